Background: an optimization exercise with open tools, aiming at small area. Do not read the settings as production practice. RTL that was checked went through simulation tests only; none was proved equivalent to the original. Order is by start time. A run may have started before the one above it ended, and the first run may already hold edits. The series may have gaps, and a smaller design here may also do less where the tests do not look. No functional check of the RTL was part of runs 5, 9 to 11 and 14. The clock port is modelled as an ideal driver; clocking choices that lean on that would not hold on a real chip. Power and IR drop assume default switching activity.

## design.v

```verilog
`timescale 1ns/1ps
module ddr2_ctrl #
  (
   parameter BANK_WIDTH    = 2,
   parameter COL_WIDTH     = 10,
   parameter CS_BITS       = 0,
   parameter CS_NUM        = 1,
   parameter ROW_WIDTH     = 14,
   parameter ADDITIVE_LAT  = 0,
   parameter BURST_LEN     = 4,
   parameter CAS_LAT       = 5,
   parameter ECC_ENABLE    = 0,
   parameter REG_ENABLE    = 1,
   parameter TREFI_NS      = 7800,
   parameter TRAS          = 40000,
   parameter TRCD          = 15000,
   parameter TRRD          = 10000,
   parameter TRFC          = 105000,
   parameter TRP           = 15000,
   parameter TRTP          = 7500,
   parameter TWR           = 15000,
   parameter TWTR          = 10000,
   parameter CLK_PERIOD    = 3000,
   parameter MULTI_BANK_EN = 1,
   parameter TWO_T_TIME_EN = 0,
   parameter DDR_TYPE      = 1
   )
  (
   input                   clk,
   input                   rst,
   input [2:0]             af_cmd,
   input [30:0]            af_addr,
   input                   af_empty,
   input                   phy_init_done,
   output                  ctrl_ref_flag,
   output                  ctrl_af_rden,
   output reg              ctrl_wren,
   output reg              ctrl_rden,
   output [ROW_WIDTH-1:0]  ctrl_addr,
   output [BANK_WIDTH-1:0] ctrl_ba,
   output                  ctrl_ras_n,
   output                  ctrl_cas_n,
   output                  ctrl_we_n,
   output [CS_NUM-1:0]     ctrl_cs_n
   );
  localparam ROW_RANGE_START     = COL_WIDTH;
  localparam ROW_RANGE_END       = ROW_WIDTH + ROW_RANGE_START - 1;
  localparam BANK_RANGE_START    = ROW_RANGE_END + 1;
  localparam BANK_RANGE_END      = BANK_WIDTH + BANK_RANGE_START - 1;
  localparam CS_RANGE_START      = BANK_RANGE_START + BANK_WIDTH;
  localparam CS_RANGE_END        = CS_BITS + CS_RANGE_START - 1;
  localparam CMP_WIDTH            = CS_BITS + BANK_WIDTH + ROW_WIDTH;
  localparam CMP_ROW_RANGE_START  = 0;
  localparam CMP_ROW_RANGE_END    = ROW_WIDTH + CMP_ROW_RANGE_START - 1;
  localparam CMP_BANK_RANGE_START = CMP_ROW_RANGE_END + 1;
  localparam CMP_BANK_RANGE_END   = BANK_WIDTH + CMP_BANK_RANGE_START - 1;
  localparam CMP_CS_RANGE_START   = CMP_BANK_RANGE_END + 1;
  localparam CMP_CS_RANGE_END     = CS_BITS + CMP_CS_RANGE_START-1;
  localparam BURST_LEN_DIV2      = BURST_LEN / 2;
  localparam OPEN_BANK_NUM       = 4;
  localparam CS_BITS_FIX         = (CS_BITS == 0) ? 1 : CS_BITS;
  localparam integer TRAS_CYC = (TRAS + CLK_PERIOD)/CLK_PERIOD;
  localparam integer TRRD_CYC = (TRRD + CLK_PERIOD)/CLK_PERIOD;
  localparam integer TRCD_CYC = (((TRCD + CLK_PERIOD)/CLK_PERIOD) >
                                 ADDITIVE_LAT )?
             ((TRCD+CLK_PERIOD)/ CLK_PERIOD) - ADDITIVE_LAT : 0;
  localparam integer TRFC_CYC = (TRFC + CLK_PERIOD)/CLK_PERIOD;
  localparam integer TRP_CYC =  ((TRP + CLK_PERIOD)/CLK_PERIOD) +1;
  localparam integer TRTP_TMP_MIN = (((TRTP + CLK_PERIOD)/CLK_PERIOD) >= 2)?
                                     ((TRTP + CLK_PERIOD)/CLK_PERIOD) : 2;
  localparam integer TRTP_CYC = TRTP_TMP_MIN + ADDITIVE_LAT
                                + BURST_LEN_DIV2 - 2;
  localparam integer WR_LAT = (DDR_TYPE > 0) ? CAS_LAT + ADDITIVE_LAT - 1 : 1;
  localparam integer TWR_CYC = ((TWR + CLK_PERIOD)/CLK_PERIOD) +
             WR_LAT + BURST_LEN_DIV2 ;
  localparam integer TWTR_TMP_MIN = (TWTR + CLK_PERIOD)/CLK_PERIOD;
  localparam integer TWTR_CYC = (DDR_TYPE > 0) ? (TWTR_TMP_MIN + (CAS_LAT -1)
                                 + BURST_LEN_DIV2 ): 2;
  localparam TRTW_CYC = (DDR_TYPE > 0) ? BURST_LEN_DIV2 + 4 :
             (CAS_LAT == 25) ? 2 + BURST_LEN_DIV2 : CAS_LAT + BURST_LEN_DIV2;
  localparam integer CAS_LAT_RD = (CAS_LAT == 25) ? 2 : CAS_LAT;
  localparam TRAS_COUNT = (TRAS_CYC > 0) ? TRAS_CYC : 0;
  localparam TRCD_COUNT = (TRCD_CYC > 0) ? TRCD_CYC : 0;
  localparam TRRD_COUNT = (TRRD_CYC > 0) ? TRRD_CYC : 0;
  localparam TRFC_COUNT = (TRFC_CYC > 0) ? TRFC_CYC : 0;
  localparam TRP_COUNT  = (TRP_CYC > 0)  ? TRP_CYC  : 0;
  localparam TRTP_COUNT = (TRTP_CYC > 0) ? TRTP_CYC : 0;
  localparam TWR_COUNT  = (TWR_CYC > 0)  ? TWR_CYC  : 0;
  localparam TWTR_COUNT = (TWTR_CYC > 0) ? TWTR_CYC : 0;
  localparam TRTW_COUNT = (TRTW_CYC > 0) ? TRTW_CYC : 0;
  localparam TREFI_COUNT = ((TREFI_NS * 1000)/CLK_PERIOD) - 1;
  localparam   CTRL_IDLE                =     5'h00;
  localparam   CTRL_PRECHARGE           =     5'h01;
  localparam   CTRL_PRECHARGE_WAIT      =     5'h02;
  localparam   CTRL_AUTO_REFRESH        =     5'h03;
  localparam   CTRL_AUTO_REFRESH_WAIT   =     5'h04;
  localparam   CTRL_ACTIVE              =     5'h05;
  localparam   CTRL_ACTIVE_WAIT         =     5'h06;
  localparam   CTRL_BURST_READ          =     5'h07;
  localparam   CTRL_READ_WAIT           =     5'h08;
  localparam   CTRL_BURST_WRITE         =     5'h09;
  localparam   CTRL_WRITE_WAIT          =     5'h0A;
  localparam   CTRL_PRECHARGE_WAIT1     =     5'h0B;
  reg [CMP_WIDTH-1:0]                      act_addr_r;
  wire [30:0]                              af_addr_r;
  reg [30:0]                               af_addr_r1;
  reg [30:0]                               af_addr_r2;
  reg [30:0]                               af_addr_r3;
  wire [2:0]                               af_cmd_r;
  reg [2:0]                                af_cmd_r1;
  reg [2:0]                                af_cmd_r2;
  reg                                      af_valid_r;
  reg                                      af_valid_r1;
  reg                                      af_valid_r2;
  reg [CS_BITS_FIX :0]                     auto_cnt_r;
  reg                                      auto_ref_r;
  reg [(OPEN_BANK_NUM*CMP_WIDTH)-1:0]      bank_cmp_addr_r;
  reg [OPEN_BANK_NUM-1:0]                  bank_hit;
  reg [OPEN_BANK_NUM-1:0]                  bank_hit_r;
  reg [OPEN_BANK_NUM-1:0]                  bank_hit_r1;
  reg [OPEN_BANK_NUM-1:0]                  bank_valid_r;
  reg                                      bank_conflict_r;
  reg                                      conflict_resolved_r;
  reg                                      ctrl_af_rden_r;
  reg                                      conflict_detect_r;
  wire                                     conflict_detect;
  reg                                      cs_change_r;
  reg                                      cs_change_sticky_r;
  reg [ROW_WIDTH-1:0]                      ddr_addr_r;
  wire [ROW_WIDTH-1:0]                     ddr_addr_col;
  wire [ROW_WIDTH-1:0]                     ddr_addr_row;
  reg [BANK_WIDTH-1:0]                     ddr_ba_r;
  reg                                      ddr_cas_n_r;
  reg [CS_NUM-1:0]                         ddr_cs_n_r;
  reg                                      ddr_ras_n_r;
  reg                                      ddr_we_n_r;
  reg [4:0]                                next_state;
  reg                                      no_precharge_wait_r;
  reg                                      no_precharge_r;
  reg                                      no_precharge_r1;
  reg                                      phy_init_done_r;
  reg [4:0]                                precharge_ok_cnt_r;
  reg                                      precharge_ok_r;
  reg [4:0]                                ras_cnt_r;
  reg [3:0]                                rcd_cnt_r;
  reg                                      rcd_cnt_ok_r;
  reg [2:0]                                rdburst_cnt_r;
  reg                                      rdburst_ok_r;
  reg                                      rdburst_rden_ok_r;
  reg                                      rd_af_flag_r;
  wire                                     rd_flag;
  reg                                      rd_flag_r;
  reg [4:0]                                rd_to_wr_cnt_r;
  reg                                      rd_to_wr_ok_r;
  reg                                      ref_flag_r;
  reg [11:0]                               refi_cnt_r;
  reg                                      refi_cnt_ok_r;
  reg                                      rst_r
                                            ;
  reg                                      rst_r1
                                            ;
  reg [7:0]                                rfc_cnt_r;
  reg                                      rfc_ok_r;
  reg [3:0]                                row_miss;
  reg [3:0]                                row_conflict_r;
  reg [3:0]                                rp_cnt_r;
  reg                                      rp_cnt_ok_r;
  reg [CMP_WIDTH-1:0]                      sb_open_add_r;
  reg [4:0]                                state_r;
  reg [4:0]                                state_r1;
  wire                                     sm_rden;
  reg                                      sm_rden_r;
  reg [2:0]                                trrd_cnt_r;
  reg                                      trrd_cnt_ok_r;
  reg [2:0]                                two_t_enable_r;
  reg [CS_NUM-1:0]                         two_t_enable_r1;
  reg [2:0]                                wrburst_cnt_r;
  reg                                      wrburst_ok_r;
  reg                                      wrburst_wren_ok_r;
  wire                                     wr_flag;
  reg                                      wr_flag_r;
  reg [4:0]                                wr_to_rd_cnt_r;
  reg                                      wr_to_rd_ok_r;
  assign sm_rden = ((state_r == CTRL_BURST_WRITE) ||
                    (state_r == CTRL_BURST_READ)) ;
  assign ctrl_af_rden = sm_rden || rd_af_flag_r;
  always @(posedge clk) begin
    rst_r  <= rst;
    rst_r1 <= rst_r;
  end
  assign wr_flag = (af_valid_r2) ? ((af_cmd_r2 == 3'b000) ? 1'b1 : 1'b0): 1'b0;
  assign rd_flag = (af_valid_r2) ? ((af_cmd_r2 == 3'b001) ? 1'b1 : 1'b0): 1'b0;
  always @(posedge clk) begin
    rd_flag_r <= rd_flag;
    wr_flag_r <= wr_flag;
  end
  always @(posedge clk) begin
    if (rst_r1)
      rd_af_flag_r <= 1'd0;
    else if((ctrl_af_rden_r) ||
            (rd_af_flag_r && (af_valid_r || af_valid_r1)))
         rd_af_flag_r <= 1'd0;
    else if (~af_valid_r1 || ~af_valid_r)
         rd_af_flag_r <= 1'd1;
  end
  always @(posedge clk) begin
    if (rst_r1)begin
      af_valid_r <= 1'd0;
    end else begin
      if (ctrl_af_rden_r || sm_rden_r || ~af_valid_r1
          || ~af_valid_r2)begin
        af_valid_r <= ctrl_af_rden_r;
      end
    end
  end
  assign af_addr_r = af_addr;
  assign af_cmd_r = af_cmd;
  always@(posedge clk) begin
    if (rst_r1)begin
      af_valid_r1 <= 1'd0;
      af_addr_r1 <= {31{1'b0}};
      af_cmd_r1 <= {3{1'b0}};
    end else if (~af_valid_r1 || sm_rden_r ||
                  ~af_valid_r2) begin
      af_valid_r1 <= af_valid_r;
      af_addr_r1 <= af_addr_r;
      af_cmd_r1 <= af_cmd_r;
    end
  end
  always@(posedge clk) begin
    if (rst_r1)begin
      af_valid_r2 <= 1'd0;
      af_addr_r2 <= {31{1'b0}};
      af_cmd_r2 <= {3{1'b0}};
      bank_hit_r <= {OPEN_BANK_NUM{1'b0}};
      bank_conflict_r <= 1'b0;
      row_conflict_r <= 4'b0;
    end else if(sm_rden || ~af_valid_r2)begin
      af_valid_r2 <= af_valid_r1;
      af_addr_r2 <= af_addr_r1;
      af_cmd_r2 <= af_cmd_r1;
      if(MULTI_BANK_EN)begin
        bank_hit_r <= bank_hit;
        row_conflict_r <= row_miss;
        bank_conflict_r <= (~(|bank_hit));
      end else begin
        bank_hit_r <= {OPEN_BANK_NUM{1'b0}};
        bank_conflict_r <= 1'd0;
        row_conflict_r[0] <= (af_addr_r1[CS_RANGE_END:ROW_RANGE_START]
                              != sb_open_add_r[CMP_WIDTH-1:0]);
      end
    end
  end  
  generate
    if(CS_NUM > 1) begin: gen_cs_change
       always @(posedge clk) begin
          if(sm_rden || ~af_valid_r2)begin
            cs_change_r <= af_addr_r1[CS_RANGE_END:CS_RANGE_START] !=
                       af_addr_r2[CS_RANGE_END:CS_RANGE_START] ;
            cs_change_sticky_r <=
             af_addr_r1[CS_RANGE_END:CS_RANGE_START] !=
             af_addr_r2[CS_RANGE_END:CS_RANGE_START] ;
          end else
            cs_change_r <= 1'd0;
       end
    end  
    else begin: gen_cs_0
       always @(posedge clk) begin
          cs_change_r <= 1'd0;
          cs_change_sticky_r <= 1'd0;
       end
    end
 endgenerate
  assign conflict_detect = (MULTI_BANK_EN) ?
                           ((|(row_conflict_r[3:0] & bank_hit_r[3:0]))
                            | bank_conflict_r) & af_valid_r2 :
                           row_conflict_r[0] & af_valid_r2;
  always @(posedge clk) begin
    conflict_detect_r <= conflict_detect;
    sm_rden_r <= sm_rden;
    af_addr_r3 <= af_addr_r2;
    ctrl_af_rden_r <= ctrl_af_rden & ~af_empty;
  end
  always @(posedge clk) begin
   conflict_resolved_r <= (act_addr_r ==
                           af_addr_r2[CS_RANGE_END:ROW_RANGE_START]);
    if((state_r == CTRL_ACTIVE))
      act_addr_r <= af_addr_r2[CS_RANGE_END:ROW_RANGE_START];
  end
  genvar bank_i;
  generate  
    if(MULTI_BANK_EN) begin: gen_multi_bank_open
      for (bank_i = 0; bank_i < OPEN_BANK_NUM;
           bank_i = bank_i + 1) begin: gen_bank_hit1
        always @(*) begin
          bank_hit[bank_i]
            = ((bank_cmp_addr_r[(CMP_WIDTH*(bank_i+1))-1:
                                (CMP_WIDTH*bank_i)+ROW_WIDTH] ==
                af_addr_r1[CS_RANGE_END:BANK_RANGE_START]) &&
               bank_valid_r[bank_i]);
          row_miss[bank_i]
            = (bank_cmp_addr_r[(CMP_WIDTH*bank_i)+ROW_WIDTH-1:
                               (CMP_WIDTH*bank_i)] !=
               af_addr_r1[ROW_RANGE_END:ROW_RANGE_START]);
        end
      end
      always @(posedge clk) begin
        no_precharge_wait_r  <= bank_valid_r[3] & bank_conflict_r;
        bank_hit_r1 <= bank_hit_r;
      end
      always@(*)
        no_precharge_r = ~bank_valid_r[3] & bank_conflict_r;
      always@(posedge clk)
        no_precharge_r1 <= no_precharge_r;
      always @(posedge clk) begin
        if ((state_r1 == CTRL_AUTO_REFRESH)) begin
          bank_valid_r    <= {(OPEN_BANK_NUM-1){1'b0}};
          bank_cmp_addr_r <= {(OPEN_BANK_NUM*CMP_WIDTH-1){1'b0}};
        end else begin
          if (state_r1 == CTRL_ACTIVE) begin
            bank_cmp_addr_r[CMP_WIDTH-1:0]
              <= af_addr_r3[CS_RANGE_END:ROW_RANGE_START];
            bank_valid_r[0] <= 1'b1;
            case ({bank_hit_r1[2:0]})
              3'b001: begin
                bank_cmp_addr_r[CMP_WIDTH-1:0]
                  <= af_addr_r3[CS_RANGE_END:ROW_RANGE_START];
                bank_valid_r[0] <= 1'b1;
              end
              3'b010: begin  
                bank_cmp_addr_r[(2*CMP_WIDTH)-1:CMP_WIDTH]
                  <= bank_cmp_addr_r[CMP_WIDTH-1:0];
                bank_valid_r[1] <= bank_valid_r[0];
              end
              3'b100:begin  
                bank_cmp_addr_r[(2*CMP_WIDTH)-1:CMP_WIDTH]
                  <= bank_cmp_addr_r[CMP_WIDTH-1:0];
                bank_cmp_addr_r[(3*CMP_WIDTH)-1:2*CMP_WIDTH]
                  <= bank_cmp_addr_r[(2*CMP_WIDTH)-1:CMP_WIDTH];
                bank_valid_r[1] <= bank_valid_r[0];
                bank_valid_r[2] <= bank_valid_r[1];
              end
              default: begin  
                bank_cmp_addr_r[(2*CMP_WIDTH)-1:CMP_WIDTH]
                  <= bank_cmp_addr_r[CMP_WIDTH-1:0];
                bank_cmp_addr_r[(3*CMP_WIDTH)-1:2*CMP_WIDTH]
                  <= bank_cmp_addr_r[(2*CMP_WIDTH)-1:CMP_WIDTH];
                bank_cmp_addr_r[(4*CMP_WIDTH)-1:3*CMP_WIDTH]
                  <= bank_cmp_addr_r[(3*CMP_WIDTH)-1:2*CMP_WIDTH];
                bank_valid_r[1] <= bank_valid_r[0];
                bank_valid_r[2] <= bank_valid_r[1];
                bank_valid_r[3] <= bank_valid_r[2];
              end
            endcase
          end
        end
      end
    end else begin: gen_single_bank_open  
      always @(posedge clk) begin
        no_precharge_r       <= 1'd0;
        no_precharge_r1      <= 1'd0;
        no_precharge_wait_r  <= 1'd0;
        if (rst_r1)
          sb_open_add_r <= {CMP_WIDTH{1'b0}};
        else if (state_r == CTRL_ACTIVE)
          sb_open_add_r <= af_addr_r2[CS_RANGE_END:ROW_RANGE_START];
      end
    end
  endgenerate
  always @(posedge clk) begin
    if (state_r == CTRL_BURST_WRITE) begin
      wrburst_cnt_r <= BURST_LEN_DIV2;
    end else if (wrburst_cnt_r >= 3'd1)
      wrburst_cnt_r <= wrburst_cnt_r - 1;
  end  
  always @(posedge clk) begin
    if (rst_r1) begin
      ctrl_wren   <= 1'b0;
    end else if (state_r == CTRL_BURST_WRITE) begin
      ctrl_wren   <= 1'b1;
    end else if (wrburst_wren_ok_r)
      ctrl_wren   <= 1'b0;
  end
  always @(posedge clk) begin
    if ((state_r == CTRL_BURST_WRITE)
        && (BURST_LEN_DIV2 > 2))
      wrburst_ok_r <= 1'd0;
    else if ((wrburst_cnt_r <= 3'd3) ||
             (BURST_LEN_DIV2 <= 2))
      wrburst_ok_r <= 1'b1;
  end
  always @(posedge clk) begin
     if(wrburst_cnt_r == 3'd2)
       wrburst_wren_ok_r <=1'b1;
     else
       wrburst_wren_ok_r <= 1'b0;
  end
  always @(posedge clk) begin
   if (state_r == CTRL_BURST_READ) begin
      rdburst_cnt_r <= BURST_LEN_DIV2;
    end else if (rdburst_cnt_r >= 3'd1)
      rdburst_cnt_r <= rdburst_cnt_r - 1;
  end  
   always @(posedge clk) begin
    if (rst_r1) begin
      ctrl_rden   <= 1'b0;
    end else if (state_r == CTRL_BURST_READ) begin
      ctrl_rden   <= 1'b1;
    end else if (rdburst_rden_ok_r)
      ctrl_rden   <= 1'b0;
   end
  always @(posedge clk) begin
    if ((state_r == CTRL_BURST_READ)
        && (BURST_LEN_DIV2 > 2))
      rdburst_ok_r <= 1'd0;
    else if ((rdburst_cnt_r <=( 3'd3 - cs_change_sticky_r)) ||
             (BURST_LEN_DIV2 <= 2))
      rdburst_ok_r <= 1'b1;
  end
  always @(posedge clk) begin
     if (rdburst_cnt_r == 3'd2)
       rdburst_rden_ok_r <= 1'b1;
     else
       rdburst_rden_ok_r <= 1'b0;
  end
  always @(posedge clk) begin
    if (state_r == CTRL_PRECHARGE)
      rp_cnt_r <= TRP_COUNT;
    else if (rp_cnt_r != 4'd0)
      rp_cnt_r <= rp_cnt_r - 1;
  end
  always @(posedge clk) begin
    if (state_r == CTRL_PRECHARGE)
      rp_cnt_ok_r <= 1'd0;
    else if (rp_cnt_r <= 4'd3)
      rp_cnt_ok_r <= 1'd1;
  end
  always @(posedge clk) begin
    if (state_r == CTRL_AUTO_REFRESH)
      rfc_cnt_r <= TRFC_COUNT;
    else if (rfc_cnt_r != 8'd0)
      rfc_cnt_r <= rfc_cnt_r - 1;
  end
  always @(posedge clk) begin
    if (state_r == CTRL_AUTO_REFRESH)
      rfc_ok_r <= 1'b0;
    else if(rfc_cnt_r <= 8'd3)
      rfc_ok_r <= 1'b1;
  end
  always @(posedge clk) begin
    if (state_r == CTRL_ACTIVE)
      rcd_cnt_r <= TRCD_COUNT;
    else if (rcd_cnt_r != 4'd0)
      rcd_cnt_r <= rcd_cnt_r - 1;
  end
  always @(posedge clk) begin
    if ((state_r == CTRL_ACTIVE)
        && (TRCD_COUNT > 2))
      rcd_cnt_ok_r <= 1'd0;
    else if (rcd_cnt_r <= 4'd3)
      rcd_cnt_ok_r <= 1;
  end
  always @(posedge clk) begin
    if (state_r == CTRL_ACTIVE)
      trrd_cnt_r <= TRRD_COUNT;
    else if (trrd_cnt_r != 3'd0)
      trrd_cnt_r <= trrd_cnt_r - 1;
  end
  always @(posedge clk) begin
    if (state_r == CTRL_ACTIVE)
      trrd_cnt_ok_r <= 1'd0;
    else if (trrd_cnt_r <= 3'd3)
      trrd_cnt_ok_r <= 1;
  end
  always @(posedge clk) begin
    if (state_r == CTRL_ACTIVE)
      ras_cnt_r <= TRAS_COUNT;
    else if (ras_cnt_r != 5'd0)
      ras_cnt_r <= ras_cnt_r - 1;
  end
  always @(posedge clk) begin
    if (state_r == CTRL_BURST_READ) begin
      if (precharge_ok_cnt_r < TRTP_COUNT)
        precharge_ok_cnt_r <= TRTP_COUNT;
    end else if (state_r == CTRL_BURST_WRITE)
      precharge_ok_cnt_r <= TWR_COUNT;
    else if (state_r == CTRL_ACTIVE)
      precharge_ok_cnt_r <= TRAS_COUNT;
    else if (precharge_ok_cnt_r != 5'd0)
      precharge_ok_cnt_r <= precharge_ok_cnt_r - 1;
  end
  always @(posedge clk) begin
    if ((state_r == CTRL_BURST_READ) ||
        (state_r == CTRL_BURST_WRITE)||
        (state_r == CTRL_ACTIVE))
      precharge_ok_r <= 1'd0;
    else if(precharge_ok_cnt_r <= 5'd3)
      precharge_ok_r <=1'd1;
  end
  always @(posedge clk) begin
    if (rst_r1)
      wr_to_rd_cnt_r <= 5'd0;
    else if (state_r == CTRL_BURST_WRITE)
      wr_to_rd_cnt_r <= (TWTR_COUNT);
    else if (wr_to_rd_cnt_r != 5'd0)
      wr_to_rd_cnt_r <= wr_to_rd_cnt_r - 1;
  end
  always @(posedge clk) begin
    if (state_r == CTRL_BURST_WRITE)
      wr_to_rd_ok_r <= 1'd0;
    else if (wr_to_rd_cnt_r <= 5'd3)
      wr_to_rd_ok_r <= 1'd1;
  end
  always @(posedge clk) begin
    if (rst_r1)
      rd_to_wr_cnt_r <= 5'd0;
    else if (state_r == CTRL_BURST_READ)
      rd_to_wr_cnt_r <= (TRTW_COUNT);
    else if (rd_to_wr_cnt_r != 5'd0)
      rd_to_wr_cnt_r <= rd_to_wr_cnt_r - 1;
  end
  always @(posedge clk) begin
    if (state_r == CTRL_BURST_READ)
      rd_to_wr_ok_r <= 1'b0;
    else if (rd_to_wr_cnt_r <= 5'd3)
      rd_to_wr_ok_r <= 1'b1;
  end
  always @(posedge clk) begin
     if(refi_cnt_r == (TREFI_COUNT -1))
       refi_cnt_ok_r <= 1'b1;
     else
       refi_cnt_ok_r <= 1'b0;
  end
  always @(posedge clk) begin
    if ((rst_r1) || (refi_cnt_ok_r))  begin
      refi_cnt_r <= 12'd0;
    end else begin
      refi_cnt_r <= refi_cnt_r + 1;
    end
  end  
  always @(posedge clk) begin
    if (refi_cnt_ok_r) begin
      ref_flag_r <= 1'b1;
    end else begin
      ref_flag_r <= 1'b0;
    end
  end  
  assign ctrl_ref_flag = ref_flag_r;
  always @(posedge clk)begin
    if (rst_r1)
      auto_ref_r <= 1'b0;
    else if (ref_flag_r)
      auto_ref_r <= 1'b1;
    else if (state_r == CTRL_AUTO_REFRESH)
      auto_ref_r <= 1'b0;
  end
  always @(posedge clk)begin
    if (rst_r1 || (state_r1 == CTRL_PRECHARGE))
      auto_cnt_r <= 'd0;
    else if (state_r1 == CTRL_AUTO_REFRESH)
      auto_cnt_r <= auto_cnt_r + 1;
  end
  always @(posedge clk)
    phy_init_done_r <= phy_init_done;
  always @(posedge clk)begin
    if (rst_r1) begin
      state_r    <= CTRL_IDLE;
      state_r1 <= CTRL_IDLE;
    end else begin
      state_r    <= next_state;
      state_r1 <= state_r;
    end
  end
  always @(*) begin
    next_state = state_r;
    (* full_case, parallel_case *) case (state_r)
      CTRL_IDLE: begin
        if (phy_init_done_r)
          next_state = CTRL_AUTO_REFRESH;
      end
      CTRL_PRECHARGE: begin
        if (auto_ref_r)
          next_state = CTRL_PRECHARGE_WAIT1;
        else if (no_precharge_wait_r && !TWO_T_TIME_EN)
          next_state = CTRL_ACTIVE;
        else
          next_state = CTRL_PRECHARGE_WAIT;
      end
      CTRL_PRECHARGE_WAIT:begin
        if (rp_cnt_ok_r)begin
          if (auto_ref_r)
            next_state = CTRL_PRECHARGE;
          else
            next_state = CTRL_ACTIVE;
        end
      end
      CTRL_PRECHARGE_WAIT1:
        if (rp_cnt_ok_r)
          next_state = CTRL_AUTO_REFRESH;
      CTRL_AUTO_REFRESH:
        next_state = CTRL_AUTO_REFRESH_WAIT;
      CTRL_AUTO_REFRESH_WAIT:
        if (auto_cnt_r < (CS_NUM))begin
           if (rfc_ok_r )
              next_state = CTRL_AUTO_REFRESH;
           end else if (rfc_ok_r)begin
              if(auto_ref_r)
                next_state = CTRL_PRECHARGE;
              else if  ( wr_flag || rd_flag)
                next_state = CTRL_ACTIVE;
            end
      CTRL_ACTIVE:
        next_state = CTRL_ACTIVE_WAIT;
      CTRL_ACTIVE_WAIT: begin
        if (rcd_cnt_ok_r) begin
          if ((conflict_detect_r && ~conflict_resolved_r) ||
              auto_ref_r) begin
            if (no_precharge_r1 && ~auto_ref_r && trrd_cnt_ok_r)
              next_state = CTRL_ACTIVE;
            else  if(precharge_ok_r)
              next_state = CTRL_PRECHARGE;
          end else if ((wr_flag_r) && (rd_to_wr_ok_r))
            next_state = CTRL_BURST_WRITE;
          else if ((rd_flag_r)&& (wr_to_rd_ok_r))
            next_state = CTRL_BURST_READ;
        end
      end
      CTRL_BURST_WRITE: begin
        if (BURST_LEN_DIV2 == 1) begin
          if (wr_flag)
            next_state = CTRL_BURST_WRITE;
          else
            next_state = CTRL_WRITE_WAIT;
        end else
          next_state = CTRL_WRITE_WAIT;
      end
      CTRL_WRITE_WAIT: begin
        if ((conflict_detect) || auto_ref_r) begin
          if (no_precharge_r && ~auto_ref_r && wrburst_ok_r)
            next_state = CTRL_ACTIVE;
          else if (precharge_ok_r)
            next_state = CTRL_PRECHARGE;
        end else if (wrburst_ok_r && wr_flag)
          next_state = CTRL_BURST_WRITE;
        else if ((rd_flag) && (wr_to_rd_ok_r))
          next_state = CTRL_BURST_READ;
      end
      CTRL_BURST_READ: begin
        if (BURST_LEN_DIV2 == 1) begin
          if (rd_flag)
            next_state = CTRL_BURST_READ;
          else
            next_state = CTRL_READ_WAIT;
        end else
          next_state = CTRL_READ_WAIT;
      end
      CTRL_READ_WAIT: begin
        if ((conflict_detect) || auto_ref_r)begin
          if (no_precharge_r && ~auto_ref_r && rdburst_ok_r)
            next_state = CTRL_ACTIVE;
          else if (precharge_ok_r)
            next_state = CTRL_PRECHARGE;
        end else if (rdburst_ok_r  && rd_flag && ~cs_change_r)
          next_state = CTRL_BURST_READ;
        else if (wr_flag && (rd_to_wr_ok_r))
          next_state = CTRL_BURST_WRITE;
      end
    endcase
  end
  always @(posedge clk) begin
     if ((state_r == CTRL_AUTO_REFRESH) ||
         (state_r == CTRL_ACTIVE) ||
         (state_r == CTRL_PRECHARGE)) begin
       ddr_ras_n_r <= 1'b0;
       two_t_enable_r[0] <= 1'b0;
     end else begin
       if (TWO_T_TIME_EN)
         ddr_ras_n_r <= two_t_enable_r[0] ;
       else
         ddr_ras_n_r <= 1'd1;
       two_t_enable_r[0] <= 1'b1;
     end
  end
  always @(posedge clk)begin
    if ((state_r == CTRL_BURST_WRITE) ||
        (state_r == CTRL_BURST_READ) ||
        (state_r == CTRL_AUTO_REFRESH)) begin
      ddr_cas_n_r <= 1'b0;
      two_t_enable_r[1] <= 1'b0;
    end else begin
      if (TWO_T_TIME_EN)
        ddr_cas_n_r <= two_t_enable_r[1];
      else
        ddr_cas_n_r <= 1'b1;
      two_t_enable_r[1] <= 1'b1;
    end
  end
  always @(posedge clk) begin
    if ((state_r == CTRL_BURST_WRITE) ||
        (state_r == CTRL_PRECHARGE)) begin
      ddr_we_n_r <= 1'b0;
      two_t_enable_r[2] <= 1'b0;
    end else begin
      if(TWO_T_TIME_EN)
        ddr_we_n_r <= two_t_enable_r[2];
      else
        ddr_we_n_r <= 1'b1;
      two_t_enable_r[2] <= 1'b1;
    end
  end
  generate
    if (TWO_T_TIME_EN) begin: gen_addr_col_two_t
      if (COL_WIDTH == ROW_WIDTH-1) begin: gen_ddr_addr_col_0
        assign ddr_addr_col = {af_addr_r3[COL_WIDTH-1:10], 1'b0,
                               af_addr_r3[9:0]};
      end else begin
        if (COL_WIDTH > 10) begin: gen_ddr_addr_col_1
          assign ddr_addr_col = {{(ROW_WIDTH-COL_WIDTH-1){1'b0}},
                                 af_addr_r3[COL_WIDTH-1:10], 1'b0,
                                 af_addr_r3[9:0]};
        end else begin: gen_ddr_addr_col_2
          assign ddr_addr_col = {{(ROW_WIDTH-COL_WIDTH-1){1'b0}}, 1'b0,
                               af_addr_r3[COL_WIDTH-1:0]};
        end
      end
    end else begin: gen_addr_col_one_t
      if (COL_WIDTH == ROW_WIDTH-1) begin: gen_ddr_addr_col_0_1
        assign ddr_addr_col = {af_addr_r2[COL_WIDTH-1:10], 1'b0,
                               af_addr_r2[9:0]};
      end else begin
        if (COL_WIDTH > 10) begin: gen_ddr_addr_col_1_1
          assign ddr_addr_col = {{(ROW_WIDTH-COL_WIDTH-1){1'b0}},
                                 af_addr_r2[COL_WIDTH-1:10], 1'b0,
                                 af_addr_r2[9:0]};
        end else begin: gen_ddr_addr_col_2_1
          assign ddr_addr_col = {{(ROW_WIDTH-COL_WIDTH-1){1'b0}}, 1'b0,
                                 af_addr_r2[COL_WIDTH-1:0]};
        end
      end
    end
  endgenerate
  generate
    if (TWO_T_TIME_EN)
      assign ddr_addr_row = af_addr_r3[ROW_RANGE_END:ROW_RANGE_START];
    else
      assign ddr_addr_row = af_addr_r2[ROW_RANGE_END:ROW_RANGE_START];
  endgenerate
  always @(posedge clk)begin
    if ((state_r == CTRL_ACTIVE) ||
        ((state_r1 == CTRL_ACTIVE) && TWO_T_TIME_EN))
      ddr_addr_r <= ddr_addr_row;
    else if ((state_r == CTRL_BURST_WRITE) ||
             (state_r == CTRL_BURST_READ)  ||
             (((state_r1 == CTRL_BURST_WRITE) ||
               (state_r1 == CTRL_BURST_READ)) &&
              TWO_T_TIME_EN))
      ddr_addr_r <= ddr_addr_col;
    else if (((state_r == CTRL_PRECHARGE)  ||
              ((state_r1 == CTRL_PRECHARGE) && TWO_T_TIME_EN))
             && auto_ref_r) begin
      ddr_addr_r <= {ROW_WIDTH{1'b0}};
      ddr_addr_r[10] <= 1'b1;
    end else if ((state_r == CTRL_PRECHARGE) ||
                 ((state_r1 == CTRL_PRECHARGE) && TWO_T_TIME_EN))
      ddr_addr_r <= {ROW_WIDTH{1'b0}};
    else
      ddr_addr_r <= {ROW_WIDTH{1'b0}};
  end
  always @(posedge clk)begin
    if (((state_r == CTRL_PRECHARGE)  ||
         ((state_r1 == CTRL_PRECHARGE) && TWO_T_TIME_EN)) &&
        bank_conflict_r && MULTI_BANK_EN)
      ddr_ba_r <= bank_cmp_addr_r[(3*CMP_WIDTH)+CMP_BANK_RANGE_END:
                                  (3*CMP_WIDTH)+CMP_BANK_RANGE_START];
    else begin
      if (TWO_T_TIME_EN)
        ddr_ba_r <= af_addr_r3[BANK_RANGE_END:BANK_RANGE_START];
      else
        ddr_ba_r <= af_addr_r2[BANK_RANGE_END:BANK_RANGE_START];
    end
  end
  generate
    if (CS_BITS == 0) begin: gen_ddr_cs_0
      always @(posedge clk)
        if (rst_r1)
          ddr_cs_n_r[0] <= 1'b1;
        else
          ddr_cs_n_r[0] <= 1'b0;
      end else begin: gen_ddr_cs_1
      if(TWO_T_TIME_EN) begin: gen_2t_cs
         always @(posedge clk)
           if (rst_r1)
             ddr_cs_n_r <= {CS_NUM{1'b1}};
           else if ((state_r1 == CTRL_AUTO_REFRESH)) begin
             ddr_cs_n_r <= {CS_NUM{1'b1}};
             ddr_cs_n_r[auto_cnt_r] <= 1'b0;
           end else if (auto_ref_r && (state_r1 == CTRL_PRECHARGE)) begin
             ddr_cs_n_r <= {CS_NUM{1'b0}};
           end else if ((state_r1 == CTRL_PRECHARGE) && ( bank_conflict_r
                    && MULTI_BANK_EN))begin
                  ddr_cs_n_r <= {CS_NUM{1'b1}};
                  ddr_cs_n_r[bank_cmp_addr_r[(3*CMP_WIDTH)+CMP_CS_RANGE_END:
                  (3*CMP_WIDTH)+CMP_CS_RANGE_START]] <= 1'b0;
           end else begin
             ddr_cs_n_r <= {CS_NUM{1'b1}};
             ddr_cs_n_r[af_addr_r3[CS_RANGE_END:CS_RANGE_START]] <= 1'b0;
           end  
        end else begin: gen_1t_cs  
         always @(posedge clk)
           if (rst_r1)
             ddr_cs_n_r <= {CS_NUM{1'b1}};
           else if ((state_r == CTRL_AUTO_REFRESH) ) begin
             ddr_cs_n_r <= {CS_NUM{1'b1}};
             ddr_cs_n_r[auto_cnt_r] <= 1'b0;
           end else if (auto_ref_r && (state_r == CTRL_PRECHARGE) ) begin
             ddr_cs_n_r <= {CS_NUM{1'b0}};
           end else if ((state_r == CTRL_PRECHARGE)  &&
                 (bank_conflict_r && MULTI_BANK_EN))begin
                  ddr_cs_n_r <= {CS_NUM{1'b1}};
                  ddr_cs_n_r[bank_cmp_addr_r[(3*CMP_WIDTH)+CMP_CS_RANGE_END:
                  (3*CMP_WIDTH)+CMP_CS_RANGE_START]] <= 1'b0;
           end else begin
             ddr_cs_n_r <= {CS_NUM{1'b1}};
             ddr_cs_n_r[af_addr_r2[CS_RANGE_END:CS_RANGE_START]] <= 1'b0;
           end  
        end  
    end
  endgenerate
  always @(posedge clk)begin
     if(&two_t_enable_r)
        two_t_enable_r1 <= {CS_NUM{1'b1}};
     else
        two_t_enable_r1 <= {CS_NUM{1'b0}};
  end
  assign ctrl_addr  = ddr_addr_r;
  assign ctrl_ba    = ddr_ba_r;
  assign ctrl_ras_n = ddr_ras_n_r;
  assign ctrl_cas_n = ddr_cas_n_r;
  assign ctrl_we_n  = ddr_we_n_r;
  assign ctrl_cs_n  = (TWO_T_TIME_EN) ?
                      (ddr_cs_n_r | two_t_enable_r1) :
                      ddr_cs_n_r;
endmodule
`timescale 1ns/1ps
module ddr2_ctrl_top (
  input         clk,
  input         rst,
  input  [2:0]  af_cmd,
  input  [30:0] af_addr,
  input         af_empty,
  input         phy_init_done,
  output        ctrl_ref_flag,
  output        ctrl_af_rden,
  output        ctrl_wren,
  output        ctrl_rden,
  output [12:0] ctrl_addr,
  output [1:0]  ctrl_ba,
  output        ctrl_ras_n,
  output        ctrl_cas_n,
  output        ctrl_we_n,
  output [0:0]  ctrl_cs_n
);
  ddr2_ctrl #(
    .BANK_WIDTH    (2),
    .COL_WIDTH     (10),
    .CS_BITS       (0),
    .CS_NUM        (1),
    .ROW_WIDTH     (13),
    .ADDITIVE_LAT  (0),
    .BURST_LEN     (4),
    .CAS_LAT       (5),
    .ECC_ENABLE    (0),
    .REG_ENABLE    (1),
    .TREFI_NS      (7800),
    .TRAS          (45000),
    .TRCD          (15000),
    .TRRD          (10000),
    .TRFC          (127333),
    .TRP           (15000),
    .TRTP          (7500),
    .TWR           (15000),
    .TWTR          (10000),
    .CLK_PERIOD    (3759),
    .MULTI_BANK_EN (1),
    .TWO_T_TIME_EN (0),
    .DDR_TYPE      (1)
  ) u_ctrl (
    .clk           (clk),
    .rst           (rst),
    .af_cmd        (af_cmd),
    .af_addr       (af_addr),
    .af_empty      (af_empty),
    .phy_init_done (phy_init_done),
    .ctrl_ref_flag (ctrl_ref_flag),
    .ctrl_af_rden  (ctrl_af_rden),
    .ctrl_wren     (ctrl_wren),
    .ctrl_rden     (ctrl_rden),
    .ctrl_addr     (ctrl_addr),
    .ctrl_ba       (ctrl_ba),
    .ctrl_ras_n    (ctrl_ras_n),
    .ctrl_cas_n    (ctrl_cas_n),
    .ctrl_we_n     (ctrl_we_n),
    .ctrl_cs_n     (ctrl_cs_n)
  );
endmodule
```

## run.sh

```bash
#!/bin/bash
# synth_recipe.tcl (not shown) runs the flow's synth.tcl, then flattens the netlist and writes it again
# the make line also repeats each setting of config.mk as NAME=value (left out here)
make -C /OpenROAD-flow-scripts/flow DESIGN_CONFIG=/design/flow/config.mk WORK_HOME=/design/flow/orfs CLKGATE_MAP_FILE= SYNTH_SCRIPT=/design/flow/synth_recipe.tcl finish
```

## config.mk

```make
export PLATFORM = sky130hd
export DESIGN_NAME = ddr2_ctrl_top
export DESIGN_NICKNAME = ddr2_ctrl_top
export VERILOG_FILES = /design/flow/design.v
export SDC_FILE = /design/flow/constraint.sdc
export NUM_CORES = 4
export LEC_CHECK = 0
export CAP_MARGIN = 20
export CORE_MARGIN = 2
export CORE_UTILIZATION = 40
export PLACE_DENSITY = 0.6
export SLEW_MARGIN = 20
```

## constraint.sdc

```tcl
create_clock -name core_clock -period 5.0 [get_ports {clk}]
set_input_delay 1.0000 -clock core_clock [delete_from_list [all_inputs] [get_ports {clk}]]
set_output_delay 1.0000 -clock core_clock [all_outputs]
set_load 0.01 [all_outputs]
```

==> results of run 1 <==
-- report_power, final --
group	switching, uW	leakage [uW]	internal [uW]
sequential	246	0.00227	2470
combinational	451	0.00240	447
clock	877	0.000460	1190
-- cell usage in the layout (no fill, tap or decap), types with 9 or more instances in the layout --
master,netlist,layout
nor3_1,27,27
xor2_1,28,28
nand2_1,199,199
nand2b_1,15,15
inv_1,35,35
mux2i_1,49,49
a21oi_1,114,114
clkdlybuf4s50_1,0,54
nand3_1,16,16
nor2_1,109,108
xnor2_1,75,75
nor2b_1,17,16
nand4_1,19,19
dfxtp_1,254,253
or3_1,9,9
nor4_1,13,13
ha_1,26,26
edfxtp_1,20,20
clkbuf_16,0,29
o21ai_0,15,15
-- worst max-delay path by stage --
stage / cells after the start / from / end / slack (ns)
5_1_grt: 4 / u_ctrl.state_r[1] / ctrl_af_rden / 1.20
4_1_cts: 4 / u_ctrl.state_r[1] / ctrl_af_rden / 1.32
3_5_place_dp: 4 / u_ctrl.state_r[1] / ctrl_af_rden / 1.93
2_1_floorplan: 4 / u_ctrl.state_r[3] / ctrl_af_rden / 2.88
3_3_place_gp: 4 / u_ctrl.state_r[1] / ctrl_af_rden / 1.92
6_report: 4 / u_ctrl.state_r[1] / ctrl_af_rden / 1.31
-- state kept, by name, indices dropped and copies added (netlist names), 5 cells and up --
name                       flops
u_ctrl.bank_cmp_addr_r        60
u_ctrl.af_addr_r3             15
u_ctrl.rfc_cnt_r               8
u_ctrl.rd_to_wr_cnt_r          5
u_ctrl.refi_cnt_r             12
u_ctrl.wr_to_rd_cnt_r          5
u_ctrl.state_r                 5
u_ctrl.af_addr_r2             25
u_ctrl.act_addr_r             15
u_ctrl.ddr_addr_r             13
u_ctrl.precharge_ok_cnt_r      5
u_ctrl.af_addr_r1             25
u_ctrl.state_r1                5
-- kinds of logic (layout without fill, tap and decap cells) --
kind of cell	after synthesis	in the layout	share of synthesized area, %
compound gates	184	184	9.690
xor+xnor	103	103	8.096
fa+ha+maj	27	27	3.009
buf+inv	106	151	4.087
flops	274	274	51.02
mux	54	54	4.907
other cells	1	1	0.03365
simple gates	463	463	19.16
-- layout make-up --
| class | instances | area, sq um |
|---|---|---|
| tap | 378 | 473.0 |
| fill | 2716 | 14790 |
| multi-input combinational | 832 | 5019 |
| timing repair buffer | 61 | 593.1 |
| clock buffer | 39 | 803.3 |
| clock inverter | 15 | 122.6 |
| sequential | 274 | 5689 |
| inverter | 36 | 135.1 |
-- cells in the mapped netlist (all sizes together), types with 6 or more instances --
library cell / n / area, sq um
dfxtp: 254 / 5085
nand2: 199 / 747.0
a21oi: 115 / 579.3
nor2: 111 / 426.7
xnor2: 75 / 656.9
mux2i: 49 / 490.5
clkbuf: 39 / 146.4
inv: 36 / 135.1
buf: 31 / 173.9
nor3: 28 / 145.1
xor2: 28 / 245.2
ha: 26 / 325.3
edfxtp: 20 / 600.6
nand4: 19 / 118.9
nor2b: 18 / 115.1
o21ai: 17 / 85.08
nand3: 16 / 80.08
nand2b: 15 / 93.84
nor4: 13 / 81.33
and2: 10 / 62.56
or3: 9 / 56.30
a31oi: 7 / 43.79
nor3b: 7 / 73.82
a211oi: 6 / 50.05
and3: 6 / 38.79
-- critical path, delay by kind of cell, from the launching register on --
kind | cells | cell delay [ns]
DFF | 1 | 0.87
and+or+nand+nor | 2 | 0.46
buffers and inverters | 1 | 0.48
AOI/OAI and AO/OA | 1 | 0.32
-- metal layers --
| metal | GRT usage [%] | vias up | share of wire [%] |
|---|---|---|---|
| met2 | 26.93 | 108 | 45 |
| li1 | - | 4115 | - |
| met3 | 2.359 | 28 | 3.5 |
| met1 | 22.59 | 3704 | 50 |
| met5 | 0 | - | 0 |
| met4 | 4.237 | 0 | 1.7 |
-- metrics by stage --
stage / instance area (sq um) / util, % / setup WS, ns / instances / power (uW)
global route: 12830 / 46.45 / 1.195 / 1635 / 6005
global placement: 11910 / 43.09 / 1.919 / 1581 / 3624
finish: 12830 / 46.45 / 1.312 / 1635 / 5677
CTS: 12830 / 46.44 / 1.316 / 1635 / 5743
detailed placement: 11910 / 43.09 / 1.934 / 1581 / 3662
floorplan: 11140 / - / 2.877 / 1212 / 3439
==> summary.md, run 1 <==
| Metric | Value |
|---|---|
| DRC errors left | 0 |
| R2r startpoint | u_ctrl.state_r[1] |
| Synth Flop Type | dfxtp_1 |
| Vias | 7,955 |
| CTS Buffer Depth | 3 |
| Die Width | about 170 microns |
| Die area | about 29,000 sq um |
| Pwr/cell area | around 440 nW/um^2 |
| Post-synth cell types | 73 |
| Final Hold Fails | 0 |
| RSZ-0062 raised after global routing | no |
| Post-route ant nets | 0 |
| Final Skew | around 0.011 ns |
| Vias in the first global route | between 7,000 and 8,000 |
| CTS-repair resized insts | 0 |
| CTS Buf Count | 29 |
| Nature of the critical path startpoint | register |
| Routability cong. | 0.8855 |
| CTS tree | yes |
| Setup TNS | 0 ns |
| GR Overflow Total | 0 |
| Die Span Y | between 150 and 200 microns |
| Critical path fanouts, max | 26 |
| CTS Root Cell | clkbuf_16 |
| Fmax | about 0.27 GHz |
| CP arrival | about 2.7 ns |
| Seq/Total Area, Yosys | between 50% and 60% |
| Max Slew Vio Count | 0 |
| Maxcap violations | 0 |
| Initial DRC Count | 410 |
| # H-tree levels | 1 |
| # rows | 61 |
| Setup bufs post-CTS | 0 |
| DR pass1 iterations | 4 |
| Async S/R FF share, synth | 0% |
| Hold Path Class | register to register |
| Syn Area/Cell | around 9.2 sq um |
| Critical path endpoint category | output pin |
| Min Tclk post-route | ~3.7 ns |
| Vias per inst | about 4.9 |
| Critical R2R Capture | u_ctrl.precharge_ok_cnt_r[1] |
| HPWL Detailed | 15.94 mm |
| Wirelength per Cell | 14.39 microns |
| Layout cells sized above 1 | a little over 6% |
| Post-synth EDFFs | 20 |
| I/O pin count | between 60 and 70 |
| VDD IR-drop max | ~0.23 mV |
| Core Box Area | 27,630 sq um |
| Yosys reg bits | 274 |
| Mapped cell area | between 10,000 and 15,000 sq um |
| Initial Utilization | 40.33% |
| Slowest stage cell on the critical path | dfxtp_1 |
| Status | no timing/DRC/antenna violations |
| Final period utilization | between 70% and 80% |
| Critical path type | register to output pin |
| Delay of the slowest cell on the worst path | 0.87 ns |
| Initial antenna violation count | 0 |
| Later-pin clock latency in the skew report | between 0.5 and 0.6 ns |
| R2R cell count | 4 |
| Post-Syn Instances | roughly 1,200 |
| Net total in the final layout | between 1,000 and 1,500 |
| # setup viols final | 0 |
| GR Util All Layers | 16.36% |
| Reg clk slew, reported paths | approximately 0.07 ns |
| P&R area growth vs syn | 15.18% |
| WHS | about 0.32 ns |
| Crit-path cells | nor3b_2, o21a_2, or2_2, clkdlybuf4s50_1 |
| Total Routed Length | approximately 24 mm |
| Worst hold endpoint | u_ctrl.rst_r1 |
| Hold path startpoint | u_ctrl.rst_r |
| R2R setup slack | ~2.3 ns |
| Port-buffer cells | 54 |
| Max-slew headroom | between 40% and 50% |
| Cts hold-fix bufs | 0 |
| WHS Path Cells | 0 |
| Clk sinks | 274 |
| First-pass GRT wire length | ~39 mm |
| Req. time, crit path | ~4.0 ns |
| Leakage | between 0.005 and 0.006 uW |
| Synth warn | 1 |
| Inserted Diodes | 0 |
| Largest net degree at the start of global routing | 66 |
| Worst-Margin Slew | approximately 0.84 ns |
==> inputs of run 2 (changes only) <==
==> design.v (replaced) <==
`timescale 1ns/1ps
module ddr2_ctrl
  (
   input         clk,
   input         rst,
   input  [2:0]  af_cmd,
   input  [30:0] af_addr,
   input         af_empty,
   input         phy_init_done,
   output        ctrl_ref_flag,
   output        ctrl_af_rden,
   output        ctrl_wren,
   output        ctrl_rden,
   output [12:0] ctrl_addr,
   output [1:0]  ctrl_ba,
   output        ctrl_ras_n,
   output        ctrl_cas_n,
   output        ctrl_we_n,
   output [0:0]  ctrl_cs_n
   );
  localparam [3:0] S_IDLE = 4'b0000;
  localparam [3:0] S_ARW  = 4'b0001;    
  localparam [3:0] S_PW   = 4'b0010;    
  localparam [3:0] S_PW1  = 4'b0011;    
  localparam [3:0] S_AW   = 4'b0100;    
  localparam [3:0] S_WW   = 4'b0110;    
  localparam [3:0] S_RW   = 4'b0111;    
  localparam [3:0] S_AR   = 4'b1001;    
  localparam [3:0] S_PRE  = 4'b1010;    
  localparam [3:0] S_ACT  = 4'b1011;    
  localparam [3:0] S_BW   = 4'b1100;    
  localparam [3:0] S_BR   = 4'b1101;    
  reg [3:0] state_r;
  reg [3:0] next_state;
  wire is_cmd  = state_r[3];
  wire is_bst  = state_r[3] & state_r[2];                   
  wire is_bw   = is_bst & ~state_r[0];
  wire is_br   = is_bst &  state_r[0];
  wire is_ar   = state_r[3] & ~state_r[2] & ~state_r[1];
  wire is_pre  = state_r[3] & ~state_r[2] & state_r[1] & ~state_r[0];
  wire is_act  = state_r[3] & ~state_r[2] & state_r[1] &  state_r[0];
  wire is_arw  = (state_r == S_ARW);
  reg rst_r, rst_r1, cs_n_r;
  always @(posedge clk) begin
    rst_r  <= rst;
    rst_r1 <= rst_r;
    cs_n_r <= rst_r1;
  end
  reg phy_init_done_r;
  always @(posedge clk)
    phy_init_done_r <= phy_init_done;
  reg  [11:0] ref_cnt;
  wire        ref_top  = ref_cnt[11] & ref_cnt[4] & ref_cnt[3];      
  wire        ref_flag = ref_top & ref_cnt[1] & ref_cnt[0];          
  wire        ref_near = ref_top & (ref_cnt[1] ^ ref_cnt[0]);        
  always @(posedge clk) begin
    if (rst_r1 & ~ref_near)
      ref_cnt <= 12'd0;
    else if (~rst_r1 & ref_flag)
      ref_cnt <= 12'd1;
    else
      ref_cnt <= ref_cnt + 12'd1;
  end
  reg auto_ref_r;
  always @(posedge clk) begin
    if (rst_r1)
      auto_ref_r <= 1'b0;
    else if (ref_flag)
      auto_ref_r <= 1'b1;
    else if (is_ar)
      auto_ref_r <= 1'b0;
  end
  reg [5:0] wait_cnt;
  always @(posedge clk) begin
    if (is_ar)
      wait_cnt <= 6'd32;
    else if (is_act)
      wait_cnt <= 6'd2;
    else if (is_pre)
      wait_cnt <= 6'd3;
    else if (wait_cnt != 6'd0)
      wait_cnt <= wait_cnt - 6'd1;
  end
  wire wait_ok  = (wait_cnt == 6'd0);
  wire first_arw = is_arw & wait_cnt[5];    
  reg [2:0] ta_cnt;
  reg       last_wr;
  always @(posedge clk) begin
    if (rst_r1)
      ta_cnt <= 3'd0;
    else if (is_bw)
      ta_cnt <= 3'd7;
    else if (is_br)
      ta_cnt <= 3'd4;
    else if (ta_cnt != 3'd0)
      ta_cnt <= ta_cnt - 3'd1;
  end
  always @(posedge clk) begin
    if (is_bw)
      last_wr <= 1'b1;
    else if (is_br)
      last_wr <= 1'b0;
  end
  wire ta_zero    = (ta_cnt == 3'd0);
  wire wr_to_rd_ok = ~last_wr | ta_zero;
  wire rd_to_wr_ok =  last_wr | ta_zero;
  wire r1_bw      =  last_wr & (ta_cnt == 3'd7);    
  wire r1_br      = ~last_wr & ta_cnt[2];           
  wire sm_rden_r  = r1_bw | r1_br;
  assign ctrl_wren =  last_wr & ta_cnt[2] & ta_cnt[1];
  assign ctrl_rden = ~last_wr & (ta_cnt[2] | (ta_cnt[1] & ta_cnt[0]));
  reg [3:0] pre_cnt;
  always @(posedge clk) begin
    if (is_act)
      pre_cnt <= 4'd10;
    else if (is_bw)
      pre_cnt <= 4'd8;
    else if (is_br)
      pre_cnt <= pre_cnt;
    else if (pre_cnt != 4'd0)
      pre_cnt <= pre_cnt - 4'd1;
  end
  wire precharge_ok = (pre_cnt == 4'd0) & ~r1_br;
  wire sm_rden = is_bst;
  reg  rd_af_flag_r, ctrl_af_rden_r;
  reg  af_valid_r, af_valid_r1, af_valid_r2;
  reg  [1:0]  bank1, bank2;
  reg  [12:0] row1, row2;
  reg  [9:0]  col1, col2;
  reg         rd1, rd2;        
  reg         bank_conflict_r;
  assign ctrl_af_rden = sm_rden | rd_af_flag_r;
  always @(posedge clk) begin
    if (rst_r1)
      rd_af_flag_r <= 1'b0;
    else if (ctrl_af_rden_r | (rd_af_flag_r & (af_valid_r | af_valid_r1)))
      rd_af_flag_r <= 1'b0;
    else if (~af_valid_r1 | ~af_valid_r)
      rd_af_flag_r <= 1'b1;
  end
  always @(posedge clk)
    ctrl_af_rden_r <= ctrl_af_rden & ~af_empty;
  always @(posedge clk) begin
    if (rst_r1)
      af_valid_r <= 1'b0;
    else if (ctrl_af_rden_r | sm_rden_r | ~af_valid_r1 | ~af_valid_r2)
      af_valid_r <= ctrl_af_rden_r;
  end
  wire en1 = ~af_valid_r1 | sm_rden_r | ~af_valid_r2;
  always @(posedge clk) begin
    if (rst_r1) begin
      af_valid_r1 <= 1'b0;
      bank1       <= 2'b00;
    end else if (en1) begin
      af_valid_r1 <= af_valid_r;
      bank1       <= af_addr[24:23];
    end
    if (en1) begin
      row1 <= af_addr[22:10];
      col1 <= af_addr[9:0];
      rd1  <= af_cmd[0];
    end
  end
  wire en2 = sm_rden | ~af_valid_r2;
  always @(posedge clk) begin
    if (rst_r1)
      af_valid_r2 <= 1'b0;
    else if (en2)
      af_valid_r2 <= af_valid_r1;
  end
  reg  [3:0]  bank_open;
  reg  [1:0]  mru0, mru1, mru2;
  reg  [12:0] open_row [0:3];
  wire        all_open = &bank_open;
  wire [1:0]  lru_bank = all_open ? (mru0 ^ mru1 ^ mru2) : 2'b00;
  always @(posedge clk) begin
    if (en2) begin
      bank2 <= bank1;
      row2  <= row1;
      col2  <= col1;
      rd2   <= rd1;
      bank_conflict_r <= ~bank_open[bank1];
    end
  end
  wire act_upd = is_act & ~rst_r1;
  wire hit0 = (mru0 == bank2);
  wire hit1 = (mru1 == bank2);
  always @(posedge clk) begin
    if (first_arw)
      bank_open <= 4'b0000;
    else if (act_upd)
      bank_open[bank2] <= 1'b1;
    if (act_upd) begin
      mru0 <= bank2;
      if (~hit0)
        mru1 <= mru0;
      if (~hit0 & ~hit1)
        mru2 <= mru1;
      open_row[bank2] <= row2;
    end
  end
  wire wr_flag = af_valid_r2 & ~rd2;
  wire rd_flag = af_valid_r2 &  rd2;
  wire row_miss = (open_row[bank2] != row2);
  wire conflict_detect = af_valid_r2 & (bank_conflict_r | row_miss);
  wire no_precharge = bank_conflict_r & ~all_open;
  always @(posedge clk) begin
    if (rst_r1)
      state_r <= S_IDLE;
    else
      state_r <= next_state;
  end
  always @(*) begin
    next_state = state_r;
    case (state_r)
      S_IDLE:
        if (phy_init_done_r)
          next_state = S_AR;
      S_PRE:
        next_state = auto_ref_r ? S_PW1 : S_PW;
      S_PW:
        if (wait_ok)
          next_state = auto_ref_r ? S_PRE : S_ACT;
      S_PW1:
        if (wait_ok)
          next_state = S_AR;
      S_AR:
        next_state = S_ARW;
      S_ARW:
        if (wait_ok) begin
          if (auto_ref_r)
            next_state = S_PRE;
          else if (af_valid_r2)
            next_state = S_ACT;
        end
      S_ACT:
        next_state = S_AW;
      S_AW:
        if (wait_ok) begin
          if (auto_ref_r) begin
            if (precharge_ok)
              next_state = S_PRE;
          end else if (~rd2 & rd_to_wr_ok)
            next_state = S_BW;
          else if (rd2 & wr_to_rd_ok)
            next_state = S_BR;
        end
      S_BW:
        next_state = S_WW;
      S_WW:
        if (conflict_detect | auto_ref_r) begin
          if (no_precharge & ~auto_ref_r)
            next_state = S_ACT;
          else if (precharge_ok)
            next_state = S_PRE;
        end else if (wr_flag)
          next_state = S_BW;
        else if (rd_flag & wr_to_rd_ok)
          next_state = S_BR;
      S_BR:
        next_state = S_RW;
      S_RW:
        if (conflict_detect | auto_ref_r) begin
          if (no_precharge & ~auto_ref_r)
            next_state = S_ACT;
          else if (precharge_ok)
            next_state = S_PRE;
        end else if (rd_flag)
          next_state = S_BR;
        else if (wr_flag & rd_to_wr_ok)
          next_state = S_BW;
      default:
        next_state = state_r;
    endcase
  end
  reg        ras_n_r, cas_n_r, we_n_r;
  reg [12:0] addr_r;
  reg [1:0]  ba_r;
  always @(posedge clk) begin
    ras_n_r <= ~is_cmd | state_r[2];
    cas_n_r <= ~is_cmd | state_r[1];
    we_n_r  <= ~is_cmd | state_r[0];
  end
  always @(posedge clk) begin
    if (is_act)
      addr_r <= row2;
    else if (is_bst)
      addr_r <= {3'b000, col2};
    else
      addr_r <= {2'b00, is_pre & auto_ref_r, 10'd0};
    if (is_pre & bank_conflict_r)
      ba_r <= lru_bank;
    else
      ba_r <= bank2;
  end
  assign ctrl_ref_flag = ref_flag;
  assign ctrl_addr  = addr_r;
  assign ctrl_ba    = ba_r;
  assign ctrl_ras_n = ras_n_r;
  assign ctrl_cas_n = cas_n_r;
  assign ctrl_we_n  = we_n_r;
  assign ctrl_cs_n  = cs_n_r;
endmodule
`timescale 1ns/1ps
module ddr2_ctrl_top (
  input         clk,
  input         rst,
  input  [2:0]  af_cmd,
  input  [30:0] af_addr,
  input         af_empty,
  input         phy_init_done,
  output        ctrl_ref_flag,
  output        ctrl_af_rden,
  output        ctrl_wren,
  output        ctrl_rden,
  output [12:0] ctrl_addr,
  output [1:0]  ctrl_ba,
  output        ctrl_ras_n,
  output        ctrl_cas_n,
  output        ctrl_we_n,
  output [0:0]  ctrl_cs_n
);
  ddr2_ctrl u_ctrl (
    .clk           (clk),
    .rst           (rst),
    .af_cmd        (af_cmd),
    .af_addr       (af_addr),
    .af_empty      (af_empty),
    .phy_init_done (phy_init_done),
    .ctrl_ref_flag (ctrl_ref_flag),
    .ctrl_af_rden  (ctrl_af_rden),
    .ctrl_wren     (ctrl_wren),
    .ctrl_rden     (ctrl_rden),
    .ctrl_addr     (ctrl_addr),
    .ctrl_ba       (ctrl_ba),
    .ctrl_ras_n    (ctrl_ras_n),
    .ctrl_cas_n    (ctrl_cas_n),
    .ctrl_we_n     (ctrl_we_n),
    .ctrl_cs_n     (ctrl_cs_n)
  );
endmodule
==> summary.md, run 2 <==
| Metric | Value |
|---|---|
| Post-route cell area | 8144 sq um (was 12,830 sq um) |
| P&R area growth vs syn | 20.11% (was 15.18%) |
| Syn Area/Cell | 13.92 sq um (was 9.194 sq um) |
| Post-Syn Instances | 487 (was 1,212) |
| Total Routed Length | 12.39 mm (was 23.53 mm) |
| Fmax | 0.3128 GHz (was 0.2712 GHz) |
| Share of the synthesized area in the top cell type | 48.27% (was 45.63%) |
| Post-route ant nets | 0 (unchanged) |
| Slowest stage cell on the critical path | dfxtp_1 (unchanged) |
| Most common cell after layout, fill and taps aside | edfxtp_1 (was dfxtp_1) |
| Reg area | 4594 sq um (was 5689 sq um) |
| Req. time, crit path | 4.00 ns (about the same) |
| Mux share of post-synthesis cell area | 6.293% (was 4.907%) |
| Yosys reg bits | 175 (was 274) |
| Biggest register | u_ctrl.open_row (was u_ctrl.bank_cmp_addr_r) |
| # setup viols final | 0 (unchanged) |
| Layout cells sized above 1 | 9.660% (was 6.046%) |
| HPWL Detailed | 8.256 mm (was 15.94 mm) |
| Main combinational cell family by area after synthesis | simple AND/OR/NAND/NOR gates (unchanged) |
| GR Util All Layers | 14.75% (was 16.36%) |
| Max-slew headroom | 36.96% (was 43.96%) |
| Vias in the first global route | 3,939 (was 7,673) |
| Setup TNS | 0 ns (unchanged) |
| Area of the multi-input gates | 2059 sq um (was 5019 sq um) |
| Critical path fanouts, max | 15 (was 26) |
| Inst Count DP | 747 (was 1,581) |
| GR Overflow Total | 0 (unchanged) |
| Post-synth EDFFs | 109 (was 20) |
| Max Slew Vio Count | 0 (unchanged) |
| Wirelength per Cell | 15.91 microns (was 14.39 microns) |
| CTS tree | yes (unchanged) |
| Routability cong. | 0.8437 (was 0.8855) |
| Final Hold Fails | 0 (unchanged) |
| Fillcell total | 1,430 (was 2,716) |
| Nature of the critical path startpoint | register (unchanged) |
| Inserted Diodes | 0 (unchanged) |
| CP arrival | 2.20 ns (was 2.69 ns) |
| Min Tclk post-route | 3.197 ns (was 3.688 ns) |
| Initial Utilization | 40.89% (was 40.33%) |
| DRC errors left | 0 (unchanged) |
| Synth Flop Type | edfxtp_1 (was dfxtp_1) |
| Top cells by area, synth | edfxtp_1 48%, dfxtp_1 19%, mux4_1 3.9%, xnor2_1 3.4%, nor2_1 2.5% (was dfxtp_1 46%, nand2_1 6.7%, xnor2_1 5.9%, edfxtp_1 5.4%, a21oi_1 5.1%) |
| Initial DRC Count | 229 (was 410) |
| Post-synth cell types | 56 (was 73) |
| Synth warn | 1 (unchanged) |
| VDD IR-drop max | 0.2620 mV (was 0.2324 mV) |
| RSZ-0062 raised after global routing | no (unchanged) |
| Worst-Margin Slew | 0.9445 ns (was 0.8395 ns) |
| I/O pin count | 61 (unchanged) |
| Final Skew | 0.008851 ns (was 0.01054 ns) |
| Crit-path cells | nand2_1, nand2b_1, clkdlybuf4s50_1 (was nor3b_2, o21a_2, or2_2, clkdlybuf4s50_1) |
| First-pass GRT wire length | 20.41 mm (was 38.91 mm) |
| Leakage | 0.002881 uW (was 0.005127 uW) |
| CTS Buf Count | 17 (was 29) |
| Commonest cells post-synth | 109 x edfxtp_1, 66 x dfxtp_1, 45 x nor2_1 (was 254 x dfxtp_1, 199 x nand2_1, 114 x a21oi_1) |
| Cell with the most instances after synthesis | edfxtp_1 (was dfxtp_1) |
| DR pass1 iterations | 4 (unchanged) |
| Mapped cell area | 6780 sq um (was 11,140 sq um) |
| Pwr/cell area | 459.0 nW/um^2 (was 442.3 nW/um^2) |
| Post-Synth Adder-Cell Area | 1.255% (was 3.009%) |
| Async S/R FF share, synth | 0% (unchanged) |
| Post-Synth XOR/XNOR Area | 4.909% (was 8.096%) |
| Clk sinks | 175 (was 274) |
| Later-pin clock latency in the skew report | 0.43 ns (was 0.55 ns) |
| Hold Path Class | register to register (unchanged) |
| Delay of the slowest cell on the worst path | 0.64 ns (was 0.87 ns) |
| Critical path endpoint category | output pin (unchanged) |
| Place WS | 1.822 ns (was 1.934 ns) |
| Die Span Y | 134.2 microns (was 170.9 microns) |
| Seq/Total Area, Yosys | 67.76% (was 51.02%) |
| Vias | 3,929 (was 7,955) |
| Compound-gate portion of the synthesized area | 8.249% (was 9.690%) |
| Vias per inst | 5.044 (was 4.865) |
| CTS Root Cell | clkbuf_16 (unchanged) |
| # rows | 47 (was 61) |
| Largest net degree at the start of global routing | 30 (was 66) |
| Initial antenna violation count | 0 (unchanged) |
| Die area | 18,010 sq um (was 29,210 sq um) |
| Max reg flops | 52 (was 60) |
| Net total in the final layout | 590 (was 1,298) |
| Maxcap violations | 0 (unchanged) |
| Die Width | 134.2 microns (was 170.9 microns) |
| Placed cell areas | 7548 sq um (was 11,910 sq um) |
| Final setup margin | 1.803 ns (was 1.312 ns) |
| Port-buffer cells | 52 (was 54) |
| Reg clk slew, reported paths | 0.07 ns (about the same) |
| Area leader, netlist | edfxtp_1 (was dfxtp_1) |
| Status | no timing/DRC/antenna violations (unchanged) |
| CTS Buffer Depth | 2 (was 3) |
| Commonest non-fill, non-tap cells in the layout | 109 x edfxtp_1, 66 x dfxtp_1, 52 x clkdlybuf4s50_1, 44 x nor2_1, 26 x xnor2_1 (was 253 x dfxtp_1, 199 x nand2_1, 114 x a21oi_1, 108 x nor2_1, 75 x xnor2_1) |
| Final period utilization | 63.95% (was 73.75%) |
| Synth Area in Simple Gates | 9.541% (was 19.16%) |
| Setup bufs post-CTS | 0 (unchanged) |
| Critical path type | register to output pin (unchanged) |
| Cts hold-fix bufs | 0 (unchanged) |
| CTS-repair resized insts | 0 (unchanged) |
| Final std cells w/o fill | 779 (was 1,635) |
| Core Box Area | 16,580 sq um (was 27,630 sq um) |
| # H-tree levels | 4 (was 1) |
## run 2: cell types whose count changed in the layout (fill, tap and decap cells not counted), sizes merged, moves of 20 or more
| cell | before | now |
|---|---|---|
| dfxtp | 254 | 66 |
| nand2 | 199 | 23 |
| a21oi | 115 | 21 |
| edfxtp | 20 | 109 |
| nor2 | 111 | 45 |
| xnor2 | 75 | 26 |
| mux2i | 49 | 4 |
| nor3 | 28 | 4 |
| clkbuf | 39 | 17 |
| ha | 26 | 6 |
## run 2: final timing paths
check | startpoint | to | slack [ns] | depth (start not counted)
worst max-delay path | u_ctrl.state_r[2] | ctrl_af_rden | 1.80 | 3
worst min-delay path | u_ctrl.rst_r | u_ctrl.rst_r1 | 0.34 | 0
worst max register to register | register | u_ctrl.state_r[0] | 1.87 | 7
worst min register to register | u_ctrl.rst_r | u_ctrl.rst_r1 | 0.34 | 0
## run 2: metal layers
layer	track usage, %	routed length [microns]	vias up	share of wire [%]
li1	-	-	1927	-
met5	0	0	-	0
met1	20.68	5880	1905	47
met4	6.199	227	0	1.8
met3	3.175	480	16	3.9
met2	22.36	5804	81	47
## run 2: where the power goes
group	switching, uW	leakage (uW)	internal [uW]
Combinational	307	0.000987	313
Clock	616	0.000292	673
Sequential	163	0.00160	1670
Total	1090	0.00288	2650
## run 2: logic make-up after synthesis
group | count (synthesis)
compound gates | 83
flops | 175
xor+xnor | 38
simple gates | 129
buf+inv | 34
fa+ha+maj | 7
mux | 21
## run 2: layout make-up
class / count / area share [%]
Tap cell: 220 / 3.380
Timing Repair Buffer: 57 / 6.852
Clock inverter: 15 / 2.059
Inverter: 17 / 0.7835
Sequential cell: 175 / 56.41
Multi-Input combinational cell: 278 / 25.29
Clock buffer: 17 / 5.224
## run 2: worst max-delay path, delay by kind of cell, from the launching register on
| family | cells | cell delay (ns) |
|---|---|---|
| simple gates | 2 | 0.56 |
| flops | 1 | 0.64 |
| buf+inv | 1 | 0.56 |
## run 2: per-stage QoR
step                hold slack (ns)  utilization, %  total power, uW
floorplan                    0.3096               -             2277
global placement             0.3218           45.52             2447
detailed placement           0.3261           45.52             2474
CTS                          0.3428           49.09             3759
global route                 0.3525           49.11             3921
finish                       0.3443           49.11             3738
==> inputs of run 3 (changes only) <==
==> flow/run.sh (new file) <==
#!/bin/bash
# Standard ORFS layout with two changes: ports are buffered with buf_1, and
# CTS inserts no dummy loads. Each tool's output goes to a log file here.
set -euo pipefail
export BUFFER_PORTS_ARGS="-buffer_cell sky130_fd_sc_hd__buf_1"
export CTS_ARGS="-sink_clustering_enable -repair_clock_nets -dont_use_dummy_load"
bash standard.sh > standard.log 2>&1
==> standard.sh (new file) <==
#!/bin/bash
# synth_recipe.tcl (not shown) runs the flow's synth.tcl, then flattens the netlist and writes it again
# the make line also repeats each setting of config.mk as NAME=value (left out here)
make -C /OpenROAD-flow-scripts/flow DESIGN_CONFIG=/design/flow/config.mk WORK_HOME=/design/flow/orfs CLKGATE_MAP_FILE= SYNTH_SCRIPT=/design/flow/synth_recipe.tcl "${@:-finish}"
removed: run.sh
==> summary.md, run 3 <==
| Metric | Value |
|---|---|
| Post-route cell area | 7651 sq um (was 8144 sq um) |
| R2R setup slack | 1.81 ns (was 1.87 ns) |
| Inserted Diodes | 0 (unchanged) |
| Switch Pwr | 924.8 uW (was 1086 uW) |
| Fillcell total | 1,502 (was 1,430) |
| Max Slew Vio Count | 0 (unchanged) |
| Max reg flops | 52 (unchanged) |
| Largest net degree at the start of global routing | 30 (unchanged) |
| Wirelength per Cell | 15.82 microns (was 15.91 microns) |
| Final period utilization | 63.70% (was 63.95%) |
| RSZ-0062 raised after global routing | no (unchanged) |
| Post-synth cell types | 56 (unchanged) |
| Status | no timing/DRC/antenna violations (unchanged) |
| Clock power share | 30.0% (was 34.5%) |
| Commonest cells post-synth | 109 x edfxtp_1, 66 x dfxtp_1, 45 x nor2_1 (unchanged) |
| CTS tree | yes (unchanged) |
| Seq/Total Area, Yosys | 67.76% (unchanged) |
| Synth warn | 1 (unchanged) |
| Hold path startpoint | u_ctrl.rst_r (unchanged) |
| Req. time, crit path | 5.32 ns (was 4.00 ns) |
| CTS Root Cell | clkbuf_16 (unchanged) |
| Combinational share of power | 16.9% (was 16.6%) |
| Pwr/cell area | 451.3 nW/um^2 (was 459.0 nW/um^2) |
| Register share of total power | 53.1% (was 48.9%) |
| CP arrival | 3.51 ns (was 2.20 ns) |
| Worst path bufs/invs | 0 (was 1) |
| Internal | 2528 uW (was 2652 uW) |
| Post-route ant nets | 0 (unchanged) |
| I/O pin count | 61 (unchanged) |
| Total Routed Length | 12.09 mm (was 12.39 mm) |
| CTS-repair resized insts | 0 (unchanged) |
| Share of the synthesized area in the top cell type | 48.27% (unchanged) |
| Slowest stage cell on the critical path | dfxtp_1 (unchanged) |
| Die area | 18,010 sq um (unchanged) |
| Die Width | 134.2 microns (unchanged) |
| Vias | 3,910 (was 3,929) |
| Post-Syn Instances | 487 (unchanged) |
| Routability cong. | 0.8830 (was 0.8437) |
| Critical path fanouts, max | 13 (was 15) |
| Synth Flop Type | edfxtp_1 (unchanged) |
| P&R area growth vs syn | 12.84% (was 20.11%) |
| Commonest non-fill, non-tap cells in the layout | 109 x edfxtp_1, 66 x dfxtp_1, 52 x buf_1, 44 x nor2_1, 26 x xnor2_1 (was 109 x edfxtp_1, 66 x dfxtp_1, 52 x clkdlybuf4s50_1, 44 x nor2_1, 26 x xnor2_1) |
| Worst hold endpoint | u_ctrl.rst_r1 (unchanged) |
| Reg clk slew, reported paths | 0.06 ns (was 0.07 ns) |
| Worst-Margin Slew | 0.9086 ns (was 0.9445 ns) |
| DRC errors left | 0 (unchanged) |
| Initial antenna violation count | 0 (unchanged) |
| Setup bufs post-CTS | 0 (unchanged) |
| Design Power | 3453 uW (was 3738 uW) |
| Crit path max-delay family | simple AND/OR/NAND/NOR gates (was flip-flops) |
| Initial Utilization | 40.89% (unchanged) |
| Setup TNS | 0 ns (unchanged) |
| Fmax | 0.3140 GHz (was 0.3128 GHz) |
| Vias in the first global route | 3,892 (was 3,939) |
| Net Sw Frac | 26.79% (was 29.05%) |
| DR pass1 iterations | 5 (was 4) |
| Hold Path Class | register to register (unchanged) |
| Port-buffer cells | 52 (unchanged) |
| Area leader, netlist | edfxtp_1 (unchanged) |
| Layout cells sized above 1 | 7.353% (was 9.660%) |
| HPWL Detailed | 8.134 mm (was 8.256 mm) |
| Async S/R FF share, synth | 0% (unchanged) |
| Critical path endpoint category | register (was output pin) |
| Critical R2R Capture | u_ctrl.state_r[0] (unchanged) |
| Core Box Area | 16,580 sq um (unchanged) |
| Die Span Y | 134.2 microns (unchanged) |
| Post-synth EDFFs | 109 (unchanged) |
| # H-tree levels | 4 (unchanged) |
| Net total in the final layout | 590 (unchanged) |
| CTS Buffer Depth | 2 (unchanged) |
| # setup viols final | 0 (unchanged) |
| Placed cell areas | 7223 sq um (was 7548 sq um) |
| Initial DRC Count | 218 (was 229) |
| GR Overflow Total | 0 (unchanged) |
| R2R cell count | 7 (unchanged) |
| First-pass GRT wire length | 19.90 mm (was 20.41 mm) |
| Min Tclk post-route | 3.185 ns (was 3.197 ns) |
| Clk sinks | 175 (unchanged) |
| Vias per inst | 5.118 (was 5.044) |
| Most common cell after layout, fill and taps aside | edfxtp_1 (unchanged) |
| WHS Path Cells | 0 (unchanged) |
| Cts hold-fix bufs | 0 (unchanged) |
| Place WS | 1.823 ns (was 1.822 ns) |
| Yosys reg bits | 175 (unchanged) |
| Crit-path cells | mux4_2, xor2_1, or3_4, nor4_4, o211ai_2, and2_4, a311oi_2 (was nand2_1, nand2b_1, clkdlybuf4s50_1) |
| Biggest register | u_ctrl.open_row (unchanged) |
| GR Util All Layers | 14.24% (was 14.75%) |
| Final Hold Fails | 0 (unchanged) |
| VDD IR-drop max | 0.2343 mV (was 0.2620 mV) |
| Cell with the most instances after synthesis | edfxtp_1 (unchanged) |
| Syn Area/Cell | 13.92 sq um (unchanged) |
| # rows | 47 (unchanged) |
| Final Skew | 0.02162 ns (was 0.008851 ns) |
| Final setup margin | 1.815 ns (was 1.803 ns) |
| Nature of the critical path startpoint | register (unchanged) |
| Later-pin clock latency in the skew report | 0.42 ns (was 0.43 ns) |
| Critical path type | register to register (was register to output pin) |
| Top cells by area, synth | edfxtp_1 48%, dfxtp_1 19%, mux4_1 3.9%, xnor2_1 3.4%, nor2_1 2.5% (unchanged) |
| CTS Buf Count | 17 (unchanged) |
| WHS | 0.3306 ns (was 0.3443 ns) |
| Max-slew headroom | 39.36% (was 36.96%) |
| Delay of the slowest cell on the worst path | 0.82 ns (was 0.64 ns) |
| Maxcap violations | 0 (unchanged) |
| Leakage | 0.002664 uW (was 0.002881 uW) |
| Mapped cell area | 6780 sq um (unchanged) |
-- run 3: cell counts after synthesis --
No cell type changed its count.
-- run 3: cell type report --
type | instances | area, sq um | share of cell area [%]
flip-flops and latches | 175 | 4594 | 60.05
repair buffers | 57 | 232.7 | 3.042
inverters | 17 | 63.81 | 0.8340
clock buffers | 17 | 425.4 | 5.560
well taps | 220 | 275.3 | 3.598
multi-input cells | 278 | 2059 | 26.92
-- run 3: per-stage QoR --
stage          util [%]  cells
2_1_floorplan         -    487
3_3_place_gp      43.56    747
3_5_place_dp      43.56    747
4_1_cts           46.12    764
5_1_grt           46.14    764
6_report          46.14    764
-- run 3: per-layer routing --
layer	wire [microns]	global-route usage [%]	share of wire, %
met3	501	3.137	4.1
met4	175	6.023	1.4
met5	0	0	0
met2	5741	22.19	48
met1	5668	19.36	47
-- run 3: how the worst max path moves through the flow --
| stage | depth (start not counted) | from | endpoint |
|---|---|---|---|
| finish | 7 | register | u_ctrl.state_r[0] |
| CTS | 7 | register | u_ctrl.state_r[0] |
| floorplan | 4 | u_ctrl.state_r[3] | u_ctrl.open_row[0][0] |
| global placement | 7 | register | u_ctrl.state_r[0] |
| detailed placement | 7 | register | u_ctrl.state_r[0] |
| global route | 5 | u_ctrl.state_r[3] | u_ctrl.open_row[3][1] |
-- run 3: kinds of logic after synthesis --
family                     synth area share [%]
adders and majority gates                 1.255
buffers and inverters                     1.993
AOI/OAI and AO/OA                         8.249
muxes                                     6.293
and+or+nand+nor                           9.540
xor gates and xnor gates                  4.909
DFF                                       67.76
-- run 3: power by group through the flow --
| stage | logic, uW | registers, uW | clock network (uW) |
|---|---|---|---|
| finish | 582 | 1830 | 1040 |
| global route | 662 | 1850 | 1120 |
| CTS | 583 | 1830 | 1060 |
| detailed placement | 579 | 1860 | 0 |
| global placement | 552 | 1850 | 0 |
| floorplan | 497 | 1780 | 0 |
==> inputs of run 4 (changes only) <==
==> run.sh (new file) <==
#!/bin/bash
# synth_recipe.tcl (not shown) runs the flow's synth.tcl, then flattens the netlist and writes it again
# the make line also repeats each setting of config.mk as NAME=value (left out here)
make -C /OpenROAD-flow-scripts/flow DESIGN_CONFIG=/design/flow/config.mk WORK_HOME=/design/flow/orfs CLKGATE_MAP_FILE= SYNTH_SCRIPT=/design/flow/synth_recipe.tcl finish
--- a/config.mk
+++ b/config.mk
@@ -8,5 +8,8 @@
 export CAP_MARGIN = 20
 export CORE_MARGIN = 2
 export CORE_UTILIZATION = 40
+export CTS_BUF_LIST = sky130_fd_sc_hd__clkbuf_8
+export CTS_CLUSTER_DIAMETER = 100
+export CTS_CLUSTER_SIZE = 30
 export PLACE_DENSITY = 0.6
 export SLEW_MARGIN = 20
removed: flow/run.sh
removed: standard.sh
==> summary.md, run 4 <==
| Metric | Value |
|---|---|
| Status | no timing/DRC/antenna violations (unchanged) |
| Final Hold Fails | 0 (unchanged) |
| Mapped cell area | 6780 sq um (unchanged) |
| Core Box Area | 16,580 sq um (unchanged) |
| # rows | 47 (unchanged) |
| Die area | 18,010 sq um (unchanged) |
| Syn Area/Cell | 13.92 sq um (unchanged) |
| Maxcap violations | 0 (unchanged) |
| Cts hold-fix bufs | 0 (unchanged) |
| Setup bufs post-CTS | 0 (unchanged) |
| Wirelength per Cell | 15.89 microns (was 15.82 microns) |
| Synth Flop Type | edfxtp_1 (unchanged) |
| Cell with the most instances after synthesis | edfxtp_1 (unchanged) |
| CP arrival | 2.23 ns (was 3.51 ns) |
| Max-slew headroom | 38.43% (was 39.36%) |
| Max reg flops | 52 (unchanged) |
| Post-synth cell types | 56 (unchanged) |
| Worst hold endpoint | u_ctrl.rst_r1 (unchanged) |
| Hold path startpoint | u_ctrl.rst_r (unchanged) |
| HPWL Detailed | 8.256 mm (was 8.134 mm) |
| Final Skew | 0.009419 ns (was 0.02162 ns) |
| Slowest stage cell on the critical path | dfxtp_1 (unchanged) |
| Share of the synthesized area in the top cell type | 48.27% (unchanged) |
| Die Span Y | 134.2 microns (unchanged) |
| Biggest register | u_ctrl.open_row (unchanged) |
| Post-route cell area | 7953 sq um (was 7651 sq um) |
| I/O pin count | 61 (unchanged) |
| # setup viols final | 0 (unchanged) |
| Async S/R FF share, synth | 0% (unchanged) |
| Crit-path cells | nand2_1, nand2b_1, clkdlybuf4s50_1 (was mux4_2, xor2_1, or3_4, nor4_4, o211ai_2, and2_4, a311oi_2) |
| Synth warn | 1 (unchanged) |
| Post-Syn Instances | 487 (unchanged) |
| CTS-repair resized insts | 0 (unchanged) |
| VDD IR-drop max | 0.1862 mV (was 0.2343 mV) |
| Post-synth EDFFs | 109 (unchanged) |
| CTS Buffer Depth | 2 (unchanged) |
| Initial Utilization | 40.89% (unchanged) |
| Max Slew Vio Count | 0 (unchanged) |
| Fillcell total | 1,458 (was 1,502) |
| Largest net degree at the start of global routing | 30 (unchanged) |
| Port-buffer cells | 52 (unchanged) |
| Min Tclk post-route | 3.225 ns (was 3.185 ns) |
| Vias in the first global route | 3,907 (was 3,892) |
| Total Routed Length | 12.38 mm (was 12.09 mm) |
| Yosys reg bits | 175 (unchanged) |
| Net total in the final layout | 590 (unchanged) |
| Die Width | 134.2 microns (unchanged) |
| Critical R2R Capture | u_ctrl.state_r[0] (unchanged) |
| Initial DRC Count | 239 (was 218) |
| Clk sinks | 175 (unchanged) |
| Commonest non-fill, non-tap cells in the layout | 109 x edfxtp_1, 66 x dfxtp_1, 52 x clkdlybuf4s50_1, 44 x nor2_1, 26 x xnor2_1 (was 109 x edfxtp_1, 66 x dfxtp_1, 52 x buf_1, 44 x nor2_1, 26 x xnor2_1) |
| WHS Path Cells | 0 (unchanged) |
| Req. time, crit path | 4.00 ns (was 5.32 ns) |
| Nature of the critical path startpoint | register (unchanged) |
| Critical path type | register to output pin (was register to register) |
| Setup TNS | 0 ns (unchanged) |
| Delay of the slowest cell on the worst path | 0.65 ns (was 0.82 ns) |
| CTS Root Cell | clkbuf_8 (was clkbuf_16) |
| Inserted Diodes | 0 (unchanged) |
| DR pass1 iterations | 4 (was 5) |
| Vias per inst | 5.023 (was 5.118) |
| R2R cell count | 7 (unchanged) |
| Layout cells sized above 1 | 9.660% (was 7.353%) |
| R2R setup slack | 1.88 ns (was 1.81 ns) |
| CTS Buf Count | 17 (unchanged) |
| # H-tree levels | 4 (unchanged) |
| Reg clk slew, reported paths | 0.09 ns (was 0.06 ns) |
| Critical path endpoint category | output pin (was register) |
| GR Util All Layers | 14.68% (was 14.24%) |
| RSZ-0062 raised after global routing | no (unchanged) |
| CTS tree | yes (unchanged) |
| Most common cell after layout, fill and taps aside | edfxtp_1 (unchanged) |
| Hold Path Class | register to register (unchanged) |
| Post-route ant nets | 0 (unchanged) |
| Leakage | 0.002793 uW (was 0.002664 uW) |
| Worst-Margin Slew | 0.9225 ns (was 0.9086 ns) |
| DRC errors left | 0 (unchanged) |
| Later-pin clock latency in the skew report | 0.46 ns (was 0.42 ns) |
| Initial antenna violation count | 0 (unchanged) |
| Vias | 3,913 (was 3,910) |
| Crit path max-delay family | flip-flops (was simple AND/OR/NAND/NOR gates) |
| P&R area growth vs syn | 17.29% (was 12.84%) |
| Area leader, netlist | edfxtp_1 (unchanged) |
| Critical path fanouts, max | 15 (was 13) |
| GR Overflow Total | 0 (unchanged) |
| Placed cell areas | 7548 sq um (was 7223 sq um) |
| Seq/Total Area, Yosys | 67.76% (unchanged) |
| First-pass GRT wire length | 20.36 mm (was 19.90 mm) |
| Top cells by area, synth | edfxtp_1 48%, dfxtp_1 19%, mux4_1 3.9%, xnor2_1 3.4%, nor2_1 2.5% (unchanged) |
| Fmax | 0.3101 GHz (was 0.3140 GHz) |
| Final period utilization | 64.50% (was 63.70%) |
| Commonest cells post-synth | 109 x edfxtp_1, 66 x dfxtp_1, 45 x nor2_1 (unchanged) |
| Routability cong. | 0.8437 (was 0.8830) |
| Pwr/cell area | 427.5 nW/um^2 (was 451.3 nW/um^2) |
| Worst path bufs/invs | 1 (was 0) |
[run 4: cell types whose count changed in the layout (fill, tap and decap cells not counted), sizes merged]
cell | previous run | this run
buf | 57 | 5
clkdlybuf4s50 | 0 | 52
clkinv | 0 | 7
inv | 17 | 25
[run 4: layer usage]
layer / vias to the layer above / track usage [%] / wire [microns]
li1: 1917 / - / -
met5: - / 0 / 0
met4: 0 / 5.380 / 199
met3: 19 / 3.553 / 452
met2: 85 / 22.19 / 5785
met1: 1892 / 20.71 / 5942
[run 4: kinds of logic after synthesis]
| kind of cell | Yosys count | share of synthesized area [%] |
|---|---|---|
| AOI/OAI and AO/OA | 83 | 8.249 |
| xor gates and xnor gates | 38 | 4.909 |
| adders and majority gates | 7 | 1.255 |
| buffers and inverters | 34 | 1.993 |
| DFF | 175 | 67.76 |
| muxes | 21 | 6.293 |
| and+or+nand+nor | 129 | 9.540 |
[run 4: worst max path at each step]
stage / start / endpoint / slack [ns] / cells after the start
2_1_floorplan: u_ctrl.state_r[3] / u_ctrl.open_row[0][0] / 2.28 / 4
3_3_place_gp: register / u_ctrl.state_r[0] / 1.84 / 7
3_5_place_dp: register / u_ctrl.state_r[0] / 1.82 / 7
4_1_cts: u_ctrl.state_r[3] / ctrl_af_rden / 1.78 / 3
5_1_grt: register / u_ctrl.state_r[0] / 1.63 / 7
6_report: u_ctrl.state_r[2] / ctrl_af_rden / 1.77 / 3
[run 4: through the flow]
stage | power (uW) | hold WS [ns] | std cells | util (%) | setup slack, ns
after floorplan | 2277 | 0.3096 | 487 | - | 2.283
after global placement | 2447 | 0.3218 | 747 | 45.52 | 1.840
after detailed placement | 2474 | 0.3261 | 747 | 45.52 | 1.822
after CTS | 3423 | 0.3495 | 779 | 47.94 | 1.783
after global routing | 3586 | 0.3572 | 779 | 47.96 | 1.630
final | 3400 | 0.3453 | 779 | 47.96 | 1.775
[run 4: cell type report]
class                   count  area, sq um  area share (%)
flip-flops and latches    175         4594           57.77
multi-input cells         278         2059           25.90
repair buffers             57        558.0           7.017
well taps                 220        275.3           3.461
clock buffers              17        234.0           2.942
clock inverters            15        167.7           2.108
inverters                  17        63.81          0.8024
[run 4: power breakdown]
group          leakage, uW  total [uW]  internal, uW  switching (uW)
clock             0.000205         952           380             572
combinational     0.000987         620           313             307
sequential         0.00160        1830          1670             163
total              0.00279        3400          2360            1040
==> inputs of run 5 (changes only) <==
--- a/design.v
+++ b/design.v
@@ -75,13 +75,18 @@
     if (is_ar)
       wait_cnt <= 6'd32;
     else if (is_act)
-      wait_cnt <= 6'd2;
+      wait_cnt <= 6'd10;
     else if (is_pre)
       wait_cnt <= 6'd3;
+    else if (is_bw)
+      wait_cnt <= 6'd8;
+    else if (is_br)
+      wait_cnt <= wait_cnt;
     else if (wait_cnt != 6'd0)
       wait_cnt <= wait_cnt - 6'd1;
   end
-  wire wait_ok  = (wait_cnt == 6'd0);
+  wire wait_ok   = (wait_cnt == 6'd0);
+  wire rcd_ok    = ~wait_cnt[3] | (wait_cnt[2:0] == 3'd0);   
   wire first_arw = is_arw & wait_cnt[5];    
   reg [2:0] ta_cnt;
   reg       last_wr;
@@ -109,18 +114,7 @@
   wire sm_rden_r  = r1_bw | r1_br;
   assign ctrl_wren =  last_wr & ta_cnt[2] & ta_cnt[1];
   assign ctrl_rden = ~last_wr & (ta_cnt[2] | (ta_cnt[1] & ta_cnt[0]));
-  reg [3:0] pre_cnt;
-  always @(posedge clk) begin
-    if (is_act)
-      pre_cnt <= 4'd10;
-    else if (is_bw)
-      pre_cnt <= 4'd8;
-    else if (is_br)
-      pre_cnt <= pre_cnt;
-    else if (pre_cnt != 4'd0)
-      pre_cnt <= pre_cnt - 4'd1;
-  end
-  wire precharge_ok = (pre_cnt == 4'd0) & ~r1_br;
+  wire precharge_ok = wait_ok & ~r1_br;
   wire sm_rden = is_bst;
   reg  rd_af_flag_r, ctrl_af_rden_r;
   reg  af_valid_r, af_valid_r1, af_valid_r2;
@@ -236,7 +230,7 @@
       S_ACT:
         next_state = S_AW;
       S_AW:
-        if (wait_ok) begin
+        if (rcd_ok) begin
           if (auto_ref_r) begin
             if (precharge_ok)
               next_state = S_PRE;
==> flow/run.sh (new file) <==
#!/bin/bash
# Standard ORFS layout with two changes: ports are buffered with buf_1, and
# CTS inserts no dummy loads and uses small clock buffers. Each tool's output
# goes to a log file here.
set -euo pipefail
export BUFFER_PORTS_ARGS="-buffer_cell sky130_fd_sc_hd__buf_1"
export CTS_ARGS="-sink_clustering_enable -repair_clock_nets -dont_use_dummy_load -buf_list sky130_fd_sc_hd__clkbuf_8 -sink_clustering_size 30 -sink_clustering_max_diameter 100"
bash standard.sh > standard.log 2>&1
==> standard.sh (new file) <==
#!/bin/bash
# synth_recipe.tcl (not shown) runs the flow's synth.tcl, then flattens the netlist and writes it again
# the make line also repeats each setting of config.mk as NAME=value (left out here)
make -C /OpenROAD-flow-scripts/flow DESIGN_CONFIG=/design/flow/config.mk WORK_HOME=/design/flow/orfs CLKGATE_MAP_FILE= SYNTH_SCRIPT=/design/flow/synth_recipe.tcl "${@:-finish}"
--- a/config.mk
+++ b/config.mk
@@ -8,8 +8,5 @@
 export CAP_MARGIN = 20
 export CORE_MARGIN = 2
 export CORE_UTILIZATION = 40
-export CTS_BUF_LIST = sky130_fd_sc_hd__clkbuf_8
-export CTS_CLUSTER_DIAMETER = 100
-export CTS_CLUSTER_SIZE = 30
 export PLACE_DENSITY = 0.6
 export SLEW_MARGIN = 20
removed: run.sh
==> summary.md, run 5 <==
| Metric | Value |
|---|---|
| I/O pin count | 61 (unchanged) |
| Synth Flop Type | edfxtp_1 (unchanged) |
| Yosys reg bits | 171 (was 175) |
| Final Hold Fails | 0 (unchanged) |
| Internal | 2181 uW (was 2358 uW) |
| Hold Path Class | register to register (unchanged) |
| Critical path type | register to register (was register to output pin) |
| Reg clk slew, reported paths | 0.09 ns (about the same) |
| Met3 usage | 4.483% (was 3.553%) |
| CTS-repair resized insts | 0 (unchanged) |
| Synth Area in Simple Gates | 8.785% (was 9.541%) |
| Main combinational cell family by area after synthesis | simple AND/OR/NAND/NOR gates (unchanged) |
| Setup TNS | 0 ns (unchanged) |
| Most common cell after layout, fill and taps aside | edfxtp_1 (unchanged) |
| CTS Buffer Depth | 2 (unchanged) |
| Syn Area/Cell | 13.49 sq um (was 13.92 sq um) |
| DR pass1 iterations | 4 (unchanged) |
| Compound-gate portion of the synthesized area | 8.557% (was 8.249%) |
| WHS | 0.3415 ns (was 0.3453 ns) |
| Final period utilization | 65.48% (was 64.50%) |
| GR Overflow Total | 0 (unchanged) |
| CTS Root Cell | clkbuf_8 (unchanged) |
| Status | no timing/DRC/antenna violations (unchanged) |
| Final setup margin | 1.726 ns (was 1.775 ns) |
| Port-buffer cells | 52 (unchanged) |
| Area of the multi-input gates | 1939 sq um (was 2059 sq um) |
| Fillcell total | 1,492 (was 1,458) |
| P&R area growth vs syn | 9.769% (was 17.29%) |
| Area leader, netlist | edfxtp_1 (unchanged) |
| Pwr/cell area | 422.7 nW/um^2 (was 427.5 nW/um^2) |
| # H-tree levels | 4 (unchanged) |
| Post-Syn Instances | 490 (was 487) |
| Cts hold-fix bufs | 0 (unchanged) |
| GR Util All Layers | 14.67% (was 14.68%) |
| Routability cong. | 0.8362 (was 0.8437) |
| Die Width | 132.5 microns (was 134.2 microns) |
| Initial DRC Count | 277 (was 239) |
| Design Power | 3067 uW (was 3400 uW) |
| HPWL Detailed | 7.899 mm (was 8.256 mm) |
| Wirelength per Cell | 15.92 microns (was 15.89 microns) |
| First-pass GRT wire length | 20.11 mm (was 20.36 mm) |
| Later-pin clock latency in the skew report | 0.44 ns (was 0.46 ns) |
| Inst Count DP | 741 (was 747) |
| Min Tclk post-route | 3.274 ns (was 3.225 ns) |
| Commonest non-fill, non-tap cells in the layout | 109 x edfxtp_1, 62 x dfxtp_1, 52 x buf_1, 49 x nor2_1, 39 x nand2_1 (was 109 x edfxtp_1, 66 x dfxtp_1, 52 x clkdlybuf4s50_1, 44 x nor2_1, 26 x xnor2_1) |
| Nature of the critical path startpoint | register (unchanged) |
| Combinational share of power | 18.8% (was 18.2%) |
| Register share of total power | 58.4% (was 53.8%) |
| Vias per inst | 5.074 (was 5.023) |
| Critical path fanouts, max | 14 (was 15) |
| Setup bufs post-CTS | 0 (unchanged) |
| Post-synth cell types | 50 (was 56) |
| CTS Buf Count | 17 (unchanged) |
| GR Util met2 | 24.15% (was 22.19%) |
| Mapped cell area | 6609 sq um (was 6780 sq um) |
| DRC errors left | 0 (unchanged) |
| Post-route ant nets | 0 (unchanged) |
| Top cells by area, synth | edfxtp_1 50%, dfxtp_1 19%, mux4_2 4.1%, nor2_1 2.8%, xnor2_1 2.4% (was edfxtp_1 48%, dfxtp_1 19%, mux4_1 3.9%, xnor2_1 3.4%, nor2_1 2.5%) |
| RSZ-0062 raised after global routing | no (unchanged) |
| Layout cells sized above 1 | 8.303% (was 9.660%) |
| Leakage | 0.002475 uW (was 0.002793 uW) |
| Async S/R FF share, synth | 0% (unchanged) |
| Biggest register | u_ctrl.open_row (unchanged) |
| # rows | 46 (was 47) |
| Vias | 3,846 (was 3,913) |
| Die area | 17,570 sq um (was 18,010 sq um) |
| Inserted Diodes | 0 (unchanged) |
| Net total in the final layout | 588 (was 590) |
| Max-slew headroom | 37.09% (was 38.43%) |
| Clock power share | 22.9% (was 28.0%) |
| Post-Synth XOR/XNOR Area | 4.638% (was 4.909%) |
| Commonest cells post-synth | 109 x edfxtp_1, 62 x dfxtp_1, 50 x nor2_1 (was 109 x edfxtp_1, 66 x dfxtp_1, 45 x nor2_1) |
| VDD IR-drop max | 0.1843 mV (was 0.1862 mV) |
| Total Routed Length | 12.07 mm (was 12.38 mm) |
| Max reg flops | 52 (unchanged) |
| Place WS | 1.651 ns (was 1.822 ns) |
| Initial Utilization | 41.30% (was 40.89%) |
| Clk sinks | 171 (was 175) |
| Worst-Margin Slew | 0.9426 ns (was 0.9225 ns) |
| Cell with the most instances after synthesis | edfxtp_1 (unchanged) |
| GRT met1 Usage | 18.15% (was 20.71%) |
| Synth warn | 1 (unchanged) |
| CP arrival | 3.61 ns (was 2.23 ns) |
| Fmax | 0.3054 GHz (was 0.3101 GHz) |
| Core Box Area | 16,000 sq um (was 16,580 sq um) |
| Vias in the first global route | 3,962 (was 3,907) |
| Req. time, crit path | 5.33 ns (was 4.00 ns) |
| Initial antenna violation count | 0 (unchanged) |
| Post-synth EDFFs | 109 (unchanged) |
| Maxcap violations | 0 (unchanged) |
| Seq/Total Area, Yosys | 68.31% (was 67.76%) |
| Share of the synthesized area in the top cell type | 49.53% (was 48.27%) |
| Mux share of post-synthesis cell area | 5.964% (was 6.293%) |
| CTS tree | yes (unchanged) |
| Post-Synth Adder-Cell Area | 1.287% (was 1.255%) |
| Gr busiest metal | met2 (unchanged) |
| Largest net degree at the start of global routing | 30 (unchanged) |
| Net Sw Frac | 28.87% (was 30.65%) |
| Final Skew | 0.02865 ns (was 0.009419 ns) |
| Final std cells w/o fill | 758 (was 779) |
| Switch Pwr | 885.5 uW (was 1042 uW) |
| # setup viols final | 0 (unchanged) |
| Reg area | 4514 sq um (was 4594 sq um) |
| Max Slew Vio Count | 0 (unchanged) |
| Die Span Y | 132.5 microns (was 134.2 microns) |
| Critical path endpoint category | register (was output pin) |
==> run 5: cell count changes after synthesis, moves of 7 or more <==
cell      before  now
nand2_1       23   39
mux4_1        10    0
clkbuf_1      10   18
mux4_2         4   12
o21ai_0       19   11
xnor2_1       26   18
nand3_1       14    7
==> run 5: layer usage <==
metal  up-vias  share of wire [%]
met1      1846                 44
li1       1883                  -
met2       107                 50
met5         -                  0
met3        10                5.3
met4         0                1.2
==> run 5: path summary, 6_finish.rpt <==
check                                  start                end  slack (ns)  depth (start not counted)
worst max-delay path                register  u_ctrl.state_r[3]        1.73                          7
worst min-delay path            u_ctrl.rst_r      u_ctrl.rst_r1        0.34                          0
worst max register to register      register  u_ctrl.state_r[3]        1.73                          7
worst min register to register  u_ctrl.rst_r      u_ctrl.rst_r1        0.34                          0
==> run 5: cells by family after synthesis <==
group	count (synthesis)
DFF	171
xor gates and xnor gates	35
adders and majority gates	7
buffers and inverters	39
and+or+nand+nor	130
AOI/OAI and AO/OA	84
muxes	24
==> run 5: worst max-delay path, cell delays in order (launching register included) <==
cell       delay, ns
dfxtp_1         0.88
mux4_2          0.60
xor2_1          0.16
nor4_1          0.39
nand4_1         0.32
o21a_1          0.24
a41o_1          0.24
a2111oi_2       0.34
==> run 5: metrics by stage <==
step	instance area, sq um	util, %
finish	7254	45.34
global route	7254	45.34
CTS	7254	45.34
detailed placement	7020	43.88
global placement	7018	43.86
floorplan	6609	-
==> run 5: power by group through the flow <==
stage                     clock (uW)  combinational (uW)  sequential [uW]
after detailed placement           0                 573             1820
after floorplan                    0                 499             1730
after global placement             0                 556             1810
final                            701                 576             1790
after global routing             789                 650             1810
after CTS                        733                 576             1790
==> run 5: final cells by class <==
| cell class | instances | share of cell area, % |
|---|---|---|
| clock buffer | 17 | 3.225 |
| multi-input combinational | 280 | 26.73 |
| sequential | 171 | 62.23 |
| inverter | 17 | 0.8796 |
| timing repair buffer | 57 | 3.208 |
| tap | 216 | 3.725 |
==> inputs of run 6 (changes only) <==
--- a/design.v
+++ b/design.v
@@ -50,16 +50,17 @@
   always @(posedge clk)
     phy_init_done_r <= phy_init_done;
   reg  [11:0] ref_cnt;
-  wire        ref_top  = ref_cnt[11] & ref_cnt[4] & ref_cnt[3];      
-  wire        ref_flag = ref_top & ref_cnt[1] & ref_cnt[0];          
-  wire        ref_near = ref_top & (ref_cnt[1] ^ ref_cnt[0]);        
+  wire [11:0] ref_nxt  = {ref_cnt[10:0],
+                          ~(ref_cnt[11] ^ ref_cnt[5] ^ ref_cnt[3] ^ ref_cnt[0])};
+  wire        ref_flag = (ref_cnt == 12'd1968);
+  wire        ref_near = (ref_cnt == 12'd2540) | (ref_cnt == 12'd984);
   always @(posedge clk) begin
     if (rst_r1 & ~ref_near)
       ref_cnt <= 12'd0;
     else if (~rst_r1 & ref_flag)
       ref_cnt <= 12'd1;
     else
-      ref_cnt <= ref_cnt + 12'd1;
+      ref_cnt <= ref_nxt;
   end
   reg auto_ref_r;
   always @(posedge clk) begin
@@ -120,7 +121,7 @@
   reg  af_valid_r, af_valid_r1, af_valid_r2;
   reg  [1:0]  bank1, bank2;
   reg  [12:0] row1, row2;
-  reg  [9:0]  col1, col2;
+  reg  [9:0]  col1;
   reg         rd1, rd2;        
   reg         bank_conflict_r;
   assign ctrl_af_rden = sm_rden | rd_af_flag_r;
@@ -171,11 +172,14 @@
     if (en2) begin
       bank2 <= bank1;
       row2  <= row1;
-      col2  <= col1;
       rd2   <= rd1;
       bank_conflict_r <= ~bank_open[bank1];
     end
   end
+  reg [9:0] col_r;
+  always @(posedge clk)
+    if (~af_valid_r2 | sm_rden_r)
+      col_r <= col1;
   wire act_upd = is_act & ~rst_r1;
   wire hit0 = (mru0 == bank2);
   wire hit1 = (mru1 == bank2);
@@ -268,27 +272,25 @@
     endcase
   end
   reg        ras_n_r, cas_n_r, we_n_r;
-  reg [12:0] addr_r;
-  reg [1:0]  ba_r;
   always @(posedge clk) begin
     ras_n_r <= ~is_cmd | state_r[2];
     cas_n_r <= ~is_cmd | state_r[1];
     we_n_r  <= ~is_cmd | state_r[0];
   end
+  reg        a10_r;
+  reg [1:0]  ba_r;
   always @(posedge clk) begin
-    if (is_act)
-      addr_r <= row2;
-    else if (is_bst)
-      addr_r <= {3'b000, col2};
-    else
-      addr_r <= {2'b00, is_pre & auto_ref_r, 10'd0};
+    a10_r <= is_pre & auto_ref_r;
     if (is_pre & bank_conflict_r)
       ba_r <= lru_bank;
     else
       ba_r <= bank2;
   end
+  wire cmd_act = ~ras_n_r & cas_n_r & we_n_r;
+  assign ctrl_addr[12:11] = row2[12:11] & {2{cmd_act}};
+  assign ctrl_addr[10]    = (row2[10] & cmd_act) | a10_r;
+  assign ctrl_addr[9:0]   = (row2[9:0] & {10{cmd_act}}) | (col_r & {10{ras_n_r}});
   assign ctrl_ref_flag = ref_flag;
-  assign ctrl_addr  = addr_r;
   assign ctrl_ba    = ba_r;
   assign ctrl_ras_n = ras_n_r;
   assign ctrl_cas_n = cas_n_r;
==> flow/run.sh (replaced) <==
#!/bin/bash
# Standard ORFS layout with two changes: ports are buffered with buf_1, and
# CTS inserts no dummy loads and uses small clock buffers. Each tool's output
# goes to a log file here.
set -euo pipefail
export BUFFER_PORTS_ARGS="-buffer_cell sky130_fd_sc_hd__buf_1"
export CTS_ARGS="-sink_clustering_enable -repair_clock_nets -dont_use_dummy_load -buf_list sky130_fd_sc_hd__clkbuf_4 sky130_fd_sc_hd__clkbuf_8"
bash standard.sh > standard.log 2>&1
==> config.mk (replaced) <==
export PLATFORM = sky130hd
export DESIGN_NAME = ddr2_ctrl_top
export DESIGN_NICKNAME = ddr2_ctrl_top
export VERILOG_FILES = /design/flow/design.v
export SDC_FILE = /design/flow/constraint.sdc
export NUM_CORES = 4
export LEC_CHECK = 0
export CAP_MARGIN = 0
export CORE_MARGIN = 2
export CORE_UTILIZATION = 70
export PLACE_DENSITY = 0.8
export SLEW_MARGIN = 0
==> summary.md, run 6 <==
| Metric | Value |
|---|---|
| Routability cong. | 0.8917 (was 0.8362) |
| Synth warn | 1 (unchanged) |
| Post-synth EDFFs | 109 (unchanged) |
| Place WS | 2.078 ns (was 1.651 ns) |
| Area leader, netlist | edfxtp_1 (unchanged) |
| Post-synth cell types | 60 (was 50) |
| HPWL Detailed | 7.546 mm (was 7.899 mm) |
| Die Width | 99.14 microns (was 132.5 microns) |
| Synth Flop Type | edfxtp_1 (unchanged) |
| Syn Area/Cell | 14.14 sq um (was 13.49 sq um) |
| Async S/R FF share, synth | 0% (unchanged) |
| I/O pin count | 61 (unchanged) |
| First Err | [ERROR STA-0564] clock_tree_synthesis positional arguments not supported. |
| # rows | 34 (was 46) |
| Stopping stage | clock tree synthesis |
| Port-buffer cells | 52 (unchanged) |
| Inst Count DP | 592 (was 741) |
| Seq/Total Area, Yosys | 67.46% (was 68.31%) |
| Top cells by area, synth | edfxtp_1 52%, dfxtp_1 16%, mux4_1 2.9%, mux4_2 2.5%, xor2_1 2.5% (was edfxtp_1 50%, dfxtp_1 19%, mux4_2 4.1%, nor2_1 2.8%, xnor2_1 2.4%) |
| Status | did not finish (was no timing/DRC/antenna violations) |
| Die Span Y | 99.14 microns (was 132.5 microns) |
| Yosys reg bits | 159 (was 171) |
| Initial Utilization | 72.30% (was 41.30%) |
| Cell with the most instances after synthesis | edfxtp_1 (unchanged) |
| Commonest cells post-synth | 109 x edfxtp_1, 50 x dfxtp_1, 29 x nor2_1 (was 109 x edfxtp_1, 62 x dfxtp_1, 50 x nor2_1) |
| Mapped cell area | 6336 sq um (was 6609 sq um) |
| Share of the synthesized area in the top cell type | 51.66% (was 49.53%) |
| Post-Syn Instances | 448 (was 490) |
-- run 6: cell count changes after synthesis, sizes merged, moves of 9 or more --
cell,change
a21oi,-10
o21ai,+9
and2,+13
nand2,-13
nor2,-21
xnor2,-10
dfxtp,-12
-- run 6: worst max path at each step --
stage	start	endpoint	slack, ns
floorplan	u_ctrl.state_r[2]	u_ctrl.open_row[2][0]	2.30
global placement	register	u_ctrl.state_r[2]	2.13
detailed placement	register	u_ctrl.state_r[0]	2.08
-- run 6: per-stage QoR --
| stage | util (%) | area, sq um | hold slack, ns |
|---|---|---|---|
| 2_1_floorplan | - | 6336 | 0.3096 |
| 3_3_place_gp | 75.63 | 6628 | 0.3127 |
| 3_5_place_dp | 75.63 | 6628 | 0.3240 |
-- run 6: logic make-up after synthesis --
group | after synthesis | synth area share (%)
buffers and inverters | 36 | 2.251
adder cells (fa/ha/maj) | 6 | 1.145
multiplexers | 21 | 6.536
AND/OR/NAND/NOR | 115 | 9.716
flip-flops | 159 | 67.46
AO/OA/AOI/OAI | 85 | 9.301
XOR/XNOR | 26 | 3.594
-- run 6: power by group through the flow --
stage               Combinational [uW]  Clock [uW]  Sequential (uW)
floorplan                          510           0             1600
detailed placement                 599           0             1680
global placement                   585           0             1670
==> inputs of run 7 (changes only) <==
==> flow/run.sh (replaced) <==
#!/bin/bash
# Standard ORFS layout with two changes: ports are buffered with buf_1, and
# CTS inserts no dummy loads and uses small clock buffers. Each tool's output
# goes to a log file here.
set -euo pipefail
export BUFFER_PORTS_ARGS="-buffer_cell sky130_fd_sc_hd__buf_1"
export CTS_ARGS="-sink_clustering_enable -repair_clock_nets -dont_use_dummy_load -buf_list {sky130_fd_sc_hd__clkbuf_4 sky130_fd_sc_hd__clkbuf_8}"
bash standard.sh > standard.log 2>&1
==> summary.md, run 7 <==
| Metric | Value |
|---|---|
| Initial DRC Count | between 200 and 300 |
| Top cells by area, synth | edfxtp_1 52%, dfxtp_1 16%, mux4_1 2.9%, mux4_2 2.5%, xor2_1 2.5% (unchanged) |
| Pwr/cell area | 427.2 nW/um^2 |
| # H-tree levels | 4 |
| Vias in the first global route | ~3,500 |
| Delay of the slowest cell on the worst path | 0.68 ns |
| Inserted Diodes | 0 |
| Initial antenna violation count | 0 |
| Cell with the most instances after synthesis | edfxtp_1 (unchanged) |
| Min Tclk post-route | around 3.0 ns |
| CTS tree | yes |
| Maxcap violations | 0 |
| Final Skew | just over 0.04 ns |
| Wirelength per Cell | around 19 microns |
| Critical path type | register to output pin |
| Net total in the final layout | 546 |
| GR Overflow Total | 0 |
| Internal | approximately 2100 uW |
| Mapped cell area | 6336 sq um (unchanged) |
| Core Box Area | around 9000 sq um |
| Detailed route wirelength on metal2 | between 5 and 6 mm |
| Uppermost layer routed | met4 |
| Post-Syn Instances | 448 (unchanged) |
| Initial Utilization | 72.30% (unchanged) |
| Post-route ant nets | 0 |
| Biggest register | u_ctrl.open_row |
| Layout cells sized above 1 | 8.782% |
| GR Util All Layers | around 24% |
| Register share of total power | a little under three fifths |
| Setup bufs post-CTS | 0 |
| Synth Flop Type | edfxtp_1 (unchanged) |
| Status | no timing/DRC/antenna violations (was did not finish) |
| Later-pin clock latency in the skew report | 0.44 ns |
| Share of the synthesized area in the top cell type | 51.66% (unchanged) |
| Clock power share | a little under a quarter |
| Commonest non-fill, non-tap cells in the layout | 109 x edfxtp_1, 52 x buf_1, 50 x dfxtp_1, 29 x nor2_1, 26 x nand2_1 |
| Largest regs | u_ctrl.open_row: 52 flops, u_ctrl.row1: 13 flops, u_ctrl.row2: 13 flops |
| DRT met1 WL | just over 5 mm |
| Port-buffer cells | 52 (unchanged) |
| Leakage | between 0.002 and 0.0025 uW |
| Inst Count DP | 592 (unchanged) |
| HPWL Detailed | 7.546 mm (unchanged) |
| First-pass GRT wire length | 17.91 mm |
| Final Hold Fails | 0 |
| DRC errors left | 0 |
| Setup TNS | 0 ns |
| Area leader, netlist | edfxtp_1 (unchanged) |
| Critical path fanouts, max | 13 |
| Req. time, crit path | roughly 4 ns |
| Die area | just under 10,000 sq um |
| CTS Buffer Depth | 2 |
| Die Width | 99.14 microns (unchanged) |
| Nature of the critical path startpoint | register |
| Max-slew headroom | 25.32% |
| RSZ-0062 raised after global routing | no |
| Max Slew Vio Count | 0 |
| Combinational share of power | between 20% and 30% |
| Final std cells w/o fill | between 600 and 700 |
| Slowest stage cell on the critical path | and3b_1 |
| CTS Buf Count | 17 |
| Syn Area/Cell | 14.14 sq um (unchanged) |
| CTS-repair resized insts | 0 |
| Max reg flops | between 50 and 60 |
| Crit-path cells | and3b_1, a22o_1, buf_1 |
| Switch Pwr | about 850 uW |
| Reg clk slew, reported paths | roughly 0.07 ns |
| Critical path endpoint category | output pin |
| Hold Path Class | register to register |
| # rows | 34 (unchanged) |
| Die Span Y | 99.14 microns (unchanged) |
| Vias | around 3,700 |
| Clk sinks | 159 |
| Synth warn | 1 (unchanged) |
| DR pass1 iterations | 5 |
| Routability cong. | 0.8917 (unchanged) |
| Worst-Margin Slew | around 1.1 ns |
| Cts hold-fix bufs | 0 |
| I/O pin count | 61 (unchanged) |
| Total Routed Length | between 10 and 15 mm |
| Final period utilization | a little under 60% |
| Seq/Total Area, Yosys | 67.46% (unchanged) |
| Net Sw Frac | 28.96% |
| Most common cell after layout, fill and taps aside | edfxtp_1 |
| # setup viols final | 0 |
| Post-synth EDFFs | 109 (unchanged) |
| Largest net degree at the start of global routing | 34 |
| Post-synth cell types | 60 (unchanged) |
| Fmax | 0.3353 GHz |
| CTS Root Cell | clkbuf_8 |
| VDD IR-drop max | 0.2958 mV |
| Async S/R FF share, synth | 0% (unchanged) |
| Wire length on met3 | 622 microns |
| Yosys reg bits | 159 (unchanged) |
| P&R area growth vs syn | 8.294% |
| Commonest cells post-synth | 109 x edfxtp_1, 50 x dfxtp_1, 29 x nor2_1 (unchanged) |
| CP arrival | about 2.0 ns |
| Vias per inst | between 6 and 7 |
## run 7: area by class of cell
class | count | area, sq um
tap | 108 | 135.1
multi-input combinational | 253 | 1929
sequential | 159 | 4274
inverter | 15 | 56.30
timing repair buffer | 57 | 232.7
clock buffer | 17 | 234.0
fill | 543 | 1902
## run 7: cells by family after synthesis
logic type      share of synthesized area (%)
buf+inv                                 2.251
fa+ha+maj                               1.145
flops                                   67.46
xor+xnor                                3.594
mux                                     6.536
simple gates                            9.716
compound gates                          9.301
## run 7: path summary, 6_finish.rpt
check                       from           endpoint  slack, ns  depth (start not counted)
setup / recovery  u_ctrl.ras_n_r       ctrl_addr[2]       2.02                          3
hold / removal      u_ctrl.rst_r      u_ctrl.rst_r1       0.34                          0
setup reg to reg        register  u_ctrl.state_r[0]       2.13                          7
hold reg to reg     u_ctrl.rst_r      u_ctrl.rst_r1       0.34                          0
## run 7: power groups by stage
stage | Clock [uW] | Combinational (uW) | Sequential, uW
5_1_grt | 727 | 677 | 1670
3_3_place_gp | 0 | 585 | 1670
4_1_cts | 681 | 606 | 1650
2_1_floorplan | 0 | 510 | 1600
6_report | 669 | 608 | 1650
3_5_place_dp | 0 | 599 | 1680
## run 7: per-layer routing
metal	vias up	GRT usage, %
met4	0	9.168
li1	1773	-
met2	138	37.21
met1	1809	34.70
met3	23	5.622
met5	-	0
## run 7: per-stage QoR
stage	hold WS (ns)	power (uW)	worst slack, ns	utilization (%)	instance area (sq um)
6_report	0.3365	2931	2.018	78.30	6862
5_1_grt	0.3509	3074	1.895	78.30	6862
4_1_cts	0.3395	2936	2.038	78.30	6862
3_5_place_dp	0.3240	2277	2.078	75.63	6628
3_3_place_gp	0.3127	2253	2.130	75.63	6628
2_1_floorplan	0.3096	2107	2.302	-	6336
## run 7: critical path: cells and delay by family (launching register included)
family | cells | cell delay [ns]
flops | 1 | 0.47
compound gates | 1 | 0.23
buf+inv | 1 | 0.18
simple gates | 1 | 0.68
==> inputs of run 8 (changes only) <==
==> flow/run.sh (replaced) <==
#!/bin/bash
# Standard ORFS layout with two changes: ports are buffered with buf_1, and
# CTS inserts no dummy loads and uses small clock buffers. Each tool's output
# goes to a log file here.
set -euo pipefail
export BUFFER_PORTS_ARGS="-buffer_cell sky130_fd_sc_hd__buf_1"
export CTS_ARGS="-sink_clustering_enable -repair_clock_nets -dont_use_dummy_load -buf_list sky130_fd_sc_hd__clkbuf_8"
bash standard.sh > standard.log 2>&1
==> summary.md, run 8 <==
| Metric | Value |
|---|---|
| Clk sinks | 159 (unchanged) |
| CTS tree | yes (unchanged) |
| First-pass GRT wire length | 17.91 mm (unchanged) |
| Setup bufs post-CTS | 0 (unchanged) |
| Vias | 3,743 (unchanged) |
| Synth warn | 1 (unchanged) |
| Layout cells sized above 1 | 8.782% (unchanged) |
| Commonest non-fill, non-tap cells in the layout | 109 x edfxtp_1, 52 x buf_1, 50 x dfxtp_1, 29 x nor2_1, 26 x nand2_1 (unchanged) |
| Worst-Margin Slew | 1.117 ns (unchanged) |
| Leakage | 0.002457 uW (unchanged) |
| Async S/R FF share, synth | 0% (unchanged) |
| Total Routed Length | 11.31 mm (unchanged) |
| Maxcap violations | 0 (unchanged) |
| Post-synth cell types | 60 (unchanged) |
| Critical path type | register to output pin (unchanged) |
| Mapped cell area | 6336 sq um (unchanged) |
| CTS Buffer Depth | 2 (unchanged) |
| Inst Count DP | 592 (unchanged) |
| Port-buffer cells | 52 (unchanged) |
| Setup TNS | 0 ns (unchanged) |
| Syn Area/Cell | 14.14 sq um (unchanged) |
| RSZ-0062 raised after global routing | no (unchanged) |
| Area leader, netlist | edfxtp_1 (unchanged) |
| Wirelength per Cell | 18.56 microns (unchanged) |
| Seq/Total Area, Yosys | 67.46% (unchanged) |
| Reg clk slew, reported paths | 0.07 ns (about the same) |
| Place WS | 2.078 ns (unchanged) |
| P&R area growth vs syn | 8.294% (unchanged) |
| Largest net degree at the start of global routing | 34 (unchanged) |
| Cell with the most instances after synthesis | edfxtp_1 (unchanged) |
| GR Util All Layers | 24.29% (unchanged) |
| Req. time, crit path | 4.00 ns (about the same) |
| Cts hold-fix bufs | 0 (unchanged) |
| DR pass1 iterations | 5 (unchanged) |
| Critical path endpoint category | output pin (unchanged) |
| Core Box Area | 8763 sq um (unchanged) |
| Initial Utilization | 72.30% (unchanged) |
| GR Overflow Total | 0 (unchanged) |
| Max Slew Vio Count | 0 (unchanged) |
| Post-Syn Instances | 448 (unchanged) |
| Critical path fanouts, max | 13 (unchanged) |
| Later-pin clock latency in the skew report | 0.44 ns (about the same) |
| # rows | 34 (unchanged) |
| # H-tree levels | 4 (unchanged) |
| Fmax | 0.3353 GHz (unchanged) |
| Yosys reg bits | 159 (unchanged) |
| Largest regs | u_ctrl.open_row: 52 flops, u_ctrl.row1: 13 flops, u_ctrl.row2: 13 flops (unchanged) |
| Final period utilization | 59.65% (unchanged) |
| Net total in the final layout | 546 (unchanged) |
| Die area | 9829 sq um (unchanged) |
| DRC errors left | 0 (unchanged) |
| Die Width | 99.14 microns (unchanged) |
| Final setup margin | 2.018 ns (unchanged) |
| Final Hold Fails | 0 (unchanged) |
| Nature of the critical path startpoint | register (unchanged) |
| Initial antenna violation count | 0 (unchanged) |
| CTS Root Cell | clkbuf_8 (unchanged) |
| Routability cong. | 0.8917 (unchanged) |
| Final Skew | 0.04072 ns (unchanged) |
| CP arrival | 1.98 ns (about the same) |
| Hold Path Class | register to register (unchanged) |
| Post-synth EDFFs | 109 (unchanged) |
| Most common cell after layout, fill and taps aside | edfxtp_1 (unchanged) |
| Initial DRC Count | 253 (unchanged) |
| Share of the synthesized area in the top cell type | 51.66% (unchanged) |
| Vias per inst | 6.146 (unchanged) |
| # setup viols final | 0 (unchanged) |
| CTS Buf Count | 17 (unchanged) |
| HPWL Detailed | 7.546 mm (unchanged) |
| Vias in the first global route | 3,533 (unchanged) |
| Die Span Y | 99.14 microns (unchanged) |
| Pwr/cell area | 427.2 nW/um^2 (unchanged) |
| VDD IR-drop max | 0.2958 mV (unchanged) |
| Synth Flop Type | edfxtp_1 (unchanged) |
| Min Tclk post-route | 2.982 ns (unchanged) |
| Status | no timing/DRC/antenna violations (unchanged) |
| Max-slew headroom | 25.32% (unchanged) |
| Max reg flops | 52 (unchanged) |
| Commonest cells post-synth | 109 x edfxtp_1, 50 x dfxtp_1, 29 x nor2_1 (unchanged) |
| Final std cells w/o fill | 609 (unchanged) |
| Biggest register | u_ctrl.open_row (unchanged) |
| Inserted Diodes | 0 (unchanged) |
| Top cells by area, synth | edfxtp_1 52%, dfxtp_1 16%, mux4_1 2.9%, mux4_2 2.5%, xor2_1 2.5% (unchanged) |
| I/O pin count | 61 (unchanged) |
| CTS-repair resized insts | 0 (unchanged) |
| Post-route ant nets | 0 (unchanged) |
-- run 8: cell counts in the layout (fill, tap and decap cells not counted) --
Identical to the previous run, type by type.
-- run 8: path summary, 6_finish.rpt --
kind / end / slack (ns) / from / cells after the start
setup reg to reg: u_ctrl.state_r[0] / 2.13 / register / 7
setup / recovery: ctrl_addr[2] / 2.02 / u_ctrl.ras_n_r / 3
hold / removal: u_ctrl.rst_r1 / 0.34 / u_ctrl.rst_r / 0
hold reg to reg: u_ctrl.rst_r1 / 0.34 / u_ctrl.rst_r / 0
-- run 8: layer usage --
layer	wire, microns	vias up	global-route usage [%]
li1	-	1773	-
met1	5115	1809	34.70
met2	5360	138	37.21
met3	622	23	5.622
met4	208	0	9.168
met5	0	-	0
-- run 8: metrics by stage --
step	hold slack [ns]	power (uW)	cell area (sq um)	utilization (%)
after detailed placement	0.3240	2277	6628	75.63
after CTS	0.3395	2936	6862	78.30
final	0.3365	2931	6862	78.30
after global routing	0.3509	3074	6862	78.30
after global placement	0.3127	2253	6628	75.63
after floorplan	0.3096	2107	6336	-
-- run 8: where the power goes --
group          internal, uW  switching, uW  total (uW)
Clock                   300            369         669
Sequential             1510            146        1650
Combinational           274            333         608
-- run 8: kinds of logic after synthesis --
group / synth area share, %
AOI/OAI and AO/OA: 9.301
adders and majority gates: 1.145
and+or+nand+nor: 9.716
xor gates and xnor gates: 3.594
DFF: 67.46
muxes: 6.536
buffers and inverters: 2.251
-- run 8: area by class of cell --
cell class	count	area [sq um]
multi-input cells	253	1929
flip-flops and latches	159	4274
clock buffers	17	234.0
inverters	15	56.30
well taps	108	135.1
repair buffers	57	232.7
fillers	543	1902
-- run 8: critical path, cell delays in order (launching register included) --
cell and delay (ns):
dfxtp_1 0.47, and3b_1 0.68, a22o_1 0.23, buf_1 0.18
==> inputs of run 9 (changes only) <==
--- a/design.v
+++ b/design.v
@@ -18,28 +18,15 @@
    output        ctrl_we_n,
    output [0:0]  ctrl_cs_n
    );
-  localparam [3:0] S_IDLE = 4'b0000;
-  localparam [3:0] S_ARW  = 4'b0001;    
-  localparam [3:0] S_PW   = 4'b0010;    
-  localparam [3:0] S_PW1  = 4'b0011;    
-  localparam [3:0] S_AW   = 4'b0100;    
-  localparam [3:0] S_WW   = 4'b0110;    
-  localparam [3:0] S_RW   = 4'b0111;    
-  localparam [3:0] S_AR   = 4'b1001;    
-  localparam [3:0] S_PRE  = 4'b1010;    
-  localparam [3:0] S_ACT  = 4'b1011;    
-  localparam [3:0] S_BW   = 4'b1100;    
-  localparam [3:0] S_BR   = 4'b1101;    
-  reg [3:0] state_r;
-  reg [3:0] next_state;
-  wire is_cmd  = state_r[3];
-  wire is_bst  = state_r[3] & state_r[2];                   
-  wire is_bw   = is_bst & ~state_r[0];
-  wire is_br   = is_bst &  state_r[0];
-  wire is_ar   = state_r[3] & ~state_r[2] & ~state_r[1];
-  wire is_pre  = state_r[3] & ~state_r[2] & state_r[1] & ~state_r[0];
-  wire is_act  = state_r[3] & ~state_r[2] & state_r[1] &  state_r[0];
-  wire is_arw  = (state_r == S_ARW);
+  reg st_idle, st_pre, st_pw, st_pw1, st_ar, st_arw, st_act, st_aw,
+      st_bw, st_ww, st_br, st_rw;
+  wire is_bw   = st_bw;
+  wire is_br   = st_br;
+  wire is_bst  = st_bw | st_br;
+  wire is_ar   = st_ar;
+  wire is_pre  = st_pre;
+  wire is_act  = st_act;
+  wire is_arw  = st_arw;
   reg rst_r, rst_r1, cs_n_r;
   always @(posedge clk) begin
     rst_r  <= rst;
@@ -201,81 +188,74 @@
   wire rd_flag = af_valid_r2 &  rd2;
   wire row_miss = (open_row[bank2] != row2);
   wire conflict_detect = af_valid_r2 & (bank_conflict_r | row_miss);
-  wire no_precharge = bank_conflict_r & ~all_open;
+  wire no_precharge = bank_conflict_r;
+  reg n_idle, n_pre, n_pw, n_pw1, n_ar, n_arw, n_act, n_aw, n_bw, n_ww, n_br, n_rw;
+  always @(*) begin
+    {n_idle, n_pre, n_pw, n_pw1, n_ar, n_arw, n_act, n_aw, n_bw, n_ww, n_br, n_rw} = 12'd0;
+    if (st_idle) begin
+      if (phy_init_done_r) n_ar = 1'b1; else n_idle = 1'b1;
+    end
+    if (st_pre) begin
+      if (auto_ref_r) n_pw1 = 1'b1; else n_pw = 1'b1;
+    end
+    if (st_pw) begin
+      if (~wait_ok) n_pw = 1'b1;
+      else if (auto_ref_r) n_pre = 1'b1;
+      else n_act = 1'b1;
+    end
+    if (st_pw1) begin
+      if (wait_ok) n_ar = 1'b1; else n_pw1 = 1'b1;
+    end
+    if (st_ar)
+      n_arw = 1'b1;
+    if (st_arw) begin
+      if (wait_ok & auto_ref_r) n_pre = 1'b1;
+      else if (wait_ok & af_valid_r2) n_act = 1'b1;
+      else n_arw = 1'b1;
+    end
+    if (st_act)
+      n_aw = 1'b1;
+    if (st_aw) begin
+      if (rcd_ok & auto_ref_r & precharge_ok) n_pre = 1'b1;
+      else if (rcd_ok & ~auto_ref_r & ~rd2 & rd_to_wr_ok) n_bw = 1'b1;
+      else if (rcd_ok & ~auto_ref_r & rd2 & wr_to_rd_ok) n_br = 1'b1;
+      else n_aw = 1'b1;
+    end
+    if (st_bw)
+      n_ww = 1'b1;
+    if (st_ww) begin
+      if (conflict_detect | auto_ref_r) begin
+        if (no_precharge & ~auto_ref_r) n_act = 1'b1;
+        else if (precharge_ok) n_pre = 1'b1;
+        else n_ww = 1'b1;
+      end else if (wr_flag) n_bw = 1'b1;
+      else if (rd_flag & wr_to_rd_ok) n_br = 1'b1;
+      else n_ww = 1'b1;
+    end
+    if (st_br)
+      n_rw = 1'b1;
+    if (st_rw) begin
+      if (conflict_detect | auto_ref_r) begin
+        if (no_precharge & ~auto_ref_r) n_act = 1'b1;
+        else if (precharge_ok) n_pre = 1'b1;
+        else n_rw = 1'b1;
+      end else if (rd_flag) n_br = 1'b1;
+      else if (wr_flag & rd_to_wr_ok) n_bw = 1'b1;
+      else n_rw = 1'b1;
+    end
+  end
   always @(posedge clk) begin
     if (rst_r1)
-      state_r <= S_IDLE;
+      {st_idle, st_pre, st_pw, st_pw1, st_ar, st_arw, st_act, st_aw, st_bw, st_ww, st_br, st_rw} <= 12'b1000_0000_0000;
     else
-      state_r <= next_state;
-  end
-  always @(*) begin
-    next_state = state_r;
-    case (state_r)
-      S_IDLE:
-        if (phy_init_done_r)
-          next_state = S_AR;
-      S_PRE:
-        next_state = auto_ref_r ? S_PW1 : S_PW;
-      S_PW:
-        if (wait_ok)
-          next_state = auto_ref_r ? S_PRE : S_ACT;
-      S_PW1:
-        if (wait_ok)
-          next_state = S_AR;
-      S_AR:
-        next_state = S_ARW;
-      S_ARW:
-        if (wait_ok) begin
-          if (auto_ref_r)
-            next_state = S_PRE;
-          else if (af_valid_r2)
-            next_state = S_ACT;
-        end
-      S_ACT:
-        next_state = S_AW;
-      S_AW:
-        if (rcd_ok) begin
-          if (auto_ref_r) begin
-            if (precharge_ok)
-              next_state = S_PRE;
-          end else if (~rd2 & rd_to_wr_ok)
-            next_state = S_BW;
-          else if (rd2 & wr_to_rd_ok)
-            next_state = S_BR;
-        end
-      S_BW:
-        next_state = S_WW;
-      S_WW:
-        if (conflict_detect | auto_ref_r) begin
-          if (no_precharge & ~auto_ref_r)
-            next_state = S_ACT;
-          else if (precharge_ok)
-            next_state = S_PRE;
-        end else if (wr_flag)
-          next_state = S_BW;
-        else if (rd_flag & wr_to_rd_ok)
-          next_state = S_BR;
-      S_BR:
-        next_state = S_RW;
-      S_RW:
-        if (conflict_detect | auto_ref_r) begin
-          if (no_precharge & ~auto_ref_r)
-            next_state = S_ACT;
-          else if (precharge_ok)
-            next_state = S_PRE;
-        end else if (rd_flag)
-          next_state = S_BR;
-        else if (wr_flag & rd_to_wr_ok)
-          next_state = S_BW;
-      default:
-        next_state = state_r;
-    endcase
+      {st_idle, st_pre, st_pw, st_pw1, st_ar, st_arw, st_act, st_aw, st_bw, st_ww, st_br, st_rw} <=
+        {n_idle, n_pre, n_pw, n_pw1, n_ar, n_arw, n_act, n_aw, n_bw, n_ww, n_br, n_rw};
   end
   reg        ras_n_r, cas_n_r, we_n_r;
   always @(posedge clk) begin
-    ras_n_r <= ~is_cmd | state_r[2];
-    cas_n_r <= ~is_cmd | state_r[1];
-    we_n_r  <= ~is_cmd | state_r[0];
+    ras_n_r <= ~(st_ar | st_act | st_pre);
+    cas_n_r <= ~(is_bst | st_ar);
+    we_n_r  <= ~(st_bw | st_pre);
   end
   reg        a10_r;
   reg [1:0]  ba_r;
==> summary.md, run 9 <==
| Metric | Value |
|---|---|
| Status | no timing/DRC/antenna violations (unchanged) |
| Vias in the first global route | 3,486 (was 3,533) |
| Uppermost layer routed | met4 (unchanged) |
| Layout cells sized above 1 | 5.979% (was 8.782%) |
| Leakage | 0.002451 uW (was 0.002457 uW) |
| DRC errors left | 0 (unchanged) |
| Largest regs | u_ctrl.open_row: 52 flops, u_ctrl.row1: 13 flops, u_ctrl.row2: 13 flops (unchanged) |
| Core Box Area | 8721 sq um (was 8763 sq um) |
| HPWL Detailed | 7.383 mm (was 7.546 mm) |
| Async S/R FF share, synth | 0% (unchanged) |
| Cts hold-fix bufs | 0 (unchanged) |
| Hold Path Class | register to register (unchanged) |
| Mapped cell area | 6317 sq um (was 6336 sq um) |
| Critical path fanouts, max | 13 (unchanged) |
| CTS Buffer Depth | 2 (unchanged) |
| Initial Utilization | 72.44% (was 72.30%) |
| Die Width | 99 microns (was 99.14 microns) |
| Most common cell after layout, fill and taps aside | edfxtp_1 (unchanged) |
| Commonest non-fill, non-tap cells in the layout | 109 x edfxtp_1, 58 x dfxtp_1, 52 x buf_1, 31 x nor2_1, 23 x xnor2_1 (was 109 x edfxtp_1, 52 x buf_1, 50 x dfxtp_1, 29 x nor2_1, 26 x nand2_1) |
| Crit-path cells | nor2_1, a22o_1, buf_1 (was and3b_1, a22o_1, buf_1) |
| CTS Buf Count | 17 (unchanged) |
| Nature of the critical path startpoint | register (unchanged) |
| Synth warn | 1 (unchanged) |
| Syn Area/Cell | 14.79 sq um (was 14.14 sq um) |
| Reg clk slew, reported paths | 0.09 ns (was 0.07 ns) |
| Port-buffer cells | 52 (unchanged) |
| Inserted Diodes | 0 (unchanged) |
| Req. time, crit path | 4.00 ns (about the same) |
| Max reg flops | 52 (unchanged) |
| DRT met1 WL | 4.634 mm (was 5.115 mm) |
| CTS Root Cell | clkbuf_8 (unchanged) |
| Maxcap violations | 0 (unchanged) |
| Post-synth EDFFs | 109 (unchanged) |
| Biggest register | u_ctrl.open_row (unchanged) |
| GR Util All Layers | 23.72% (was 24.29%) |
| Final period utilization | 64.71% (was 59.65%) |
| CTS-repair resized insts | 0 (unchanged) |
| Wire length on met3 | 750 microns (was 622 microns) |
| Pwr/cell area | 379.0 nW/um^2 (was 427.2 nW/um^2) |
| Top cells by area, synth | edfxtp_1 52%, dfxtp_1 18%, mux4_1 4.6%, xnor2_1 3.2%, nor2_1 1.8% (was edfxtp_1 52%, dfxtp_1 16%, mux4_1 2.9%, mux4_2 2.5%, xor2_1 2.5%) |
| Wirelength per Cell | 18.25 microns (was 18.56 microns) |
| Clk sinks | 167 (was 159) |
| Setup TNS | 0 ns (unchanged) |
| Critical path type | register to output pin (unchanged) |
| Die area | 9801 sq um (was 9829 sq um) |
| Die Span Y | 99 microns (was 99.14 microns) |
| Final setup margin | 1.765 ns (was 2.018 ns) |
| Max-slew headroom | 28.58% (was 25.32%) |
| Initial antenna violation count | 0 (unchanged) |
| Slowest stage cell on the critical path | nor2_1 (was and3b_1) |
| Vias per inst | 6.062 (was 6.146) |
| Delay of the slowest cell on the worst path | 0.89 ns (was 0.68 ns) |
| Min Tclk post-route | 3.235 ns (was 2.982 ns) |
| Total Routed Length | 10.82 mm (was 11.31 mm) |
| GR Overflow Total | 0 (unchanged) |
| WHS | 0.3345 ns (was 0.3365 ns) |
| Final Hold Fails | 0 (unchanged) |
| CTS tree | yes (unchanged) |
| Final std cells w/o fill | 593 (was 609) |
| Share of the synthesized area in the top cell type | 51.81% (was 51.66%) |
| VDD IR-drop max | 0.2664 mV (was 0.2958 mV) |
| Commonest cells post-synth | 109 x edfxtp_1, 58 x dfxtp_1, 31 x nor2_1 (was 109 x edfxtp_1, 50 x dfxtp_1, 29 x nor2_1) |
| Worst setup startpoint | u_ctrl.ras_n_r (unchanged) |
| Yosys reg bits | 167 (was 159) |
| Design Power | 2597 uW (was 2931 uW) |
| # setup viols final | 0 (unchanged) |
| DR pass1 iterations | 5 (unchanged) |
| Detailed route wirelength on metal2 | 5.202 mm (was 5.360 mm) |
| Max Slew Vio Count | 0 (unchanged) |
| P&R area growth vs syn | 8.477% (was 8.294%) |
| Seq/Total Area, Yosys | 70.19% (was 67.46%) |
| Vias | 3,595 (was 3,743) |
| I/O pin count | 61 (unchanged) |
| RSZ-0062 raised after global routing | no (unchanged) |
| Setup bufs post-CTS | 0 (unchanged) |
| Later-pin clock latency in the skew report | 0.44 ns (about the same) |
| Post-synth cell types | 47 (was 60) |
| Area leader, netlist | edfxtp_1 (unchanged) |
| Critical path endpoint category | output pin (unchanged) |
| Routability cong. | 0.8508 (was 0.8917) |
| Worst-Margin Slew | 1.067 ns (was 1.117 ns) |
| Synth Flop Type | edfxtp_1 (unchanged) |
| Cell with the most instances after synthesis | edfxtp_1 (unchanged) |
| Fmax | 0.3091 GHz (was 0.3353 GHz) |
| Initial DRC Count | 247 (was 253) |
| Post-route ant nets | 0 (unchanged) |
| Place WS | 2.007 ns (was 2.078 ns) |
| Largest net degree at the start of global routing | 27 (was 34) |
| R2R setup slack | 2.03 ns (was 2.13 ns) |
| CP arrival | 2.24 ns (was 1.98 ns) |
| Post-Syn Instances | 427 (was 448) |
| Inst Count DP | 576 (was 592) |
| Final Skew | 0.04010 ns (was 0.04072 ns) |
| # H-tree levels | 4 (unchanged) |
| Net total in the final layout | 530 (was 546) |
| # rows | 34 (unchanged) |
| Hold path startpoint | u_ctrl.rst_r (unchanged) |
| First-pass GRT wire length | 17.42 mm (was 17.91 mm) |
[run 9: cell count changes in the layout (fill, tap and decap cells not counted), sizes merged, moves of 4 or more]
cell / previous run / this run
xor2: 18 / 5
o21ai: 21 / 9
mux2i: 5 / 1
dfxtp: 50 / 58
nand3: 4 / 8
a31oi: 8 / 1
xnor2: 8 / 24
a21oi: 13 / 19
nand2: 26 / 21
[run 9: layer usage]
metal,track usage [%],up-vias
met2,37.68,141
met4,8.851,0
met1,32.44,1733
met3,5.816,19
li1,-,1702
met5,0,-
[run 9: path summary, 6_finish.rpt]
path	depth (start not counted)	endpoint
max	3	ctrl_addr[0]
min	0	u_ctrl.rst_r1
max reg2reg	6	u_ctrl.st_rw
min reg2reg	0	u_ctrl.rst_r1
[run 9: stage by stage]
stage                     utilization (%)  instance area, sq um
after floorplan                         -                  6317
after global placement              75.90                  6619
after detailed placement            75.90                  6619
after CTS                           78.58                  6853
after global routing                78.58                  6853
final                               78.58                  6853
[run 9: layout make-up]
class	count	area, sq um
multi-input combinational	230	1768
inverter	15	56.30
clock buffer	17	234.0
fill	486	1868
timing repair buffer	56	225.2
sequential	167	4434
tap	108	135.1
[run 9: cells by family (layout without fill, tap and decap cells)]
kind of cell / Yosys count / in the layout / share of synthesized area (%)
DFF: 167 / 167 / 70.19
and+or+nand+nor: 111 / 111 / 9.071
AOI/OAI and AO/OA: 67 / 67 / 7.388
buffers and inverters: 30 / 88 / 1.901
xor gates and xnor gates: 29 / 29 / 4.139
muxes: 17 / 17 / 6.160
adders and majority gates: 6 / 6 / 1.149
[run 9: power by group]
part,internal (uW),switching (uW)
Sequential,1540,78.2
Combinational,145,153
Clock,300,377
Total,1990,609
[run 9: worst max-delay path: cells and delay by family (launching register included)]
kind	cells	cell delay [ns]
flops	1	0.48
simple gates	1	0.89
compound gates	1	0.27
buf+inv	1	0.17
==> inputs of run 10 (changes only) <==
--- a/design.v
+++ b/design.v
@@ -18,15 +18,29 @@
    output        ctrl_we_n,
    output [0:0]  ctrl_cs_n
    );
-  reg st_idle, st_pre, st_pw, st_pw1, st_ar, st_arw, st_act, st_aw,
-      st_bw, st_ww, st_br, st_rw;
-  wire is_bw   = st_bw;
-  wire is_br   = st_br;
-  wire is_bst  = st_bw | st_br;
-  wire is_ar   = st_ar;
-  wire is_pre  = st_pre;
-  wire is_act  = st_act;
-  wire is_arw  = st_arw;
+  localparam [3:0] S_IDLE = 4'b0000;
+  localparam [3:0] S_ARW  = 4'b0001;    
+  localparam [3:0] S_PW   = 4'b0010;    
+  localparam [3:0] S_PW1  = 4'b0011;    
+  localparam [3:0] S_AW   = 4'b0100;    
+  localparam [3:0] S_WW   = 4'b0110;    
+  localparam [3:0] S_RW   = 4'b0111;    
+  localparam [3:0] S_AR   = 4'b1001;    
+  localparam [3:0] S_PRE  = 4'b1010;    
+  localparam [3:0] S_ACT  = 4'b1011;    
+  localparam [3:0] S_BW   = 4'b1100;    
+  localparam [3:0] S_BR   = 4'b1101;    
+  reg [3:0] state_r;
+  reg [3:0] next_state;
+  wire is_cmd  = state_r[3];
+  wire is_bst  = state_r[3] & state_r[2];                   
+  wire is_bw   = is_bst & ~state_r[0];
+  wire is_br   = is_bst &  state_r[0];
+  wire is_ar   = state_r[3] & ~state_r[2] & ~state_r[1];
+  wire is_pre  = state_r[3] & ~state_r[2] & state_r[1] & ~state_r[0];
+  wire is_act  = state_r[3] & ~state_r[2] & state_r[1] &  state_r[0];
+  wire is_arw  = (state_r == S_ARW);
+  reg ras_n_r, cas_n_r, we_n_r;    
   reg rst_r, rst_r1, cs_n_r;
   always @(posedge clk) begin
     rst_r  <= rst;
@@ -107,7 +121,7 @@
   reg  rd_af_flag_r, ctrl_af_rden_r;
   reg  af_valid_r, af_valid_r1, af_valid_r2;
   reg  [1:0]  bank1, bank2;
-  reg  [12:0] row1, row2;
+  reg  [12:0] row1;
   reg  [9:0]  col1;
   reg         rd1, rd2;        
   reg         bank_conflict_r;
@@ -153,12 +167,22 @@
   reg  [3:0]  bank_open;
   reg  [1:0]  mru0, mru1, mru2;
   reg  [12:0] open_row [0:3];
+  reg         row_conflict_r;
   wire        all_open = &bank_open;
+  wire        cmd_act = ~ras_n_r & cas_n_r & we_n_r;
+  reg  [1:0]  row_bank;    
+  wire [1:0]  bank1_nxt = rst_r1 ? 2'b00 : en1 ? af_addr[24:23] : bank1;
+  always @(posedge clk)
+    row_bank <= is_act ? bank2 : bank1_nxt;
+  wire [12:0] row_sel = open_row[row_bank];
+  always @(posedge clk)
+    if (en2 & af_valid_r1)
+      open_row[bank1] <= row1;
   wire [1:0]  lru_bank = all_open ? (mru0 ^ mru1 ^ mru2) : 2'b00;
   always @(posedge clk) begin
     if (en2) begin
       bank2 <= bank1;
-      row2  <= row1;
+      row_conflict_r <= (row_sel != row1);
       rd2   <= rd1;
       bank_conflict_r <= ~bank_open[bank1];
     end
@@ -181,81 +205,85 @@
         mru1 <= mru0;
       if (~hit0 & ~hit1)
         mru2 <= mru1;
-      open_row[bank2] <= row2;
     end
   end
   wire wr_flag = af_valid_r2 & ~rd2;
   wire rd_flag = af_valid_r2 &  rd2;
-  wire row_miss = (open_row[bank2] != row2);
-  wire conflict_detect = af_valid_r2 & (bank_conflict_r | row_miss);
-  wire no_precharge = bank_conflict_r;
-  reg n_idle, n_pre, n_pw, n_pw1, n_ar, n_arw, n_act, n_aw, n_bw, n_ww, n_br, n_rw;
-  always @(*) begin
-    {n_idle, n_pre, n_pw, n_pw1, n_ar, n_arw, n_act, n_aw, n_bw, n_ww, n_br, n_rw} = 12'd0;
-    if (st_idle) begin
-      if (phy_init_done_r) n_ar = 1'b1; else n_idle = 1'b1;
-    end
-    if (st_pre) begin
-      if (auto_ref_r) n_pw1 = 1'b1; else n_pw = 1'b1;
-    end
-    if (st_pw) begin
-      if (~wait_ok) n_pw = 1'b1;
-      else if (auto_ref_r) n_pre = 1'b1;
-      else n_act = 1'b1;
-    end
-    if (st_pw1) begin
-      if (wait_ok) n_ar = 1'b1; else n_pw1 = 1'b1;
-    end
-    if (st_ar)
-      n_arw = 1'b1;
-    if (st_arw) begin
-      if (wait_ok & auto_ref_r) n_pre = 1'b1;
-      else if (wait_ok & af_valid_r2) n_act = 1'b1;
-      else n_arw = 1'b1;
-    end
-    if (st_act)
-      n_aw = 1'b1;
-    if (st_aw) begin
-      if (rcd_ok & auto_ref_r & precharge_ok) n_pre = 1'b1;
-      else if (rcd_ok & ~auto_ref_r & ~rd2 & rd_to_wr_ok) n_bw = 1'b1;
-      else if (rcd_ok & ~auto_ref_r & rd2 & wr_to_rd_ok) n_br = 1'b1;
-      else n_aw = 1'b1;
-    end
-    if (st_bw)
-      n_ww = 1'b1;
-    if (st_ww) begin
-      if (conflict_detect | auto_ref_r) begin
-        if (no_precharge & ~auto_ref_r) n_act = 1'b1;
-        else if (precharge_ok) n_pre = 1'b1;
-        else n_ww = 1'b1;
-      end else if (wr_flag) n_bw = 1'b1;
-      else if (rd_flag & wr_to_rd_ok) n_br = 1'b1;
-      else n_ww = 1'b1;
-    end
-    if (st_br)
-      n_rw = 1'b1;
-    if (st_rw) begin
-      if (conflict_detect | auto_ref_r) begin
-        if (no_precharge & ~auto_ref_r) n_act = 1'b1;
-        else if (precharge_ok) n_pre = 1'b1;
-        else n_rw = 1'b1;
-      end else if (rd_flag) n_br = 1'b1;
-      else if (wr_flag & rd_to_wr_ok) n_bw = 1'b1;
-      else n_rw = 1'b1;
-    end
-  end
+  wire conflict_detect = af_valid_r2 & (bank_conflict_r | row_conflict_r);
+  wire no_precharge = bank_conflict_r & ~all_open;
   always @(posedge clk) begin
     if (rst_r1)
-      {st_idle, st_pre, st_pw, st_pw1, st_ar, st_arw, st_act, st_aw, st_bw, st_ww, st_br, st_rw} <= 12'b1000_0000_0000;
+      state_r <= S_IDLE;
     else
-      {st_idle, st_pre, st_pw, st_pw1, st_ar, st_arw, st_act, st_aw, st_bw, st_ww, st_br, st_rw} <=
-        {n_idle, n_pre, n_pw, n_pw1, n_ar, n_arw, n_act, n_aw, n_bw, n_ww, n_br, n_rw};
+      state_r <= next_state;
   end
-  reg        ras_n_r, cas_n_r, we_n_r;
-  always @(posedge clk) begin
-    ras_n_r <= ~(st_ar | st_act | st_pre);
-    cas_n_r <= ~(is_bst | st_ar);
-    we_n_r  <= ~(st_bw | st_pre);
+  always @(*) begin
+    next_state = state_r;
+    case (state_r)
+      S_IDLE:
+        if (phy_init_done_r)
+          next_state = S_AR;
+      S_PRE:
+        next_state = auto_ref_r ? S_PW1 : S_PW;
+      S_PW:
+        if (wait_ok)
+          next_state = auto_ref_r ? S_PRE : S_ACT;
+      S_PW1:
+        if (wait_ok)
+          next_state = S_AR;
+      S_AR:
+        next_state = S_ARW;
+      S_ARW:
+        if (wait_ok) begin
+          if (auto_ref_r)
+            next_state = S_PRE;
+          else if (af_valid_r2)
+            next_state = S_ACT;
+        end
+      S_ACT:
+        next_state = S_AW;
+      S_AW:
+        if (rcd_ok) begin
+          if (auto_ref_r) begin
+            if (precharge_ok)
+              next_state = S_PRE;
+          end else if (~rd2 & rd_to_wr_ok)
+            next_state = S_BW;
+          else if (rd2 & wr_to_rd_ok)
+            next_state = S_BR;
+        end
+      S_BW:
+        next_state = S_WW;
+      S_WW:
+        if (conflict_detect | auto_ref_r) begin
+          if (no_precharge & ~auto_ref_r)
+            next_state = S_ACT;
+          else if (precharge_ok)
+            next_state = S_PRE;
+        end else if (wr_flag)
+          next_state = S_BW;
+        else if (rd_flag & wr_to_rd_ok)
+          next_state = S_BR;
+      S_BR:
+        next_state = S_RW;
+      S_RW:
+        if (conflict_detect | auto_ref_r) begin
+          if (no_precharge & ~auto_ref_r)
+            next_state = S_ACT;
+          else if (precharge_ok)
+            next_state = S_PRE;
+        end else if (rd_flag)
+          next_state = S_BR;
+        else if (wr_flag & rd_to_wr_ok)
+          next_state = S_BW;
+      default:
+        next_state = state_r;
+    endcase
+  end
+  always @(posedge clk) begin
+    ras_n_r <= ~is_cmd | state_r[2];
+    cas_n_r <= ~is_cmd | state_r[1];
+    we_n_r  <= ~is_cmd | state_r[0];
   end
   reg        a10_r;
   reg [1:0]  ba_r;
@@ -266,10 +294,9 @@
     else
       ba_r <= bank2;
   end
-  wire cmd_act = ~ras_n_r & cas_n_r & we_n_r;
-  assign ctrl_addr[12:11] = row2[12:11] & {2{cmd_act}};
-  assign ctrl_addr[10]    = (row2[10] & cmd_act) | a10_r;
-  assign ctrl_addr[9:0]   = (row2[9:0] & {10{cmd_act}}) | (col_r & {10{ras_n_r}});
+  assign ctrl_addr[12:11] = row_sel[12:11] & {2{cmd_act}};
+  assign ctrl_addr[10]    = (row_sel[10] & cmd_act) | a10_r;
+  assign ctrl_addr[9:0]   = (row_sel[9:0] & {10{cmd_act}}) | (col_r & {10{ras_n_r}});
   assign ctrl_ref_flag = ref_flag;
   assign ctrl_ba    = ba_r;
   assign ctrl_ras_n = ras_n_r;
==> summary.md, run 10 <==
| Metric | Value |
|---|---|
| Status | no timing/DRC/antenna violations (unchanged) |
| VDD IR-drop max | 0.2609 mV (was 0.2664 mV) |
| HPWL Detailed | 7.465 mm (was 7.383 mm) |
| CTS-repair resized insts | 0 (unchanged) |
| Setup TNS | 0 ns (unchanged) |
| Yosys reg bits | 147 (was 167) |
| Inserted Diodes | 0 (unchanged) |
| # setup viols final | 0 (unchanged) |
| # H-tree levels | 4 (unchanged) |
| Synth warn | 1 (unchanged) |
| Syn Area/Cell | 13.38 sq um (was 14.79 sq um) |
| GR Util All Layers | 25.76% (was 23.72%) |
| Layout cells sized above 1 | 8.800% (was 5.979%) |
| DRC errors left | 0 (unchanged) |
| Synth Flop Type | edfxtp_1 (unchanged) |
| Pwr/cell area | 440.6 nW/um^2 (was 379.0 nW/um^2) |
| Initial Utilization | 72.71% (was 72.44%) |
| Wirelength per Cell | 18.36 microns (was 18.25 microns) |
| Core Box Area | 8299 sq um (was 8721 sq um) |
| GR Overflow Total | 0 (unchanged) |
| Seq/Total Area, Yosys | 64.86% (was 70.19%) |
| Critical path type | register to output pin (unchanged) |
| Largest net degree at the start of global routing | 27 (unchanged) |
| Critical path fanouts, max | 13 (unchanged) |
| WHS Path Cells | 0 (unchanged) |
| Largest regs | u_ctrl.open_row: 52 flops, u_ctrl.row1: 13 flops, u_ctrl.ref_cnt: 12 flops (was u_ctrl.open_row: 52 flops, u_ctrl.row1: 13 flops, u_ctrl.row2: 13 flops) |
| Die Width | 96.85 microns (was 99 microns) |
| Final Skew | 0.03536 ns (was 0.04010 ns) |
| Initial antenna violation count | 0 (unchanged) |
| Top cells by area, synth | edfxtp_1 48%, dfxtp_1 17%, mux4_2 5.2%, xnor2_1 2.2%, xor2_1 1.9% (was edfxtp_1 52%, dfxtp_1 18%, mux4_1 4.6%, xnor2_1 3.2%, nor2_1 1.8%) |
| Mapped cell area | 6035 sq um (was 6317 sq um) |
| Routability cong. | 0.9031 (was 0.8508) |
| Cell with the most instances after synthesis | edfxtp_1 (unchanged) |
| Post-route ant nets | 0 (unchanged) |
| CTS Root Cell | clkbuf_8 (unchanged) |
| CTS Buf Count | 17 (unchanged) |
| Final Hold Fails | 0 (unchanged) |
| GR Util met2 | 37.13% (was 37.68%) |
| Max reg flops | 52 (unchanged) |
| Async S/R FF share, synth | 0% (unchanged) |
| Max-slew headroom | 22.94% (was 28.58%) |
| Fmax | 0.2970 GHz (was 0.3091 GHz) |
| Nature of the critical path startpoint | register (unchanged) |
| Most common cell after layout, fill and taps aside | edfxtp_1 (unchanged) |
| Placed cell areas | 6290 sq um (was 6619 sq um) |
| Worst-Margin Slew | 1.151 ns (was 1.067 ns) |
| Setup bufs post-CTS | 0 (unchanged) |
| Critical path endpoint category | output pin (unchanged) |
| Area leader, netlist | edfxtp_1 (unchanged) |
| Hold Path Class | register to register (unchanged) |
| Final setup margin | 1.633 ns (was 1.765 ns) |
| Net total in the final layout | 545 (was 530) |
| Maxcap violations | 0 (unchanged) |
| Clk sinks | 147 (was 167) |
| Post-Syn Instances | 451 (was 427) |
| Vias in the first global route | 3,684 (was 3,486) |
| Post-synth EDFFs | 97 (was 109) |
| WHS | 0.3387 ns (was 0.3345 ns) |
| Total Routed Length | 11.11 mm (was 10.82 mm) |
| CP arrival | 2.37 ns (was 2.24 ns) |
| Die area | 9380 sq um (was 9801 sq um) |
| Delay of the slowest cell on the worst path | 0.92 ns (was 0.89 ns) |
| P&R area growth vs syn | 8.107% (was 8.477%) |
| GRT met1 Usage | 38.33% (was 32.44%) |
| Cts hold-fix bufs | 0 (unchanged) |
| R2R cell count | 4 (was 6) |
| Port-buffer cells | 52 (unchanged) |
| Final period utilization | 67.33% (was 64.71%) |
| First-pass GRT wire length | 18.68 mm (was 17.42 mm) |
| Vias per inst | 6.298 (was 6.062) |
| # rows | 33 (was 34) |
| Biggest register | u_ctrl.open_row (unchanged) |
| Share of the synthesized area in the top cell type | 48.27% (was 51.81%) |
| Reg clk slew, reported paths | 0.08 ns (was 0.09 ns) |
| Post-route cell area | 6524 sq um (was 6853 sq um) |
| Min Tclk post-route | 3.367 ns (was 3.235 ns) |
| Commonest non-fill, non-tap cells in the layout | 97 x edfxtp_1, 52 x buf_1, 50 x dfxtp_1, 29 x nor2_1, 27 x nand2_1 (was 109 x edfxtp_1, 58 x dfxtp_1, 52 x buf_1, 31 x nor2_1, 23 x xnor2_1) |
| Crit-path cells | mux4_2, a22o_1, buf_1 (was nor2_1, a22o_1, buf_1) |
| Gr busiest metal | met1 (was met2) |
| Max Slew Vio Count | 0 (unchanged) |
| CTS tree | yes (unchanged) |
| Die Span Y | 96.85 microns (was 99 microns) |
| Leakage | 0.002249 uW (was 0.002451 uW) |
| Req. time, crit path | 4.00 ns (about the same) |
| Initial DRC Count | 339 (was 247) |
| CTS Buffer Depth | 2 (unchanged) |
| Post-synth cell types | 62 (was 47) |
| Met3 usage | 6.503% (was 5.816%) |
| Later-pin clock latency in the skew report | 0.43 ns (was 0.44 ns) |
| Vias | 3,810 (was 3,595) |
| Slowest stage cell on the critical path | dfxtp_1 (was nor2_1) |
| Place WS | 1.735 ns (was 2.007 ns) |
| DR pass1 iterations | 5 (unchanged) |
| I/O pin count | 61 (unchanged) |
| RSZ-0062 raised after global routing | no (unchanged) |
| Commonest cells post-synth | 97 x edfxtp_1, 50 x dfxtp_1, 29 x nor2_1 (was 109 x edfxtp_1, 58 x dfxtp_1, 31 x nor2_1) |
==> run 10: cell count changes after synthesis, moves of 8 or more <==
cell / change
dfxtp_1: -8
mux4_1: -11
xnor2_1: -8
mux4_2: +11
xor2_1: +8
edfxtp_1: -12
==> run 10: power breakdown <==
group	internal (uW)	leakage [uW]	switching (uW)
combinational	297	0.000784	363
clock	299	0.000122	352
sequential	1390	0.00134	171
==> run 10: final cells by class <==
class	instances	area, sq um
Sequential cell	147	3914
Fill cell	506	1775
Multi-Input combinational cell	267	1978
Timing Repair Buffer	54	210.2
Tap cell	105	131.4
Clock buffer	17	234.0
Inverter	15	56.30
==> run 10: final timing paths <==
kind	from	end	slack, ns
max	register	ctrl_addr[4]	1.63
min	u_ctrl.rst_r	u_ctrl.rst_r1	0.34
max reg2reg	u_ctrl.state_r[3]	u_ctrl.open_row[0][1]	1.75
min reg2reg	u_ctrl.rst_r	u_ctrl.rst_r1	0.34
==> run 10: logic make-up (layout without fill, tap and decap cells) <==
kind of cell / Yosys count / count (layout) / share of synthesized area [%]
adders and majority gates: 6 / 6 / 1.203
buffers and inverters: 37 / 86 / 2.447
AOI/OAI and AO/OA: 87 / 87 / 10.12
DFF: 147 / 147 / 64.86
xor gates and xnor gates: 28 / 28 / 4.064
muxes: 17 / 17 / 5.764
and+or+nand+nor: 129 / 129 / 11.55
==> run 10: through the flow <==
| step | util (%) | total power (uW) | std cells |
|---|---|---|---|
| 4_1_cts | 78.61 | 2871 | 605 |
| 5_1_grt | 78.61 | 3036 | 605 |
| 3_5_place_dp | 75.79 | 2234 | 588 |
| 3_3_place_gp | 75.79 | 2217 | 588 |
| 2_1_floorplan | - | 2064 | 451 |
| 6_report | 78.61 | 2874 | 605 |
==> run 10: critical path, delay by kind of cell (launching register included) <==
| family | cells | cell delay (ns) |
|---|---|---|
| flops | 1 | 0.92 |
| compound gates | 1 | 0.24 |
| buf+inv | 1 | 0.14 |
| mux | 1 | 0.66 |
==> run 10: per-layer routing <==
layer,vias up,part of all wire (%)
met3,25,7.3
met4,0,2.1
met2,168,45
met5,-,0
li1,1769,-
met1,1848,46
==> inputs of run 11 (changes only) <==
--- a/design.v
+++ b/design.v
@@ -18,28 +18,15 @@
    output        ctrl_we_n,
    output [0:0]  ctrl_cs_n
    );
-  localparam [3:0] S_IDLE = 4'b0000;
-  localparam [3:0] S_ARW  = 4'b0001;    
-  localparam [3:0] S_PW   = 4'b0010;    
-  localparam [3:0] S_PW1  = 4'b0011;    
-  localparam [3:0] S_AW   = 4'b0100;    
-  localparam [3:0] S_WW   = 4'b0110;    
-  localparam [3:0] S_RW   = 4'b0111;    
-  localparam [3:0] S_AR   = 4'b1001;    
-  localparam [3:0] S_PRE  = 4'b1010;    
-  localparam [3:0] S_ACT  = 4'b1011;    
-  localparam [3:0] S_BW   = 4'b1100;    
-  localparam [3:0] S_BR   = 4'b1101;    
-  reg [3:0] state_r;
-  reg [3:0] next_state;
-  wire is_cmd  = state_r[3];
-  wire is_bst  = state_r[3] & state_r[2];                   
-  wire is_bw   = is_bst & ~state_r[0];
-  wire is_br   = is_bst &  state_r[0];
-  wire is_ar   = state_r[3] & ~state_r[2] & ~state_r[1];
-  wire is_pre  = state_r[3] & ~state_r[2] & state_r[1] & ~state_r[0];
-  wire is_act  = state_r[3] & ~state_r[2] & state_r[1] &  state_r[0];
-  wire is_arw  = (state_r == S_ARW);
+  reg st_idle, st_pre, st_pw, st_pw1, st_ar, st_arw, st_act, st_aw,
+      st_bw, st_ww, st_br, st_rw;
+  wire is_bw   = st_bw;
+  wire is_br   = st_br;
+  wire is_bst  = st_bw | st_br;
+  wire is_ar   = st_ar;
+  wire is_pre  = st_pre;
+  wire is_act  = st_act;
+  wire is_arw  = st_arw;
   reg ras_n_r, cas_n_r, we_n_r;    
   reg rst_r, rst_r1, cs_n_r;
   always @(posedge clk) begin
@@ -210,80 +197,73 @@
   wire wr_flag = af_valid_r2 & ~rd2;
   wire rd_flag = af_valid_r2 &  rd2;
   wire conflict_detect = af_valid_r2 & (bank_conflict_r | row_conflict_r);
-  wire no_precharge = bank_conflict_r & ~all_open;
+  wire no_precharge = bank_conflict_r;
+  reg n_idle, n_pre, n_pw, n_pw1, n_ar, n_arw, n_act, n_aw, n_bw, n_ww, n_br, n_rw;
+  always @(*) begin
+    {n_idle, n_pre, n_pw, n_pw1, n_ar, n_arw, n_act, n_aw, n_bw, n_ww, n_br, n_rw} = 12'd0;
+    if (st_idle) begin
+      if (phy_init_done_r) n_ar = 1'b1; else n_idle = 1'b1;
+    end
+    if (st_pre) begin
+      if (auto_ref_r) n_pw1 = 1'b1; else n_pw = 1'b1;
+    end
+    if (st_pw) begin
+      if (~wait_ok) n_pw = 1'b1;
+      else if (auto_ref_r) n_pre = 1'b1;
+      else n_act = 1'b1;
+    end
+    if (st_pw1) begin
+      if (wait_ok) n_ar = 1'b1; else n_pw1 = 1'b1;
+    end
+    if (st_ar)
+      n_arw = 1'b1;
+    if (st_arw) begin
+      if (wait_ok & auto_ref_r) n_pre = 1'b1;
+      else if (wait_ok & af_valid_r2) n_act = 1'b1;
+      else n_arw = 1'b1;
+    end
+    if (st_act)
+      n_aw = 1'b1;
+    if (st_aw) begin
+      if (rcd_ok & auto_ref_r & precharge_ok) n_pre = 1'b1;
+      else if (rcd_ok & ~auto_ref_r & ~rd2 & rd_to_wr_ok) n_bw = 1'b1;
+      else if (rcd_ok & ~auto_ref_r & rd2 & wr_to_rd_ok) n_br = 1'b1;
+      else n_aw = 1'b1;
+    end
+    if (st_bw)
+      n_ww = 1'b1;
+    if (st_ww) begin
+      if (conflict_detect | auto_ref_r) begin
+        if (no_precharge & ~auto_ref_r) n_act = 1'b1;
+        else if (precharge_ok) n_pre = 1'b1;
+        else n_ww = 1'b1;
+      end else if (wr_flag) n_bw = 1'b1;
+      else if (rd_flag & wr_to_rd_ok) n_br = 1'b1;
+      else n_ww = 1'b1;
+    end
+    if (st_br)
+      n_rw = 1'b1;
+    if (st_rw) begin
+      if (conflict_detect | auto_ref_r) begin
+        if (no_precharge & ~auto_ref_r) n_act = 1'b1;
+        else if (precharge_ok) n_pre = 1'b1;
+        else n_rw = 1'b1;
+      end else if (rd_flag) n_br = 1'b1;
+      else if (wr_flag & rd_to_wr_ok) n_bw = 1'b1;
+      else n_rw = 1'b1;
+    end
+  end
   always @(posedge clk) begin
     if (rst_r1)
-      state_r <= S_IDLE;
+      {st_idle, st_pre, st_pw, st_pw1, st_ar, st_arw, st_act, st_aw, st_bw, st_ww, st_br, st_rw} <= 12'b1000_0000_0000;
     else
-      state_r <= next_state;
+      {st_idle, st_pre, st_pw, st_pw1, st_ar, st_arw, st_act, st_aw, st_bw, st_ww, st_br, st_rw} <=
+        {n_idle, n_pre, n_pw, n_pw1, n_ar, n_arw, n_act, n_aw, n_bw, n_ww, n_br, n_rw};
   end
-  always @(*) begin
-    next_state = state_r;
-    case (state_r)
-      S_IDLE:
-        if (phy_init_done_r)
-          next_state = S_AR;
-      S_PRE:
-        next_state = auto_ref_r ? S_PW1 : S_PW;
-      S_PW:
-        if (wait_ok)
-          next_state = auto_ref_r ? S_PRE : S_ACT;
-      S_PW1:
-        if (wait_ok)
-          next_state = S_AR;
-      S_AR:
-        next_state = S_ARW;
-      S_ARW:
-        if (wait_ok) begin
-          if (auto_ref_r)
-            next_state = S_PRE;
-          else if (af_valid_r2)
-            next_state = S_ACT;
-        end
-      S_ACT:
-        next_state = S_AW;
-      S_AW:
-        if (rcd_ok) begin
-          if (auto_ref_r) begin
-            if (precharge_ok)
-              next_state = S_PRE;
-          end else if (~rd2 & rd_to_wr_ok)
-            next_state = S_BW;
-          else if (rd2 & wr_to_rd_ok)
-            next_state = S_BR;
-        end
-      S_BW:
-        next_state = S_WW;
-      S_WW:
-        if (conflict_detect | auto_ref_r) begin
-          if (no_precharge & ~auto_ref_r)
-            next_state = S_ACT;
-          else if (precharge_ok)
-            next_state = S_PRE;
-        end else if (wr_flag)
-          next_state = S_BW;
-        else if (rd_flag & wr_to_rd_ok)
-          next_state = S_BR;
-      S_BR:
-        next_state = S_RW;
-      S_RW:
-        if (conflict_detect | auto_ref_r) begin
-          if (no_precharge & ~auto_ref_r)
-            next_state = S_ACT;
-          else if (precharge_ok)
-            next_state = S_PRE;
-        end else if (rd_flag)
-          next_state = S_BR;
-        else if (wr_flag & rd_to_wr_ok)
-          next_state = S_BW;
-      default:
-        next_state = state_r;
-    endcase
-  end
-  always @(posedge clk) begin
-    ras_n_r <= ~is_cmd | state_r[2];
-    cas_n_r <= ~is_cmd | state_r[1];
-    we_n_r  <= ~is_cmd | state_r[0];
+  always @(posedge clk) begin
+    ras_n_r <= ~(st_ar | st_act | st_pre);
+    cas_n_r <= ~(is_bst | st_ar);
+    we_n_r  <= ~(st_bw | st_pre);
   end
   reg        a10_r;
   reg [1:0]  ba_r;
==> summary.md, run 11 <==
| Metric | Value |
|---|---|
| CTS tree | yes (unchanged) |
| GR Util met2 | 41.61% (was 37.13%) |
| # H-tree levels | 4 (unchanged) |
| Maxcap violations | 0 (unchanged) |
| CP arrival | 2.48 ns (was 2.37 ns) |
| Port-buffer cells | 52 (unchanged) |
| GR Util All Layers | 25.62% (was 25.76%) |
| I/O pin count | 61 (unchanged) |
| DRC errors left | 0 (unchanged) |
| Routability cong. | 0.8054 (was 0.9031) |
| Vias per inst | 6.016 (was 6.298) |
| Register share of total power | 60.0% (was 54.4%) |
| WHS Path Cells | 0 (unchanged) |
| Min Tclk post-route | 3.483 ns (was 3.367 ns) |
| Hold Path Class | register to register (unchanged) |
| Vias in the first global route | 3,693 (was 3,684) |
| First-pass GRT wire length | 18.40 mm (was 18.68 mm) |
| Final Hold Fails | 0 (unchanged) |
| Die area | 9419 sq um (was 9380 sq um) |
| Final setup margin | 1.517 ns (was 1.633 ns) |
| # rows | 33 (unchanged) |
| Max reg flops | 52 (unchanged) |
| Nature of the critical path startpoint | register (unchanged) |
| Synth warn | 1 (unchanged) |
| Die Span Y | 97.05 microns (was 96.85 microns) |
| DR pass1 iterations | 5 (unchanged) |
| Final period utilization | 69.67% (was 67.33%) |
| Internal | 1880 uW (was 1988 uW) |
| Mapped cell area | 6061 sq um (was 6035 sq um) |
| Combinational share of power | 13.0% (was 23.0%) |
| Largest net degree at the start of global routing | 25 (was 27) |
| Most common cell after layout, fill and taps aside | edfxtp_1 (unchanged) |
| Critical path type | register to output pin (unchanged) |
| P&R area growth vs syn | 8.526% (was 8.107%) |
| Reg clk slew, reported paths | 0.08 ns (about the same) |
| Leakage | 0.002347 uW (was 0.002249 uW) |
| Seq/Total Area, Yosys | 67.22% (was 64.86%) |
| Commonest cells post-synth | 97 x edfxtp_1, 58 x dfxtp_1, 36 x nor2_1 (was 97 x edfxtp_1, 50 x dfxtp_1, 29 x nor2_1) |
| Req. time, crit path | 4.00 ns (about the same) |
| Setup TNS | 0 ns (unchanged) |
| Net total in the final layout | 553 (was 545) |
| Initial DRC Count | 295 (was 339) |
| Final Skew | 0.02589 ns (was 0.03536 ns) |
| VDD IR-drop max | 0.2901 mV (was 0.2609 mV) |
| Clk sinks | 155 (was 147) |
| GR Overflow Total | 0 (unchanged) |
| Design Power | 2503 uW (was 2874 uW) |
| WHS | 0.3307 ns (was 0.3387 ns) |
| Met3 usage | 7.626% (was 6.503%) |
| Share of the synthesized area in the top cell type | 48.06% (was 48.27%) |
| Layout cells sized above 1 | 8.858% (was 8.800%) |
| Gr busiest metal | met2 (was met1) |
| Cell with the most instances after synthesis | edfxtp_1 (unchanged) |
| Initial Utilization | 73.03% (was 72.71%) |
| Clock power share | 27.0% (was 22.7%) |
| Top cells by area, synth | edfxtp_1 48%, dfxtp_1 19%, mux2i_1 3.8%, xnor2_1 3.3%, nor2_1 2.2% (was edfxtp_1 48%, dfxtp_1 17%, mux4_2 5.2%, xnor2_1 2.2%, xor2_1 1.9%) |
| Die Width | 97.05 microns (was 96.85 microns) |
| Total Routed Length | 11.70 mm (was 11.11 mm) |
| Fillcell total | 499 (was 506) |
| Post-Syn Instances | 452 (was 451) |
| RSZ-0062 raised after global routing | no (unchanged) |
| Max-slew headroom | 39.28% (was 22.94%) |
| R2R cell count | 6 (was 4) |
| Vias | 3,688 (was 3,810) |
| Yosys reg bits | 155 (was 147) |
| Place WS | 1.950 ns (was 1.735 ns) |
| Switch Pwr | 623.1 uW (was 886.4 uW) |
| Cts hold-fix bufs | 0 (unchanged) |
| GRT met1 Usage | 32.24% (was 38.33%) |
| Post-route ant nets | 0 (unchanged) |
| Pwr/cell area | 380.5 nW/um^2 (was 440.6 nW/um^2) |
| Post-synth EDFFs | 97 (unchanged) |
| Setup bufs post-CTS | 0 (unchanged) |
| Area leader, netlist | edfxtp_1 (unchanged) |
| # setup viols final | 0 (unchanged) |
| Wirelength per Cell | 19.09 microns (was 18.36 microns) |
| HPWL Detailed | 7.454 mm (was 7.465 mm) |
| CTS Buf Count | 17 (unchanged) |
| Initial antenna violation count | 0 (unchanged) |
| Syn Area/Cell | 13.41 sq um (was 13.38 sq um) |
| Status | no timing/DRC/antenna violations (unchanged) |
| Core Box Area | 8299 sq um (unchanged) |
| Async S/R FF share, synth | 0% (unchanged) |
| Critical path endpoint category | output pin (unchanged) |
| Worst-Margin Slew | 0.9095 ns (was 1.151 ns) |
| CTS Buffer Depth | 2 (unchanged) |
| Post-synth cell types | 52 (was 62) |
| Later-pin clock latency in the skew report | 0.42 ns (was 0.43 ns) |
| Net Sw Frac | 24.89% (was 30.84%) |
| Largest regs | u_ctrl.open_row: 52 flops, u_ctrl.row1: 13 flops, u_ctrl.ref_cnt: 12 flops (unchanged) |
| CTS Root Cell | clkbuf_8 (unchanged) |
| CTS-repair resized insts | 0 (unchanged) |
| Max Slew Vio Count | 0 (unchanged) |
| Fmax | 0.2871 GHz (was 0.2970 GHz) |
| Synth Flop Type | edfxtp_1 (unchanged) |
| Critical path fanouts, max | 16 (was 13) |
| Biggest register | u_ctrl.open_row (unchanged) |
| Inserted Diodes | 0 (unchanged) |
| Commonest non-fill, non-tap cells in the layout | 97 x edfxtp_1, 58 x dfxtp_1, 52 x buf_1, 36 x nor2_1, 25 x a21oi_1 (was 97 x edfxtp_1, 52 x buf_1, 50 x dfxtp_1, 29 x nor2_1, 27 x nand2_1) |
## run 11: cell types whose count changed in the layout (fill, tap and decap cells not counted), sizes merged, moves of 5 or more
cell / before / now
mux2i: 1 / 23
nor3: 6 / 12
nand2: 27 / 18
a31oi: 9 / 2
dfxtp: 50 / 58
mux4: 14 / 4
a22o: 10 / 4
buf: 54 / 59
nor2: 30 / 36
xor2: 13 / 7
mux2: 2 / 10
xnor2: 15 / 23
## run 11: kinds of logic (layout without fill, tap and decap cells)
| group | count (synthesis) | in the layout | synth area share (%) |
|---|---|---|---|
| DFF | 155 | 155 | 67.22 |
| and+or+nand+nor | 113 | 113 | 9.785 |
| AOI/OAI and AO/OA | 73 | 73 | 7.452 |
| buffers and inverters | 38 | 94 | 2.869 |
| muxes | 37 | 37 | 7.143 |
| xor gates and xnor gates | 30 | 30 | 4.335 |
| adders and majority gates | 6 | 6 | 1.197 |
## run 11: final timing paths
| check | from | to | slack [ns] |
|---|---|---|---|
| worst max-delay path | register | ctrl_addr[6] | 1.52 |
| worst min-delay path | u_ctrl.rst_r | u_ctrl.rst_r1 | 0.33 |
| worst max register to register | register | u_ctrl.row_conflict_r | 2.43 |
| worst min register to register | u_ctrl.rst_r | u_ctrl.rst_r1 | 0.33 |
## run 11: metrics by stage
stage	utilization [%]	cells	instance area, sq um
finish	79.26	613	6578
CTS	79.26	613	6578
global placement	76.44	596	6344
detailed placement	76.44	596	6344
floorplan	-	452	6061
global route	79.26	613	6578
## run 11: cell type report
| type | count | area [sq um] | area share [%] |
|---|---|---|---|
| sequential | 155 | 4074 | 61.94 |
| multi-input combinational | 259 | 1823 | 27.72 |
| timing repair buffer | 59 | 247.7 | 3.766 |
| clock buffer | 17 | 234.0 | 3.557 |
| tap | 105 | 131.4 | 1.997 |
| inverter | 18 | 67.56 | 1.027 |
## run 11: metal layers
metal	wire [microns]	share of wire, %
met1	4867	42
met4	272	2.3
met3	771	6.6
met5	0	0
met2	5790	49
## run 11: power groups by stage
stage,Combinational [uW],Sequential (uW),Clock [uW]
5_1_grt,368,1510,730
4_1_cts,324,1500,685
3_5_place_dp,319,1530,0
3_3_place_gp,308,1520,0
6_report,324,1500,677
2_1_floorplan,272,1500,0
## run 11: critical path, stage by stage, from the launching register on
cell     delay, ns
dfxtp_1       0.92
buf_4         0.33
mux2i_1       0.10
mux2_2        0.30
o21ai_0       0.23
buf_1         0.18
==> inputs of run 12 (changes only) <==
--- a/design.v
+++ b/design.v
@@ -18,15 +18,28 @@
    output        ctrl_we_n,
    output [0:0]  ctrl_cs_n
    );
-  reg st_idle, st_pre, st_pw, st_pw1, st_ar, st_arw, st_act, st_aw,
-      st_bw, st_ww, st_br, st_rw;
-  wire is_bw   = st_bw;
-  wire is_br   = st_br;
-  wire is_bst  = st_bw | st_br;
-  wire is_ar   = st_ar;
-  wire is_pre  = st_pre;
-  wire is_act  = st_act;
-  wire is_arw  = st_arw;
+  localparam [3:0] S_IDLE = 4'b0000;
+  localparam [3:0] S_ARW  = 4'b0001;    
+  localparam [3:0] S_PW   = 4'b0010;    
+  localparam [3:0] S_PW1  = 4'b0011;    
+  localparam [3:0] S_AW   = 4'b0100;    
+  localparam [3:0] S_WW   = 4'b0110;    
+  localparam [3:0] S_RW   = 4'b0111;    
+  localparam [3:0] S_AR   = 4'b1001;    
+  localparam [3:0] S_PRE  = 4'b1010;    
+  localparam [3:0] S_ACT  = 4'b1011;    
+  localparam [3:0] S_BW   = 4'b1100;    
+  localparam [3:0] S_BR   = 4'b1101;    
+  reg [3:0] state_r;
+  reg [3:0] next_state;
+  wire is_cmd  = state_r[3];
+  wire is_bst  = state_r[3] & state_r[2];                   
+  wire is_bw   = is_bst & ~state_r[0];
+  wire is_br   = is_bst &  state_r[0];
+  wire is_ar   = state_r[3] & ~state_r[2] & ~state_r[1];
+  wire is_pre  = state_r[3] & ~state_r[2] & state_r[1] & ~state_r[0];
+  wire is_act  = state_r[3] & ~state_r[2] & state_r[1] &  state_r[0];
+  wire is_arw  = (state_r == S_ARW);
   reg ras_n_r, cas_n_r, we_n_r;    
   reg rst_r, rst_r1, cs_n_r;
   always @(posedge clk) begin
@@ -70,7 +83,7 @@
     else if (is_bw)
       wait_cnt <= 6'd8;
     else if (is_br)
-      wait_cnt <= wait_cnt;
+      wait_cnt <= {wait_cnt[5:1], wait_cnt[0] | wait_ok};    
     else if (wait_cnt != 6'd0)
       wait_cnt <= wait_cnt - 6'd1;
   end
@@ -103,7 +116,6 @@
   wire sm_rden_r  = r1_bw | r1_br;
   assign ctrl_wren =  last_wr & ta_cnt[2] & ta_cnt[1];
   assign ctrl_rden = ~last_wr & (ta_cnt[2] | (ta_cnt[1] & ta_cnt[0]));
-  wire precharge_ok = wait_ok & ~r1_br;
   wire sm_rden = is_bst;
   reg  rd_af_flag_r, ctrl_af_rden_r;
   reg  af_valid_r, af_valid_r1, af_valid_r2;
@@ -194,76 +206,39 @@
         mru2 <= mru1;
     end
   end
-  wire wr_flag = af_valid_r2 & ~rd2;
-  wire rd_flag = af_valid_r2 &  rd2;
-  wire conflict_detect = af_valid_r2 & (bank_conflict_r | row_conflict_r);
-  wire no_precharge = bank_conflict_r;
-  reg n_idle, n_pre, n_pw, n_pw1, n_ar, n_arw, n_act, n_aw, n_bw, n_ww, n_br, n_rw;
-  always @(*) begin
-    {n_idle, n_pre, n_pw, n_pw1, n_ar, n_arw, n_act, n_aw, n_bw, n_ww, n_br, n_rw} = 12'd0;
-    if (st_idle) begin
-      if (phy_init_done_r) n_ar = 1'b1; else n_idle = 1'b1;
-    end
-    if (st_pre) begin
-      if (auto_ref_r) n_pw1 = 1'b1; else n_pw = 1'b1;
-    end
-    if (st_pw) begin
-      if (~wait_ok) n_pw = 1'b1;
-      else if (auto_ref_r) n_pre = 1'b1;
-      else n_act = 1'b1;
-    end
-    if (st_pw1) begin
-      if (wait_ok) n_ar = 1'b1; else n_pw1 = 1'b1;
-    end
-    if (st_ar)
-      n_arw = 1'b1;
-    if (st_arw) begin
-      if (wait_ok & auto_ref_r) n_pre = 1'b1;
-      else if (wait_ok & af_valid_r2) n_act = 1'b1;
-      else n_arw = 1'b1;
-    end
-    if (st_act)
-      n_aw = 1'b1;
-    if (st_aw) begin
-      if (rcd_ok & auto_ref_r & precharge_ok) n_pre = 1'b1;
-      else if (rcd_ok & ~auto_ref_r & ~rd2 & rd_to_wr_ok) n_bw = 1'b1;
-      else if (rcd_ok & ~auto_ref_r & rd2 & wr_to_rd_ok) n_br = 1'b1;
-      else n_aw = 1'b1;
-    end
-    if (st_bw)
-      n_ww = 1'b1;
-    if (st_ww) begin
-      if (conflict_detect | auto_ref_r) begin
-        if (no_precharge & ~auto_ref_r) n_act = 1'b1;
-        else if (precharge_ok) n_pre = 1'b1;
-        else n_ww = 1'b1;
-      end else if (wr_flag) n_bw = 1'b1;
-      else if (rd_flag & wr_to_rd_ok) n_br = 1'b1;
-      else n_ww = 1'b1;
-    end
-    if (st_br)
-      n_rw = 1'b1;
-    if (st_rw) begin
-      if (conflict_detect | auto_ref_r) begin
-        if (no_precharge & ~auto_ref_r) n_act = 1'b1;
-        else if (precharge_ok) n_pre = 1'b1;
-        else n_rw = 1'b1;
-      end else if (rd_flag) n_br = 1'b1;
-      else if (wr_flag & rd_to_wr_ok) n_bw = 1'b1;
-      else n_rw = 1'b1;
-    end
-  end
   always @(posedge clk) begin
     if (rst_r1)
-      {st_idle, st_pre, st_pw, st_pw1, st_ar, st_arw, st_act, st_aw, st_bw, st_ww, st_br, st_rw} <= 12'b1000_0000_0000;
+      state_r <= S_IDLE;
     else
-      {st_idle, st_pre, st_pw, st_pw1, st_ar, st_arw, st_act, st_aw, st_bw, st_ww, st_br, st_rw} <=
-        {n_idle, n_pre, n_pw, n_pw1, n_ar, n_arw, n_act, n_aw, n_bw, n_ww, n_br, n_rw};
+      state_r <= next_state;
   end
-  always @(posedge clk) begin
-    ras_n_r <= ~(st_ar | st_act | st_pre);
-    cas_n_r <= ~(is_bst | st_ar);
-    we_n_r  <= ~(st_bw | st_pre);
+  wire is_ww_rw  = (state_r[3:1] == 3'b011);
+  wire req_ready = af_valid_r2 & ~bank_conflict_r & ~row_conflict_r;
+  wire go_pre = wait_ok & (auto_ref_r | (is_ww_rw & af_valid_r2 & ~bank_conflict_r & row_conflict_r));
+  wire go_act = ~auto_ref_r & (((state_r == S_PW) & wait_ok) |
+                               (is_arw & wait_ok & af_valid_r2) |
+                               (is_ww_rw & af_valid_r2 & bank_conflict_r));
+  wire go_bst = ~auto_ref_r & (((state_r == S_AW) & rcd_ok) | (is_ww_rw & req_ready));
+  wire go_bw  = go_bst & ~rd2 & rd_to_wr_ok;
+  wire go_br  = go_bst &  rd2 & wr_to_rd_ok;
+  always @(*) begin
+    case (state_r)
+      S_IDLE: next_state = phy_init_done_r ? S_AR : S_IDLE;
+      S_PRE:  next_state = auto_ref_r ? S_PW1 : S_PW;
+      S_PW1:  next_state = wait_ok ? S_AR : S_PW1;
+      S_AR:   next_state = S_ARW;
+      S_ACT:  next_state = S_AW;
+      S_BW:   next_state = S_WW;
+      S_BR:   next_state = S_RW;
+      default:
+        next_state = go_pre ? S_PRE : go_act ? S_ACT : go_bw ? S_BW :
+                     go_br ? S_BR : state_r;
+    endcase
+  end
+  always @(posedge clk) begin
+    ras_n_r <= ~is_cmd | state_r[2];
+    cas_n_r <= ~is_cmd | state_r[1];
+    we_n_r  <= ~is_cmd | state_r[0];
   end
   reg        a10_r;
   reg [1:0]  ba_r;
==> summary.md, run 12 <==
| Metric | Value |
|---|---|
| Fillcell total | 506 (was 499) |
| # setup viols final | 0 (unchanged) |
| Syn Area/Cell | 14.12 sq um (was 13.41 sq um) |
| Final setup margin | 1.634 ns (was 1.517 ns) |
| Placed cell areas | 6163 sq um (was 6344 sq um) |
| Fmax | 0.2971 GHz (was 0.2871 GHz) |
| CTS Buf Count | 17 (unchanged) |
| Util after Layout | 77.86% (was 79.26%) |
| CTS Buffer Depth | 2 (unchanged) |
| RSZ-0062 raised after global routing | no (unchanged) |
| CTS Root Cell | clkbuf_8 (unchanged) |
| Wirelength per Cell | 18.51 microns (was 19.09 microns) |
| Initial antenna violation count | 0 (unchanged) |
| CTS-repair resized insts | 0 (unchanged) |
| Core Box Area | 8217 sq um (was 8299 sq um) |
| Post-Synth XOR/XNOR Area | 4.579% (was 4.335%) |
| Post-Synth Adder-Cell Area | 1.224% (was 1.197%) |
| Die Width | 96.04 microns (was 97.05 microns) |
| Main combinational cell family by area after synthesis | simple AND/OR/NAND/NOR gates (unchanged) |
| Later-pin clock latency in the skew report | 0.43 ns (was 0.42 ns) |
| Largest net degree at the start of global routing | 28 (was 25) |
| GR Util All Layers | 25.59% (was 25.62%) |
| Pwr/cell area | 429.9 nW/um^2 (was 380.5 nW/um^2) |
| Synth Area in Simple Gates | 10.80% (was 9.785%) |
| Worst path bufs/invs | 1 (was 2) |
| Vias in the first global route | 3,294 (was 3,693) |
| Nature of the critical path startpoint | register (unchanged) |
| Cts hold-fix bufs | 0 (unchanged) |
| Commonest non-fill, non-tap cells in the layout | 97 x edfxtp_1, 52 x buf_1, 50 x dfxtp_1, 29 x nor2_1, 24 x nand2_1 (was 97 x edfxtp_1, 58 x dfxtp_1, 52 x buf_1, 36 x nor2_1, 25 x a21oi_1) |
| DR pass1 iterations | 5 (unchanged) |
| Slowest stage cell on the critical path | dfxtp_1 (unchanged) |
| Layout cells sized above 1 | 8.386% (was 8.858%) |
| Vias per inst | 6.058 (was 6.016) |
| Setup bufs post-CTS | 0 (unchanged) |
| Max reg flops | 52 (unchanged) |
| Mapped cell area | 5929 sq um (was 6061 sq um) |
| Crit path max-delay family | flip-flops (unchanged) |
| R2r startpoint | u_ctrl.state_r[3] |
| Setup TNS | 0 ns (unchanged) |
| Final Hold Fails | 0 (unchanged) |
| Synth warn | 1 (unchanged) |
| Seq/Total Area, Yosys | 66.01% (was 67.22%) |
| Post-route cell area | 6397 sq um (was 6578 sq um) |
| Post-synth cell types | 64 (was 52) |
| Async S/R FF share, synth | 0% (unchanged) |
| Initial DRC Count | 214 (was 295) |
| First-pass GRT wire length | 17.00 mm (was 18.40 mm) |
| Largest regs | u_ctrl.open_row: 52 flops, u_ctrl.row1: 13 flops, u_ctrl.ref_cnt: 12 flops (unchanged) |
| Net total in the final layout | 522 (was 553) |
| Post-Syn Instances | 420 (was 452) |
| I/O pin count | 61 (unchanged) |
| Cell with the most instances after synthesis | edfxtp_1 (unchanged) |
| Die Span Y | 96.04 microns (was 97.05 microns) |
| Min Tclk post-route | 3.366 ns (was 3.483 ns) |
| Reg clk slew, reported paths | 0.07 ns (was 0.08 ns) |
| Post-route ant nets | 0 (unchanged) |
| Clk sinks | 147 (was 155) |
| P&R area growth vs syn | 7.892% (was 8.526%) |
| Place WS | 2.059 ns (was 1.950 ns) |
| # H-tree levels | 4 (unchanged) |
| Critical path fanouts, max | 13 (was 16) |
| Total Routed Length | 10.77 mm (was 11.70 mm) |
| Worst-Margin Slew | 1.131 ns (was 0.9095 ns) |
| Initial Utilization | 72.16% (was 73.03%) |
| Critical path type | register to output pin (unchanged) |
| Area leader, netlist | edfxtp_1 (unchanged) |
| Leakage | 0.002307 uW (was 0.002347 uW) |
| Compound-gate portion of the synthesized area | 7.660% (was 7.453%) |
| Max-slew headroom | 24.40% (was 39.28%) |
| Final period utilization | 67.32% (was 69.67%) |
| Maxcap violations | 0 (unchanged) |
| # rows | 33 (unchanged) |
| Inserted Diodes | 0 (unchanged) |
| DRC errors left | 0 (unchanged) |
| Port-buffer cells | 52 (unchanged) |
| VDD IR-drop max | 0.2519 mV (was 0.2901 mV) |
| HPWL Detailed | 7.422 mm (was 7.454 mm) |
| Share of the synthesized area in the top cell type | 49.12% (was 48.06%) |
| CP arrival | 2.37 ns (was 2.48 ns) |
| Status | no timing/DRC/antenna violations (unchanged) |
| Area of the multi-input gates | 1826 sq um (was 1823 sq um) |
| Max Slew Vio Count | 0 (unchanged) |
| Yosys reg bits | 147 (was 155) |
| Critical path endpoint category | output pin (unchanged) |
| Synth Flop Type | edfxtp_1 (unchanged) |
| Most common cell after layout, fill and taps aside | edfxtp_1 (unchanged) |
| Post-synth EDFFs | 97 (unchanged) |
| Crit-path cells | mux4_1, a22o_1, buf_1 (was buf_4, mux2i_1, mux2_2, o21ai_0, buf_1) |
| Commonest cells post-synth | 97 x edfxtp_1, 50 x dfxtp_1, 29 x nor2_1 (was 97 x edfxtp_1, 58 x dfxtp_1, 36 x nor2_1) |
| Mux share of post-synthesis cell area | 6.436% (was 7.143%) |
| Req. time, crit path | 4.00 ns (about the same) |
| Vias | 3,526 (was 3,688) |
| Biggest register | u_ctrl.open_row (unchanged) |
| CTS tree | yes (unchanged) |
| Routability cong. | 0.9002 (was 0.8054) |
| Hold Path Class | register to register (unchanged) |
| Die area | 9223 sq um (was 9419 sq um) |
| Hold path startpoint | u_ctrl.rst_r (unchanged) |
| Final Skew | 0.03606 ns (was 0.02589 ns) |
| Delay of the slowest cell on the worst path | 0.88 ns (was 0.92 ns) |
| Reg area | 3914 sq um (was 4074 sq um) |
| GR Overflow Total | 0 (unchanged) |
| Design Power | 2750 uW (was 2503 uW) |
| Top cells by area, synth | edfxtp_1 49%, dfxtp_1 17%, mux4_1 4.0%, xor2_1 2.4%, xnor2_1 2.2% (was edfxtp_1 48%, dfxtp_1 19%, mux2i_1 3.8%, xnor2_1 3.3%, nor2_1 2.2%) |
## run 12: cells by family after synthesis
logic type,count (synthesis)
AOI/OAI and AO/OA,65
xor gates and xnor gates,31
adders and majority gates,6
buffers and inverters,34
DFF,147
muxes,17
and+or+nand+nor,120
## run 12: worst paths after layout
path | to | slack (ns) | depth (start not counted)
setup / recovery | ctrl_addr[9] | 1.63 | 3
hold / removal | u_ctrl.rst_r1 | 0.37 | 0
setup reg to reg | u_ctrl.open_row[2][5] | 2.17 | 6
hold reg to reg | u_ctrl.rst_r1 | 0.37 | 0
## run 12: power breakdown
| part | switching, uW | total, uW | internal, uW |
|---|---|---|---|
| registers | 145 | 1540 | 1400 |
| logic | 301 | 560 | 259 |
| clock network | 349 | 648 | 299 |
| total | 795 | 2750 | 1960 |
## run 12: per-layer routing
metal	GRT usage, %	part of all wire, %	vias to the layer above
li1	-	-	1661
met1	36.47	44	1731
met2	39.81	50	121
met3	6.343	6.0	13
met4	7.024	0.93	0
met5	0	0	-
## run 12: cell type report
class | instances | area share [%]
Multi-Input combinational cell | 239 | 28.54
Timing Repair Buffer | 56 | 3.520
Clock buffer | 17 | 3.657
Inverter | 18 | 1.056
Sequential cell | 147 | 61.18
Tap cell | 105 | 2.054
## run 12: per-stage QoR
step / instances / hold slack (ns)
after floorplan: 420 / 0.3096
after global placement: 565 / 0.3325
after detailed placement: 565 / 0.3282
after CTS: 582 / 0.3648
after global routing: 582 / 0.3811
final: 582 / 0.3654
==> inputs of run 13 (changes only) <==
--- a/flow/run.sh
+++ b/flow/run.sh
@@ -4,5 +4,6 @@
 # goes to a log file here.
 set -euo pipefail
 export BUFFER_PORTS_ARGS="-buffer_cell sky130_fd_sc_hd__buf_1"
+export REMOVE_ABC_BUFFERS=1
 export CTS_ARGS="-sink_clustering_enable -repair_clock_nets -dont_use_dummy_load -buf_list sky130_fd_sc_hd__clkbuf_8"
 bash standard.sh > standard.log 2>&1
--- a/config.mk
+++ b/config.mk
@@ -8,5 +8,6 @@
 export CAP_MARGIN = 0
 export CORE_MARGIN = 2
 export CORE_UTILIZATION = 70
+export GPL_TIMING_DRIVEN = 0
 export PLACE_DENSITY = 0.8
 export SLEW_MARGIN = 0
==> summary.md, run 13 <==
| Metric | Value |
|---|---|
| Crit-path cells | mux4_1, a22o_1, buf_1 (unchanged) |
| Vias per inst | 5.993 (was 6.058) |
| Vias | 3,470 (was 3,526) |
| Critical path fanouts, max | 13 (unchanged) |
| GR Overflow Total | 0 (unchanged) |
| Reg clk slew, reported paths | 0.06 ns (was 0.07 ns) |
| DR pass1 iterations | 4 (was 5) |
| Switch Pwr | 797.5 uW (was 794.8 uW) |
| # rows | 33 (unchanged) |
| Max Slew Vio Count | 0 (unchanged) |
| Post-synth cell types | 64 (unchanged) |
| # H-tree levels | 4 (unchanged) |
| Max-slew headroom | 16.62% (was 24.40%) |
| Largest net degree at the start of global routing | 28 (unchanged) |
| Async S/R FF share, synth | 0% (unchanged) |
| VDD IR-drop max | 0.2257 mV (was 0.2519 mV) |
| CTS Root Cell | clkbuf_8 (unchanged) |
| Area leader, netlist | edfxtp_1 (unchanged) |
| Total Routed Length | 10.52 mm (was 10.77 mm) |
| Commonest cells post-synth | 97 x edfxtp_1, 50 x dfxtp_1, 29 x nor2_1 (unchanged) |
| Mapped cell area | 5929 sq um (unchanged) |
| Synth Flop Type | edfxtp_1 (unchanged) |
| Post-Syn Instances | 420 (unchanged) |
| Vias in the first global route | 3,338 (was 3,294) |
| GR Util All Layers | 24.51% (was 25.59%) |
| Final Skew | 0.03352 ns (was 0.03606 ns) |
| Slowest stage cell on the critical path | dfxtp_1 (unchanged) |
| CTS Buffer Depth | 2 (unchanged) |
| Top cells by area, synth | edfxtp_1 49%, dfxtp_1 17%, mux4_1 4.0%, xor2_1 2.4%, xnor2_1 2.2% (unchanged) |
| Req. time, crit path | 4.00 ns (about the same) |
| First-pass GRT wire length | 16.63 mm (was 17.00 mm) |
| Register share of total power | 56.1% (about the same) |
| # setup viols final | 0 (unchanged) |
| Max reg flops | 52 (unchanged) |
| Wirelength per Cell | 18.16 microns (was 18.51 microns) |
| DRC errors left | 0 (unchanged) |
| Inserted Diodes | 0 (unchanged) |
| Cell with the most instances after synthesis | edfxtp_1 (unchanged) |
| CP arrival | 2.37 ns (about the same) |
| Clk sinks | 147 (unchanged) |
| Initial DRC Count | 219 (was 214) |
| Share of the synthesized area in the top cell type | 49.12% (unchanged) |
| Delay of the slowest cell on the worst path | 0.87 ns (was 0.88 ns) |
| CTS Buf Count | 17 (unchanged) |
| Critical path endpoint category | output pin (unchanged) |
| Maxcap violations | 0 (unchanged) |
| Initial Utilization | 72.16% (unchanged) |
| Pwr/cell area | 431.6 nW/um^2 (was 429.9 nW/um^2) |
| Hold Path Class | register to register (unchanged) |
| Setup TNS | 0 ns (unchanged) |
| Post-synth EDFFs | 97 (unchanged) |
| Routability cong. | 0.8832 (was 0.9002) |
| I/O pin count | 61 (unchanged) |
| Seq/Total Area, Yosys | 66.01% (unchanged) |
| Combinational share of power | 20.2% (was 20.4%) |
| Largest regs | u_ctrl.open_row: 52 flops, u_ctrl.row1: 13 flops, u_ctrl.ref_cnt: 12 flops (unchanged) |
| Port-buffer cells | 52 (unchanged) |
| Final Hold Fails | 0 (unchanged) |
| Internal | 1956 uW (about the same) |
| Die Width | 96.04 microns (unchanged) |
| Biggest register | u_ctrl.open_row (unchanged) |
| Final period utilization | 67.40% (was 67.32%) |
| CTS-repair resized insts | 0 (unchanged) |
| Clock power share | 23.7% (was 23.6%) |
| Net Sw Frac | 28.97% (was 28.90%) |
| Synth warn | 1 (unchanged) |
| CTS tree | yes (unchanged) |
| Yosys reg bits | 147 (unchanged) |
| Critical path type | register to output pin (unchanged) |
| Worst-Margin Slew | 1.246 ns (was 1.131 ns) |
| Die area | 9223 sq um (unchanged) |
| WHS | 0.3283 ns (was 0.3654 ns) |
| Status | no timing/DRC/antenna violations (unchanged) |
| Syn Area/Cell | 14.12 sq um (unchanged) |
| P&R area growth vs syn | 7.575% (was 7.892%) |
| Leakage | 0.002292 uW (was 0.002307 uW) |
| Commonest non-fill, non-tap cells in the layout | 97 x edfxtp_1, 52 x buf_1, 50 x dfxtp_1, 29 x nor2_1, 24 x nand2_1 (unchanged) |
| Core Box Area | 8217 sq um (unchanged) |
| RSZ-0062 raised after global routing | no (unchanged) |
| Setup bufs post-CTS | 0 (unchanged) |
| Net total in the final layout | 519 (was 522) |
| Min Tclk post-route | 3.370 ns (was 3.366 ns) |
| Util after Layout | 77.63% (was 77.86%) |
| Cts hold-fix bufs | 0 (unchanged) |
| HPWL Detailed | 6.973 mm (was 7.422 mm) |
| Post-route ant nets | 0 (unchanged) |
| Nature of the critical path startpoint | register (unchanged) |
| Fmax | 0.2967 GHz (was 0.2971 GHz) |
| Most common cell after layout, fill and taps aside | edfxtp_1 (unchanged) |
| Layout cells sized above 1 | 7.806% (was 8.386%) |
| Die Span Y | 96.04 microns (unchanged) |
| Later-pin clock latency in the skew report | 0.43 ns (about the same) |
| Initial antenna violation count | 0 (unchanged) |
-- run 13: final timing paths --
check,from,to,slack (ns),cells past startpoint
worst min-delay path,u_ctrl.rst_r,u_ctrl.rst_r1,0.33,0
worst max-delay path,register,ctrl_addr[4],1.63,3
worst max register to register,u_ctrl.state_r[3],u_ctrl.open_row[2][8],1.87,5
worst min register to register,u_ctrl.rst_r,u_ctrl.rst_r1,0.33,0
-- run 13: metal layers --
metal | vias to the layer above | GRT usage (%) | share of wire, %
li1 | 1654 | - | -
met1 | 1696 | 35.29 | 45
met2 | 112 | 37.67 | 49
met3 | 8 | 5.482 | 5.3
met4 | 0 | 7.857 | 0.66
met5 | - | 0 | 0
-- run 13: power groups by stage --
stage	Combinational [uW]	Sequential, uW	Clock (uW)
6_report	556	1540	653
3_5_place_dp	553	1570	0
4_1_cts	558	1540	662
2_1_floorplan	427	1530	0
3_3_place_gp	534	1560	0
5_1_grt	627	1560	705
-- run 13: cell type report --
cell class                      instances  area (sq um)
Clock buffer                           17         234.0
Fill cell                             512          1838
Inverter                               18         67.56
Multi-Input combinational cell        239          1826
Sequential cell                       147          3914
Tap cell                              105         131.4
Timing Repair Buffer                   53         206.4
-- run 13: cells by family (layout without fill, tap and decap cells) --
logic type	after synthesis	after routing	share of synthesized area, %
AOI/OAI and AO/OA	65	65	7.660
xor gates and xnor gates	31	31	4.579
adders and majority gates	6	6	1.224
buffers and inverters	34	88	3.292
DFF	147	147	66.01
muxes	17	17	6.436
and+or+nand+nor	120	120	10.80
-- run 13: stage by stage --
step                      power [uW]  instance area [sq um]  std cells  worst slack [ns]
after CTS                       2760                   6379        579             1.594
after global placement          2094                   6128        561             1.182
final                           2753                   6379        579             1.630
after floorplan                 1954                   5802        404             2.289
after global routing            2894                   6379        579             1.513
after detailed placement        2119                   6145        562             1.896
-- run 13: worst max-delay path: cells and delay by family, from the launching register on --
kind,cells,cell delay [ns]
multiplexers,1,0.73
flip-flops,1,0.87
buffers and inverters,1,0.13
AO/OA/AOI/OAI,1,0.22
==> inputs of run 14 (changes only) <==
--- a/design.v
+++ b/design.v
@@ -21,10 +21,10 @@
   localparam [3:0] S_IDLE = 4'b0000;
   localparam [3:0] S_ARW  = 4'b0001;    
   localparam [3:0] S_PW   = 4'b0010;    
-  localparam [3:0] S_PW1  = 4'b0011;    
-  localparam [3:0] S_AW   = 4'b0100;    
-  localparam [3:0] S_WW   = 4'b0110;    
-  localparam [3:0] S_RW   = 4'b0111;    
+  localparam [3:0] S_AW   = 4'b0011;    
+  localparam [3:0] S_WW   = 4'b0100;    
+  localparam [3:0] S_RW   = 4'b0101;    
+  localparam [3:0] S_PW1  = 4'b0110;    
   localparam [3:0] S_AR   = 4'b1001;    
   localparam [3:0] S_PRE  = 4'b1010;    
   localparam [3:0] S_ACT  = 4'b1011;    
@@ -50,16 +50,17 @@
   reg phy_init_done_r;
   always @(posedge clk)
     phy_init_done_r <= phy_init_done;
+  localparam [11:0] REF_S0 = 12'd2756;
+  localparam [11:0] REF_F  = 12'd708;
+  localparam [11:0] REF_H  = 12'd354;
   reg  [11:0] ref_cnt;
+  wire        ref_flag = (ref_cnt == REF_F);
+  wire        ref_hold = (ref_cnt == REF_H);
   wire [11:0] ref_nxt  = {ref_cnt[10:0],
-                          ~(ref_cnt[11] ^ ref_cnt[5] ^ ref_cnt[3] ^ ref_cnt[0])};
-  wire        ref_flag = (ref_cnt == 12'd1968);
-  wire        ref_near = (ref_cnt == 12'd2540) | (ref_cnt == 12'd984);
-  always @(posedge clk) begin
-    if (rst_r1 & ~ref_near)
-      ref_cnt <= 12'd0;
-    else if (~rst_r1 & ref_flag)
-      ref_cnt <= 12'd1;
+                          ~(ref_cnt[11] ^ ref_cnt[5] ^ ref_cnt[3] ^ ref_cnt[0]) ^ ref_flag};
+  always @(posedge clk) begin
+    if (rst_r1 & cs_n_r & ~ref_hold)
+      ref_cnt <= REF_S0;
     else
       ref_cnt <= ref_nxt;
   end
@@ -212,7 +213,7 @@
     else
       state_r <= next_state;
   end
-  wire is_ww_rw  = (state_r[3:1] == 3'b011);
+  wire is_ww_rw  = (state_r[3:1] == 3'b010);
   wire req_ready = af_valid_r2 & ~bank_conflict_r & ~row_conflict_r;
   wire go_pre = wait_ok & (auto_ref_r | (is_ww_rw & af_valid_r2 & ~bank_conflict_r & row_conflict_r));
   wire go_act = ~auto_ref_r & (((state_r == S_PW) & wait_ok) |
@@ -226,10 +227,8 @@
       S_IDLE: next_state = phy_init_done_r ? S_AR : S_IDLE;
       S_PRE:  next_state = auto_ref_r ? S_PW1 : S_PW;
       S_PW1:  next_state = wait_ok ? S_AR : S_PW1;
-      S_AR:   next_state = S_ARW;
-      S_ACT:  next_state = S_AW;
-      S_BW:   next_state = S_WW;
-      S_BR:   next_state = S_RW;
+      S_AR, S_ACT, S_BW, S_BR:
+              next_state = {1'b0, state_r[2:0]};    
       default:
         next_state = go_pre ? S_PRE : go_act ? S_ACT : go_bw ? S_BW :
                      go_br ? S_BR : state_r;
==> summary.md, run 14 <==
| Metric | Value |
|---|---|
| Die Span Y | 96.42 microns (was 96.04 microns) |
| Commonest cells post-synth | 97 x edfxtp_1, 50 x dfxtp_1, 29 x nor2_1 (unchanged) |
| Critical path endpoint category | register (was output pin) |
| Wirelength per Cell | 19.43 microns (was 18.16 microns) |
| Req. time, crit path | 5.02 ns (was 4.00 ns) |
| # setup viols final | 0 (unchanged) |
| Post-route ant nets | 0 (unchanged) |
| Commonest non-fill, non-tap cells in the layout | 97 x edfxtp_1, 52 x buf_1, 50 x dfxtp_1, 29 x nor2_1, 23 x nand2_1 (was 97 x edfxtp_1, 52 x buf_1, 50 x dfxtp_1, 29 x nor2_1, 24 x nand2_1) |
| Crit-path cells | nand2_1, nand2_1, and2_1, nand2_1, nor2_1 (was mux4_1, a22o_1, buf_1) |
| Mapped cell area | 5978 sq um (was 5929 sq um) |
| Post-synth cell types | 62 (was 64) |
| Initial DRC Count | 295 (was 219) |
| Largest regs | u_ctrl.open_row: 52 flops, u_ctrl.row1: 13 flops, u_ctrl.ref_cnt: 12 flops (unchanged) |
| Cell with the most instances after synthesis | edfxtp_1 (unchanged) |
| Share of the synthesized area in the top cell type | 48.72% (was 49.12%) |
| Worst-Margin Slew | 1.282 ns (was 1.246 ns) |
| Total Routed Length | 11.44 mm (was 10.52 mm) |
| Nature of the critical path startpoint | register (unchanged) |
| Seq/Total Area, Yosys | 65.47% (was 66.01%) |
| Synth warn | 1 (unchanged) |
| Initial Utilization | 72.39% (was 72.16%) |
| Vias per inst | 6.289 (was 5.993) |
| Design Power | 2957 uW (was 2753 uW) |
| Biggest register | u_ctrl.open_row (unchanged) |
| Area leader, netlist | edfxtp_1 (unchanged) |
| I/O pin count | 61 (unchanged) |
| # rows | 33 (unchanged) |
| Post-synth EDFFs | 97 (unchanged) |
| CTS Root Cell | clkbuf_8 (unchanged) |
| Routability cong. | 0.8715 (was 0.8832) |
| Slowest stage cell on the critical path | nor2_1 (was dfxtp_1) |
| Final std cells w/o fill | 589 (was 579) |
| VDD IR-drop max | 0.3477 mV (was 0.2257 mV) |
| CTS tree | yes (unchanged) |
| Later-pin clock latency in the skew report | 0.43 ns (about the same) |
| Die Width | 96.42 microns (was 96.04 microns) |
| Final Skew | 0.01966 ns (was 0.03352 ns) |
| Port-buffer cells | 52 (unchanged) |
| Reg clk slew, reported paths | 0.07 ns (was 0.06 ns) |
| Clk sinks | 147 (unchanged) |
| Max reg flops | 52 (unchanged) |
| Post-Syn Instances | 433 (was 420) |
| Initial antenna violation count | 0 (unchanged) |
| Worst path bufs/invs | 0 (was 1) |
| Hold Path Class | register to register (unchanged) |
| Min Tclk post-route | 3.365 ns (was 3.370 ns) |
| Layout cells sized above 1 | 9.091% (was 7.806%) |
| Vias in the first global route | 3,496 (was 3,338) |
| DRC errors left | 0 (unchanged) |
| Max-slew headroom | 14.23% (was 16.62%) |
| DR pass1 iterations | 5 (was 4) |
| Setup bufs post-CTS | 0 (unchanged) |
| RSZ-0062 raised after global routing | no (unchanged) |
| Inst Count DP | 572 (was 562) |
| P&R area growth vs syn | 8.141% (was 7.575%) |
| Maxcap violations | 0 (unchanged) |
| Async S/R FF share, synth | 0% (unchanged) |
| Yosys reg bits | 147 (unchanged) |
| GR Overflow Total | 0 (unchanged) |
| HPWL Detailed | 7.585 mm (was 6.973 mm) |
| First-pass GRT wire length | 17.84 mm (was 16.63 mm) |
| Fmax | 0.2972 GHz (was 0.2967 GHz) |
| Crit path max-delay family | simple AND/OR/NAND/NOR gates (was flip-flops) |
| Synth Flop Type | edfxtp_1 (unchanged) |
| CP arrival | 3.39 ns (was 2.37 ns) |
| CTS Buffer Depth | 2 (unchanged) |
| CTS-repair resized insts | 0 (unchanged) |
| Final period utilization | 67.29% (was 67.40%) |
| Final Hold Fails | 0 (unchanged) |
| Most common cell on crit path | nand2_1 |
| Vias | 3,704 (was 3,470) |
| Critical path fanouts, max | 28 (was 13) |
| # H-tree levels | 4 (unchanged) |
| Top cells by area, synth | edfxtp_1 49%, dfxtp_1 17%, mux4_2 5.3%, xnor2_1 2.6%, xor2_1 1.9% (was edfxtp_1 49%, dfxtp_1 17%, mux4_1 4.0%, xor2_1 2.4%, xnor2_1 2.2%) |
| Setup TNS | 0 ns (unchanged) |
| Util after Layout | 78.29% (was 77.63%) |
| Inserted Diodes | 0 (unchanged) |
| Net total in the final layout | 529 (was 519) |
| CTS Buf Count | 17 (unchanged) |
| Die area | 9296 sq um (was 9223 sq um) |
| Largest net degree at the start of global routing | 29 (was 28) |
| Cts hold-fix bufs | 0 (unchanged) |
| Delay of the slowest cell on the worst path | 0.96 ns (was 0.87 ns) |
| Pwr/cell area | 457.4 nW/um^2 (was 431.6 nW/um^2) |
| Core Box Area | 8258 sq um (was 8217 sq um) |
| Critical path type | register to register (was register to output pin) |
| GR Util All Layers | 26.52% (was 24.51%) |
| Leakage | 0.002277 uW (was 0.002292 uW) |
| Most common cell after layout, fill and taps aside | edfxtp_1 (unchanged) |
| Status | no timing/DRC/antenna violations (unchanged) |
| Max Slew Vio Count | 0 (unchanged) |
| Syn Area/Cell | 13.81 sq um (was 14.12 sq um) |
## run 14: metal layers
layer,global-route usage (%),routed length (microns)
met1,35.59,4859
met2,42.59,5570
met3,6.982,826
met4,9.038,187
met5,0,0
## run 14: metrics by stage
| stage | hold WS (ns) | worst slack (ns) | cell area [sq um] |
|---|---|---|---|
| after floorplan | 0.3096 | 2.133 | 5888 |
| after global placement | 0.3102 | 1.039 | 6215 |
| after detailed placement | 0.3259 | 1.642 | 6231 |
| after CTS | 0.3540 | 1.584 | 6465 |
| after global routing | 0.3582 | 1.326 | 6465 |
| final | 0.3459 | 1.635 | 6465 |
## run 14: kinds of logic after synthesis
kind of cell    share of synthesized area, %
buf+inv                                2.637
flops                                  65.47
xor+xnor                               4.542
fa+ha+maj                              1.214
simple gates                           10.76
compound gates                         8.853
mux                                    6.530
## run 14: path summary, 6_finish.rpt
| check | cells after the start | slack (ns) | endpoint | start |
|---|---|---|---|---|
| min | 0 | 0.35 | u_ctrl.rst_r1 | u_ctrl.rst_r |
| min reg2reg | 0 | 0.35 | u_ctrl.rst_r1 | u_ctrl.rst_r |
| max | 5 | 1.64 | u_ctrl.open_row[1][8] | u_ctrl.state_r[3] |
| max reg2reg | 5 | 1.64 | u_ctrl.open_row[1][8] | u_ctrl.state_r[3] |
## run 14: area by class of cell
| class | instances | area (sq um) |
|---|---|---|
| multi-input combinational | 249 | 1912 |
| clock buffer | 17 | 234.0 |
| sequential | 147 | 3914 |
| tap | 105 | 131.4 |
| fill | 512 | 1793 |
| inverter | 18 | 67.56 |
| timing repair buffer | 53 | 206.4 |
## run 14: power by group
part           total, uW  switching, uW  leakage [uW]  internal (uW)
clock network        672            372      0.000122            300
registers           1600            187       0.00135           1420
logic                682            354      0.000808            329
total               2960            913       0.00228           2040
==> inputs of run 15 (changes only) <==
==> design.v: back to that of run 12 <==
--- a/flow/run.sh
+++ b/flow/run.sh
@@ -5,5 +5,6 @@
 set -euo pipefail
 export BUFFER_PORTS_ARGS="-buffer_cell sky130_fd_sc_hd__buf_1"
 export REMOVE_ABC_BUFFERS=1
+export RECOVER_POWER=100
 export CTS_ARGS="-sink_clustering_enable -repair_clock_nets -dont_use_dummy_load -buf_list sky130_fd_sc_hd__clkbuf_8"
 bash standard.sh > standard.log 2>&1
==> summary.md, run 15 <==
| Metric | Value |
|---|---|
| Net total in the final layout | 519 (was 529) |
| Vias | 3,452 (was 3,704) |
| Routability cong. | 0.8832 (was 0.8715) |
| Share of the synthesized area in the top cell type | 49.12% (was 48.72%) |
| Synth Flop Type | edfxtp_1 (unchanged) |
| Cts hold-fix bufs | 0 (unchanged) |
| Core Box Area | 8217 sq um (was 8258 sq um) |
| Placed cell areas | 6145 sq um (was 6231 sq um) |
| Initial Utilization | 72.16% (was 72.39%) |
| Max Slew Vio Count | 0 (unchanged) |
| # setup viols final | 0 (unchanged) |
| CTS Root Cell | clkbuf_8 (unchanged) |
| Post-route cell area | 6349 sq um (was 6465 sq um) |
| Die Width | 96.04 microns (was 96.42 microns) |
| Port-buffer cells | 52 (unchanged) |
| Area of the multi-input gates | 1803 sq um (was 1912 sq um) |
| Most common cell on crit path | nand2_1 (unchanged) |
| CP arrival | 3.50 ns (was 3.39 ns) |
| Crit-path cells | nand2_1, nand2_1, and2_0, nor3b_1, clkbuf_1 (was nand2_1, nand2_1, and2_1, nand2_1, nor2_1) |
| Max-slew headroom | 15.60% (was 14.23%) |
| Slowest stage cell on the critical path | nor3b_1 (was nor2_1) |
| Final Skew | 0.03203 ns (was 0.01966 ns) |
| Hold Path Class | register to register (unchanged) |
| Setup bufs post-CTS | 0 (unchanged) |
| First-pass GRT wire length | 16.63 mm (was 17.84 mm) |
| Final period utilization | 68.94% (was 67.29%) |
| Fillcell total | 518 (was 512) |
| Seq/Total Area, Yosys | 66.01% (was 65.47%) |
| RSZ-0062 raised after global routing | no (unchanged) |
| Critical path type | register to register (unchanged) |
| Nature of the critical path startpoint | register (unchanged) |
| Reg clk slew, reported paths | 0.07 ns (about the same) |
| Inst Count DP | 562 (was 572) |
| Syn Area/Cell | 14.12 sq um (was 13.81 sq um) |
| Final std cells w/o fill | 579 (was 589) |
| # H-tree levels | 4 (unchanged) |
| VDD IR-drop max | 0.2256 mV (was 0.3477 mV) |
| GR Overflow Total | 0 (unchanged) |
| DRC errors left | 0 (unchanged) |
| Pwr/cell area | 431.7 nW/um^2 (was 457.4 nW/um^2) |
| Later-pin clock latency in the skew report | 0.43 ns (about the same) |
| Max reg flops | 52 (unchanged) |
| Async S/R FF share, synth | 0% (unchanged) |
| CTS-repair resized insts | 0 (unchanged) |
| Leakage | 0.002272 uW (was 0.002277 uW) |
| Layout cells sized above 1 | 6.540% (was 9.091%) |
| Initial DRC Count | 267 (was 295) |
| Critical path fanouts, max | 20 (was 28) |
| Top cells by area, synth | edfxtp_1 49%, dfxtp_1 17%, mux4_1 4.0%, xor2_1 2.4%, xnor2_1 2.2% (was edfxtp_1 49%, dfxtp_1 17%, mux4_2 5.3%, xnor2_1 2.6%, xor2_1 1.9%) |
| Status | no timing/DRC/antenna violations (unchanged) |
| CTS Buf Count | 17 (unchanged) |
| CTS tree | yes (unchanged) |
| Initial antenna violation count | 0 (unchanged) |
| HPWL Detailed | 6.973 mm (was 7.585 mm) |
| Biggest register | u_ctrl.open_row (unchanged) |
| Mapped cell area | 5929 sq um (was 5978 sq um) |
| Synth warn | 1 (unchanged) |
| Die area | 9223 sq um (was 9296 sq um) |
| Worst-Margin Slew | 1.261 ns (was 1.282 ns) |
| Post-Syn Instances | 420 (was 433) |
| P&R area growth vs syn | 7.069% (was 8.141%) |
| Fmax | 0.2901 GHz (was 0.2972 GHz) |
| Clk sinks | 147 (unchanged) |
| Post-synth cell types | 64 (was 62) |
| Reg area | 3914 sq um (unchanged) |
| Vias per inst | 5.962 (was 6.289) |
| Critical path endpoint category | register (unchanged) |
| Setup TNS | 0 ns (unchanged) |
| Vias in the first global route | 3,338 (was 3,496) |
| Die Span Y | 96.04 microns (was 96.42 microns) |
| Post-synth EDFFs | 97 (unchanged) |
| Largest net degree at the start of global routing | 28 (was 29) |
| Delay of the slowest cell on the worst path | 0.99 ns (was 0.96 ns) |
| Commonest non-fill, non-tap cells in the layout | 97 x edfxtp_1, 52 x buf_1, 50 x dfxtp_1, 30 x nor2_1, 24 x nand2_1 (was 97 x edfxtp_1, 52 x buf_1, 50 x dfxtp_1, 29 x nor2_1, 23 x nand2_1) |
| GR Util All Layers | 24.51% (was 26.52%) |
| Min Tclk post-route | 3.447 ns (was 3.365 ns) |
| I/O pin count | 61 (unchanged) |
| Largest regs | u_ctrl.open_row: 52 flops, u_ctrl.row1: 13 flops, u_ctrl.ref_cnt: 12 flops (unchanged) |
| Area leader, netlist | edfxtp_1 (unchanged) |
| Maxcap violations | 0 (unchanged) |
| CTS Buffer Depth | 2 (unchanged) |
| Yosys reg bits | 147 (unchanged) |
| Final Hold Fails | 0 (unchanged) |
| Total Routed Length | 10.51 mm (was 11.44 mm) |
| Commonest cells post-synth | 97 x edfxtp_1, 50 x dfxtp_1, 29 x nor2_1 (unchanged) |
| Wirelength per Cell | 18.15 microns (was 19.43 microns) |
| # rows | 33 (unchanged) |
| Most common cell after layout, fill and taps aside | edfxtp_1 (unchanged) |
| Req. time, crit path | 5.06 ns (was 5.02 ns) |
| Cell with the most instances after synthesis | edfxtp_1 (unchanged) |
| DR pass1 iterations | 8 (was 5) |
| Post-route ant nets | 0 (unchanged) |
| Inserted Diodes | 0 (unchanged) |
==> run 15: kinds of logic after synthesis <==
group | after synthesis | synth area share, %
buffers and inverters | 34 | 3.292
DFF | 147 | 66.01
xor gates and xnor gates | 31 | 4.579
adders and majority gates | 6 | 1.224
and+or+nand+nor | 120 | 10.80
AOI/OAI and AO/OA | 65 | 7.660
muxes | 17 | 6.436
==> run 15: area by class of cell <==
type / instances / share of cell area [%]
clock buffer: 17 / 3.685
inverter: 18 / 1.064
multi-input combinational: 239 / 28.40
sequential: 147 / 61.65
tap: 105 / 2.069
timing repair buffer: 53 / 3.134
==> run 15: per-layer routing <==
layer | vias up | global-route usage [%] | routed length, microns
li1 | 1650 | - | -
met4 | 0 | 7.857 | 77
met2 | 113 | 37.67 | 5127
met3 | 8 | 5.482 | 526
met1 | 1681 | 35.29 | 4775
met5 | - | 0 | 0
==> run 15: path summary, 6_finish.rpt <==
path,start,endpoint,slack (ns),depth (start not counted)
setup / recovery,u_ctrl.state_r[3],u_ctrl.open_row[0][8],1.55,5
hold / removal,u_ctrl.rst_r,u_ctrl.rst_r1,0.33,0
setup reg to reg,u_ctrl.state_r[3],u_ctrl.open_row[0][8],1.55,5
hold reg to reg,u_ctrl.rst_r,u_ctrl.rst_r1,0.33,0
==> run 15: power by group <==
| group | internal, uW | switching (uW) | leakage (uW) | total, uW |
|---|---|---|---|---|
| combinational | 252 | 294 | 0.000807 | 546 |
| clock | 300 | 354 | 0.000122 | 654 |
| sequential | 1400 | 144 | 0.00134 | 1540 |
| total | 1950 | 792 | 0.00227 | 2740 |
==> run 15: critical path: cells and delay by family, from the launching register on <==
family | cells | cell delay (ns)
simple gates | 4 | 1.89
flops | 1 | 0.73
buf+inv | 1 | 0.45
==> run 15: per-stage QoR <==
step                      setup slack (ns)  hold WS [ns]  power (uW)  util, %
after floorplan                      2.289        0.3096        1954        -
after CTS                            1.594        0.3291        2760    77.63
after global routing                 1.293        0.3438        2881    77.27
final                                1.553        0.3285        2741    77.27
after detailed placement             1.896        0.3144        2119    74.78
after global placement               1.182        0.3122        2094    74.59
==> inputs of run 16 (changes only) <==
==> flow/run.sh (replaced) <==
#!/bin/bash
# The standard ORFS layout (standard.sh) with these changes:
#  - ports are buffered with buf_1 (BUFFER_PORTS_ARGS);
#  - CTS uses clkbuf_8 and inserts no dummy loads (CTS_ARGS);
#  - after CTS, flow/downsize.tcl gives each logic cell the smallest drive
#    strength of its kind that keeps setup slack above 0.8 ns, hold slack
#    above 0.05 ns and no slew/capacitance violation; the clock tree and the
#    registers are left as they are.
# Each tool's output goes to a log file of its own here.
set -euo pipefail
export BUFFER_PORTS_ARGS="-buffer_cell sky130_fd_sc_hd__buf_1"
export REMOVE_ABC_BUFFERS=1
export CTS_ARGS="-sink_clustering_enable -repair_clock_nets -dont_use_dummy_load -buf_list sky130_fd_sc_hd__clkbuf_8"
bash standard.sh cts > standard_cts.log 2>&1
R=orfs/results/sky130hd/ddr2_ctrl_top/base
DSZ_LIB=$FLOW_HOME/platforms/sky130hd/lib/sky130_fd_sc_hd__tt_025C_1v80.lib \
DSZ_RC=$FLOW_HOME/platforms/sky130hd/setRC.tcl \
DSZ_IN=$R/4_cts.odb DSZ_SDC=$R/4_cts.sdc DSZ_OUT=$R/4_cts_dsz.odb \
DSZ_MIN_SLACK=0.8 DSZ_DONT_USE="" \
  openroad -no_init -exit flow/downsize.tcl > downsize.log 2>&1
cp $R/4_cts_dsz.odb $R/4_cts.odb
bash standard.sh > standard.log 2>&1
==> flow/downsize.tcl (new file) <==
# Area recovery: replace each logic cell by the smallest cell of the same
# function and pin names that keeps the design's timing and slew/cap limits.
# Reads $::env(DSZ_IN) (odb) and $::env(DSZ_SDC), writes $::env(DSZ_OUT).
read_liberty $::env(DSZ_LIB)
read_db $::env(DSZ_IN)
read_sdc $::env(DSZ_SDC)
source $::env(DSZ_RC)
set_propagated_clock [all_clocks]
estimate_parasitics -placement

set min_slack $::env(DSZ_MIN_SLACK)
proc ok_now {} {
  global min_slack
  estimate_parasitics -placement
  set s [sta::worst_slack_cmd max]
  set h [sta::worst_slack_cmd min]
  if { $s < $min_slack * 1e-9 || $h < 0.05e-9 } { return 0 }
  if { [sta::max_slew_violation_count] > 0 } { return 0 }
  if { [sta::max_capacitance_violation_count] > 0 } { return 0 }
  return 1
}
puts "start: setup [sta::worst_slack_cmd max] hold [sta::worst_slack_cmd min]"

# equivalent cells by family name (cell name without the drive suffix)
set lib_cells [get_lib_cells sky130_fd_sc_hd__*]
array set fam {}
foreach lc $lib_cells {
  set n [get_name $lc]
  if { [regexp {^(sky130_fd_sc_hd__\w+?)_(\d+)$} $n -> base drv] } {
    lappend fam($base) $n
  }
}
set saved 0.0
set dont [list]
foreach d $::env(DSZ_DONT_USE) { lappend dont $d }
foreach inst [get_cells *] {
  set m [get_property $inst ref_name]
  if { [string match "*df*" $m] || [string match "*clkbuf*" $m] || [string match "*clkinv*" $m] } { continue }
  if { [string match "*tap*" $m] || [string match "*fill*" $m] || [string match "*decap*" $m] || [string match "*conb*" $m] } { continue }
  if { ![regexp {^(sky130_fd_sc_hd__\w+?)_(\d+)$} $m -> base drv] } { continue }
  if { ![info exists fam($base)] } { continue }
  set a0 [get_property [get_lib_cells $m] area]
  set cands [list]
  foreach c $fam($base) {
    if { $c eq $m } { continue }
    if { [lsearch $dont $c] >= 0 } { continue }
    set a [get_property [get_lib_cells $c] area]
    if { $a < $a0 } { lappend cands [list $a $c] }
  }
  foreach ac [lsort -real -index 0 $cands] {
    set c [lindex $ac 1]
    replace_cell $inst $c
    if { [ok_now] } {
      puts "downsized [get_name $inst] $m -> $c ([expr $a0 - [lindex $ac 0]])"
      set saved [expr $saved + $a0 - [lindex $ac 0]]
      break
    } else {
      replace_cell $inst $m
    }
  }
}
estimate_parasitics -placement
puts "saved $saved um2; setup [sta::worst_slack_cmd max] hold [sta::worst_slack_cmd min]"
write_db $::env(DSZ_OUT)
==> summary.md, run 16 <==
| Metric | Value |
|---|---|
| Post-synth cell types | 64 (unchanged) |
| GR Util All Layers | 24.70% (was 24.51%) |
| Final period utilization | 68.80% (was 68.94%) |
| Leakage | 0.002243 uW (was 0.002272 uW) |
| Reg clk slew, reported paths | 0.07 ns (about the same) |
| Commonest cells post-synth | 97 x edfxtp_1, 50 x dfxtp_1, 29 x nor2_1 (unchanged) |
| CTS Buffer Depth | 2 (unchanged) |
| CP arrival | 3.50 ns (about the same) |
| P&R area growth vs syn | 6.141% (was 7.069%) |
| Post-route cell area | 6294 sq um (was 6349 sq um) |
| Delay of the slowest cell on the worst path | 0.97 ns (was 0.99 ns) |
| Reg area | 3914 sq um (unchanged) |
| Largest regs | u_ctrl.open_row: 52 flops, u_ctrl.row1: 13 flops, u_ctrl.ref_cnt: 12 flops (unchanged) |
| Most common cell after layout, fill and taps aside | edfxtp_1 (unchanged) |
| Initial Utilization | 72.16% (unchanged) |
| R2R setup slack | 1.56 ns (was 1.55 ns) |
| RSZ-0062 raised after global routing | no (unchanged) |
| Synth warn | 1 (unchanged) |
| Wirelength per Cell | 18.30 microns (was 18.15 microns) |
| Final Skew | 0.03383 ns (was 0.03203 ns) |
| Max Slew Vio Count | 0 (unchanged) |
| Post-synth EDFFs | 97 (unchanged) |
| Yosys reg bits | 147 (unchanged) |
| Die area | 9223 sq um (unchanged) |
| GR Overflow Total | 0 (unchanged) |
| Port-buffer cells | 52 (unchanged) |
| Layout cells sized above 1 | 7.595% (was 6.540%) |
| VDD IR-drop max | 0.2265 mV (was 0.2256 mV) |
| Status | no timing/DRC/antenna violations (unchanged) |
| DR pass1 iterations | 4 (was 8) |
| Seq/Total Area, Yosys | 66.01% (unchanged) |
| Most common cell on crit path | nand2_1 (unchanged) |
| Vias | 3,498 (was 3,452) |
| Synth Flop Type | edfxtp_1 (unchanged) |
| DRT met1 WL | 4.781 mm (was 4.775 mm) |
| Setup TNS | 0 ns (unchanged) |
| Crit-path cells | nand2_1, nand2_1, and2_1, nor3b_1, buf_1 (was nand2_1, nand2_1, and2_0, nor3b_1, clkbuf_1) |
| CTS-repair resized insts | 0 (unchanged) |
| Place WS | 1.896 ns (unchanged) |
| CTS Buf Count | 17 (unchanged) |
| Cts hold-fix bufs | 0 (unchanged) |
| Critical path fanouts, max | 20 (unchanged) |
| Clk sinks | 147 (unchanged) |
| First-pass GRT wire length | 16.74 mm (was 16.63 mm) |
| Biggest register | u_ctrl.open_row (unchanged) |
| Req. time, crit path | 5.06 ns (about the same) |
| Inserted Diodes | 0 (unchanged) |
| Placed cell areas | 6145 sq um (unchanged) |
| Total Routed Length | 10.60 mm (was 10.51 mm) |
| Setup bufs post-CTS | 0 (unchanged) |
| # rows | 33 (unchanged) |
| Maxcap violations | 0 (unchanged) |
| Mapped cell area | 5929 sq um (unchanged) |
| Die Width | 96.04 microns (unchanged) |
| Fillcell total | 531 (was 518) |
| Detailed route wirelength on metal2 | 5.116 mm (was 5.127 mm) |
| Die Span Y | 96.04 microns (unchanged) |
| Syn Area/Cell | 14.12 sq um (unchanged) |
| Routability cong. | 0.8832 (unchanged) |
| I/O pin count | 61 (unchanged) |
| Commonest non-fill, non-tap cells in the layout | 97 x edfxtp_1, 53 x buf_1, 50 x dfxtp_1, 31 x nor2_1, 24 x nand2_1 (was 97 x edfxtp_1, 52 x buf_1, 50 x dfxtp_1, 30 x nor2_1, 24 x nand2_1) |
| Min Tclk post-route | 3.440 ns (was 3.447 ns) |
| Critical path type | register to register (unchanged) |
| Vias per inst | 6.041 (was 5.962) |
| Max reg flops | 52 (unchanged) |
| Area leader, netlist | edfxtp_1 (unchanged) |
| # setup viols final | 0 (unchanged) |
| Largest net degree at the start of global routing | 28 (unchanged) |
| Hold Path Class | register to register (unchanged) |
| Wire length on met3 | 612 microns (was 526 microns) |
| HPWL Detailed | 6.973 mm (unchanged) |
| Initial antenna violation count | 0 (unchanged) |
| Top cells by area, synth | edfxtp_1 49%, dfxtp_1 17%, mux4_1 4.0%, xor2_1 2.4%, xnor2_1 2.2% (unchanged) |
| Async S/R FF share, synth | 0% (unchanged) |
| Nature of the critical path startpoint | register (unchanged) |
| # H-tree levels | 4 (unchanged) |
| CTS tree | yes (unchanged) |
| Later-pin clock latency in the skew report | 0.44 ns (was 0.43 ns) |
| Fmax | 0.2907 GHz (was 0.2901 GHz) |
| Post-route ant nets | 0 (unchanged) |
| Final Hold Fails | 0 (unchanged) |
| CTS Root Cell | clkbuf_8 (unchanged) |
| Slowest stage cell on the critical path | nor3b_1 (unchanged) |
| Net total in the final layout | 519 (unchanged) |
| Worst-Margin Slew | 1.259 ns (was 1.261 ns) |
| Post-Syn Instances | 420 (unchanged) |
| Initial DRC Count | 283 (was 267) |
| Critical path endpoint category | register (unchanged) |
| Share of the synthesized area in the top cell type | 49.12% (unchanged) |
| DRC errors left | 0 (unchanged) |
| Area of the multi-input gates | 1748 sq um (was 1803 sq um) |
| Pwr/cell area | 433.7 nW/um^2 (was 431.7 nW/um^2) |
| Uppermost layer routed | met4 (unchanged) |
| Vias in the first global route | 3,328 (was 3,338) |
| Core Box Area | 8217 sq um (unchanged) |
| Max-slew headroom | 15.77% (was 15.60%) |
| Final setup margin | 1.560 ns (was 1.553 ns) |
| Cell with the most instances after synthesis | edfxtp_1 (unchanged) |
-- run 16: area by class of cell --
class	count	area share [%]
timing repair buffer	53	3.161
tap	105	2.087
inverter	18	1.074
sequential	147	62.19
multi-input combinational	239	27.77
clock buffer	17	3.718
-- run 16: through the flow --
stage	std cells	hold slack, ns	util, %	power [uW]
2_1_floorplan	404	0.3096	-	1954
3_3_place_gp	561	0.3122	74.59	2094
3_5_place_dp	562	0.3144	74.78	2119
4_1_cts	579	0.3291	77.63	2760
5_1_grt	579	0.3438	76.60	2866
6_report	579	0.3280	76.60	2729
-- run 16: metal layers --
metal  up-vias  global-route usage (%)
met5         -                       0
met4         0                   7.857
met3        10                   5.482
met2       121                   37.62
met1      1721                   35.93
li1       1646                       -
-- run 16: critical path: cells and delay by family (launching register included) --
kind	cells	cell delay [ns]
simple gates	4	1.86
buf+inv	1	0.47
flops	1	0.74
-- run 16: where the power goes --
part           internal (uW)  switching [uW]  leakage, uW
Combinational            245             289     0.000778
Clock                    299             356     0.000122
Sequential              1400             142      0.00134
Total                   1940             787      0.00224
-- run 16: cells by family after synthesis --
kind of cell | after synthesis | share of synthesized area [%]
DFF | 147 | 66.01
xor gates and xnor gates | 31 | 4.579
buffers and inverters | 34 | 3.292
AOI/OAI and AO/OA | 65 | 7.660
adders and majority gates | 6 | 1.224
muxes | 17 | 6.436
and+or+nand+nor | 120 | 10.80
-- run 16: final timing paths --
path,depth (start not counted),from,endpoint
max,5,u_ctrl.state_r[3],u_ctrl.open_row[0][8]
min,0,u_ctrl.rst_r,u_ctrl.rst_r1
min reg2reg,0,u_ctrl.rst_r,u_ctrl.rst_r1
max reg2reg,5,u_ctrl.state_r[3],u_ctrl.open_row[0][8]
==> inputs of run 17 (changes only) <==
--- a/flow/run.sh
+++ b/flow/run.sh
@@ -1,5 +1,8 @@
 #!/bin/bash
 # The standard ORFS layout (standard.sh) with these changes:
+#  - after the standard synthesis, flow/restructure.tcl re-maps the
+#    combinational logic for area (OpenROAD restructure -target area); the
+#    registers are kept as the standard synthesis made them;
 #  - ports are buffered with buf_1 (BUFFER_PORTS_ARGS);
 #  - CTS uses clkbuf_8 and inserts no dummy loads (CTS_ARGS);
 #  - after CTS, flow/downsize.tcl gives each logic cell the smallest drive
@@ -11,10 +14,20 @@
 export BUFFER_PORTS_ARGS="-buffer_cell sky130_fd_sc_hd__buf_1"
 export REMOVE_ABC_BUFFERS=1
 export CTS_ARGS="-sink_clustering_enable -repair_clock_nets -dont_use_dummy_load -buf_list sky130_fd_sc_hd__clkbuf_8"
+R=orfs/results/sky130hd/ddr2_ctrl_top/base
+LIB=$FLOW_HOME/platforms/sky130hd/lib/sky130_fd_sc_hd__tt_025C_1v80.lib
+
+bash standard.sh synth > standard_synth.log 2>&1
+cp $R/1_synth.odb $R/1_synth_std.odb
+mkdir -p restructure_work
+RS_LIB=$LIB RS_IN=$R/1_synth_std.odb RS_SDC=$R/1_synth.sdc RS_OUT=$R/1_synth_rs.odb \
+RS_WORK=$PWD/restructure_work \
+  openroad -no_init -exit flow/restructure.tcl > restructure.log 2>&1
+cp $R/1_synth_rs.odb $R/1_synth.odb
+touch $R/1_synth.sdc
+
 bash standard.sh cts > standard_cts.log 2>&1
-R=orfs/results/sky130hd/ddr2_ctrl_top/base
-DSZ_LIB=$FLOW_HOME/platforms/sky130hd/lib/sky130_fd_sc_hd__tt_025C_1v80.lib \
-DSZ_RC=$FLOW_HOME/platforms/sky130hd/setRC.tcl \
+DSZ_LIB=$LIB DSZ_RC=$FLOW_HOME/platforms/sky130hd/setRC.tcl \
 DSZ_IN=$R/4_cts.odb DSZ_SDC=$R/4_cts.sdc DSZ_OUT=$R/4_cts_dsz.odb \
 DSZ_MIN_SLACK=0.8 DSZ_DONT_USE="" \
   openroad -no_init -exit flow/downsize.tcl > downsize.log 2>&1
==> flow/restructure.tcl (new file) <==
# Area recovery on the standard synthesis's netlist: OpenROAD's restructure
# re-maps the combinational logic between the registers with ABC for area.
# The registers (their cells and names) are not touched.
read_liberty $::env(RS_LIB)
read_db $::env(RS_IN)
read_sdc $::env(RS_SDC)
set_dont_use [get_lib_cells {sky130_fd_sc_hd__probe_p_8 sky130_fd_sc_hd__probec_p_8 sky130_fd_sc_hd__lpflow_*}]
report_design_area
restructure -target area -liberty_file $::env(RS_LIB) \
  -tielo_port sky130_fd_sc_hd__conb_1/LO -tiehi_port sky130_fd_sc_hd__conb_1/HI \
  -work_dir $::env(RS_WORK)
report_design_area
report_worst_slack
write_db $::env(RS_OUT)
==> summary.md, run 17 <==
| Metric | Value |
|---|---|
| Util after Layout | 79.44% (was 76.60%) |
| Final Skew | 0.02329 ns (was 0.03383 ns) |
| Total Routed Length | 11.17 mm (was 10.60 mm) |
| Clock power share | 24.2% (was 24.0%) |
| Post-Syn Instances | 442 (was 420) |
| Initial Utilization | 72.14% (was 72.16%) |
| GR Util All Layers | 27.52% (was 24.70%) |
| Max Slew Vio Count | 0 (unchanged) |
| Combinational share of power | 19.4% (was 19.6%) |
| DR pass1 iterations | 5 (was 4) |
| Wirelength per Cell | 18.19 microns (was 18.30 microns) |
| WHS | 0.3359 ns (was 0.3280 ns) |
| Net total in the final layout | 552 (was 519) |
| Die Width | 93.01 microns (was 96.04 microns) |
| Slowest stage cell on the critical path | clkinv_1 (was nor3b_1) |
| Mapped cell area | 5545 sq um (was 5929 sq um) |
| Leakage | 0.001988 uW (was 0.002243 uW) |
| Inst Count DP | 597 (was 562) |
| # H-tree levels | 4 (unchanged) |
| CTS Buffer Depth | 2 (unchanged) |
| Register share of total power | 56.4% (about the same) |
| Reg area | 3914 sq um (unchanged) |
| Commonest non-fill, non-tap cells in the layout | 97 x edfxtp_1, 52 x buf_1, 50 x dfxtp_1, 50 x clkinv_1, 41 x o22ai_1 (was 97 x edfxtp_1, 53 x buf_1, 50 x dfxtp_1, 31 x nor2_1, 24 x nand2_1) |
| Delay of the slowest cell on the worst path | 1.03 ns (was 0.97 ns) |
| Most common cell after layout, fill and taps aside | edfxtp_1 (unchanged) |
| Status | no timing/DRC/antenna violations (unchanged) |
| Place WS | 1.152 ns (was 1.896 ns) |
| GR Overflow Total | 0 (unchanged) |
| Worst-Margin Slew | 1.307 ns (was 1.259 ns) |
| Critical path fanouts, max | 27 (was 20) |
| Inserted Diodes | 0 (unchanged) |
| Initial DRC Count | 470 (was 283) |
| Die area | 8650 sq um (was 9223 sq um) |
| Setup TNS | 0 ns (unchanged) |
| Routability cong. | 0.9118 (was 0.8832) |
| Biggest register | u_ctrl.open_row (unchanged) |
| Final Hold Fails | 0 (unchanged) |
| Final std cells w/o fill | 614 (was 579) |
| CTS Buf Count | 17 (unchanged) |
| Area of the multi-input gates | 1444 sq um (was 1748 sq um) |
| Max reg flops | 52 (unchanged) |
| Layout cells sized above 1 | 3.516% (was 7.595%) |
| Largest net degree at the start of global routing | 28 (unchanged) |
| Nature of the critical path startpoint | register (unchanged) |
| Net Sw Frac | 29.17% (was 28.84%) |
| Switch Pwr | 778.2 uW (was 787.2 uW) |
| VDD IR-drop max | 0.2448 mV (was 0.2265 mV) |
| Synth warn | 1 (unchanged) |
| P&R area growth vs syn | 10.13% (was 6.141%) |
| HPWL Detailed | 7.597 mm (was 6.973 mm) |
| Final setup margin | 0.6243 ns (was 1.560 ns) |
| Crit-path cells | clkinv_1, o22ai_1, o22a_1, o21ai_0, buf_1 (was nand2_1, nand2_1, and2_1, nor3b_1, buf_1) |
| # setup viols final | 0 (unchanged) |
| Critical path endpoint category | output pin (was register) |
| Min Tclk post-route | 4.376 ns (was 3.440 ns) |
| Reg clk slew, reported paths | 0.07 ns (about the same) |
| Setup bufs post-CTS | 0 (unchanged) |
| # rows | 32 (was 33) |
| CTS tree | yes (unchanged) |
| Maxcap violations | 0 (unchanged) |
| DRC errors left | 0 (unchanged) |
| Vias | 3,836 (was 3,498) |
| Vias per inst | 6.248 (was 6.041) |
| Clk sinks | 147 (unchanged) |
| Crit path max-delay family | buffers and inverters (was simple AND/OR/NAND/NOR gates) |
| Worst path bufs/invs | 2 (was 1) |
| Die Span Y | 93.01 microns (was 96.04 microns) |
| Final period utilization | 87.51% (was 68.80%) |
| RSZ-0062 raised after global routing | no (unchanged) |
| Initial antenna violation count | 0 (unchanged) |
| CTS-repair resized insts | 0 (unchanged) |
| Cts hold-fix bufs | 0 (unchanged) |
| Fillcell total | 462 (was 531) |
| Internal | 1890 uW (was 1942 uW) |
| CTS Root Cell | clkbuf_8 (unchanged) |
| Core Box Area | 7687 sq um (was 8217 sq um) |
| Pwr/cell area | 436.8 nW/um^2 (was 433.7 nW/um^2) |
| Largest regs | u_ctrl.open_row: 52 flops, u_ctrl.row1: 13 flops, u_ctrl.ref_cnt: 12 flops (unchanged) |
| I/O pin count | 61 (unchanged) |
| Later-pin clock latency in the skew report | 0.42 ns (was 0.44 ns) |
| Syn Area/Cell | 12.55 sq um (was 14.12 sq um) |
| Post-route ant nets | 0 (unchanged) |
| Vias in the first global route | 3,612 (was 3,328) |
| Max-slew headroom | 12.54% (was 15.77%) |
| Hold Path Class | register to register (unchanged) |
| CP arrival | 3.38 ns (was 3.50 ns) |
| Critical path type | register to output pin (was register to register) |
| First-pass GRT wire length | 17.81 mm (was 16.74 mm) |
| Req. time, crit path | 4.00 ns (was 5.06 ns) |
| Port-buffer cells | 52 (unchanged) |
| Fmax | 0.2285 GHz (was 0.2907 GHz) |
run 17: area by class of cell:
class / instances / share of cell area (%)
Clock buffer: 17 / 3.831
Inverter: 50 / 3.073
Sequential cell: 147 / 64.09
Tap cell: 102 / 2.090
Multi-Input combinational cell: 245 / 23.64
Timing Repair Buffer: 53 / 3.278
run 17: routing by layer:
metal	GRT usage (%)	share of wire, %
met5	0	0
met4	9.191	1.1
met3	6.205	7.4
met2	43.96	49
met1	38.12	43
run 17: through the flow:
step / area, sq um / power (uW)
floorplan: 5545 / 1867
global placement: 5868 / 2021
detailed placement: 5873 / 2036
CTS: 6107 / 2667
global route: 6107 / 2795
finish: 6107 / 2668
run 17: worst paths after layout:
check,slack (ns),endpoint,from,cells after the start
setup / recovery,0.62,ctrl_addr[4],register,5
hold / removal,0.34,u_ctrl.rst_r1,u_ctrl.rst_r,0
hold reg to reg,0.34,u_ctrl.rst_r1,u_ctrl.rst_r,0
setup reg to reg,1.01,u_ctrl.row_conflict_r,register,7
run 17: worst reg2reg max path: stages, from the launching register on:
cell and delay (ns):
dfxtp_1 1.00, clkinv_1 1.04, o22ai_1 0.37, o22a_1 0.22, a2bb2oi_1 0.19, o2111ai_1 0.16
a2111oi_0 0.54, nand4_1 0.19
run 17: power by group through the flow:
stage	registers, uW	clock network (uW)	logic (uW)
final	1500	645	519
after global routing	1520	699	578
after detailed placement	1530	0	508
after global placement	1520	0	498
after floorplan	1500	0	367
after CTS	1500	654	510
==> inputs of run 18 (changes only) <==
==> flow/run.sh (replaced) <==
#!/bin/bash
# The standard ORFS layout (standard.sh) with these changes:
#  - after the standard synthesis, flow/restructure.tcl re-maps the
#    combinational logic for area (OpenROAD restructure -target area); the
#    registers are kept as the standard synthesis made them;
#  - ports are buffered with buf_1 (BUFFER_PORTS_ARGS);
#  - CTS uses clkbuf_8 and inserts no dummy loads (CTS_ARGS).
# Each tool's output goes to a log file of its own here.
set -euo pipefail
export BUFFER_PORTS_ARGS="-buffer_cell sky130_fd_sc_hd__buf_1"
export REMOVE_ABC_BUFFERS=1
export CTS_ARGS="-sink_clustering_enable -repair_clock_nets -dont_use_dummy_load -buf_list sky130_fd_sc_hd__clkbuf_8"
R=orfs/results/sky130hd/ddr2_ctrl_top/base
LIB=$FLOW_HOME/platforms/sky130hd/lib/sky130_fd_sc_hd__tt_025C_1v80.lib

bash standard.sh synth > standard_synth.log 2>&1
cp $R/1_synth.odb $R/1_synth_std.odb
mkdir -p restructure_work
RS_LIB=$LIB RS_IN=$R/1_synth_std.odb RS_SDC=$R/1_synth.sdc RS_OUT=$R/1_synth_rs.odb \
RS_WORK=$PWD/restructure_work \
  openroad -no_init -exit flow/restructure.tcl > restructure.log 2>&1
cp $R/1_synth_rs.odb $R/1_synth.odb
touch $R/1_synth.sdc

bash standard.sh > standard.log 2>&1
removed: flow/downsize.tcl
==> summary.md, run 18 <==
| Metric | Value |
|---|---|
| Reg area | 3914 sq um (unchanged) |
| Setup bufs post-CTS | 0 (unchanged) |
| Req. time, crit path | 4.00 ns (about the same) |
| Cts hold-fix bufs | 0 (unchanged) |
| Clk sinks | 147 (unchanged) |
| RSZ-0062 raised after global routing | no (unchanged) |
| CTS-repair resized insts | 0 (unchanged) |
| Final Hold Fails | 0 (unchanged) |
| Total Routed Length | 11.17 mm (unchanged) |
| Core Box Area | 7687 sq um (unchanged) |
| Met3 usage | 6.205% (unchanged) |
| Routability cong. | 0.9118 (unchanged) |
| Pwr/cell area | 436.8 nW/um^2 (unchanged) |
| DRC errors left | 0 (unchanged) |
| Mapped cell area | 5545 sq um (unchanged) |
| Layout cells sized above 1 | 3.516% (unchanged) |
| Nature of the critical path startpoint | register (unchanged) |
| Port-buffer cells | 52 (unchanged) |
| Max-slew headroom | 12.54% (unchanged) |
| CP arrival | 3.38 ns (about the same) |
| Wirelength per Cell | 18.19 microns (unchanged) |
| Later-pin clock latency in the skew report | 0.42 ns (about the same) |
| Inserted Diodes | 0 (unchanged) |
| Syn Area/Cell | 12.55 sq um (unchanged) |
| Reg clk slew, reported paths | 0.07 ns (about the same) |
| Critical path type | register to output pin (unchanged) |
| Slowest stage cell on the critical path | clkinv_1 (unchanged) |
| First-pass GRT wire length | 17.81 mm (unchanged) |
| HPWL Detailed | 7.597 mm (unchanged) |
| Final period utilization | 87.51% (unchanged) |
| Hold Path Class | register to register (unchanged) |
| Largest regs | u_ctrl.open_row: 52 flops, u_ctrl.row1: 13 flops, u_ctrl.ref_cnt: 12 flops (unchanged) |
| VDD IR-drop max | 0.2448 mV (unchanged) |
| Biggest register | u_ctrl.open_row (unchanged) |
| Inst Count DP | 597 (unchanged) |
| Delay of the slowest cell on the worst path | 1.03 ns (about the same) |
| CTS Buf Count | 17 (unchanged) |
| Net total in the final layout | 552 (unchanged) |
| GR Overflow Total | 0 (unchanged) |
| I/O pin count | 61 (unchanged) |
| Die Span Y | 93.01 microns (unchanged) |
| Min Tclk post-route | 4.376 ns (unchanged) |
| DR pass1 iterations | 5 (unchanged) |
| P&R area growth vs syn | 10.13% (unchanged) |
| GRT met1 Usage | 38.12% (unchanged) |
| Critical path fanouts, max | 27 (unchanged) |
| Die area | 8650 sq um (unchanged) |
| GR Util All Layers | 27.52% (unchanged) |
| Status | no timing/DRC/antenna violations (unchanged) |
| Final Skew | 0.02329 ns (unchanged) |
| Crit-path cells | clkinv_1, o22ai_1, o22a_1, o21ai_0, buf_1 (unchanged) |
| Initial DRC Count | 470 (unchanged) |
| Max Slew Vio Count | 0 (unchanged) |
| CTS Root Cell | clkbuf_8 (unchanged) |
| Initial antenna violation count | 0 (unchanged) |
| Util after Layout | 79.44% (unchanged) |
| Leakage | 0.001988 uW (unchanged) |
| Initial Utilization | 72.14% (unchanged) |
| Most common cell after layout, fill and taps aside | edfxtp_1 (unchanged) |
| Post-route ant nets | 0 (unchanged) |
| Fillcell total | 462 (unchanged) |
| # H-tree levels | 4 (unchanged) |
| Area of the multi-input gates | 1444 sq um (unchanged) |
| Post-Syn Instances | 442 (unchanged) |
| Worst-Margin Slew | 1.307 ns (unchanged) |
| Vias | 3,836 (unchanged) |
| Die Width | 93.01 microns (unchanged) |
| Maxcap violations | 0 (unchanged) |
| GR Util met2 | 43.96% (unchanged) |
| Vias per inst | 6.248 (unchanged) |
| # rows | 32 (unchanged) |
| Synth warn | 1 (unchanged) |
| Vias in the first global route | 3,612 (unchanged) |
| Commonest non-fill, non-tap cells in the layout | 97 x edfxtp_1, 52 x buf_1, 50 x dfxtp_1, 50 x clkinv_1, 41 x o22ai_1 (unchanged) |
| Fmax | 0.2285 GHz (unchanged) |
| Gr busiest metal | met2 (unchanged) |
| # setup viols final | 0 (unchanged) |
| Critical path endpoint category | output pin (unchanged) |
| Final std cells w/o fill | 614 (unchanged) |
| Largest net degree at the start of global routing | 28 (unchanged) |
| Setup TNS | 0 ns (unchanged) |
| CTS Buffer Depth | 2 (unchanged) |
| Max reg flops | 52 (unchanged) |
| CTS tree | yes (unchanged) |
run 18: final timing paths:
path / cells past startpoint / slack (ns) / startpoint / end
worst max-delay path: 5 / 0.62 / register / ctrl_addr[4]
worst min-delay path: 0 / 0.34 / u_ctrl.rst_r / u_ctrl.rst_r1
worst max register to register: 7 / 1.01 / register / u_ctrl.row_conflict_r
worst min register to register: 0 / 0.34 / u_ctrl.rst_r / u_ctrl.rst_r1
run 18: power by group:
group	total [uW]	switching [uW]	internal, uW
clock network	645	345	300
logic	519	323	196
registers	1500	110	1390
total	2670	778	1890
run 18: layer usage:
metal	vias to the layer above	wire length, microns
met1	1803	4782
met2	182	5428
li1	1838	-
met4	0	124
met3	13	832
met5	-	0
run 18: area by class of cell:
| cell class | instances | share of cell area [%] |
|---|---|---|
| inverters | 50 | 3.073 |
| multi-input cells | 245 | 23.64 |
| well taps | 102 | 2.090 |
| flip-flops and latches | 147 | 64.09 |
| clock buffers | 17 | 3.831 |
| repair buffers | 53 | 3.278 |
run 18: through the flow:
stage / hold slack, ns / setup slack (ns) / power, uW / area [sq um]
after global routing: 0.3568 / 0.3779 / 2795 / 6107
after CTS: 0.3396 / 0.6699 / 2667 / 6107
after detailed placement: 0.3230 / 1.152 / 2036 / 5873
final: 0.3359 / 0.6243 / 2668 / 6107
after floorplan: 0.3096 / 2.112 / 1867 / 5545
after global placement: 0.3107 / 1.178 / 2021 / 5868
run 18: critical path, delay by kind of cell, from the launching register on:
kind,cells,cell delay [ns]
buf+inv,2,1.19
flops,1,1.00
compound gates,3,0.77
==> inputs of run 19 (changes only) <==
--- a/flow/run.sh
+++ b/flow/run.sh
@@ -1,8 +1,9 @@
 #!/bin/bash
 # The standard ORFS layout (standard.sh) with these changes:
 #  - after the standard synthesis, flow/restructure.tcl re-maps the
-#    combinational logic for area (OpenROAD restructure -target area); the
-#    registers are kept as the standard synthesis made them;
+#    combinational logic for area (OpenROAD restructure -target area, with
+#    the platform's don't-use cells taken out of the Liberty file it maps
+#    to); the registers are kept as the standard synthesis made them;
 #  - ports are buffered with buf_1 (BUFFER_PORTS_ARGS);
 #  - CTS uses clkbuf_8 and inserts no dummy loads (CTS_ARGS).
 # Each tool's output goes to a log file of its own here.
@@ -16,7 +17,9 @@
 bash standard.sh synth > standard_synth.log 2>&1
 cp $R/1_synth.odb $R/1_synth_std.odb
 mkdir -p restructure_work
-RS_LIB=$LIB RS_IN=$R/1_synth_std.odb RS_SDC=$R/1_synth.sdc RS_OUT=$R/1_synth_rs.odb \
+python3 flow/filter_lib.py $LIB restructure_work/abc.lib > filter_lib.log 2>&1
+RS_LIB=$LIB RS_ABC_LIB=$PWD/restructure_work/abc.lib \
+RS_IN=$R/1_synth_std.odb RS_SDC=$R/1_synth.sdc RS_OUT=$R/1_synth_rs.odb \
 RS_WORK=$PWD/restructure_work \
   openroad -no_init -exit flow/restructure.tcl > restructure.log 2>&1
 cp $R/1_synth_rs.odb $R/1_synth.odb
==> flow/filter_lib.py (new file) <==
"""Write a copy of a Liberty file without the cells the platform marks
don't-use (sky130hd: probe_p_8, probec_p_8 and lpflow_* cells), for
restructure's ABC mapping, which reads the Liberty file directly."""
import re
import sys

src, dst = sys.argv[1], sys.argv[2]
text = open(src).read()
drop = re.compile(r'^sky130_fd_sc_hd__(probe_p_8|probec_p_8|lpflow_\w+)$')
out = []
pos = 0
for m in re.finditer(r'\n(\s*)cell\s*\(\s*"?(\w+)"?\s*\)\s*\{', text):
    if m.start() < pos:
        continue
    # find the end of this cell block by brace matching
    depth = 0
    i = m.end() - 1
    while True:
        c = text[i]
        if c == '{':
            depth += 1
        elif c == '}':
            depth -= 1
            if depth == 0:
                break
        i += 1
    out.append(text[pos:m.start()])
    if not drop.match(m.group(2)):
        out.append(text[m.start():i + 1])
    pos = i + 1
out.append(text[pos:])
open(dst, 'w').write(''.join(out))
==> flow/restructure.tcl (replaced) <==
# Area recovery on the standard synthesis's netlist: OpenROAD's restructure
# re-maps the combinational logic between the registers with ABC for area,
# using a copy of the Liberty file without the platform's don't-use cells.
# The registers (their cells and names) are not touched.
read_liberty $::env(RS_LIB)
read_db $::env(RS_IN)
read_sdc $::env(RS_SDC)
report_design_area
restructure -target area -liberty_file $::env(RS_ABC_LIB) \
  -tielo_port sky130_fd_sc_hd__conb_1/LO -tiehi_port sky130_fd_sc_hd__conb_1/HI \
  -work_dir $::env(RS_WORK)
report_design_area
report_worst_slack
write_db $::env(RS_OUT)
==> summary.md, run 19 <==
| Metric | Value |
|---|---|
| Req. time, crit path | 4.00 ns (about the same) |
| Critical path type | register to output pin (unchanged) |
| Largest regs | u_ctrl.open_row: 52 flops, u_ctrl.row1: 13 flops, u_ctrl.ref_cnt: 12 flops (unchanged) |
| Cts hold-fix bufs | 0 (unchanged) |
| VDD IR-drop max | 0.2895 mV (was 0.2448 mV) |
| Die Span Y | 93.01 microns (unchanged) |
| Internal | 1889 uW (was 1890 uW) |
| Inst Count DP | 596 (was 597) |
| Nature of the critical path startpoint | register (unchanged) |
| Inserted Diodes | 0 (unchanged) |
| CTS tree | yes (unchanged) |
| I/O pin count | 61 (unchanged) |
| Largest net degree at the start of global routing | 28 (unchanged) |
| Reg clk slew, reported paths | 0.08 ns (was 0.07 ns) |
| DR pass1 iterations | 5 (unchanged) |
| Worst hold endpoint | u_ctrl.rst_r1 (unchanged) |
| WHS | 0.3406 ns (was 0.3359 ns) |
| Die Width | 93.01 microns (unchanged) |
| Critical path fanouts, max | 27 (unchanged) |
| Net Sw Frac | 29.63% (was 29.17%) |
| Hold path startpoint | u_ctrl.rst_r (unchanged) |
| R2R cell count | 7 (unchanged) |
| Setup bufs post-CTS | 0 (unchanged) |
| Register share of total power | 56.2% (was 56.4%) |
| GR Util All Layers | 28.39% (was 27.52%) |
| First-pass GRT wire length | 18.12 mm (was 17.81 mm) |
| Synth warn | 1 (unchanged) |
| Worst-Margin Slew | 1.346 ns (was 1.307 ns) |
| Syn Area/Cell | 12.55 sq um (unchanged) |
| Final setup margin | 0.5698 ns (was 0.6243 ns) |
| Final period utilization | 88.60% (was 87.51%) |
| R2R setup slack | 0.89 ns (was 1.01 ns) |
| CTS Buf Count | 17 (unchanged) |
| Setup TNS | 0 ns (unchanged) |
| DRC errors left | 0 (unchanged) |
| Maxcap violations | 0 (unchanged) |
| RSZ-0062 raised after global routing | no (unchanged) |
| Fmax | 0.2257 GHz (was 0.2285 GHz) |
| # setup viols final | 0 (unchanged) |
| CTS-repair resized insts | 0 (unchanged) |
| Max reg flops | 52 (unchanged) |
| Combinational share of power | 19.6% (was 19.4%) |
| # rows | 32 (unchanged) |
| HPWL Detailed | 7.924 mm (was 7.597 mm) |
| Mapped cell area | 5545 sq um (unchanged) |
| Status | no timing/DRC/antenna violations (unchanged) |
| Critical path endpoint category | output pin (unchanged) |
| Post-Syn Instances | 442 (unchanged) |
| Biggest register | u_ctrl.open_row (unchanged) |
| GR Overflow Total | 0 (unchanged) |
| Initial DRC Count | 335 (was 470) |
| Leakage | 0.001983 uW (was 0.001988 uW) |
| CP arrival | 3.43 ns (was 3.38 ns) |
| # H-tree levels | 4 (unchanged) |
| CTS Buffer Depth | 2 (unchanged) |
| Clk sinks | 147 (unchanged) |
| Most common cell after layout, fill and taps aside | edfxtp_1 (unchanged) |
| Place WS | 1.012 ns (was 1.152 ns) |
| Commonest non-fill, non-tap cells in the layout | 97 x edfxtp_1, 52 x buf_1, 50 x dfxtp_1, 50 x clkinv_1, 41 x o22ai_1 (unchanged) |
| Switch Pwr | 795.5 uW (was 778.2 uW) |
| Layout cells sized above 1 | 3.327% (was 3.516%) |
| Total Routed Length | 11.71 mm (was 11.17 mm) |
| Initial Utilization | 72.14% (unchanged) |
| Hold Path Class | register to register (unchanged) |
| CTS Root Cell | clkbuf_8 (unchanged) |
| P&R area growth vs syn | 10.04% (was 10.13%) |
| Later-pin clock latency in the skew report | 0.43 ns (was 0.42 ns) |
| Max-slew headroom | 9.960% (was 12.54%) |
| Min Tclk post-route | 4.430 ns (was 4.376 ns) |
| Die area | 8650 sq um (unchanged) |
| Post-route ant nets | 0 (unchanged) |
| Critical R2R Capture | u_ctrl.row_conflict_r (unchanged) |
| Clock power share | 24.2% (about the same) |
| Max Slew Vio Count | 0 (unchanged) |
| Pwr/cell area | 440.0 nW/um^2 (was 436.8 nW/um^2) |
| WHS Path Cells | 0 (unchanged) |
| Port-buffer cells | 52 (unchanged) |
| Vias | 3,950 (was 3,836) |
| Final std cells w/o fill | 613 (was 614) |
| Wirelength per Cell | 19.11 microns (was 18.19 microns) |
| Routability cong. | 0.9216 (was 0.9118) |
| Vias per inst | 6.444 (was 6.248) |
| Core Box Area | 7687 sq um (unchanged) |
| Initial antenna violation count | 0 (unchanged) |
| Final Skew | 0.02701 ns (was 0.02329 ns) |
| Vias in the first global route | 3,766 (was 3,612) |
| Final Hold Fails | 0 (unchanged) |
| Net total in the final layout | 551 (was 552) |
run 19: routing by layer:
layer  GRT usage [%]  vias to the layer above  wire length [microns]
met2           45.41                      246                   5658
li1                -                     1829                      -
met5               0                        -                      0
met1           37.89                     1853                   4730
met4           11.15                        0                    240
met3           7.252                       22                   1084
run 19: area by class of cell:
cell class | count | area, sq um
Sequential cell | 147 | 3914
Fill cell | 467 | 1585
Multi-Input combinational cell | 245 | 1444
Clock buffer | 17 | 234.0
Timing Repair Buffer | 52 | 195.2
Inverter | 50 | 187.7
Tap cell | 102 | 127.6
run 19: metrics by stage:
step	total power, uW	utilization, %	instance area (sq um)
finish	2685	79.38	6102
global route	2797	79.38	6102
CTS	2683	79.38	6102
detailed placement	2044	76.33	5868
global placement	2022	76.33	5868
floorplan	1867	-	5545
run 19: how the worst max path moves through the flow:
stage,start,to,cells past startpoint
after floorplan,register,ctrl_addr[5],4
after global placement,register,u_ctrl.row_conflict_r,7
after detailed placement,register,u_ctrl.row_conflict_r,7
after CTS,register,ctrl_addr[9],5
after global routing,register,ctrl_addr[1],5
final,register,ctrl_addr[9],5
run 19: critical path: stages (launching register included):
cell and delay [ns]:
dfxtp_1 1.03, clkinv_1 1.04, o22ai_1 0.40, o22a_1 0.26, o21ai_0 0.13, buf_1 0.16
run 19: power groups by stage:
| stage | registers (uW) | clock network, uW | logic (uW) |
|---|---|---|---|
| after global placement | 1520 | 0 | 497 |
| after detailed placement | 1530 | 0 | 512 |
| after floorplan | 1500 | 0 | 367 |
| after global routing | 1520 | 696 | 579 |
| final | 1510 | 651 | 525 |
| after CTS | 1510 | 662 | 515 |
==> inputs of run 20 (changes only) <==
--- a/design.v
+++ b/design.v
@@ -56,9 +56,12 @@
   wire        ref_flag = (ref_cnt == 12'd1968);
   wire        ref_near = (ref_cnt == 12'd2540) | (ref_cnt == 12'd984);
   always @(posedge clk) begin
-    if (rst_r1 & ~ref_near)
-      ref_cnt <= 12'd0;
-    else if (~rst_r1 & ref_flag)
+    if (rst_r1) begin
+      if (ref_near)
+        ref_cnt <= ref_nxt;
+      else
+        ref_cnt <= 12'd0;
+    end else if (ref_flag)
       ref_cnt <= 12'd1;
     else
       ref_cnt <= ref_nxt;
==> summary.md, run 20 <==
| Metric | Value |
|---|---|
| Fmax | 0.2244 GHz (was 0.2257 GHz) |
| CTS-repair resized insts | 0 (unchanged) |
| Critical path fanouts, max | 27 (unchanged) |
| # setup viols final | 0 (unchanged) |
| Max Slew Vio Count | 0 (unchanged) |
| Initial DRC Count | 373 (was 335) |
| WHS | 0.3109 ns (was 0.3406 ns) |
| CTS Buffer Depth | 2 (unchanged) |
| R2R setup slack | 0.87 ns (was 0.89 ns) |
| Largest regs | u_ctrl.open_row: 52 flops, u_ctrl.row1: 13 flops, u_ctrl.ref_cnt: 12 flops (unchanged) |
| Vias | 3,912 (was 3,950) |
| Final Skew | 0.03255 ns (was 0.02701 ns) |
| Mapped cell area | 5587 sq um (was 5545 sq um) |
| HPWL Detailed | 7.833 mm (was 7.924 mm) |
| Inserted Diodes | 0 (unchanged) |
| Final period utilization | 89.14% (was 88.60%) |
| Crit-path cells | clkinv_1, a22o_1, o22ai_1, o21ai_0, buf_1 (was clkinv_1, o22ai_1, o22a_1, o21ai_0, buf_1) |
| Reg clk slew, reported paths | 0.08 ns (about the same) |
| Delay of the slowest cell on the worst path | 0.99 ns (was 1.04 ns) |
| CTS tree | yes (unchanged) |
| Setup bufs post-CTS | 0 (unchanged) |
| GR Util All Layers | 28.33% (was 28.39%) |
| Status | no timing/DRC/antenna violations (unchanged) |
| Die area | 8711 sq um (was 8650 sq um) |
| # H-tree levels | 4 (unchanged) |
| # rows | 32 (unchanged) |
| Die Span Y | 93.34 microns (was 93.01 microns) |
| Max-slew headroom | 12.72% (was 9.960%) |
| Hold Path Class | register to register (unchanged) |
| Place WS | 0.9834 ns (was 1.012 ns) |
| Post-Syn Instances | 440 (was 442) |
| Slowest stage cell on the critical path | clkinv_1 (unchanged) |
| DR pass1 iterations | 5 (unchanged) |
| Biggest register | u_ctrl.open_row (unchanged) |
| Max reg flops | 52 (unchanged) |
| Util after Layout | 79.60% (was 79.38%) |
| Met3 usage | 7.091% (was 7.252%) |
| Nature of the critical path startpoint | register (unchanged) |
| Leakage | 0.002024 uW (was 0.001983 uW) |
| Vias in the first global route | 3,814 (was 3,766) |
| Synth warn | 1 (unchanged) |
| RSZ-0062 raised after global routing | no (unchanged) |
| P&R area growth vs syn | 10.10% (was 10.04%) |
| Cts hold-fix bufs | 0 (unchanged) |
| Net total in the final layout | 550 (was 551) |
| Critical path type | register to output pin (unchanged) |
| Worst-Margin Slew | 1.304 ns (was 1.346 ns) |
| Req. time, crit path | 4.00 ns (about the same) |
| Wirelength per Cell | 19.22 microns (was 19.11 microns) |
| Fillcell total | 476 (was 467) |
| Largest net degree at the start of global routing | 28 (unchanged) |
| Critical path endpoint category | output pin (unchanged) |
| Final Hold Fails | 0 (unchanged) |
| GRT met1 Usage | 37.79% (was 37.89%) |
| DRC errors left | 0 (unchanged) |
| I/O pin count | 61 (unchanged) |
| VDD IR-drop max | 0.2545 mV (was 0.2895 mV) |
| Die Width | 93.34 microns (was 93.01 microns) |
| Clk sinks | 147 (unchanged) |
| Port-buffer cells | 52 (unchanged) |
| Later-pin clock latency in the skew report | 0.43 ns (about the same) |
| Design Power | 2682 uW (was 2685 uW) |
| Total Routed Length | 11.76 mm (was 11.71 mm) |
| Layout cells sized above 1 | 3.529% (was 3.327%) |
| GR Overflow Total | 0 (unchanged) |
| Commonest non-fill, non-tap cells in the layout | 97 x edfxtp_1, 52 x buf_1, 50 x dfxtp_1, 46 x clkinv_1, 44 x nor2_1 (was 97 x edfxtp_1, 52 x buf_1, 50 x dfxtp_1, 50 x clkinv_1, 41 x o22ai_1) |
| Pwr/cell area | 436.1 nW/um^2 (was 440.0 nW/um^2) |
| Min Tclk post-route | 4.457 ns (was 4.430 ns) |
| Routability cong. | 0.8966 (was 0.9216) |
| Most common cell after layout, fill and taps aside | edfxtp_1 (unchanged) |
| Final setup margin | 0.5428 ns (was 0.5698 ns) |
| CTS Buf Count | 17 (unchanged) |
| Setup TNS | 0 ns (unchanged) |
| CP arrival | 3.46 ns (was 3.43 ns) |
| Maxcap violations | 0 (unchanged) |
| Initial antenna violation count | 0 (unchanged) |
| First-pass GRT wire length | 18.37 mm (was 18.12 mm) |
| Post-route ant nets | 0 (unchanged) |
| Initial Utilization | 72.30% (was 72.14%) |
| CTS Root Cell | clkbuf_8 (unchanged) |
| Vias per inst | 6.392 (was 6.444) |
| Core Box Area | 7727 sq um (was 7687 sq um) |
| Gr busiest metal | met2 (unchanged) |
| Syn Area/Cell | 12.70 sq um (was 12.55 sq um) |
| GR Util met2 | 45.38% (was 45.41%) |
[run 20: worst paths after layout]
| path | startpoint | cells past startpoint | endpoint |
|---|---|---|---|
| worst max register to register | register | 7 | u_ctrl.row_conflict_r |
| worst min register to register | u_ctrl.rst_r | 0 | u_ctrl.rst_r1 |
| worst min-delay path | u_ctrl.rst_r | 0 | u_ctrl.rst_r1 |
| worst max-delay path | register | 5 | ctrl_addr[7] |
[run 20: power by group]
part           switching, uW  internal (uW)
logic                    318            205
clock network            357            300
registers                111           1390
[run 20: worst max-delay path, delay by kind of cell, from the launching register on]
kind | cells | cell delay [ns]
buf+inv | 2 | 1.16
flops | 1 | 0.98
compound gates | 3 | 0.88
[run 20: layout make-up]
class,count,area (sq um),share of cell area [%]
timing repair buffer,53,202.7,3.295
multi-input combinational,247,1500,24.39
clock buffer,17,234.0,3.804
sequential,147,3914,63.63
tap,102,127.6,2.075
inverter,46,172.7,2.807
[run 20: metal layers]
layer | vias up | routed length (microns)
met5 | - | 0
met4 | 0 | 161
met3 | 22 | 938
met2 | 174 | 5726
met1 | 1882 | 4937
li1 | 1834 | -
[run 20: per-stage QoR]
step,instance area (sq um),cells
3_3_place_gp,5909,594
2_1_floorplan,5587,440
5_1_grt,6151,612
4_1_cts,6151,612
3_5_place_dp,5917,595
6_report,6151,612
==> inputs of run 21 (changes only) <==
--- a/design.v
+++ b/design.v
@@ -50,20 +50,21 @@
   reg phy_init_done_r;
   always @(posedge clk)
     phy_init_done_r <= phy_init_done;
+  localparam [11:0] REF_S0 = 12'd2756;
+  localparam [11:0] REF_F  = 12'd708;
+  localparam [11:0] REF_H  = 12'd354;
   reg  [11:0] ref_cnt;
+  wire        ref_flag = (ref_cnt == REF_F);
+  wire        ref_hold = (ref_cnt == REF_H);
   wire [11:0] ref_nxt  = {ref_cnt[10:0],
-                          ~(ref_cnt[11] ^ ref_cnt[5] ^ ref_cnt[3] ^ ref_cnt[0])};
-  wire        ref_flag = (ref_cnt == 12'd1968);
-  wire        ref_near = (ref_cnt == 12'd2540) | (ref_cnt == 12'd984);
+                          ~(ref_cnt[11] ^ ref_cnt[5] ^ ref_cnt[3] ^ ref_cnt[0]) ^ ref_flag};
   always @(posedge clk) begin
-    if (rst_r1) begin
-      if (ref_near)
+    if (rst_r1 & cs_n_r) begin
+      if (ref_hold)
         ref_cnt <= ref_nxt;
       else
-        ref_cnt <= 12'd0;
-    end else if (ref_flag)
-      ref_cnt <= 12'd1;
-    else
+        ref_cnt <= REF_S0;
+    end else
       ref_cnt <= ref_nxt;
   end
   reg auto_ref_r;
==> summary.md, run 21 <==
| Metric | Value |
|---|---|
| # rows | 32 (unchanged) |
| Max-slew headroom | 11.31% (was 12.72%) |
| Maxcap violations | 0 (unchanged) |
| Hold path startpoint | u_ctrl.rst_r (unchanged) |
| Reg clk slew, reported paths | 0.08 ns (about the same) |
| Later-pin clock latency in the skew report | 0.44 ns (was 0.43 ns) |
| Post-route ant nets | 0 (unchanged) |
| Critical path type | register to output pin (unchanged) |
| Clk sinks | 147 (unchanged) |
| GR Util met2 | 42.51% (was 45.38%) |
| WHS | 0.3373 ns (was 0.3109 ns) |
| Inserted Diodes | 0 (unchanged) |
| Most common cell after layout, fill and taps aside | edfxtp_1 (unchanged) |
| Total Routed Length | 11.23 mm (was 11.76 mm) |
| GR Overflow Total | 0 (unchanged) |
| CTS Root Cell | clkbuf_8 (unchanged) |
| # setup viols final | 0 (unchanged) |
| Initial DRC Count | 335 (was 373) |
| CTS-repair resized insts | 0 (unchanged) |
| Worst-Margin Slew | 1.325 ns (was 1.304 ns) |
| Critical path fanouts, max | 27 (unchanged) |
| CP arrival | 3.51 ns (was 3.46 ns) |
| CTS tree | yes (unchanged) |
| Met3 usage | 9.750% (was 7.091%) |
| Design Power | 2729 uW (was 2682 uW) |
| P&R area growth vs syn | 10.11% (was 10.10%) |
| I/O pin count | 61 (unchanged) |
| Commonest non-fill, non-tap cells in the layout | 97 x edfxtp_1, 52 x buf_1, 50 x dfxtp_1, 43 x clkinv_1, 37 x nor2_1 (was 97 x edfxtp_1, 52 x buf_1, 50 x dfxtp_1, 46 x clkinv_1, 44 x nor2_1) |
| CTS Buffer Depth | 2 (unchanged) |
| Fmax | 0.2216 GHz (was 0.2244 GHz) |
| RSZ-0062 raised after global routing | no (unchanged) |
| Vias per inst | 6.259 (was 6.392) |
| GR Util All Layers | 27.63% (was 28.33%) |
| Core Box Area | 7727 sq um (unchanged) |
| Synth warn | 1 (unchanged) |
| Wirelength per Cell | 18.41 microns (was 19.22 microns) |
| Largest regs | u_ctrl.open_row: 52 flops, u_ctrl.row1: 13 flops, u_ctrl.ref_cnt: 12 flops (unchanged) |
| Gr busiest metal | met2 (unchanged) |
| Initial Utilization | 71.89% (was 72.30%) |
| Cts hold-fix bufs | 0 (unchanged) |
| Pwr/cell area | 446.2 nW/um^2 (was 436.1 nW/um^2) |
| DRC errors left | 0 (unchanged) |
| DR pass1 iterations | 5 (unchanged) |
| GRT met1 Usage | 36.55% (was 37.79%) |
| Status | no timing/DRC/antenna violations (unchanged) |
| Initial antenna violation count | 0 (unchanged) |
| Inst Count DP | 593 (was 595) |
| Post-Syn Instances | 438 (was 440) |
| Final std cells w/o fill | 610 (was 612) |
| Final Skew | 0.02729 ns (was 0.03255 ns) |
| Req. time, crit path | 4.00 ns (about the same) |
| CTS Buf Count | 17 (unchanged) |
| Nature of the critical path startpoint | register (unchanged) |
| Die Span Y | 93.09 microns (was 93.34 microns) |
| Setup TNS | 0 ns (unchanged) |
| # H-tree levels | 4 (unchanged) |
| Vias in the first global route | 3,669 (was 3,814) |
| Setup bufs post-CTS | 0 (unchanged) |
| Min Tclk post-route | 4.512 ns (was 4.457 ns) |
| Layout cells sized above 1 | 3.543% (was 3.529%) |
| HPWL Detailed | 7.448 mm (was 7.833 mm) |
| Hold Path Class | register to register (unchanged) |
| Leakage | 0.002029 uW (was 0.002024 uW) |
| Biggest register | u_ctrl.open_row (unchanged) |
| Placed cell areas | 5883 sq um (was 5917 sq um) |
| Die Width | 93.09 microns (was 93.34 microns) |
| Vias | 3,818 (was 3,912) |
| Critical path endpoint category | output pin (unchanged) |
| Final period utilization | 90.25% (was 89.14%) |
| Max Slew Vio Count | 0 (unchanged) |
| Port-buffer cells | 52 (unchanged) |
| Routability cong. | 0.8914 (was 0.8966) |
| Post-route cell area | 6117 sq um (was 6151 sq um) |
| Largest net degree at the start of global routing | 28 (unchanged) |
| Net total in the final layout | 548 (was 550) |
| Die area | 8665 sq um (was 8711 sq um) |
| VDD IR-drop max | 0.4140 mV (was 0.2545 mV) |
| Final Hold Fails | 0 (unchanged) |
| Max reg flops | 52 (unchanged) |
| Mapped cell area | 5555 sq um (was 5587 sq um) |
| Syn Area/Cell | 12.68 sq um (was 12.70 sq um) |
| First-pass GRT wire length | 17.56 mm (was 18.37 mm) |
-- run 21: changes by cell type in the layout (fill, tap and decap cells not counted), sizes merged, moves of 3 or more --
cell	before	now
o21a	11	15
clkinv	46	43
nand2	19	27
nor2	44	37
or2	1	6
-- run 21: final cells by class --
cell class	count	area, sq um
clock buffers	17	234.0
fillers	464	1610
inverters	43	161.4
multi-input cells	248	1480
flip-flops and latches	147	3914
well taps	102	127.6
repair buffers	53	200.2
-- run 21: worst max-delay path, stage by stage (launching register included) --
cell and delay [ns]:
dfxtp_1 0.97, clkinv_1 0.99, a22o_1 0.44, o22ai_1 0.33
o21ai_0 0.19, buf_1 0.16
-- run 21: path summary, 6_finish.rpt --
kind,endpoint,slack [ns],cells after the start
setup reg to reg,u_ctrl.row_conflict_r,0.94,7
hold reg to reg,u_ctrl.rst_r1,0.34,0
hold / removal,u_ctrl.rst_r1,0.34,0
setup / recovery,ctrl_addr[8],0.49,5
-- run 21: per-layer routing --
| metal | wire length (microns) | share of wire (%) | vias up |
|---|---|---|---|
| met5 | 0 | 0 | - |
| met4 | 214 | 1.9 | 0 |
| met3 | 867 | 7.7 | 22 |
| met2 | 5299 | 47 | 169 |
| met1 | 4847 | 43 | 1810 |
| li1 | - | - | 1817 |
-- run 21: power by group --
part / switching (uW) / internal (uW)
clock network: 352 / 298
registers: 125 / 1410
logic: 341 / 199
-- run 21: per-stage QoR --
stage,setup slack (ns),util (%)
after floorplan,1.970,-
after global placement,1.055,76.07
after detailed placement,1.032,76.13
after CTS,0.5749,79.16
after global routing,0.3745,79.16
final,0.4876,79.16
==> inputs of run 22 (changes only) <==
--- a/design.v
+++ b/design.v
@@ -173,6 +173,7 @@
   reg         row_conflict_r;
   wire        all_open = &bank_open;
   wire        cmd_act = ~ras_n_r & cas_n_r & we_n_r;
+  wire        cmd_bst =  ras_n_r & ~cas_n_r;
   reg  [1:0]  row_bank;    
   wire [1:0]  bank1_nxt = rst_r1 ? 2'b00 : en1 ? af_addr[24:23] : bank1;
   always @(posedge clk)
@@ -183,8 +184,11 @@
       open_row[bank1] <= row1;
   wire [1:0]  lru_bank = all_open ? (mru0 ^ mru1 ^ mru2) : 2'b00;
   always @(posedge clk) begin
-    if (en2) begin
+    if (rst_r1)
+      bank2 <= 2'b00;
+    else if (en2)
       bank2 <= bank1;
+    if (en2) begin
       row_conflict_r <= (row_sel != row1);
       rd2   <= rd1;
       bank_conflict_r <= ~bank_open[bank1];
@@ -255,7 +259,7 @@
   end
   assign ctrl_addr[12:11] = row_sel[12:11] & {2{cmd_act}};
   assign ctrl_addr[10]    = (row_sel[10] & cmd_act) | a10_r;
-  assign ctrl_addr[9:0]   = (row_sel[9:0] & {10{cmd_act}}) | (col_r & {10{ras_n_r}});
+  assign ctrl_addr[9:0]   = (row_sel[9:0] & {10{cmd_act}}) | (col_r & {10{cmd_bst}});
   assign ctrl_ref_flag = ref_flag;
   assign ctrl_ba    = ba_r;
   assign ctrl_ras_n = ras_n_r;
==> summary.md, run 22 <==
| Metric | Value |
|---|---|
| Vias in the first global route | 3,780 (was 3,669) |
| Pwr/cell area | 442.9 nW/um^2 (was 446.2 nW/um^2) |
| CTS Buffer Depth | 2 (unchanged) |
| Wirelength per Cell | 18.90 microns (was 18.41 microns) |
| Core Box Area | 7727 sq um (unchanged) |
| RSZ-0062 raised after global routing | no (unchanged) |
| # rows | 32 (unchanged) |
| # H-tree levels | 4 (unchanged) |
| DRC errors left | 0 (unchanged) |
| Setup TNS | 0 ns (unchanged) |
| Max reg flops | 52 (unchanged) |
| Crit-path cells | clkinv_1, a22o_1, o22ai_1, o22ai_1, buf_1 (was clkinv_1, a22o_1, o22ai_1, o21ai_0, buf_1) |
| CTS tree | yes (unchanged) |
| Delay of the slowest cell on the worst path | 1.00 ns (was 0.99 ns) |
| I/O pin count | 61 (unchanged) |
| Die area | 8672 sq um (was 8665 sq um) |
| WHS | 0.3343 ns (was 0.3373 ns) |
| Cts hold-fix bufs | 0 (unchanged) |
| Critical path type | register to output pin (unchanged) |
| WHS Path Cells | 0 (unchanged) |
| Final Hold Fails | 0 (unchanged) |
| Vias per inst | 6.523 (was 6.259) |
| Inserted Diodes | 0 (unchanged) |
| Initial antenna violation count | 0 (unchanged) |
| Setup bufs post-CTS | 0 (unchanged) |
| Total Routed Length | 11.61 mm (was 11.23 mm) |
| Most common cell on crit path | o22ai_1 |
| Initial Utilization | 71.96% (was 71.89%) |
| Commonest non-fill, non-tap cells in the layout | 95 x edfxtp_1, 54 x clkinv_1, 52 x dfxtp_1, 52 x buf_1, 34 x nor2_1 (was 97 x edfxtp_1, 52 x buf_1, 50 x dfxtp_1, 43 x clkinv_1, 37 x nor2_1) |
| GRT met1 Usage | 35.77% (was 36.55%) |
| Final Skew | 0.02922 ns (was 0.02729 ns) |
| P&R area growth vs syn | 10.78% (was 10.11%) |
| Die Span Y | 93.13 microns (was 93.09 microns) |
| R2R cell count | 8 (was 7) |
| Later-pin clock latency in the skew report | 0.42 ns (was 0.44 ns) |
| HPWL Detailed | 7.769 mm (was 7.448 mm) |
| Slowest stage cell on the critical path | dfxtp_1 (was clkinv_1) |
| CTS Root Cell | clkbuf_8 (unchanged) |
| # setup viols final | 0 (unchanged) |
| Port-buffer cells | 52 (unchanged) |
| Hold path startpoint | u_ctrl.rst_r (unchanged) |
| Maxcap violations | 0 (unchanged) |
| Mapped cell area | 5560 sq um (was 5555 sq um) |
| Reg clk slew, reported paths | 0.08 ns (about the same) |
| Crit path max-delay family | buffers and inverters (unchanged) |
| Post-route ant nets | 0 (unchanged) |
| Post-Syn Instances | 439 (was 438) |
| VDD IR-drop max | 0.3253 mV (was 0.4140 mV) |
| Req. time, crit path | 4.00 ns (about the same) |
| Final period utilization | 90.37% (was 90.25%) |
| GR Overflow Total | 0 (unchanged) |
| Min Tclk post-route | 4.519 ns (was 4.512 ns) |
| Initial DRC Count | 433 (was 335) |
| Clk sinks | 147 (unchanged) |
| Fillcell total | 473 (was 464) |
| Gr busiest metal | met2 (unchanged) |
| DR pass1 iterations | 6 (was 5) |
| Met3 usage | 6.688% (was 9.750%) |
| Layout cells sized above 1 | 4.492% (was 3.543%) |
| Most common cell after layout, fill and taps aside | edfxtp_1 (unchanged) |
| Worst-Margin Slew | 1.303 ns (was 1.325 ns) |
| Vias | 4,005 (was 3,818) |
| CP arrival | 3.52 ns (was 3.51 ns) |
| Critical R2R Capture | u_ctrl.row_conflict_r (unchanged) |
| GR Util met2 | 46.92% (was 42.51%) |
| Hold Path Class | register to register (unchanged) |
| Status | no timing/DRC/antenna violations (unchanged) |
| Net total in the final layout | 552 (was 548) |
| Max-slew headroom | 12.79% (was 11.31%) |
| Fmax | 0.2213 GHz (was 0.2216 GHz) |
| R2R setup slack | 0.58 ns (was 0.94 ns) |
| Routability cong. | 0.9048 (was 0.8914) |
| Biggest register | u_ctrl.open_row (unchanged) |
| Synth warn | 1 (unchanged) |
| First-pass GRT wire length | 18.25 mm (was 17.56 mm) |
| Syn Area/Cell | 12.67 sq um (was 12.68 sq um) |
| Max Slew Vio Count | 0 (unchanged) |
| GR Util All Layers | 28.00% (was 27.63%) |
| Worst path bufs/invs | 2 (unchanged) |
| CTS Buf Count | 17 (unchanged) |
| Die Width | 93.13 microns (was 93.09 microns) |
| Nature of the critical path startpoint | register (unchanged) |
| CTS-repair resized insts | 0 (unchanged) |
| Largest regs | u_ctrl.open_row: 52 flops, u_ctrl.row1: 13 flops, u_ctrl.ref_cnt: 12 flops (unchanged) |
| Leakage | 0.002031 uW (was 0.002029 uW) |
| Critical path endpoint category | output pin (unchanged) |
| Critical path fanouts, max | 27 (unchanged) |
| Worst hold endpoint | u_ctrl.rst_r1 (unchanged) |
| Largest net degree at the start of global routing | 28 (unchanged) |
run 22: worst register-to-register path: cells and delay by family, from the launching register on:
kind | cells | cell delay (ns)
compound gates | 6 | 1.92
buf+inv | 1 | 0.98
flops | 1 | 1.00
simple gates | 1 | 0.19
run 22: layer usage:
metal	vias to the layer above	part of all wire [%]	wire length [microns]
met2	246	50	5777
met5	-	0	0
li1	1838	-	-
met3	36	7.9	917
met1	1885	40	4656
met4	0	2.2	253
run 22: worst max path at each step:
stage	slack, ns	endpoint	cells after the start	from
finish	0.48	ctrl_addr[3]	5	register
detailed placement	0.77	u_ctrl.row_conflict_r	8	register
global route	0.38	ctrl_addr[3]	5	register
floorplan	1.99	ctrl_addr[3]	4	register
CTS	0.53	ctrl_addr[3]	5	register
global placement	0.68	u_ctrl.open_row[2][8]	4	u_ctrl.state_r[3]
run 22: per-stage QoR:
step / setup slack [ns] / utilization (%) / area, sq um / std cells / total power [uW]
after floorplan: 1.989 / - / 5560 / 439 / 1904
after global placement: 0.6785 / 76.13 / 5883 / 593 / 2056
after detailed placement: 0.7653 / 76.68 / 5926 / 597 / 2081
after CTS: 0.5262 / 79.71 / 6160 / 614 / 2713
after global routing: 0.3842 / 79.71 / 6160 / 614 / 2845
final: 0.4814 / 79.71 / 6160 / 614 / 2728
run 22: power breakdown:
part | total, uW | internal, uW | switching, uW
clock | 645 | 299 | 346
combinational | 566 | 205 | 362
sequential | 1520 | 1410 | 111
total | 2730 | 1910 | 818
run 22: final cells by class:
type	instances	area, sq um	area share, %
Sequential cell	147	3894	63.21
Multi-Input combinational cell	238	1476	23.97
Clock buffer	17	234.0	3.798
Timing Repair Buffer	56	225.2	3.656
Inverter	54	202.7	3.291
Tap cell	102	127.6	2.072

static timing again, ports no longer ideal:
The results above use ideal ports. As a check the final layouts listed here were re-extracted and re-timed, cells and wires unchanged.
Step 1, drivers: a clkbuf_16 drives clk and a buf_2 each remaining input, both assumed.
Step 2 adds t to the input delays and takes it off the output delays; t is the mean of the earliest and latest rising clock arrival at the registers after step 1. Input paths then give back, and output paths get back, about the clock's delay inside the block.
Slacks: ideal / step 1 / step 2; pairs: ideal / step 1.
run	shift t [ns]	setup slack, ns	slew at the worst register clock pin (ns)	worst data-port slew with drivers (ns)	cell pins on the clock port's net
run 1	0.593	1.312 / 1.265 / 1.858	0.07 / 0.07	0.04	1
run 2	0.463	1.803 / 1.766 / 1.871	0.07 / 0.07	0.04	1
run 3	0.454	1.815 / 1.815 / 1.815	0.07 / 0.07	0.03	1
run 4	0.494	1.775 / 1.738 / 1.877	0.10 / 0.10	0.04	1
run 5	0.467	1.726 / 1.726 / 1.726	0.10 / 0.10	0.03	1
run 7	0.455	2.018 / 1.986 / 2.126	0.09 / 0.09	0.03	1
run 8	0.455	2.018 / 1.986 / 2.126	0.09 / 0.09	0.03	1
run 9	0.452	1.765 / 1.733 / 2.028	0.09 / 0.09	0.03	1
run 10	0.448	1.633 / 1.598 / 1.752	0.09 / 0.09	0.04	1
run 11	0.450	1.517 / 1.483 / 1.933	0.09 / 0.09	0.04	1
run 12	0.449	1.634 / 1.600 / 2.049	0.09 / 0.09	0.04	1
run 13	0.446	1.630 / 1.600 / 1.874	0.09 / 0.09	0.04	1
run 14	0.461	1.635 / 1.611 / 1.635	0.08 / 0.08	0.04	1
run 15	0.447	1.553 / 1.553 / 1.553	0.09 / 0.09	0.04	1
run 16	0.453	1.560 / 1.560 / 1.560	0.09 / 0.09	0.04	1
run 17	0.442	0.624 / 0.592 / 1.014	0.08 / 0.08	0.04	1
run 18	0.442	0.624 / 0.592 / 1.014	0.08 / 0.08	0.04	1
run 19	0.456	0.570 / 0.534 / 0.888	0.09 / 0.09	0.05	1
run 20	0.451	0.543 / 0.509 / 0.874	0.09 / 0.09	0.03	1
run 21	0.466	0.488 / 0.456 / 0.922	0.09 / 0.09	0.03	1
run 22	0.439	0.481 / 0.450 / 0.582	0.08 / 0.08	0.04	1
After both steps every run listed still meets setup and hold.
